From an optimization exercise on the open Yosys and OpenROAD flow, aimed at small area; shortcuts taken in it are not production practice. Only simulation tests tie the RTL to the original design; equivalence was not proved. The runs stand in the order in which they began. Some may have run side by side, so a run need not build on the results above it, and the first need not be the original design. Some runs may be left out. An edit can pass the tests and still lose a function that they never use. In runs 9 to 16 the design's own scripts or RTL, not TritonCTS, make the clock network. The flow treats the clock pin as an ideal source. Dropping or thinning the clock tree relies on that and would not hold on a real chip. Power and IR drop assume default switching activity.

===== flow/run.sh =====
#!/bin/bash
# synth_recipe.tcl (not shown) runs the flow's synth.tcl, then flattens the netlist and writes it again
# the make line also repeats each setting of config.mk as NAME=value (left out here)
make -C /OpenROAD-flow-scripts/flow DESIGN_CONFIG=/design/flow/config.mk WORK_HOME=/design/flow/orfs CLKGATE_MAP_FILE= SYNTH_SCRIPT=/design/flow/synth_recipe.tcl finish

===== flow/config.mk =====
export PLATFORM = sky130hd
export DESIGN_NAME = LiftController
export DESIGN_NICKNAME = LiftController
export VERILOG_FILES = /design/flow/design.v
export SDC_FILE = /design/flow/constraint.sdc
export NUM_CORES = 4
export LEC_CHECK = 0
export CAP_MARGIN = 20
export CORE_MARGIN = 2
export CORE_UTILIZATION = 40
export SLEW_MARGIN = 20

===== flow/constraint.sdc =====
create_clock -name core_clock -period 5.0 [get_ports {clk}]
set_input_delay 1.0000 -clock core_clock [delete_from_list [all_inputs] [get_ports {clk}]]
set_output_delay 1.0000 -clock core_clock [all_outputs]
set_load 0.01 [all_outputs]

===== flow/design.v =====
`timescale 1ns / 1ps
module LiftController(d_up,d_down,f,p_dir,rfloor,clk, reset);
input  [3:0] d_up;  
input [3:0] d_down;  
input [4:0] f;  
output reg [1:0] p_dir;  
input clk , reset;
output reg[2:0]rfloor;  
parameter S0 = 4'd1 , U01 = 4'd2, D01 = 4'd3,  S1 = 4'd4, U12 = 4'd5, D12 = 4'd6, S2 = 4'd7, U23 = 4'd8, D23 = 4'd9, S3 = 4'd10,  U34 = 4'd11, D34 = 4'd12, S4= 4'd13 , M = 4'd14;
reg [2:0] pfloor;
reg [1:0] count;
reg [1:0] ndir;
reg [4:0] pstate , nstate;
reg [2:0] nfloor;
reg[1:0] pdir ;
reg rdir;
always @(posedge clk) begin
    if(reset) begin
        pstate <= S0;
        pfloor <= 3'd0;
        rdir = 1'b0;
        nstate = S0;
        rfloor = 3'd0;
        count = 2'd0;
        nfloor = 3'd0;
        pdir = 2'b10;
        p_dir = 2'b00;
        ndir = 2'b00;
    end else begin
        pstate <= nstate;
        pfloor <= nfloor;
        case (pstate)
            S0: begin 
                    if(f[1] == 1) begin 
                        rfloor = 3'd1; rdir = 1'b1;
                    end else if(f[2] == 1) begin 
                        rfloor = 3'd2; rdir = 1'b1;
                    end else if(f[3] == 1) begin 
                        rfloor = 3'd3; rdir = 1'b1;
                    end else if(f[4] == 1) begin 
                        rfloor = 3'd4; rdir = 1'b1;
                    end else if(d_up[1] == 1) begin 
                        rfloor = 3'd1; rdir = 1'b1;
                    end else if(d_down[0] == 1) begin 
                        rfloor = 3'd1; rdir = 1'b0;
                    end else if(d_up[2] == 1) begin 
                        rfloor = 3'd2; rdir = 1'b1;
                    end else if(d_down[1] == 1) begin 
                        rfloor = 3'd2; rdir = 1'b0;
                    end else if(d_up[3] == 1) begin 
                        rfloor = 3'd3; rdir = 1'b1;
                    end else if(d_down[2] == 1) begin 
                        rfloor = 3'd3; rdir = 1'b0;
                    end else if(d_down[3] == 1) begin 
                        rfloor = 3'd4; rdir = 1'b0;
                    end
                    if (rfloor != 3'd0) begin 
                        nstate = U01; nfloor = 3'd0; pdir = 2'b10; ndir = 2'b10;
                    end else begin 
                        nstate = S0; nfloor = 3'd0; ndir = 2'b00;
                    end
                    if(f == 5'd0 && d_up == 4'd0 && d_down == 4'd0) begin nstate = S0; nfloor = 3'd0; ndir = 2'b00; end
                end
            U01:begin 
                    if(f[1] == 1) begin 
                        rfloor = 3'd1; rdir = 1'b1;
                    end else if(f[2] == 1) begin 
                        rfloor = 3'd2; rdir = 1'b1;
                    end else if(f[3] == 1) begin 
                        rfloor = 3'd3; rdir = 1'b1;
                    end else if(f[4] == 1) begin 
                        rfloor = 3'd4; rdir = 1'b1;
                    end else if(d_up[1] == 1) begin 
                        rfloor = 3'd1; rdir = 1'b1;
                    end  else if(d_up[2] == 1) begin 
                        rfloor = 3'd2; rdir = 1'b1;
                    end else if(d_up[3] == 1) begin 
                        rfloor = 3'd3; rdir = 1'b1;
                    end  else if(d_down[3] == 1) begin 
                        rfloor = 3'd4; rdir = 1'b0;
                    end
                    if(count == 2'd2) begin 
                        count = 0; 
                        if(ndir == 2'b00) begin 
                            nstate = S1;
                            nfloor = 3'd1;
                        end else begin 
                            nstate = M;
                            nfloor = 3'd1;
                        end
                    end else begin 
                        nstate = U01;
                        count = count + 1; 
                        if(f[1] == 1) begin 
                            ndir = 2'b00;
                        end else if (rfloor == 3'd4 || rdir == 1) begin 
                            if(d_up[1] == 1) ndir = 2'b00;
                        end 
                    end
                    pdir = 2'b10; 
                end
            S1: begin 
                    if (rfloor == 3'd1) begin
                        if(rdir) begin 
                            if(f[2] == 1) begin 
                                rfloor = 3'd2; rdir = 1'b1;
                            end else if(f[3] == 1) begin 
                                rfloor = 3'd3; rdir = 1'b1;
                            end else if(f[4] == 1) begin 
                                rfloor = 3'd4; rdir = 1'b1;
                            end if(d_up[2] == 1) begin 
                                rfloor = 3'd2; rdir = 1'b1;
                            end else if(d_down[1] == 1) begin 
                                rfloor = 3'd2; rdir = 1'b0;
                            end else if(d_up[3] == 1) begin 
                                rfloor = 3'd3; rdir = 1'b1;
                            end else if(d_down[2] == 1) begin 
                                rfloor = 3'd3; rdir = 1'b0;
                            end else if(d_down[3] == 1) begin 
                                rfloor = 3'd4; rdir = 1'b0;
                            end
                            if(rfloor == 3'd1) begin 
                                if(f[0] == 1) begin 
                                    rfloor = 3'd0; rdir = 1'b0;pdir = 2'b01;
                                end else if(d_up[0] == 1) begin 
                                    rfloor = 3'd0; rdir = 1'b0;pdir = 2'b01;
                                end      
                            end else pdir = 2'b10;
                            if (rfloor != 3'd1) begin 
                                if(pdir == 2'b10) begin
                                    nstate = U12; ndir = 2'b10;
                                end else begin 
                                    nstate = D01; ndir = 2'b01; 
                                end
                            end else begin 
                                nstate = S1; nfloor = 3'd1; ndir = 2'b00;
                            end
                        end else begin 
                            if(f[0] == 1) begin 
                                rfloor = 3'd0; rdir = 1'b0;
                            end else if(d_up[0] == 1) begin 
                                rfloor = 3'd0; rdir = 1'b1;
                            end
                            if(rfloor == 3'd1) begin 
                                if(f != 5'd0) begin 
                                    if(f[2] == 1) begin 
                                        rfloor = 3'd2; rdir = 1'b1;
                                    end else if(f[3] == 1) begin 
                                        rfloor = 3'd3; rdir = 1'b1;
                                    end else if(f[4] == 1) begin 
                                        rfloor = 3'd4; rdir = 1'b1;
                                    end
                                end else if (d_up != 4'd0 || d_down != 4'd0) begin 
                                    if(d_up[2] == 1) begin 
                                        rfloor = 3'd2; rdir = 1'b1;pdir =  2'b10;
                                    end else if(d_down[1] == 1) begin 
                                        rfloor = 3'd2; rdir = 1'b0;pdir =  2'b10;
                                    end else if(d_up[3] == 1) begin 
                                        rfloor = 3'd3; rdir = 1'b1;pdir =  2'b10;
                                    end else if(d_down[2] == 1) begin 
                                        rfloor = 3'd3; rdir = 1'b0;pdir =  2'b10;
                                    end else if(d_down[3] == 1) begin 
                                        rfloor = 3'd4; rdir = 1'b0;pdir =  2'b10;
                                    end 
                                end
                            end else pdir =  2'b01;
                            if (rfloor != 3'd1) begin 
                                if(pdir ==  2'b10) begin
                                    nstate = U12; ndir = 2'b10;
                                end else begin 
                                    nstate = D01; ndir = 2'b01; 
                                end
                            end else begin 
                                nstate = S1; nfloor = 3'd1; ndir = 2'b00;
                            end
                        end
                    end else begin 
                        if(pdir ==  2'b10) begin 
                            nstate = U12; ndir = 2'b10; 
                        end else begin 
                            nstate = D01; ndir = 2'b01;
                        end
                    end
                    if(f == 5'd0 && d_up == 4'd0 && d_down == 4'd0) begin nstate = S1; nfloor = 3'd1; ndir = 2'b00; end
                end
            D01:begin 
                    if(count == 2'd2) begin 
                        count = 0; 
                        nstate = S0;
                        nfloor = 0;
                    end else begin 
                        nstate = D01;
                        count = count + 1; 
                        ndir = 2'b00;
                    end
                    pdir =  2'b01; 
                end
            U12:begin 
                     if(f[2] == 1) begin 
                        rfloor = 3'd2; rdir = 1'b1;
                    end else if(f[3] == 1) begin 
                        rfloor = 3'd3; rdir = 1'b1;
                    end else if(f[4] == 1) begin 
                        rfloor = 3'd4; rdir = 1'b1;
                    end  else if(d_up[2] == 1) begin 
                        rfloor = 3'd2; rdir = 1'b1;
                    end else if(d_up[3] == 1) begin 
                        rfloor = 3'd3; rdir = 1'b1;
                    end  else if(d_down[3] == 1) begin 
                        rfloor = 3'd4; rdir = 1'b0;
                    end
                    if(count == 2'd2) begin 
                        count = 0; 
                        if(ndir == 2'b00) begin 
                            nstate = S2;
                            nfloor = 3'd2;
                        end else begin 
                            nstate = M;
                            nfloor = 3'd2;
                        end
                    end else begin 
                        nstate = U12;
                        count = count + 1; 
                        if(f[2] == 1) begin 
                            ndir = 2'b00;
                        end else if (rfloor == 3'd4 || rdir == 1) begin 
                            if(d_up[2] == 1) ndir = 2'b00;
                        end 
                    end
                    pdir =  2'b10; 
                end
            D12:begin 
                     if(f[1] == 1) begin 
                           rfloor = 3'd1; rdir = 1'b0;pdir =  2'b01;
                       end else if(f[0] == 1) begin 
                           rfloor = 3'd0; rdir = 1'b0;pdir =  2'b01;
                       end  else if(d_down[0] == 1) begin 
                           rfloor = 3'd1; rdir = 1'b0;pdir =  2'b01; 
                       end else if(d_up[0] == 1) begin 
                           rfloor = 3'd0; rdir = 1'b1;pdir =  2'b01;
                       end
                    if(count == 2'd2) begin 
                        count = 0; 
                        if(ndir == 2'b00) begin 
                            nstate = S1;
                            nfloor = 3'd1;
                        end else begin 
                            nstate = M;
                            nfloor = 3'd1;
                        end
                    end else begin 
                        nstate = D12;
                        count = count + 1; 
                        if(f[1] == 1) begin 
                            ndir = 2'b00;
                        end else if (rfloor == 3'd0 || rdir == 0) begin 
                            if(d_down[0] == 1) ndir = 2'b00;
                        end 
                    end
                    pdir =  2'b01; 
                end
            S2:begin 
                    if (rfloor == 3'd2) begin
                        if(rdir) begin
                            if(f[3] == 1) begin 
                                rfloor = 3'd3; rdir = 1'b1;
                            end else if(f[4] == 1) begin 
                                rfloor = 3'd4; rdir = 1'b1;
                            end else if(d_up[3] == 1) begin 
                                rfloor = 3'd3; rdir = 1'b1;
                            end else if(d_down[2] == 1) begin 
                                rfloor = 3'd3; rdir = 1'b0;
                            end else if(d_down[3] == 1) begin 
                                rfloor = 3'd4; rdir = 1'b0;
                            end
                            if(rfloor == 3'd2) begin 
                                if(f[1] == 1) begin 
                                    rfloor = 3'd1; rdir = 1'b0; pdir =  2'b01;
                                end else if(f[0] == 1) begin 
                                    rfloor = 3'd0; rdir = 1'b0; pdir =  2'b01;
                                end else if(d_up[1] == 1) begin 
                                    rfloor = 3'd1; rdir = 1'b1; pdir = 2'b01;
                                end else if(d_down[0] == 1) begin 
                                    rfloor = 3'd1; rdir = 1'b0; pdir =  2'b01;
                                end else if(d_up[0] == 1) begin 
                                    rfloor = 3'd0; rdir = 1'b1; pdir =  2'b01;
                                end 
                            end else pdir =  2'b10;
                            if (rfloor != 3'd2) begin 
                                if(pdir ==  2'b10) begin
                                    nstate = U23; ndir = 2'b10;
                                end else begin 
                                    nstate = D12; ndir = 2'b01; 
                                end
                            end else begin 
                                nstate = S2; nfloor = 3'd2; ndir = 2'b00;
                            end
                        end else begin 
                            if(f[1] == 1) begin 
                                rfloor = 3'd1; rdir = 1'b0;
                            end else if(f[0] == 1) begin 
                                rfloor = 3'd0; rdir = 1'b0;
                            end else if(d_up[1] == 1) begin 
                                rfloor = 3'd1; rdir = 1'b1; 
                            end else if(d_down[0] == 1) begin 
                                rfloor = 3'd1; rdir = 1'b0; 
                            end else if(d_up[0] == 1) begin 
                                rfloor = 3'd0; rdir = 1'b1;
                            end
                            if(rfloor == 3'd2) begin 
                                if(f[3] == 1) begin 
                                    rfloor = 3'd3; rdir = 1'b1;pdir =  2'b10;
                                end else if(f[4] == 1) begin 
                                    rfloor = 3'd4; rdir = 1'b1;pdir =  2'b10;
                                end if(d_up[3] == 1) begin 
                                    rfloor = 3'd3; rdir = 1'b1;pdir =  2'b10;
                                end else if(d_down[2] == 1) begin 
                                    rfloor = 3'd3; rdir = 1'b0;pdir =  2'b10;
                                end else if(d_down[3] == 1) begin 
                                    rfloor = 3'd4; rdir = 1'b0;pdir =  2'b10;
                                end 
                            end else pdir =  2'b01;
                            if (rfloor != 3'd2) begin 
                                if(pdir ==  2'b10) begin
                                    nstate = U23; ndir = 2'b10;
                                end else begin 
                                    nstate = D12; ndir = 2'b01; 
                                end
                            end else begin 
                                nstate = S2; nfloor = 3'd2; ndir = 2'b00;
                            end
                        end
                    end else begin 
                        if(pdir ==  2'b10) begin 
                            nstate = U23; ndir = 2'b10; 
                        end else begin 
                            nstate = D12; ndir = 2'b01;
                        end
                    end
                    if(f == 5'd0 && d_up == 4'd0 && d_down == 4'd0) begin nstate = S2; nfloor = 3'd2; ndir = 2'b00; end
                end
            U23:begin 
                    if(f[3] == 1) begin 
                        rfloor = 3'd3; rdir = 1'b1;
                    end else if(f[4] == 1) begin 
                        rfloor = 3'd4; rdir = 1'b1;
                    end  else if(d_up[3] == 1) begin 
                        rfloor = 3'd3; rdir = 1'b1;
                    end  else if(d_down[3] == 1) begin 
                        rfloor = 3'd4; rdir = 1'b0;
                    end
                    if(count == 2'd2) begin 
                        count = 0; 
                        if(ndir == 2'b00) begin 
                            nstate = S3;
                            nfloor = 3'd3;
                        end else begin 
                            nstate = M;
                            nfloor = 3'd3;
                        end
                    end else begin 
                        nstate = U23;
                        count = count + 1; 
                        if(f[3] == 1) begin 
                            ndir = 2'b00;
                        end else if (rfloor == 3'd4 || rdir == 1) begin 
                            if(d_up[3] == 1) ndir = 2'b00;
                        end 
                    end
                    pdir =  2'b10; 
                end
            D23:begin 
                   if(f[2] == 1) begin 
                       rfloor = 3'd2; rdir = 1'b0;pdir =  2'b01;
                   end else if(f[1] == 1) begin 
                       rfloor = 3'd1; rdir = 1'b0;pdir =  2'b01;
                   end else if(f[0] == 1) begin 
                       rfloor = 3'd0; rdir = 1'b0;pdir =  2'b01;
                   end  else if(d_down[1] == 1) begin 
                       rfloor = 3'd2; rdir = 1'b0;pdir =  2'b01;
                   end  else if(d_down[0] == 1) begin 
                       rfloor = 3'd1; rdir = 1'b0;pdir =  2'b01; 
                   end else if(d_up[0] == 1) begin 
                       rfloor = 3'd0; rdir = 1'b1;pdir =  2'b01;
                   end
                    if(count == 2'd2) begin 
                        count = 0; 
                        if(ndir == 2'b00) begin 
                            nstate = S2;
                            nfloor = 3'd2;
                        end else begin 
                            nstate = M;
                            nfloor = 3'd2;
                    end
                    end else begin 
                        nstate = D23;
                        count = count + 1; 
                        if(f[2] == 1) begin 
                            ndir = 2'b00;
                        end else if (rfloor == 3'd0 || rdir == 0) begin 
                            if(d_down[1] == 1) ndir = 2'b00;
                        end 
                    end
                    pdir =  2'b01; 
                end
            S3:begin 
                    if (rfloor == 3'd3) begin
                        if(rdir) begin
                            if(f[4] == 1) begin 
                                rfloor = 3'd4; rdir = 1'b1;
                            end else if(d_down[3] == 1) begin 
                                rfloor = 3'd4; rdir = 1'b0;
                            end
                            if(rfloor == 3'd3) begin 
                                if(f[2] == 1) begin 
                                    rfloor = 3'd2; rdir = 1'b0; pdir =  2'b01;
                                end else if(f[1] == 1) begin 
                                    rfloor = 3'd1; rdir = 1'b0; pdir =  2'b01;
                                end else if(f[0] == 1) begin 
                                    rfloor = 3'd0; rdir = 1'b0; pdir = 2'b01;
                                end else if(d_up[2] == 1) begin 
                                    rfloor = 3'd2; rdir = 1'b1; pdir = 2'b01;
                                end else if(d_down[1] == 1) begin 
                                    rfloor = 3'd2; rdir = 1'b0; pdir =  2'b01;
                                end else if(d_up[1] == 1) begin 
                                    rfloor = 3'd1; rdir = 1'b1; pdir =  2'b01;
                                end else if(d_down[0] == 1) begin 
                                    rfloor = 3'd1; rdir = 1'b0; pdir =  2'b01;
                                end else if(d_up[0] == 1) begin 
                                    rfloor = 3'd0; rdir = 1'b1; pdir =  2'b01;
                                end 
                            end else pdir =  2'b10;
                            if (rfloor != 3'd3) begin 
                                if(pdir ==  2'b10) begin
                                    nstate = U34; ndir = 2'b10;
                                end else begin 
                                    nstate = D23; ndir = 2'b01; 
                                end
                            end else begin 
                                nstate = S3; nfloor = 3'd3; ndir = 2'b00;
                            end
                        end else begin 
                            if(f[2] == 1) begin 
                                rfloor = 3'd2; rdir = 1'b0;
                            end else if(f[1] == 1) begin 
                                rfloor = 3'd1; rdir = 1'b0;
                            end else if(f[0] == 1) begin 
                                rfloor = 3'd0; rdir = 1'b0;
                            end else if(d_up[2] == 1) begin 
                                rfloor = 3'd2; rdir = 1'b1; 
                            end else if(d_down[1] == 1) begin 
                                rfloor = 3'd2; rdir = 1'b0;
                            end else if(d_up[1] == 1) begin 
                                rfloor = 3'd1; rdir = 1'b1; 
                            end else if(d_down[0] == 1) begin 
                                rfloor = 3'd1; rdir = 1'b0; 
                            end else if(d_up[0] == 1) begin 
                                rfloor = 3'd0; rdir = 1'b1;
                            end
                            if(rfloor == 3'd3) begin 
                                if(f[4] == 1) begin 
                                    rfloor = 3'd4; rdir = 1'b1;pdir =  2'b10;
                                end else if(d_down[3] == 1) begin 
                                    rfloor = 3'd4; rdir = 1'b0;pdir =  2'b10;
                                end 
                            end else pdir =  2'b01;
                            if (rfloor != 3'd3) begin 
                                if(pdir ==  2'b10) begin
                                    nstate = U34; ndir = 2'b10;
                                end else begin 
                                    nstate = D23; ndir = 2'b01; 
                                end
                            end else begin 
                                nstate = S3; nfloor = 3'd3; ndir = 2'b00;
                            end
                        end
                    end else begin 
                        if(pdir ==  2'b10) begin 
                            nstate = U34; ndir = 2'b10; 
                        end else begin 
                            nstate = D23; ndir = 2'b01;
                        end
                    end
                    if(f == 5'd0 && d_up == 4'd0 && d_down == 4'd0) begin nstate = S3; nfloor = 3'd3; ndir = 2'b00; end
                end
            U34:begin
                    if(count == 2'd2) begin 
                        count = 0; 
                        nstate = S4;
                        nfloor = 3'd4;
                    end else begin 
                        nstate = U34;
                        count = count + 1; 
                        ndir = 2'b00;
                    end
                    pdir =  2'b10; 
                end
            D34:begin 
                   if(f[3] == 1) begin 
                       rfloor = 3'd3; rdir = 1'b0;pdir =  2'b01;
                   end else if(f[2] == 1) begin 
                       rfloor = 3'd2; rdir = 1'b0;pdir =  2'b01;
                   end else if(f[1] == 1) begin 
                       rfloor = 3'd1; rdir = 1'b0;pdir =  2'b01;
                   end else if(f[0] == 1) begin 
                       rfloor = 3'd0; rdir = 1'b0;pdir =  2'b01;
                   end else if(d_down[2] == 1) begin 
                       rfloor = 3'd3; rdir = 1'b0;pdir =  2'b01;
                   end else if(d_down[1] == 1) begin 
                       rfloor = 3'd2; rdir = 1'b0;pdir =  2'b01;
                   end  else if(d_down[0] == 1) begin 
                       rfloor = 3'd1; rdir = 1'b0;pdir =  2'b01; 
                   end else if(d_up[0] == 1) begin 
                       rfloor = 3'd0; rdir = 1'b1;pdir =  2'b01;
                   end
                    if(count == 2'd2) begin 
                        count = 0; 
                        if(ndir == 2'b00) begin 
                            nstate = S3;
                            nfloor = 3'd3;
                        end else begin 
                            nstate = M;
                            nfloor = 3'd3;
                        end
                    end else begin 
                        nstate = D34;
                        count = count + 1; 
                        if(f[3] == 1) begin 
                            ndir = 2'b00;
                        end else if (rfloor == 3'd0 || rdir == 0) begin 
                            if(d_down[2] == 1) ndir = 2'b00;
                        end 
                    end
                    pdir =  2'b01; 
                end     
             M : begin 
                     if(pdir ==  2'b10) begin 
                        case(pfloor) 
                            3'd1 : begin nstate = U12; 
                                         if(f[2] == 1) begin 
                                            rfloor = 3'd2; rdir = 1'b1;
                                        end else if(f[3] == 1) begin 
                                            rfloor = 3'd3; rdir = 1'b1;
                                        end else if(f[4] == 1) begin 
                                            rfloor = 3'd4; rdir = 1'b1;
                                        end  else if(d_up[2] == 1) begin 
                                            rfloor = 3'd2; rdir = 1'b1;
                                        end else if(d_up[3] == 1) begin 
                                            rfloor = 3'd3; rdir = 1'b1;
                                        end  else if(d_down[3] == 1) begin 
                                            rfloor = 3'd4; rdir = 1'b0;
                                        end
                                   end
                            3'd2:  begin nstate = U23; 
                                        if(f[3] == 1) begin 
                                           rfloor = 3'd3; rdir = 1'b1;
                                       end else if(f[4] == 1) begin 
                                           rfloor = 3'd4; rdir = 1'b1;
                                       end  else if(d_up[3] == 1) begin 
                                           rfloor = 3'd3; rdir = 1'b1;
                                       end  else if(d_down[3] == 1) begin 
                                           rfloor = 3'd4; rdir = 1'b0;
                                       end
                                  end
                            3'd3 : begin nstate= U34; end
                        endcase
                        pdir =  2'b10;
                        ndir = 2'b10;
                    end
                 else begin 
                        case(pfloor) 
                            3'd1 :begin nstate = D01; end
                            3'd2: begin nstate = D12;
                                      if(f[1] == 1) begin 
                                          rfloor = 3'd1; rdir = 1'b0;pdir =  2'b01;
                                      end else if(f[0] == 1) begin 
                                          rfloor = 3'd0; rdir = 1'b0;pdir =  2'b01;
                                      end  else if(d_down[0] == 1) begin 
                                          rfloor = 3'd1; rdir = 1'b0;pdir =  2'b01; 
                                      end else if(d_up[0] == 1) begin 
                                          rfloor = 3'd0; rdir = 1'b1;pdir =  2'b01;
                                      end
                                 end
                            3'd3 : begin nstate= D23;  
                                         if(f[2] == 1) begin 
                                             rfloor = 3'd2; rdir = 1'b0;pdir =  2'b01;
                                         end else if(f[1] == 1) begin 
                                             rfloor = 3'd1; rdir = 1'b0;pdir =  2'b01;
                                         end else if(f[0] == 1) begin 
                                             rfloor = 3'd0; rdir = 1'b0;pdir =  2'b01;
                                         end  else if(d_down[1] == 1) begin 
                                             rfloor = 3'd2; rdir = 1'b0;pdir =  2'b01;
                                         end  else if(d_down[0] == 1) begin 
                                             rfloor = 3'd1; rdir = 1'b0;pdir =  2'b01; 
                                         end else if(d_up[0] == 1) begin 
                                             rfloor = 3'd0; rdir = 1'b1;pdir =  2'b01;
                                         end
                                   end
                        endcase
                        pdir =  2'b01;
                        ndir = 2'b01;
                    end
             end
            S4:begin      
                    if(f[3] == 1) begin 
                        rfloor = 3'd3; rdir = 1'b0;pdir =  2'b01;
                    end else if(f[2] == 1) begin 
                        rfloor = 3'd2; rdir = 1'b0;pdir =  2'b01;
                    end else if(f[1] == 1) begin 
                        rfloor = 3'd1; rdir = 1'b0;pdir =  2'b01;
                    end else if(f[0] == 1) begin 
                        rfloor = 3'd0; rdir = 1'b0;pdir =  2'b01;
                    end else if(d_up[3] == 1) begin 
                        rfloor = 3'd3; rdir = 1'b1; pdir =  2'b01;
                    end else if(d_down[2] == 1) begin 
                        rfloor = 3'd3; rdir = 1'b0;pdir =  2'b01;
                    end else if(d_up[2] == 1) begin 
                        rfloor = 3'd2; rdir = 1'b1; pdir =  2'b01;
                    end else if(d_down[1] == 1) begin 
                        rfloor = 3'd2; rdir = 1'b0;pdir =  2'b01;
                    end else if(d_up[1] == 1) begin 
                        rfloor = 3'd1; rdir = 1'b1;pdir =  2'b01; 
                    end else if(d_down[0] == 1) begin 
                        rfloor = 3'd1; rdir = 1'b0;pdir =  2'b01; 
                    end else if(d_up[0] == 1) begin 
                        rfloor = 3'd0; rdir = 1'b1;pdir =  2'b01;
                    end
                    if (rfloor != 3'd4) begin                      
                        nstate = D34; ndir = 2'b01; 
                    end else begin 
                        nstate = S4; nfloor = 3'd4; ndir = 2'b00;
                    end                       
                    if(f == 5'd0 && d_up == 4'd0 && d_down == 4'd0) begin nstate = S4; nfloor = 3'd4; ndir = 2'b00; end
                end
        endcase
        p_dir = pdir;
        if(f == 5'd0 && d_up == 4'd0 && d_down == 4'd0)p_dir = 2'b00;
        end
end
endmodule

==> metrics.csv, run 1 <==
stage,metric,value,unit
route,vias_per_cell,7.32,
timing,whs,432,ps
finish,final_core_util,0.445,
finish,layout-drive-gt1-share,0.0958,
worst_setup_path,rr_worst_depth,7,
timing,tns,0,ps
worst_setup_path,r2r-end,rfloor[2],
status,status,"complete, no violations",
timing,rsz0062_at_grt,false,
timing,relSlewSlack,0.291,
power,powerDensity,174,mW/mm²
cts,cts_setup_buffers,0,
worst_setup_path,rrSetupSlack,1630,ps
global_routing,grt_util_all_layers,0.362,
finish,syn_to_final_growth,9.04,%
timing,layout_setup_ws,1020,ps
synthesis,ys_warn_count,1,
global_routing,grt_pass1_wl,31.4,mm
worst_setup_path,critPathMaxFanout,16,
worst_setup_path,critPathSlowestCell,clkdlybuf4s50_1,
floorplan,die_h,106,µm
worst_setup_path,cp.buffers_inverters,1,
cts,cts_buffers,3,
cts,htree_levels,1,
worst_setup_path,r2r-start,pstate[1],
timing,worstMarginPinSlew,1060,ps
synthesis,synthArstFlopShare,0,
synthesis,synth_area,0.00418,mm²
route,drtPass1Iterations,6,
cts,cts_root_buf,clkbuf_8,
cts,cts_tree,built,
worst_setup_path,cp.required,5180,ps
placed_design,gp_congestion,1.04,
worst_hold_path,min_to,pstate[0],
cts,clk-insertion-delay-late,290,ps
route,antenna_left,0,
worst_setup_path,crit_arrival,4160,ps
worst_setup_path,critPathKind,input port to flop,
worst_hold_path,min_from,nstate[0],
cts,cts_buffer_depth,2,
worst_setup_path,max_stage_delay,760,ps
worst_hold_path,hold_class,flop to flop,
power,ir_worst_vdd,0.128,mV
route,wl,20.6,mm
synthesis,synth_seq_cells,26,
worst_setup_path,startpoint_type,input port,
synthesis,syn_inst,647,
floorplan,core_region_area,0.0102,mm²
synthesis,synth-edff-count,0,
synthesis,synth.yosys.seq_area_share,0.125,
global_routing,grt.overflow.total,0,
finish,n_antenna_cell,0,
timing,finalCritPeriodShare,0.797,
synthesis,synthesis.nets,662,
route,post_drt_wl_per_cell,26.7,µm
placed_design,io_buffers,19,
global_routing,grt_pass1_vias,5192,
placed_design,dp_worst_setup_slack,842,ps
timing,period_minus_slack,3980,ps
synthesis,avgSynthCellArea,6.46,µm²
timing,report.final.slew_viol_count,0,
cts,cts_resized,0,
timing,max_freq,251,MHz
run,maxCapViolCount,0,
floorplan,dieArea,0.0113,mm²
global_routing,antenna_found_initial,0,
cts,postCtsHoldBufs,0,
worst_setup_path,crit_chain,clkdlybuf4s50_1 > nor4_1 > nand3_1 > a41oi_1 > nor4_1 > a2111oi_0 > a32oi_1 > or2_2,
timing,skew,8.25,ps
route,drt_iter0_drc,877,
worst_hold_path,worst_hold_path.num_cells,2,
worst_setup_path,critPathCaptureType,flop,
route,drc_errors,0,
timing,setup_viol,0,
cts,clk_pin_slew,100,ps
floorplan,ios,20,
floorplan,rows,37,
finish,nets,653,
timing,hold_viol,0,
worst_setup_path,path_common_cell,nor4_1,
floorplan,die_width,106,µm
synthesis,synth.distinct_cells,81,
synthesis,synth-main-ff-cell,dfxtp_1,
power,power.leakage,1.46,nW
floorplan,floorplan.initialDensity,0.408,
worst_setup_path,path_delay_family,simple AND/OR/NAND/NOR gates,
power,power.total,0.000791,W
cts,cts_num_sinks,26,
route,via_count,5661,
global_routing,grt_max_degree,37,
placed_design,place_hpwl,15.4,mm
## per-layer routing
metal | part of all wire | GRT usage | wire [µm] | up-vias
met5 | 0 | 0 | 0 | -
met4 | 0.027 | 0.102 | 563 | 0
met3 | 0.13 | 0.0975 | 2780 | 57
met2 | 0.43 | 0.533 | 8900 | 443
met1 | 0.41 | 0.514 | 8390 | 2701
li1 | - | - | - | 2460
## area by class of cell
cell class              instances  area (µm²)
fillers                      1110        5680
multi-input cells             544        3340
flip-flops and latches         26         520
repair buffers                 45         385
well taps                     136         170
inverters                      18        67.6
clock buffers                   3        41.3
clock inverters                 1        30.0
## layout by cell type (no fill, tap or decap), types with 5 or more instances in the layout
cell             Yosys  routed
a221oi_1             5       5
nand2_1             47      47
inv_1               18      18
nand4_1              9       9
a2bb2oi_1            5       5
nand2b_1            11      11
o21ai_0             54      54
or2_2               12      12
nand3_1             24      24
a211o_1              5       5
o31ai_1              6       6
nor3_1              35      35
buf_4                0      26
nor4_1              15      15
clkdlybuf4s50_1      0      19
a2111oi_0            9       9
or3_1                8       8
a31oi_1             12      12
nor2b_1             26      26
dfxtp_1             26      26
o22ai_1              6       6
a22oi_1              5       5
nand3b_1             6       6
o211ai_1            19      19
a21oi_1             55      55
nor2_1              65      65
a32oi_1              5       5
a211oi_1             9       9
o2111ai_1            5       5
## flip-flops by register name, indices dropped and copies added, names as in the netlist
| name | cells |
|---|---|
| ndir | 2 |
| nfloor | 3 |
| rfloor | 3 |
| count | 2 |
| pfloor | 3 |
| p_dir | 2 |
| rdir | 1 |
| pstate | 4 |
| pdir | 2 |
| nstate | 4 |
## worst min-delay path, delay by kind of cell, from the launching register on
family | cells | cell delay, ps
and+or+nand+nor | 1 | 50
buffers and inverters | 1 | 40
DFF | 1 | 320
## synthesized netlist by cell type, drive strengths merged, types with 4 or more instances
| cell | count | area, µm² |
|---|---|---|
| nand2 | 47 | 176 |
| or2 | 12 | 75.1 |
| o22ai | 7 | 57.6 |
| a21o | 4 | 30.0 |
| inv | 18 | 67.6 |
| a32oi | 6 | 71.3 |
| a211oi | 10 | 80.1 |
| nor2b | 26 | 163 |
| nand2b | 11 | 68.8 |
| a2bb2oi | 6 | 58.8 |
| nand3 | 24 | 120 |
| a22oi | 5 | 37.5 |
| nor2 | 65 | 244 |
| and2 | 4 | 25.0 |
| o211ai | 21 | 168 |
| o31ai | 6 | 45.0 |
| o2111ai | 5 | 43.8 |
| a311oi | 4 | 35.0 |
| a2111oi | 9 | 78.8 |
| nor4 | 16 | 106 |
| mux2i | 4 | 40.0 |
| clkbuf | 42 | 158 |
| nor3 | 35 | 175 |
| a211o | 5 | 43.8 |
| a31oi | 12 | 75.1 |
| or3 | 8 | 50.1 |
| o21ai | 54 | 270 |
| nand3b | 6 | 45.0 |
| nand4 | 9 | 56.3 |
| or4 | 4 | 33.8 |
| dfxtp | 26 | 521 |
| a21oi | 55 | 275 |
| buf | 17 | 91.3 |
| a221oi | 5 | 43.8 |
## how the worst max path moves through the flow
| stage | from | end | slack, ps | cells after the start |
|---|---|---|---|---|
| floorplan | d_up[1] | nfloor[0] | 1980 | 8 |
| global placement | f[0] | nfloor[2] | 800 | 8 |
| detailed placement | f[0] | pdir[1] | 840 | 8 |
| CTS | f[0] | pdir[1] | 1140 | 8 |
| global route | f[0] | rfloor[2] | 890 | 8 |
| finish | f[0] | pdir[1] | 1020 | 8 |
## metrics by stage
| step | instances | cell area, µm² |
|---|---|---|
| CTS | 773 | 4560 |
| floorplan | 647 | 4180 |
| finish | 773 | 4560 |
| global route | 773 | 4560 |
| detailed placement | 769 | 4480 |
| global placement | 769 | 4480 |
## cells by family (layout without fill, tap and decap cells)
logic type,count (synthesis),in the layout,share of synthesized area
mux,7,7,0.0177
flops,26,26,0.125
simple gates,286,286,0.362
compound gates,248,248,0.414
xor+xnor,3,3,0.00629
buf+inv,77,67,0.0758
## power by group
group          internal [W]  switching, W  total [W]
Clock              0.000107     0.0000765   0.000184
Combinational      0.000120      0.000234   0.000355
Sequential         0.000220     0.0000324   0.000252
==> inputs of run 2 (changes only) <==
==> flow/design.v (replaced) <==
module LiftController(d_up, d_down, f, p_dir, rfloor, clk, reset);
input  [3:0] d_up;
input  [3:0] d_down;
input  [4:0] f;
output reg [1:0] p_dir;
input  clk, reset;
output reg [2:0] rfloor;
localparam [3:0] S0 = 4'd0, U01 = 4'd1, D01 = 4'd2, S1 = 4'd3, U12 = 4'd4, D12 = 4'd5,
                 S2 = 4'd6, U23 = 4'd7, D23 = 4'd8, S3 = 4'd9, U34 = 4'd10, D34 = 4'd11,
                 S4 = 4'd12, M1 = 4'd13, M2 = 4'd14, M3 = 4'd15;
reg [3:0] pstate, nstate;
reg [1:0] count;
reg       nz;     
reg       pdir;   
reg       rdir;
wire none = ~(|f | |d_up | |d_down);
wire isS0 = pstate == S0, isS1 = pstate == S1, isS2 = pstate == S2, isS3 = pstate == S3,
     isS4 = pstate == S4, isU01 = pstate == U01, isU12 = pstate == U12, isU23 = pstate == U23,
     isU34 = pstate == U34, isD01 = pstate == D01,
     isD12 = pstate == D12, isD23 = pstate == D23, isD34 = pstate == D34,
     isM1 = pstate == M1, isM2 = pstate == M2, isM3 = pstate == M3;
wire isM = isM1 | isM2 | isM3;
wire isSk = isS1 | isS2 | isS3;
wire isU = isU01 | isU12 | isU23 | isU34;
wire isD = isD01 | isD12 | isD23 | isD34;
wire atk = isS1 & (rfloor == 3'd1) | isS2 & (rfloor == 3'd2) | isS3 & (rfloor == 3'd3);
wire mu1 = isM1 & pdir, mu2 = isM2 & pdir, md2 = isM2 & ~pdir, md3 = isM3 & ~pdir;
wire [4:1] ge = {isS0 | atk | isU01 | isU12 | isU23 | mu1 | mu2,
                 isS0 | atk & ~isS3 | isU01 | isU12 | isU23 | mu1 | mu2,
                 isS0 | atk & isS1 | isU01 | isU12 | mu1,
                 isS0 | isU01};
wire [3:0] le = {isS4 | isD34,
                 isS4 | atk & isS3 | isD34 | isD23 | md3,
                 isS4 | atk & ~isS1 | isD34 | isD23 | isD12 | md3 | md2,
                 isS4 | atk | isD34 | isD23 | isD12 | md3 | md2};
wire mv = ~(isS0 | isSk | isS4);
wire [4:1] fu = f[4:1] & ge;
wire [4:1] hu_u = {1'b0, d_up[3:1]} & ge;
wire [4:1] hu_d = d_down[3:0] & ge & {1'b1, {3{~mv}}};
wire [4:1] hu = hu_u | hu_d;
reg [2:0] fu_fl, hu_fl; reg hu_rd;
always @* begin
    casez (fu)
    4'b???1: fu_fl = 3'd1;
    4'b??10: fu_fl = 3'd2;
    4'b?100: fu_fl = 3'd3;
    default: fu_fl = 3'd4;
    endcase
    casez (hu)
    4'b???1: begin hu_fl = 3'd1; hu_rd = hu_u[1]; end
    4'b??10: begin hu_fl = 3'd2; hu_rd = hu_u[2]; end
    4'b?100: begin hu_fl = 3'd3; hu_rd = hu_u[3]; end
    default: begin hu_fl = 3'd4; hu_rd = 1'b0; end
    endcase
end
wire fu_hit = |fu;
wire hu_hit = |hu;
wire hfirst = (isS1 & rdir) | (isS2 & ~rdir);
wire s1q = isS1 & ~rdir;
wire hu_en = ~(s1q & |f[4:1]);
wire use_h = hu_en & hu_hit & (hfirst | ~fu_hit);
wire u_hit = fu_hit | (hu_en & hu_hit);
wire [2:0] u_fl = use_h ? hu_fl : fu_fl;
wire u_rd = use_h ? hu_rd : 1'b1;
wire u_pd = ~s1q | use_h;
wire [3:0] fd = f[3:0] & le;
wire [3:0] hd_u = d_up[3:0] & le & {{3{~mv}}, 1'b1};
wire [3:0] hd_d = {d_down[2:0], 1'b0} & le;
wire [3:0] hd = hd_u | hd_d;
reg [2:0] fd_fl, hd_fl; reg hd_rd;
always @* begin
    casez (fd)
    4'b1???: fd_fl = 3'd3;
    4'b01??: fd_fl = 3'd2;
    4'b001?: fd_fl = 3'd1;
    default: fd_fl = 3'd0;
    endcase
    casez (hd)
    4'b1???: begin hd_fl = 3'd3; hd_rd = hd_u[3]; end
    4'b01??: begin hd_fl = 3'd2; hd_rd = hd_u[2]; end
    4'b001?: begin hd_fl = 3'd1; hd_rd = hd_u[1]; end
    default: begin hd_fl = 3'd0; hd_rd = hd_u[0] & ~(isS1 & rdir); end
    endcase
end
wire fd_hit = |fd;
wire d_hit = fd_hit | |hd;
wire [2:0] d_fl = fd_hit ? fd_fl : hd_fl;
wire d_rd = ~fd_hit & hd_rd;
wire sel_u = u_hit & ~(atk & ~rdir & d_hit);
wire sel_d = d_hit & ~(atk & rdir & u_hit);
wire [2:0] rf = sel_u ? u_fl : sel_d ? d_fl : rfloor;
wire rd = sel_u ? u_rd : sel_d ? d_rd : rdir;
wire go0 = (u_hit | rfloor != 3'd0) & ~none;
wire go4 = (d_hit | rfloor != 3'd4) & ~none;
wire gok = (~atk | sel_u | sel_d) & ~none;
wire pd = isU | isS0 & (u_hit | rfloor != 3'd0) | pdir & ~isD &
          ~(isS4 & d_hit) & ~(isSk & sel_d) | isSk & sel_u & u_pd;
wire c2 = count == 2'd2;
wire [1:0] cnt = (isU | isD) ? (c2 ? 2'd0 : count + 2'd1) : count;
wire arrive = f[1] & (isU01 | isD12) | f[2] & (isU12 | isD23) | f[3] & (isU23 | isD34) |
              d_up[1] & isU01 | d_up[2] & isU12 | d_up[3] & isU23 |
              d_down[0] & isD12 | d_down[1] & isD23 | d_down[2] & isD34 | isU34 | isD01;
wire z = (isS0 | isS4 | isSk) ? ~(isS0 & go0 | isS4 & go4 | isSk & gok) :
         isM ? 1'b0 : (nz | ~c2 & arrive);
reg [3:0] ns;
always @* begin
    case (pstate)
    S0:  ns = go0 ? U01 : S0;
    S1:  ns = gok ? (pd ? U12 : D01) : S1;
    S2:  ns = gok ? (pd ? U23 : D12) : S2;
    S3:  ns = gok ? (pd ? U34 : D23) : S3;
    S4:  ns = go4 ? D34 : S4;
    U01: ns = c2 ? (nz ? S1 : M1) : U01;
    U12: ns = c2 ? (nz ? S2 : M2) : U12;
    U23: ns = c2 ? (nz ? S3 : M3) : U23;
    U34: ns = c2 ? S4 : U34;
    D01: ns = c2 ? S0 : D01;
    D12: ns = c2 ? (nz ? S1 : M1) : D12;
    D23: ns = c2 ? (nz ? S2 : M2) : D23;
    D34: ns = c2 ? (nz ? S3 : M3) : D34;
    M1:  ns = pdir ? U12 : D01;
    M2:  ns = pdir ? U23 : D12;
    default: ns = pdir ? U34 : D23;
    endcase
end
always @(posedge clk) begin
    if (reset) begin
        pstate <= S0; nstate <= S0; count <= 2'd0; nz <= 1'b1;
        pdir <= 1'b1; rdir <= 1'b0; rfloor <= 3'd0; p_dir <= 2'b00;
    end else begin
        pstate <= nstate;
        nstate <= ns; rfloor <= rf; rdir <= rd; count <= cnt; nz <= z; pdir <= pd;
        p_dir <= none ? 2'b00 : {pd, ~pd};
    end
end
endmodule
--- a/flow/config.mk
+++ b/flow/config.mk
@@ -6,4 +6,5 @@
 export NUM_CORES = 4
 export LEC_CHECK = 0
+export ABC_AREA = 1
 export CAP_MARGIN = 20
 export CORE_MARGIN = 2
==> metrics.csv, run 2 <==
stage,metric,value,unit
global_routing,grt.overflow.total,0,
route,drc_errors,0,
synthesis,yosysMostFrequentCell,nand2_1,
power,power.leakage,1.13,nW
worst_setup_path,critPathCaptureType,flop,
timing,relSlewSlack,0.676,
floorplan,floorplan.initialDensity,0.423,
synthesis,ys_warn_count,1,
floorplan,ios,20,
synthesis,avgSynthCellArea,5.68,µm²
timing,report.final.slew_viol_count,0,
finish,mostFrequentLayoutCells,"79 x nand2_1, 55 x inv_1, 38 x nor2_1",
synthesis,synth.distinct_cells,31,
cts,cts_buffer_depth,2,
finish,final_area,0.00216,mm²
global_routing,grt_max_degree,13,
route,wl,5.77,mm
cts,clk-insertion-delay-late,250,ps
worst_setup_path,critPathKind,input port to flop,
route,vias_per_cell,5.42,
timing,finalCritPeriodShare,0.571,
synthesis,synthesis.nets,344,
run,maxCapViolCount,0,
timing,worstMarginPinSlew,482,ps
floorplan,rows,24,
finish,layout-drive-gt1-share,0.135,
floorplan,die_h,72.4,µm
synthesis,syn_inst,329,
cts,clk_pin_slew,60,ps
placed_design,io_buffers,19,
synthesis,yosysTopAreaCell,dfxtp_1,
power,powerDensity,157,mW/mm²
finish,syn_to_final_growth,15.4,%
worst_setup_path,critPathMaxFanout,7,
placed_design,place_hpwl,4.86,mm
timing,whs,407,ps
status,status,"complete, no violations",
synthesis,synth-edff-count,0,
worst_setup_path,crit_arrival,3000,ps
synthesis,synth_seq_cells,18,
route,post_drt_wl_per_cell,14.4,µm
worst_hold_path,hold_class,flop to flop,
placed_design,gp_congestion,1.00,
synthesis,synth.yosys.seq_area_share,0.193,
cts,cts_root_buf,clkbuf_8,
route,drtPass1Iterations,5,
placed_design,place_area,0.00212,mm²
power,power.total,0.000339,W
timing,hold_viol,0,
finish,layout_commonest_cell,nand2_1,
global_routing,grt_pass1_vias,2082,
floorplan,die_width,72.4,µm
cts,cts_num_sinks,18,
cts,cts_resized,0,
floorplan,core_region_area,0.00441,mm²
synthesis,synthTopCellsByArea,"dfxtp_1 19%, nand2_1 16%, inv_1 11%, nor2_1 7.6%, nand3_1 5.6%",
synthesis,synth_area,0.00187,mm²
cts,postCtsHoldBufs,0,
route,drt_iter0_drc,172,
floorplan,dieArea,0.00524,mm²
synthesis,synth-main-ff-cell,dfxtp_1,
timing,period_minus_slack,2850,ps
timing,max_freq,350,MHz
timing,skew,2.70,ps
global_routing,grt_util_all_layers,0.232,
route,antenna_left,0,
synthesis,synthArstFlopShare,0,
cts,cts_tree,built,
finish,n_antenna_cell,0,
worst_setup_path,startpoint_type,input port,
power,ir_worst_vdd,0.211,mV
finish,nets,366,
cts,cts_buffers,3,
route,via_count,2175,
cts,htree_levels,1,
worst_setup_path,cp.required,5150,ps
synthesis,yosysTopAreaCellShare,0.193,
timing,rsz0062_at_grt,false,
global_routing,antenna_found_initial,0,
cts,cts_setup_buffers,0,
timing,setup_viol,0,
synthesis,synthTopCellsByCount,"79 x nand2_1, 55 x inv_1, 38 x nor2_1",
timing,tns,0,ps
global_routing,grt_pass1_wl,9.72,mm
==> run 2: cell type report <==
class,count,area [µm²]
multi-input combinational,247,1270
sequential,18,360
inverter,62,233
fill,503,2260
timing repair buffer,19,190
tap,52,65.1
clock buffer,3,41.3
==> run 2: power breakdown <==
group / total, W / internal [W] / switching, W
clock: 0.0000960 / 0.0000534 / 0.0000427
combinational: 0.0000836 / 0.0000341 / 0.0000494
sequential: 0.000160 / 0.000151 / 0.00000816
==> run 2: kinds of logic after synthesis <==
group,synth area share
simple gates,0.523
buf+inv,0.129
compound gates,0.155
flops,0.193
==> run 2: path summary, 6_finish.rpt <==
check	startpoint	to	slack, ps	cells past startpoint
worst max-delay path	f[1]	nstate[1]	2150	17
worst min-delay path	nstate[2]	pstate[2]	410	2
worst max register to register	pstate[0]	nstate[1]	2370	21
worst min register to register	nstate[2]	pstate[2]	410	2
==> run 2: routing by layer <==
| layer | track usage | vias to the layer above | part of all wire |
|---|---|---|---|
| met1 | 0.309 | 980 | 0.46 |
| li1 | - | 1105 | - |
| met5 | 0 | - | 0 |
| met2 | 0.390 | 75 | 0.46 |
| met4 | 0.0629 | 0 | 0.027 |
| met3 | 0.0361 | 15 | 0.049 |
==> run 2: through the flow <==
step | worst slack, ps | utilization | cells
floorplan | 2710 | - | 329
global route | 1880 | 0.489 | 401
finish | 2150 | 0.489 | 401
global placement | 1930 | 0.479 | 398
CTS | 2170 | 0.489 | 401
detailed placement | 1910 | 0.479 | 398
==> run 2: critical path: stages <==
cell	delay (ps)
clkdlybuf4s50_1	550
inv_1	90
nor2_1	200
inv_1	80
nand2_1	80
nand3b_1	130
inv_1	90
nand2_4	100
nand2_4	80
inv_2	90
nand3_2	70
nand3_1	140
nand2_1	70
nand2_1	60
nand3_1	70
nand2_1	60
inv_1	40
==> inputs of run 3 (changes only) <==
--- a/flow/design.v
+++ b/flow/design.v
@@ -3,10 +3,8 @@
 input  [3:0] d_down;
 input  [4:0] f;
-output reg [1:0] p_dir;
+output [1:0] p_dir;
 input  clk, reset;
 output reg [2:0] rfloor;
-localparam [3:0] S0 = 4'd0, U01 = 4'd1, D01 = 4'd2, S1 = 4'd3, U12 = 4'd4, D12 = 4'd5,
-                 S2 = 4'd6, U23 = 4'd7, D23 = 4'd8, S3 = 4'd9, U34 = 4'd10, D34 = 4'd11,
-                 S4 = 4'd12, M1 = 4'd13, M2 = 4'd14, M3 = 4'd15;
+localparam [3:0] S0 = 4'd15, U01 = 4'd11, D01 = 4'd0, S1 = 4'd7, U12 = 4'd13, D12 = 4'd14, S2 = 4'd9, U23 = 4'd6, D23 = 4'd2, S3 = 4'd1, U34 = 4'd10, D34 = 4'd8, S4 = 4'd4, M1 = 4'd3, M2 = 4'd12, M3 = 4'd5;
 reg [3:0] pstate, nstate;
 reg [1:0] count;
@@ -14,4 +12,6 @@
 reg       pdir;   
 reg       rdir;
+reg       idle;   
+assign p_dir = {pdir & ~idle, ~(pdir | idle)};
 wire none = ~(|f | |d_up | |d_down);
 wire isS0 = pstate == S0, isS1 = pstate == S1, isS2 = pstate == S2, isS3 = pstate == S3,
@@ -127,9 +127,9 @@
     if (reset) begin
         pstate <= S0; nstate <= S0; count <= 2'd0; nz <= 1'b1;
-        pdir <= 1'b1; rdir <= 1'b0; rfloor <= 3'd0; p_dir <= 2'b00;
+        pdir <= 1'b1; rdir <= 1'b0; rfloor <= 3'd0; idle <= 1'b1;
     end else begin
         pstate <= nstate;
         nstate <= ns; rfloor <= rf; rdir <= rd; count <= cnt; nz <= z; pdir <= pd;
-        p_dir <= none ? 2'b00 : {pd, ~pd};
+        idle <= none;
     end
 end
--- a/flow/config.mk
+++ b/flow/config.mk
@@ -10,3 +10,4 @@
 export CORE_MARGIN = 2
 export CORE_UTILIZATION = 40
+export CTS_BUF_LIST = sky130_fd_sc_hd__clkbuf_2 sky130_fd_sc_hd__clkbuf_4
 export SLEW_MARGIN = 20
==> metrics.csv, run 3 <==
stage,metric,value,unit
status,status,"complete, no violations",
finish,nets,353,
synthesis,synth_seq_cells,17,
floorplan,core_region_area,0.00406,mm²
cts,cts_root_buf,clkbuf_4,
route,vias_per_cell,5.53,
synthesis,avgSynthCellArea,5.45,µm²
synthesis,synthesis.nets,330,
power,clock_power_share,0.174,
route,post_drt_wl_per_cell,14.3,µm
route,antenna_left,0,
timing,setup_viol,0,
floorplan,die_width,69.5,µm
worst_setup_path,critPathSlowestCell,clkdlybuf4s50_1,
worst_setup_path,max_stage_delay,410,ps
worst_setup_path,cp.required,5170,ps
floorplan,floorplan.initialDensity,0.423,
synthesis,synthTopCellsByArea,"nand2_1 20%, dfxtp_1 20%, nand3_1 8.2%, inv_1 7.2%, nor2_1 7.2%",
synthesis,ys_warn_count,1,
synthesis,syn_inst,315,
route,drc_errors,0,
global_routing,grt.overflow.total,0,
synthesis,synth.distinct_cells,32,
placed_design,io_buffers,19,
power,power.total,0.000407,W
timing,finalCritPeriodShare,0.570,
timing,hold_viol,0,
timing,skew,0.673,ps
route,drtPass1Iterations,5,
cts,postCtsHoldBufs,0,
worst_setup_path,critPathMaxFanout,5,
worst_setup_path,startpoint_type,input port,
timing,layout_setup_ws,2150,ps
synthesis,yosysTopAreaCellShare,0.204,
timing,worstMarginPinSlew,412,ps
finish,layout-drive-gt1-share,0.104,
floorplan,die_h,69.5,µm
timing,report.final.slew_viol_count,0,
global_routing,grt_pass1_vias,1899,
finish,layout_commonest_cell,nand2_1,
synthesis,yosysMostFrequentCell,nand2_1,
worst_hold_path,hold_class,flop to flop,
global_routing,antenna_found_initial,0,
route,wl,5.53,mm
route,drt_iter0_drc,190,
synthesis,synthArstFlopShare,0,
synthesis,synth_area,0.00172,mm²
cts,cts_tree,built,
cts,clk_pin_slew,90,ps
placed_design,place_hpwl,4.60,mm
power,comb_power_share,0.420,
placed_design,place_area,0.00196,mm²
placed_design,gp_congestion,0.949,
power,seqPwrFrac,0.406,
worst_setup_path,critPathKind,input port to flop,
power,p_sw_frac,0.402,
cts,cts_resized,0,
power,p_switching,0.000164,W
cts,cts_buffers,3,
power,power.leakage,1.01,nW
timing,period_minus_slack,2850,ps
cts,htree_levels,1,
synthesis,synth.yosys.seq_area_share,0.198,
synthesis,synthTopCellsByCount,"93 x nand2_1, 33 x inv_1, 33 x nor2_1",
floorplan,rows,23,
global_routing,grt_pass1_wl,9.16,mm
timing,relSlewSlack,0.724,
cts,cts_buffer_depth,2,
power,p_int,0.000243,W
global_routing,grt_util_all_layers,0.234,
power,powerDensity,204,mW/mm²
power,ir_worst_vdd,0.160,mV
floorplan,dieArea,0.00483,mm²
cts,cts_num_sinks,17,
route,via_count,2140,
synthesis,yosysTopAreaCell,nand2_1,
global_routing,grt_max_degree,11,
timing,max_freq,351,MHz
finish,mostFrequentLayoutCells,"93 x nand2_1, 33 x inv_1, 33 x nor2_1",
cts,clk-insertion-delay-late,290,ps
placed_design,dp_worst_setup_slack,1880,ps
timing,tns,0,ps
run,maxCapViolCount,0,
finish,syn_to_final_growth,16.1,%
finish,n_antenna_cell,0,
finish,final_area,0.00199,mm²
worst_setup_path,crit_chain,clkdlybuf4s50_1 > inv_1 > nor2_1 > nand2_1 > o21ai_2 > a21oi_2 > nand2_1 > nand2_1 > nand3_1 > a21oi_1 > nand3_1 > o21ai_1 > nand3_1,
worst_setup_path,critPathCaptureType,flop,
synthesis,synth-main-ff-cell,dfxtp_1,
floorplan,ios,20,
timing,rsz0062_at_grt,false,
synthesis,synth-edff-count,0,
worst_setup_path,crit_arrival,3020,ps
cts,cts_setup_buffers,0,
run 3: changes by cell type in the layout (fill, tap and decap cells not counted), sizes merged, moves of 3 or more:
cell / change
inv: -15
o21ai: +3
a21oi: +4
or2: +7
nand3: +3
nor2: -13
o22ai: -4
run 3: power groups by stage:
stage,sequential (W),clock (W),combinational [W]
5_1_grt,0.000167,0.0000814,0.000191
3_3_place_gp,0.000168,0,0.000170
2_1_floorplan,0.000166,0,0.000113
4_1_cts,0.000165,0.0000744,0.000169
6_report,0.000165,0.0000709,0.000171
3_5_place_dp,0.000168,0,0.000168
run 3: stage by stage:
step	util	cells	hold slack, ps
floorplan	-	315	389
global placement	0.484	383	391
detailed placement	0.484	383	394
CTS	0.491	387	425
global route	0.491	387	437
finish	0.491	387	417
run 3: worst paths after layout:
kind          endpoint  slack, ps      start  cells past startpoint
max          nstate[0]       2150  d_down[0]                     13
min          pstate[1]        420  nstate[1]                      1
max reg2reg  nstate[3]       2260  pstate[3]                     19
min reg2reg  pstate[1]        420  nstate[1]                      1
run 3: kinds of logic (layout without fill, tap and decap cells):
kind of cell    count (synthesis)  count (layout)  synth area share
simple gates                  190             190             0.489
compound gates                 59              59             0.205
buf+inv                        49              71             0.107
flops                          17              17             0.198
run 3: critical path: cells and delay by family:
kind,cells,cell delay [ps]
buffers and inverters,2,560
AOI/OAI and AO/OA,4,680
and+or+nand+nor,7,790
run 3: cell type report:
cell class | instances | area (µm²)
Clock buffer | 3 | 22.5
Timing Repair Buffer | 19 | 190
Tap cell | 50 | 62.6
Inverter | 48 | 180
Fill cell | 449 | 2070
Sequential cell | 17 | 340
Multi-Input combinational cell | 249 | 1190
Clock inverter | 1 | 5.00
run 3: routing by layer:
metal / vias to the layer above / track usage / part of all wire
met2: 75 / 0.390 / 0.46
met3: 6 / 0.0305 / 0.050
li1: 1088 / - / -
met4: 0 / 0.0370 / 0.0098
met1: 971 / 0.328 / 0.48
met5: - / 0 / 0
==> inputs of run 4 (changes only) <==
==> flow/flow/run.sh (new file) <==
#!/bin/bash
# Standard synthesis, then a stronger area re-optimisation of its combinational logic
# (every flip-flop kept as it is), then the standard layout with small port buffers.
set -euo pipefail
R=orfs/results/${FLOW_PLATFORM}/LiftController/base
YOSYS=$FLOW_HOME/../tools/install/yosys/bin/yosys
[[ -x $YOSYS ]] || YOSYS=yosys
LIB=$FLOW_HOME/platforms/${FLOW_PLATFORM}/lib/sky130_fd_sc_hd__tt_025C_1v80.lib

bash standard.sh synth > synth.log 2>&1
cp $R/1_2_yosys.v std_yosys.v

REOPT_LIB=$LIB REOPT_DONTUSE=flow/dontuse.txt REOPT_IN=std_yosys.v REOPT_SCRIPT=flow/deep.abc \
REOPT_OUT=reopt.v REOPT_STAT=reopt_stat.txt $YOSYS -c flow/reopt.tcl > reopt.log 2>&1

cp reopt.v $R/1_2_yosys.v
rm -f $R/1_synth.odb $R/1_synth.sdc
bash standard.sh synth > synth_odb.log 2>&1

BUFFER_PORTS_ARGS="-buffer_cell sky130_fd_sc_hd__buf_1" bash standard.sh > layout.log 2>&1
==> flow/flow/LiftController (new file) <==
==> flow/flow/deep.abc (new file) <==
strash
&get -n
&deepsyn -T 20
&put
dch -f
amap
==> flow/flow/dontuse.txt (new file) <==
-dont_use sky130_fd_sc_hd__lpflow_bleeder_1 -dont_use sky130_fd_sc_hd__lpflow_clkbufkapwr_1 -dont_use sky130_fd_sc_hd__lpflow_clkbufkapwr_16 -dont_use sky130_fd_sc_hd__lpflow_clkbufkapwr_2 -dont_use sky130_fd_sc_hd__lpflow_clkbufkapwr_4 -dont_use sky130_fd_sc_hd__lpflow_clkbufkapwr_8 -dont_use sky130_fd_sc_hd__lpflow_clkinvkapwr_1 -dont_use sky130_fd_sc_hd__lpflow_clkinvkapwr_16 -dont_use sky130_fd_sc_hd__lpflow_clkinvkapwr_2 -dont_use sky130_fd_sc_hd__lpflow_clkinvkapwr_4 -dont_use sky130_fd_sc_hd__lpflow_clkinvkapwr_8 -dont_use sky130_fd_sc_hd__lpflow_decapkapwr_12 -dont_use sky130_fd_sc_hd__lpflow_decapkapwr_3 -dont_use sky130_fd_sc_hd__lpflow_decapkapwr_4 -dont_use sky130_fd_sc_hd__lpflow_decapkapwr_6 -dont_use sky130_fd_sc_hd__lpflow_decapkapwr_8 -dont_use sky130_fd_sc_hd__lpflow_inputiso0n_1 -dont_use sky130_fd_sc_hd__lpflow_inputiso0p_1 -dont_use sky130_fd_sc_hd__lpflow_inputiso1n_1 -dont_use sky130_fd_sc_hd__lpflow_inputiso1p_1 -dont_use sky130_fd_sc_hd__lpflow_inputisolatch_1 -dont_use sky130_fd_sc_hd__lpflow_isobufsrc_1 -dont_use sky130_fd_sc_hd__lpflow_isobufsrc_16 -dont_use sky130_fd_sc_hd__lpflow_isobufsrc_2 -dont_use sky130_fd_sc_hd__lpflow_isobufsrc_4 -dont_use sky130_fd_sc_hd__lpflow_isobufsrc_8 -dont_use sky130_fd_sc_hd__lpflow_isobufsrckapwr_16 -dont_use sky130_fd_sc_hd__lpflow_lsbuf_lh_hl_isowell_tap_1 -dont_use sky130_fd_sc_hd__lpflow_lsbuf_lh_hl_isowell_tap_2 -dont_use sky130_fd_sc_hd__lpflow_lsbuf_lh_hl_isowell_tap_4 -dont_use sky130_fd_sc_hd__lpflow_lsbuf_lh_isowell_4 -dont_use sky130_fd_sc_hd__lpflow_lsbuf_lh_isowell_tap_1 -dont_use sky130_fd_sc_hd__lpflow_lsbuf_lh_isowell_tap_2 -dont_use sky130_fd_sc_hd__lpflow_lsbuf_lh_isowell_tap_4 -dont_use sky130_fd_sc_hd__probe_p_8 -dont_use sky130_fd_sc_hd__probec_p_8 
==> flow/flow/reopt.tcl (new file) <==
# Re-optimise the combinational logic of the standard synthesis netlist, keeping every
# flip-flop instance (name, cell type, connections to its own nets) as it is.
set lib $::env(REOPT_LIB)
set dont_use [split [string trim [read [open $::env(REOPT_DONTUSE)]]]]
yosys read_liberty -ignore_miss_func $lib
yosys read_verilog $::env(REOPT_IN)
yosys hierarchy -top LiftController
yosys setattr -mod -set keep_hierarchy 1 sky130_fd_sc_hd__dfxtp_1
yosys flatten
yosys rename -hide w:*.*
yosys opt_clean -purge
yosys techmap
yosys opt -fast
yosys abc -script $::env(REOPT_SCRIPT) -liberty $lib {*}$dont_use
yosys opt_clean -purge
yosys hilomap -singleton -hicell sky130_fd_sc_hd__conb_1 HI -locell sky130_fd_sc_hd__conb_1 LO
yosys splitnets
yosys insbuf -buf sky130_fd_sc_hd__buf_4 A X
yosys opt_clean -purge
yosys blackbox sky130_fd_sc_hd__dfxtp_1
yosys tee -o $::env(REOPT_STAT) stat -liberty $lib
yosys select LiftController
yosys write_verilog -noattr -nohex -nodec -selected $::env(REOPT_OUT)
==> flow/standard.sh (new file) <==
#!/bin/bash
# synth_recipe.tcl (not shown) runs the flow's synth.tcl, then flattens the netlist and writes it again
# the make line also repeats each setting of config.mk as NAME=value (left out here)
make -C /OpenROAD-flow-scripts/flow DESIGN_CONFIG=/design/flow/config.mk WORK_HOME=/design/flow/orfs CLKGATE_MAP_FILE= SYNTH_SCRIPT=/design/flow/synth_recipe.tcl "${@:-finish}"
removed: flow/run.sh
==> metrics.csv, run 4 <==
stage,metric,value,unit
floorplan,die_width,63.4,µm
power,p_sw_frac,0.402,
timing,relSlewSlack,0.584,
power,ir_worst_vdd,0.134,mV
floorplan,rows,21,
power,powerDensity,244,mW/mm²
global_routing,grt.overflow.total,0,
global_routing,grt_max_degree,15,
power,power.leakage,0.533,nW
synthesis,ys_warn_count,1,
timing,hold_viol,0,
power,comb_power_share,0.390,
cts,cts_buffers,3,
worst_setup_path,startpoint_type,flop,
route,post_drt_wl_per_cell,15.2,µm
run,maxCapViolCount,0,
power,seqPwrFrac,0.418,
global_routing,grt_util_all_layers,0.239,
cts,cts_tree,built,
status,status,"complete, no violations",
power,clock_power_share,0.192,
timing,worstMarginPinSlew,615,ps
timing,tns,0,ps
route,via_count,1729,
route,drtPass1Iterations,4,
worst_setup_path,cp.required,5240,ps
worst_setup_path,critPathCaptureType,flop,
power,p_int,0.000234,W
placed_design,io_buffers,19,
timing,finalCritPeriodShare,0.887,
timing,rsz0062_at_grt,false,
synthesis,syn_inst,228,
finish,n_antenna_cell,0,
route,vias_per_cell,5.73,
synthesis,avgSynthCellArea,6.19,µm²
timing,skew,7.28,ps
route,antenna_left,0,
floorplan,floorplan.initialDensity,0.420,
placed_design,gp_congestion,0.958,
finish,layout_commonest_cell,nor2_1,
worst_setup_path,critPathMaxFanout,11,
worst_setup_path,crit_arrival,4680,ps
route,wl,4.59,mm
finish,nets,272,
floorplan,ios,20,
cts,cts_buffer_depth,2,
synthesis,synth_area,0.00141,mm²
route,drt_iter0_drc,180,
synthesis,synthesis.nets,243,
global_routing,grt_pass1_wl,7.58,mm
floorplan,core_region_area,0.00336,mm²
placed_design,place_area,0.00158,mm²
timing,setup_viol,0,
global_routing,antenna_found_initial,0,
power,p_switching,0.000158,W
timing,period_minus_slack,4440,ps
finish,layout-drive-gt1-share,0.0391,
timing,max_freq,225,MHz
cts,clk_pin_slew,110,ps
floorplan,die_h,63.4,µm
finish,fillers,379,
cts,htree_levels,1,
cts,cts_root_buf,clkbuf_4,
route,drc_errors,0,
floorplan,dieArea,0.00402,mm²
cts,cts_num_sinks,17,
timing,report.final.slew_viol_count,0,
finish,mostFrequentLayoutCells,"61 x nor2_1, 33 x clkinv_1, 19 x buf_1",
global_routing,grt_pass1_vias,1607,
worst_setup_path,critPathKind,flop to flop,
finish,final_area,0.00161,mm²
cts,cts_setup_buffers,0,
worst_hold_path,hold_class,flop to flop,
finish,syn_to_final_growth,13.8,%
placed_design,place_hpwl,3.55,mm
cts,clk-insertion-delay-late,290,ps
run 4: cell types whose count changed in the layout (fill, tap and decap cells not counted), moves of 7 or more:
cell             change
nand4_1              -7
nand3_1             -27
a21oi_1             -10
clkinv_1            +32
inv_1               -33
nand2_1             -82
or2_0                +8
buf_1               +19
nor3_1               +7
inv_2               -14
clkdlybuf4s50_1     -19
nor2_1              +28
run 4: cell type report:
class | instances | area, µm² | share of cell area
multi-input cells | 178 | 947 | 0.590
flip-flops and latches | 17 | 342 | 0.213
inverters | 33 | 124 | 0.0771
repair buffers | 24 | 109 | 0.0678
well taps | 46 | 57.6 | 0.0358
clock buffers | 3 | 22.5 | 0.0140
clock inverters | 1 | 5.00 | 0.00312
run 4: metrics by stage:
step                      hold slack [ps]  setup slack [ps]  power, W  utilization  cells
after floorplan                       391               920  0.000267            -    228
after global placement                397               494  0.000318        0.469    298
after detailed placement              397               473  0.000314        0.469    298
after CTS                             423               380  0.000389        0.477    302
after global routing                  454              70.1  0.000421        0.478    302
final                                 423               564  0.000392        0.478    302
run 4: power by group through the flow:
stage                clock, W  sequential, W  combinational (W)
finish              0.0000753       0.000164           0.000153
global route        0.0000854       0.000166           0.000170
CTS                 0.0000764       0.000163           0.000150
detailed placement          0       0.000166           0.000149
global placement            0       0.000166           0.000152
floorplan                   0       0.000167           0.000101
run 4: worst paths after layout:
check,startpoint,end,slack (ps),depth (start not counted)
max,pstate[2],nstate[0],560,21
min,nstate[3],pstate[3],420,1
max reg2reg,pstate[2],nstate[0],560,21
min reg2reg,nstate[3],pstate[3],420,1
run 4: timing repair:
item                                    in CTS  in global routing
resized for setup                            0                  2
hold buffers                                 0                  0
endpoints found under the setup margin       0                  5
run 4: per-layer routing:
layer	global-route usage	up-vias	wire length, µm
met4	0.0652	0	73
met5	0	-	0
met2	0.387	70	2130
li1	-	871	-
met1	0.319	781	2070
met3	0.0518	7	314
run 4: worst max-delay path, stage by stage (launching register included):
cell,delay (ps)
dfxtp_2,460
clkinv_1,260
nor2_1,310
clkinv_1,220
nor2_1,250
nor2_1,90
nor2_1,90
a2111oi_0,70
buf_4,170
or3_1,350
nor3_1,210
or2_0,220
o41ai_1,110
a211oi_1,170
or2_0,160
o21ai_0,110
or2_0,220
o21ai_1,240
nor2_1,80
or3_1,350
a21oi_1,130
or3_1,110
==> inputs of run 5 (changes only) <==
--- a/flow/design.v
+++ b/flow/design.v
@@ -6,5 +6,7 @@
 input  clk, reset;
 output reg [2:0] rfloor;
-localparam [3:0] S0 = 4'd15, U01 = 4'd11, D01 = 4'd0, S1 = 4'd7, U12 = 4'd13, D12 = 4'd14, S2 = 4'd9, U23 = 4'd6, D23 = 4'd2, S3 = 4'd1, U34 = 4'd10, D34 = 4'd8, S4 = 4'd4, M1 = 4'd3, M2 = 4'd12, M3 = 4'd5;
+localparam [3:0] S0 = 4'd0, U01 = 4'd1, D01 = 4'd2, S1 = 4'd3, U12 = 4'd4, D12 = 4'd5,
+                 S2 = 4'd6, U23 = 4'd7, D23 = 4'd8, S3 = 4'd9, U34 = 4'd10, D34 = 4'd11,
+                 S4 = 4'd12, M1 = 4'd13, M2 = 4'd14, M3 = 4'd15;
 reg [3:0] pstate, nstate;
 reg [1:0] count;
--- a/flow/flow/run.sh
+++ b/flow/flow/run.sh
@@ -11,10 +11,23 @@
 cp $R/1_2_yosys.v std_yosys.v
 
-REOPT_LIB=$LIB REOPT_DONTUSE=flow/dontuse.txt REOPT_IN=std_yosys.v REOPT_SCRIPT=flow/deep.abc \
-REOPT_OUT=reopt.v REOPT_STAT=reopt_stat.txt $YOSYS -c flow/reopt.tcl > reopt.log 2>&1
-
-cp reopt.v $R/1_2_yosys.v
-rm -f $R/1_synth.odb $R/1_synth.sdc
-bash standard.sh synth > synth_odb.log 2>&1
+# several seeds of the same re-optimisation in parallel; keep the smallest
+for s in 1 2 3 4; do
+  sed "s/@SEED@/$s/" flow/deep.abc > deep_$s.abc
+  REOPT_LIB=$LIB REOPT_DONTUSE=flow/dontuse.txt REOPT_IN=std_yosys.v REOPT_SCRIPT=deep_$s.abc \
+  REOPT_OUT=reopt_$s.v REOPT_STAT=reopt_stat_$s.txt $YOSYS -c flow/reopt.tcl > reopt_$s.log 2>&1 &
+done
+wait
+best=""; barea=""
+for s in 1 2 3 4; do
+  a=$(grep -i "chip area" reopt_stat_$s.txt | awk '{print $NF}') || continue
+  [[ -n "$a" ]] || continue
+  if [[ -z "$barea" ]] || awk "BEGIN{exit !($a < $barea)}"; then best=$s; barea=$a; fi
+done
+echo "seed $best area $barea" > reopt_choice.txt
+if [[ -n "$best" ]]; then
+  cp reopt_$best.v $R/1_2_yosys.v
+  rm -f $R/1_synth.odb $R/1_synth.sdc
+  bash standard.sh synth > synth_odb.log 2>&1
+fi
 
 BUFFER_PORTS_ARGS="-buffer_cell sky130_fd_sc_hd__buf_1" bash standard.sh > layout.log 2>&1
==> flow/flow/deep.abc (replaced) <==
strash
&get -n
&deepsyn -T 40 -S @SEED@
&put
dch -f
amap
--- a/flow/config.mk
+++ b/flow/config.mk
@@ -11,3 +11,4 @@
 export CORE_UTILIZATION = 40
 export CTS_BUF_LIST = sky130_fd_sc_hd__clkbuf_2 sky130_fd_sc_hd__clkbuf_4
+export GPL_TIMING_DRIVEN = 0
 export SLEW_MARGIN = 20
removed: flow/flow/LiftController
==> metrics.csv, run 5 <==
stage,metric,value,unit
global_routing,grt_pass1_wl,6.60,mm
timing,whs,457,ps
cts,clk-insertion-delay-late,310,ps
finish,nets,252,
synthesis,avgSynthCellArea,6.32,µm²
worst_setup_path,crit_arrival,4760,ps
power,power.leakage,0.499,nW
finish,layout_commonest_cell,nor2_1,
finish,mostFrequentLayoutCells,"42 x nor2_1, 32 x clkinv_1, 20 x o21ai_0",
cts,cts_tree,built,
cts,cts_root_buf,clkbuf_4,
power,ir_worst_vdd,0.127,mV
timing,layout_setup_ws,449,ps
worst_hold_path,hold_class,flop to flop,
route,post_drt_wl_per_cell,15.0,µm
global_routing,grt.overflow.total,0,
synthesis,synth_area,0.00131,mm²
cts,clk_pin_slew,100,ps
cts,cts_num_sinks,17,
placed_design,io_buffers,19,
route,via_count,1617,
synthesis,ys_warn_count,1,
cts,htree_levels,1,
synthesis,syn_inst,207,
floorplan,dieArea,0.00374,mm²
finish,n_antenna_cell,0,
cts,cts_buffer_depth,2,
route,drtPass1Iterations,4,
cts,cts_buffers,3,
floorplan,die_width,61.2,µm
cts,postCtsHoldBufs,0,
global_routing,grt_util_all_layers,0.235,
route,drc_errors,0,
status,status,"complete, no violations",
global_routing,grt_max_degree,16,
placed_design,place_hpwl,3.12,mm
timing,max_freq,220,MHz
synthesis,synthesis.nets,222,
worst_setup_path,r2r-start,pstate[1],
floorplan,floorplan.initialDensity,0.425,
floorplan,ios,20,
power,powerDensity,188,mW/mm²
timing,setup_viol,0,
worst_setup_path,rr_worst_depth,20,
finish,layout-drive-gt1-share,0.0508,
worst_hold_path,worst_hold_path.num_cells,1,
worst_setup_path,critPathMaxFanout,9,
placed_design,dp_worst_setup_slack,547,ps
worst_setup_path,startpoint_type,flop,
route,vias_per_cell,5.78,
global_routing,grt_pass1_vias,1395,
timing,hold_viol,0,
worst_hold_path,min_to,pstate[3],
worst_setup_path,critPathCaptureType,flop,
worst_hold_path,min_from,nstate[3],
timing,skew,5.24,ps
worst_setup_path,r2r-end,nstate[1],
timing,report.final.slew_viol_count,0,
timing,finalCritPeriodShare,0.910,
route,drt_iter0_drc,94,
placed_design,gp_congestion,0.985,
global_routing,antenna_found_initial,0,
finish,syn_to_final_growth,16.0,%
worst_setup_path,cp.required,5210,ps
timing,period_minus_slack,4550,ps
run,maxCapViolCount,0,
floorplan,core_region_area,0.00308,mm²
worst_setup_path,critPathKind,flop to flop,
timing,relSlewSlack,0.533,
route,wl,4.19,mm
floorplan,die_h,61.2,µm
floorplan,rows,20,
timing,worstMarginPinSlew,699,ps
route,antenna_left,0,
worst_setup_path,rrSetupSlack,450,ps
## run 5: how the worst max path moves through the flow
stage,from,endpoint,cells past startpoint
CTS,pstate[1],nstate[1],20
finish,pstate[1],nstate[1],20
global route,pstate[1],nstate[1],20
global placement,pstate[1],nstate[1],15
floorplan,pstate[1],nstate[1],20
detailed placement,pstate[1],nstate[1],20
## run 5: through the flow
step                      utilization  setup TNS, ps  area [µm²]  std cells  power (W)
final                           0.493              0        1520        280   0.000285
after global routing            0.493          -18.6        1520        280   0.000299
after CTS                       0.477              0        1470        274   0.000280
after detailed placement        0.468              0        1440        270   0.000207
after global placement          0.466              0        1430        270   0.000207
after floorplan                     -              0        1310        207   0.000185
## run 5: repair_timing
item,in CTS,in global routing
setup endpoints to repair,0,4
setup buffers,0,6
gates resized for setup,0,1
## run 5: worst max-delay path, cell delays in order, from the launching register on
cell        delay (ps)
dfxtp_1            510
clkinvlp_4         250
nor2_1             250
clkinv_1           220
nor2_1             240
clkinv_1           120
a21oi_1            140
o311ai_0           220
o211ai_1           280
clkinv_1           140
nor4_1             350
nand2b_1           190
nor2b_1             70
nand4_1            150
clkinv_1           150
o22ai_1            280
o221ai_1           230
nor2b_1            210
clkinv_1            90
a31oi_1             80
a211oi_1           270
## run 5: area by class of cell
class                           instances  area, µm²
Clock buffer                            3       22.5
Clock inverter                          1       5.00
Fill cell                             336       1560
Inverter                               33        128
Multi-Input combinational cell        157        850
Sequential cell                        17        340
Tap cell                               44       55.1
Timing Repair Buffer                   25        116
## run 5: routing by layer
metal | up-vias | GRT usage | wire (µm)
li1 | 816 | - | -
met1 | 733 | 0.329 | 1870
met2 | 57 | 0.378 | 1970
met3 | 11 | 0.0420 | 280
met4 | 0 | 0.0528 | 71
met5 | - | 0 | 0
## run 5: where the power goes
group          internal [W]  switching [W]  leakage [nW]
clock             0.0000299      0.0000484        0.0177
combinational     0.0000199      0.0000387         0.342
sequential         0.000142     0.00000568         0.140
total              0.000192      0.0000927         0.499
==> inputs of run 6 (changes only) <==
==> flow/design.v (replaced) <==
module LiftController(d_up, d_down, f, p_dir, rfloor, clk, reset);
input  [3:0] d_up;
input  [3:0] d_down;
input  [4:0] f;
output [1:0] p_dir;
input  clk, reset;
output reg [2:0] rfloor;
localparam [3:0] S0 = 4'b0000;
reg [3:0] pstate, nstate;
reg [1:0] count;
reg       nz;     
reg       pdn;    
wire      pdir = ~pdn;
reg       rdir;
reg       busy;   
wire      idle = ~busy;
assign p_dir = {pdir & ~idle, ~(pdir | idle)};
wire none = ~(|f | |d_up | |d_down);
wire [1:0] g = pstate[3:2] ^ 2'b10;
wire [1:0] i = pstate[1:0];
wire i0 = (i == 2'd0), i1 = (i == 2'd1), i3 = (i == 2'd3);
wire isU  = (g == 2'd0);
wire isD  = (g == 2'd1);
wire isS  = (g == 2'd2);           
wire isS0 = isS & i0;
wire isSk = isS & ~i0;             
wire isS1 = isS & i1;
wire isS2 = isS & (i == 2'd2);
wire isS4 = (g == 2'd3) & i0;
wire isM  = (g == 2'd3) & ~i0;
wire mv   = ~g[1] | isM;
wire atk  = isSk & (rfloor == {1'b0, i});
wire upen = isU & ~i3 | isS0 | atk | isM & pdir & ~i3;
wire [4:1] ge = {upen, upen & (i != 2'd3), upen & ~i[1], upen & i0};
wire dnen = isD & ~i0 | isS4 | atk | isM & ~pdir & ~i1;
wire [3:0] lt = {1'b0, i3, i[1], ~i0};            
wire [3:0] le = isS4 ? 4'b1111 : {4{dnen}} & (isD ? (lt | (4'b0001 << i)) : lt);
wire [4:1] fu = f[4:1] & ge;
wire [4:1] hu_u = {1'b0, d_up[3:1]} & ge;
wire [4:1] hu_d = d_down[3:0] & ge & {1'b1, {3{~mv}}};
wire [4:1] hu = hu_u | hu_d;
reg [2:0] fu_fl, hu_fl; reg hu_rd;
always @* begin
    casez (fu)
    4'b???1: fu_fl = 3'd1;
    4'b??10: fu_fl = 3'd2;
    4'b?100: fu_fl = 3'd3;
    default: fu_fl = 3'd4;
    endcase
    casez (hu)
    4'b???1: begin hu_fl = 3'd1; hu_rd = hu_u[1]; end
    4'b??10: begin hu_fl = 3'd2; hu_rd = hu_u[2]; end
    4'b?100: begin hu_fl = 3'd3; hu_rd = hu_u[3]; end
    default: begin hu_fl = 3'd4; hu_rd = 1'b0; end
    endcase
end
wire fu_hit = |fu;
wire hu_hit = |hu;
wire hfirst = (isS1 & rdir) | (isS2 & ~rdir);
wire s1q = isS1 & ~rdir;
wire hu_en = ~(s1q & |f[4:1]);
wire use_h = hu_en & hu_hit & (hfirst | ~fu_hit);
wire u_hit = fu_hit | (hu_en & hu_hit);
wire [2:0] u_fl = use_h ? hu_fl : fu_fl;
wire u_rd = use_h ? hu_rd : 1'b1;
wire u_pd = ~s1q | use_h;
wire [3:0] fd = f[3:0] & le;
wire [3:0] hd_u = d_up[3:0] & le & {{3{~mv}}, 1'b1};
wire [3:0] hd_d = {d_down[2:0], 1'b0} & le;
wire [3:0] hd = hd_u | hd_d;
reg [2:0] fd_fl, hd_fl; reg hd_rd;
always @* begin
    casez (fd)
    4'b1???: fd_fl = 3'd3;
    4'b01??: fd_fl = 3'd2;
    4'b001?: fd_fl = 3'd1;
    default: fd_fl = 3'd0;
    endcase
    casez (hd)
    4'b1???: begin hd_fl = 3'd3; hd_rd = hd_u[3]; end
    4'b01??: begin hd_fl = 3'd2; hd_rd = hd_u[2]; end
    4'b001?: begin hd_fl = 3'd1; hd_rd = hd_u[1]; end
    default: begin hd_fl = 3'd0; hd_rd = hd_u[0] & ~(isS1 & rdir); end
    endcase
end
wire fd_hit = |fd;
wire d_hit = fd_hit | |hd;
wire [2:0] d_fl = fd_hit ? fd_fl : hd_fl;
wire d_rd = ~fd_hit & hd_rd;
wire sel_u = u_hit & ~(atk & ~rdir & d_hit);
wire sel_d = d_hit & ~(atk & rdir & u_hit);
wire [2:0] rf = sel_u ? u_fl : sel_d ? d_fl : rfloor;
wire rd = sel_u ? u_rd : sel_d ? d_rd : rdir;
wire go = ~none & (isS0 & (u_hit | rfloor != 3'd0) | isS4 & (d_hit | rfloor != 3'd4) |
                   isSk & (~atk | sel_u | sel_d));
wire pd = isU | isS0 & (u_hit | rfloor != 3'd0) | pdir & ~isD &
          ~(isS4 & d_hit) & ~(isSk & sel_d) | isSk & sel_u & u_pd;
wire c2 = count == 2'd2;
wire [1:0] cnt = ~g[1] ? (c2 ? 2'd0 : count + 2'd1) : count;
wire [3:0] tgt = 4'b0001 << (isU ? i + 2'd1 : i);    
wire arrive = isU & (i3 | |(tgt[3:1] & (f[3:1] | d_up[3:1]))) |
              isD & (i0 | |(tgt[3:1] & (f[3:1] | d_down[2:0])));
wire z = g[1] ? (~isM & ~go) : (nz | ~c2 & arrive);
wire leave = isM | go;
wire up = isS0 | ~isS4 & (isM ? pdir : pd);
wire [3:0] ns0 = ~g[1] ? (c2 ? (isU ? {1'b1, ~nz | i3, i + 2'd1} : {1'b1, ~nz & ~i0, i}) : {g, i})
                       : (leave ? (up ? {2'b00, i} : {2'b01, i - 2'd1}) : {g, i});
wire [3:0] ns = ns0 ^ 4'b1000;
always @(posedge clk) begin
    rdir <= rd; nz <= z;
    if (reset) begin
        pstate <= S0; nstate <= S0; count <= 2'd0;
        pdn <= 1'b0; rfloor <= 3'd0; busy <= 1'b0;
    end else begin
        pstate <= nstate;
        nstate <= ns; rfloor <= rf; count <= cnt; pdn <= ~pd;
        busy <= ~none;
    end
end
endmodule
==> flow/flow/deep.abc (replaced) <==
strash
&get -n
&deepsyn -T 60 -S @SEED@
&put
dch -f
amap
==> metrics.csv, run 6 <==
stage,metric,value,unit
synthesis,ys_warn_count,1,
status,status,aborted with a tool error,
status,error,"[ERROR STA-0171] /design/flow/orfs/results/sky130hd/LiftController/base/1_2_yosys.v line 201, syntax error",
status,failed_stage,netlist read-in after synthesis,
==> inputs of run 7 (changes only) <==
--- a/flow/design.v
+++ b/flow/design.v
@@ -6,16 +6,14 @@
 input  clk, reset;
 output reg [2:0] rfloor;
-localparam [3:0] S0 = 4'b0000;
+localparam [3:0] S0 = 4'b1000;
 reg [3:0] pstate, nstate;
 reg [1:0] count;
 reg       nz;     
-reg       pdn;    
-wire      pdir = ~pdn;
+reg       pdir;   
 reg       rdir;
-reg       busy;   
-wire      idle = ~busy;
+reg       idle;   
 assign p_dir = {pdir & ~idle, ~(pdir | idle)};
 wire none = ~(|f | |d_up | |d_down);
-wire [1:0] g = pstate[3:2] ^ 2'b10;
+wire [1:0] g = pstate[3:2];
 wire [1:0] i = pstate[1:0];
 wire i0 = (i == 2'd0), i1 = (i == 2'd1), i3 = (i == 2'd3);
@@ -104,16 +102,14 @@
 wire leave = isM | go;
 wire up = isS0 | ~isS4 & (isM ? pdir : pd);
-wire [3:0] ns0 = ~g[1] ? (c2 ? (isU ? {1'b1, ~nz | i3, i + 2'd1} : {1'b1, ~nz & ~i0, i}) : {g, i})
-                       : (leave ? (up ? {2'b00, i} : {2'b01, i - 2'd1}) : {g, i});
-wire [3:0] ns = ns0 ^ 4'b1000;
+wire [3:0] ns = ~g[1] ? (c2 ? (isU ? {1'b1, ~nz | i3, i + 2'd1} : {1'b1, ~nz & ~i0, i}) : pstate)
+                       : (leave ? (up ? {2'b00, i} : {2'b01, i - 2'd1}) : pstate);
 always @(posedge clk) begin
-    rdir <= rd; nz <= z;
     if (reset) begin
-        pstate <= S0; nstate <= S0; count <= 2'd0;
-        pdn <= 1'b0; rfloor <= 3'd0; busy <= 1'b0;
+        pstate <= S0; nstate <= S0; count <= 2'd0; nz <= 1'b1;
+        pdir <= 1'b1; rdir <= 1'b0; rfloor <= 3'd0; idle <= 1'b1;
     end else begin
         pstate <= nstate;
-        nstate <= ns; rfloor <= rf; count <= cnt; pdn <= ~pd;
-        busy <= ~none;
+        nstate <= ns; rfloor <= rf; rdir <= rd; count <= cnt; nz <= z; pdir <= pd;
+        idle <= none;
     end
 end
==> flow/flow/deep.abc (replaced) <==
strash
&get -n
&deepsyn -T 60 -S @SEED@
&put
dch -f
amap -m -F 4 -A 10 -C 1000
--- a/flow/flow/reopt.tcl
+++ b/flow/flow/reopt.tcl
@@ -6,5 +6,5 @@
 yosys read_verilog $::env(REOPT_IN)
 yosys hierarchy -top LiftController
-yosys setattr -mod -set keep_hierarchy 1 sky130_fd_sc_hd__dfxtp_1
+yosys setattr -mod -set keep_hierarchy 1 sky130_fd_sc_hd__*df* sky130_fd_sc_hd__*dl*
 yosys flatten
 yosys rename -hide w:*.*
@@ -18,5 +18,5 @@
 yosys insbuf -buf sky130_fd_sc_hd__buf_4 A X
 yosys opt_clean -purge
-yosys blackbox sky130_fd_sc_hd__dfxtp_1
+yosys blackbox sky130_fd_sc_hd__*df* sky130_fd_sc_hd__*dl*
 yosys tee -o $::env(REOPT_STAT) stat -liberty $lib
 yosys select LiftController
--- a/flow/config.mk
+++ b/flow/config.mk
@@ -8,7 +8,7 @@
 export ABC_AREA = 1
 export CAP_MARGIN = 20
-export CORE_MARGIN = 2
-export CORE_UTILIZATION = 40
+export CORE_AREA = 2.3 2.72 77.74 76.16
 export CTS_BUF_LIST = sky130_fd_sc_hd__clkbuf_2 sky130_fd_sc_hd__clkbuf_4
+export DIE_AREA = 0 0 80 80
 export GPL_TIMING_DRIVEN = 0
 export SLEW_MARGIN = 20
==> metrics.csv, run 7 <==
stage,metric,value,unit
cts,cts_root_buf,clkbuf_4,
timing,report.final.slew_viol_count,0,
worst_setup_path,critPathSlowestCell,dfxtp_1,
route,antenna_left,0,
worst_setup_path,startpoint_type,flop,
worst_setup_path,cp.required,5160,ps
timing,period_minus_slack,4040,ps
global_routing,grt_pass1_vias,1277,
power,ir_worst_vdd,0.103,mV
worst_setup_path,crit_path_start,pstate[1],
worst_setup_path,path_delay_family,compound AO/OA/AOI/OAI gates,
timing,tns,0,ps
synthesis,syn_inst,177,
worst_setup_path,rrSetupSlack,960,ps
placed_design,gp_congestion,0.906,
worst_hold_path,hold_class,flop to flop,
route,via_count,1391,
finish,layout-drive-gt1-share,0.0200,
status,status,"complete, no violations",
synthesis,ys_warn_count,1,
route,vias_per_cell,5.11,
global_routing,grt.overflow.total,0,
cts,cts_num_sinks,17,
floorplan,rows,27,
finish,fillers,644,
power,powerDensity,233,mW/mm²
global_routing,grt_pass1_wl,5.84,mm
floorplan,dieArea,0.00640,mm²
finish,layout_commonest_cell,nor2_1,
floorplan,ios,20,
finish,n_antenna_cell,0,
route,drtPass1Iterations,4,
synthesis,synth_area,0.00117,mm²
global_routing,grt_max_degree,13,
worst_setup_path,critPathKind,flop to flop,
cts,cts_buffers,3,
cts,postCtsHoldBufs,0,
worst_setup_path,r2r-end,nstate[1],
finish,syn_to_final_growth,16.1,%
floorplan,floorplan.initialDensity,0.211,
cts,clk_pin_slew,100,ps
worst_setup_path,crit_chain,clkinv_1 > nor2_1 > clkinv_1 > a31oi_1 > o2111ai_1 > a32oi_1 > clkinv_1 > o21ai_0 > o221ai_1 > o21ai_0 > a21oi_1 > o21ai_0 > nor2_1 > o21ai_0 > a21oi_1,
timing,worstMarginPinSlew,691,ps
worst_setup_path,rr_worst_depth,15,
power,power.total,0.000317,W
placed_design,io_buffers,19,
timing,skew,3.89,ps
placed_design,place_hpwl,2.75,mm
route,drc_errors,0,
timing,hold_viol,0,
synthesis,synthesis.nets,192,
worst_setup_path,crit_arrival,4200,ps
worst_setup_path,crit_cells,15,
timing,relSlewSlack,0.533,
finish,nets,216,
run,maxCapViolCount,0,
cts,cts_setup_buffers,0,
global_routing,grt_util_all_layers,0.113,
timing,rsz0062_at_grt,false,
power,power.leakage,0.443,nW
timing,max_freq,248,MHz
synthesis,avgSynthCellArea,6.61,µm²
global_routing,antenna_found_initial,0,
route,post_drt_wl_per_cell,12.6,µm
timing,finalCritPeriodShare,0.807,
floorplan,die_width,80,µm
cts,htree_levels,1,
worst_setup_path,critPathMaxFanout,12,
route,wl,3.43,mm
cts,cts_buffer_depth,2,
cts,clk-insertion-delay-late,290,ps
cts,cts_resized,0,
route,drt_iter0_drc,138,
worst_setup_path,path_common_cell,o21ai_0,
floorplan,core_region_area,0.00554,mm²
worst_setup_path,max_stage_delay,600,ps
worst_setup_path,cp.buffers_inverters,3,
worst_setup_path,critPathCaptureType,flop,
worst_setup_path,crit_end,nstate[1],
cts,cts_tree,built,
timing,setup_viol,0,
worst_setup_path,r2r-start,pstate[1],
floorplan,die_h,80,µm
finish,mostFrequentLayoutCells,"41 x nor2_1, 24 x clkinv_1, 19 x buf_1",
run 7: report_power, final:
group / total (W) / internal (W) / switching (W)
logic: 0.0000891 / 0.0000311 / 0.0000580
registers: 0.000156 / 0.000145 / 0.0000105
clock network: 0.0000721 / 0.0000298 / 0.0000424
run 7: metal layers:
layer / up-vias / routed length [µm] / GRT usage
li1: 693 / - / -
met1: 619 / 1560 / 0.158
met2: 65 / 1480 / 0.167
met3: 14 / 306 / 0.0339
met4: 0 / 80 / 0.0322
met5: - / 0 / 0
run 7: area by class of cell:
type	count	area (µm²)	share of cell area
Tap cell	72	90.1	0.0663
Inverter	24	90.1	0.0663
Timing Repair Buffer	19	71.3	0.0525
Clock inverter	1	5.00	0.00368
Multi-Input combinational cell	136	739	0.544
Clock buffer	3	22.5	0.0166
Sequential cell	17	340	0.250
run 7: worst min-delay path by stage:
stage | startpoint | to | cells past startpoint
2_1_floorplan | nstate[3] | pstate[3] | 1
3_3_place_gp | nstate[3] | pstate[3] | 1
3_5_place_dp | nstate[3] | pstate[3] | 1
4_1_cts | nstate[3] | pstate[3] | 1
5_1_grt | nstate[0] | pstate[0] | 1
6_report | nstate[3] | pstate[3] | 1
run 7: per-stage QoR:
stage | cells | util | area [µm²] | worst slack, ps | hold WS, ps
2_1_floorplan | 177 | - | 1170 | 1920 | 391
3_3_place_gp | 268 | 0.240 | 1330 | 1020 | 397
3_5_place_dp | 268 | 0.240 | 1330 | 1060 | 404
4_1_cts | 272 | 0.245 | 1360 | 1050 | 442
5_1_grt | 272 | 0.245 | 1360 | 606 | 450
6_report | 272 | 0.245 | 1360 | 965 | 436
==> inputs of run 8 (changes only) <==
--- a/flow/design.v
+++ b/flow/design.v
@@ -29,7 +29,7 @@
 wire mv   = ~g[1] | isM;
 wire atk  = isSk & (rfloor == {1'b0, i});
-wire upen = isU & ~i3 | isS0 | atk | isM & pdir & ~i3;
+wire upen = (isU | isM) & ~i3 | isS;
 wire [4:1] ge = {upen, upen & (i != 2'd3), upen & ~i[1], upen & i0};
-wire dnen = isD & ~i0 | isS4 | atk | isM & ~pdir & ~i1;
+wire dnen = isD & ~i0 | isS4 | isSk | isM & ~i1;
 wire [3:0] lt = {1'b0, i3, i[1], ~i0};            
 wire [3:0] le = isS4 ? 4'b1111 : {4{dnen}} & (isD ? (lt | (4'b0001 << i)) : lt);
@@ -86,6 +86,8 @@
 wire [2:0] d_fl = fd_hit ? fd_fl : hd_fl;
 wire d_rd = ~fd_hit & hd_rd;
-wire sel_u = u_hit & ~(atk & ~rdir & d_hit);
-wire sel_d = d_hit & ~(atk & rdir & u_hit);
+wire u_ok = ~(isSk & ~atk) & ~(isM & ~pdir);
+wire d_ok = ~(isSk & ~atk) & ~(isM & pdir);
+wire sel_u = u_hit & u_ok & ~(atk & ~rdir & d_hit);
+wire sel_d = d_hit & d_ok & ~(atk & rdir & u_hit);
 wire [2:0] rf = sel_u ? u_fl : sel_d ? d_fl : rfloor;
 wire rd = sel_u ? u_rd : sel_d ? d_rd : rdir;
==> metrics.csv, run 8 <==
stage,metric,value,unit
finish,multi_input_area,752,µm²
timing,finalCritPeriodShare,0.783,
route,drtPass1Iterations,4,
cts,cts_buffers,3,
finish,syn_to_final_growth,16.0,%
floorplan,rows,27,
global_routing,grt_util_all_layers,0.118,
synthesis,avgSynthCellArea,6.66,µm²
worst_setup_path,path_delay_family,compound AO/OA/AOI/OAI gates,
worst_setup_path,cp.required,5220,ps
placed_design,gp_congestion,0.961,
timing,worstMarginPinSlew,563,ps
floorplan,floorplan.initialDensity,0.213,
cts,clk_pin_slew,100,ps
timing,tns,0,ps
timing,max_freq,256,MHz
timing,setup_viol,0,
finish,nets,216,
worst_setup_path,max_stage_delay,490,ps
synthesis,syn_inst,177,
power,powerDensity,222,mW/mm²
global_routing,grt_max_degree,14,
route,vias_per_cell,5.15,
synthesis,ys_warn_count,1,
power,ir_worst_vdd,0.0696,mV
power,power.total,0.000304,W
global_routing,grt_pass1_vias,1296,
finish,fillers,643,
cts,cts_resized,0,
floorplan,ios,20,
cts,cts_setup_buffers,0,
cts,cts_tree,built,
cts,cts_buffer_depth,2,
placed_design,io_buffers,19,
worst_setup_path,crit_arrival,4130,ps
floorplan,dieArea,0.00640,mm²
finish,n_antenna_cell,0,
worst_setup_path,critPathSlowestCell,dfxtp_1,
timing,relSlewSlack,0.625,
worst_setup_path,critPathKind,flop to flop,
route,drt_iter0_drc,69,
worst_setup_path,startpoint_type,flop,
route,post_drt_wl_per_cell,13.2,µm
placed_design,place_hpwl,2.82,mm
finish,layout-drive-gt1-share,0.0200,
cts,postCtsHoldBufs,0,
worst_setup_path,crit_chain,clkinv_1 > nor2_1 > clkinv_1 > nand2_1 > o21ai_0 > nor2_1 > or3_1 > nor2_1 > a221oi_1 > o22ai_1 > a31oi_1 > clkinv_1 > nand2_1 > o21ai_0 > o21ai_0 > o21a_1 > or2_0 > o21ai_0 > a211oi_1,
route,antenna_left,0,
worst_setup_path,cp.buffers_inverters,3,
route,wl,3.59,mm
floorplan,die_width,80,µm
floorplan,core_region_area,0.00554,mm²
timing,period_minus_slack,3910,ps
global_routing,antenna_found_initial,0,
floorplan,die_h,80,µm
synthesis,synthesis.nets,192,
worst_setup_path,path_common_cell,o21ai_0,
cts,cts_num_sinks,17,
synthesis,synth_area,0.00118,mm²
finish,seqCellArea,340,µm²
worst_setup_path,critPathMaxFanout,12,
status,status,"complete, no violations",
global_routing,grt.overflow.total,0,
worst_setup_path,critPathCaptureType,flop,
timing,report.final.slew_viol_count,0,
run,maxCapViolCount,0,
timing,hold_viol,0,
finish,mostFrequentLayoutCells,"34 x nor2_1, 23 x clkinv_1, 20 x o21ai_0",
cts,htree_levels,1,
timing,skew,1.12,ps
global_routing,grt_pass1_wl,5.99,mm
cts,clk-insertion-delay-late,300,ps
route,drc_errors,0,
timing,rsz0062_at_grt,false,
route,via_count,1401,
finish,layout_commonest_cell,nor2_1,
cts,cts_root_buf,clkbuf_4,
worst_hold_path,hold_class,flop to flop,
power,power.leakage,0.467,nW
## run 8: routing by layer
metal | vias up | part of all wire | track usage | wire length [µm]
met5 | - | 0 | 0 | 0
met4 | 0 | 0.033 | 0.0610 | 119
met3 | 13 | 0.072 | 0.0124 | 260
met2 | 60 | 0.41 | 0.173 | 1470
met1 | 631 | 0.49 | 0.167 | 1740
li1 | 697 | - | - | -
## run 8: where the power goes
group          internal [W]  leakage (nW)  switching, W   total, W
Combinational     0.0000284         0.310     0.0000459  0.0000743
Clock             0.0000298        0.0177     0.0000452  0.0000751
Sequential         0.000144         0.140     0.0000102   0.000154
Total              0.000202         0.467      0.000101   0.000304
## run 8: layout make-up
cell class,count,share of cell area
well taps,72,0.0659
clock buffers,3,0.0165
repair buffers,19,0.0522
multi-input cells,137,0.550
clock inverters,1,0.00366
inverters,23,0.0631
flip-flops and latches,17,0.249
## run 8: final timing paths
kind,from,endpoint,slack [ps],depth (start not counted)
setup / recovery,pstate[1],nstate[1],1090,19
hold / removal,nstate[3],pstate[3],430,1
setup reg to reg,pstate[1],nstate[1],1090,19
hold reg to reg,nstate[3],pstate[3],430,1
## run 8: metrics by stage
step | cells | worst slack (ps) | instance area [µm²] | hold WS, ps | util
floorplan | 177 | 1850 | 1180 | 391 | -
global placement | 268 | 1080 | 1340 | 394 | 0.242
detailed placement | 268 | 1190 | 1340 | 412 | 0.242
CTS | 272 | 1160 | 1370 | 425 | 0.247
global route | 272 | 660 | 1370 | 445 | 0.247
finish | 272 | 1090 | 1370 | 427 | 0.247
==> inputs of run 9 (changes only) <==
--- a/flow/design.v
+++ b/flow/design.v
@@ -28,8 +28,8 @@
 wire isM  = (g == 2'd3) & ~i0;
 wire mv   = ~g[1] | isM;
-wire atk  = isSk & (rfloor == {1'b0, i});
-wire upen = (isU | isM) & ~i3 | isS;
+wire atk  = isSk & (rfloor[1:0] == i);    
+wire upen = isU & ~i3 | isS0 | atk | isM & pdir & ~i3;
 wire [4:1] ge = {upen, upen & (i != 2'd3), upen & ~i[1], upen & i0};
-wire dnen = isD & ~i0 | isS4 | isSk | isM & ~i1;
+wire dnen = isD & ~i0 | isS4 | atk | isM & ~pdir & ~i1;
 wire [3:0] lt = {1'b0, i3, i[1], ~i0};            
 wire [3:0] le = isS4 ? 4'b1111 : {4{dnen}} & (isD ? (lt | (4'b0001 << i)) : lt);
@@ -86,16 +86,14 @@
 wire [2:0] d_fl = fd_hit ? fd_fl : hd_fl;
 wire d_rd = ~fd_hit & hd_rd;
-wire u_ok = ~(isSk & ~atk) & ~(isM & ~pdir);
-wire d_ok = ~(isSk & ~atk) & ~(isM & pdir);
-wire sel_u = u_hit & u_ok & ~(atk & ~rdir & d_hit);
-wire sel_d = d_hit & d_ok & ~(atk & rdir & u_hit);
+wire sel_u = u_hit & ~(atk & ~rdir & d_hit);
+wire sel_d = d_hit & ~(atk & rdir & u_hit);
 wire [2:0] rf = sel_u ? u_fl : sel_d ? d_fl : rfloor;
 wire rd = sel_u ? u_rd : sel_d ? d_rd : rdir;
-wire go = ~none & (isS0 & (u_hit | rfloor != 3'd0) | isS4 & (d_hit | rfloor != 3'd4) |
+wire go = ~none & (isS0 & (u_hit | rfloor != 3'd0) | isS4 & (d_hit | ~rfloor[2]) |
                    isSk & (~atk | sel_u | sel_d));
 wire pd = isU | isS0 & (u_hit | rfloor != 3'd0) | pdir & ~isD &
           ~(isS4 & d_hit) & ~(isSk & sel_d) | isSk & sel_u & u_pd;
-wire c2 = count == 2'd2;
-wire [1:0] cnt = ~g[1] ? (c2 ? 2'd0 : count + 2'd1) : count;
+wire c2 = count[1];
+wire [1:0] cnt = ~g[1] ? {count[0], ~(count[0] | count[1])} : count;
 wire [3:0] tgt = 4'b0001 << (isU ? i + 2'd1 : i);    
 wire arrive = isU & (i3 | |(tgt[3:1] & (f[3:1] | d_up[3:1]))) |
--- a/flow/flow/run.sh
+++ b/flow/flow/run.sh
@@ -1,5 +1,6 @@
 #!/bin/bash
 # Standard synthesis, then a stronger area re-optimisation of its combinational logic
-# (every flip-flop kept as it is), then the standard layout with small port buffers.
+# (every flip-flop kept as it is), then the standard layout with small port buffers
+# and a single clock buffer. Each tool's output goes to its own log file here.
 set -euo pipefail
 R=orfs/results/${FLOW_PLATFORM}/LiftController/base
@@ -11,13 +12,15 @@
 cp $R/1_2_yosys.v std_yosys.v
 
-# several seeds of the same re-optimisation in parallel; keep the smallest
-for s in 1 2 3 4; do
+# several seeds of the same re-optimisation, four at a time; keep the smallest
+SEEDS="1 2 3 4 5 6 7 8"
+for s in $SEEDS; do
   sed "s/@SEED@/$s/" flow/deep.abc > deep_$s.abc
   REOPT_LIB=$LIB REOPT_DONTUSE=flow/dontuse.txt REOPT_IN=std_yosys.v REOPT_SCRIPT=deep_$s.abc \
   REOPT_OUT=reopt_$s.v REOPT_STAT=reopt_stat_$s.txt $YOSYS -c flow/reopt.tcl > reopt_$s.log 2>&1 &
+  if (( s % 4 == 0 )); then wait; fi
 done
 wait
 best=""; barea=""
-for s in 1 2 3 4; do
+for s in $SEEDS; do
   a=$(grep -i "chip area" reopt_stat_$s.txt | awk '{print $NF}') || continue
   [[ -n "$a" ]] || continue
@@ -31,3 +34,5 @@
 fi
 
-BUFFER_PORTS_ARGS="-buffer_cell sky130_fd_sc_hd__buf_1" bash standard.sh > layout.log 2>&1
+# small port buffers; one clock buffer for all flip-flops instead of an H-tree
+BUFFER_PORTS_ARGS="-buffer_cell sky130_fd_sc_hd__buf_1" PRE_CTS_TCL=$(pwd)/flow/one_clkbuf.tcl \
+  bash standard.sh > layout.log 2>&1
==> flow/flow/deep.abc (replaced) <==
strash
&get -n
&deepsyn -T 45 -S @SEED@
&put
dch -f
amap -m -F 4 -A 10 -C 1000
==> flow/flow/one_clkbuf.tcl (new file) <==
# Clock distribution for a small design: one clock buffer drives every flip-flop clock pin
# (the clock port then feeds a single cell), in place of the H-tree that CTS builds.
set cb_master_name [expr {[info exists ::env(ONE_CLKBUF)] ? $::env(ONE_CLKBUF) : "sky130_fd_sc_hd__clkbuf_8"}]
set block [ord::get_db_block]
set db [ord::get_db]
set master [$db findMaster $cb_master_name]
set clknet [$block findNet clk]
set leaf [odb::dbNet_create $block clknet_leaf]
$leaf setSigType CLOCK
set buf [odb::dbInst_create $block $master clkbuf_leaf]
set sx 0; set sy 0; set n 0
foreach it [$clknet getITerms] {
  set inst [$it getInst]
  if {$inst eq $buf} { continue }
  $it disconnect
  $it connect $leaf
  set bb [$inst getBBox]
  set sx [expr {$sx + ([$bb xMin] + [$bb xMax]) / 2}]
  set sy [expr {$sy + ([$bb yMin] + [$bb yMax]) / 2}]
  incr n
}
[$buf findITerm A] connect $clknet
[$buf findITerm X] connect $leaf
$buf setLocation [expr {$sx / $n}] [expr {$sy / $n}]
$buf setPlacementStatus PLACED
global_connect
puts "one_clkbuf: $cb_master_name drives $n clock pins"
proc clock_tree_synthesis {args} { puts "one_clkbuf: clock_tree_synthesis skipped" }
set_propagated_clock [all_clocks]
==> metrics.csv, run 9 <==
stage,metric,value,unit
route,drc_errors,0,
global_routing,antenna_found_initial,0,
synthesis,ys_warn_count,1,
timing,max_freq,222,MHz
worst_setup_path,crit_path_start,pstate[1],
timing,setup_viol,0,
worst_setup_path,critPathKind,flop to flop,
route,via_count,1459,
power,power.leakage,0.432,nW
timing,report.final.slew_viol_count,0,
worst_setup_path,cp.required,5080,ps
worst_hold_path,hold_class,flop to flop,
worst_setup_path,startpoint_type,flop,
timing,tns,0,ps
power,ir_worst_vdd,0.0984,mV
timing,worstMarginPinSlew,648,ps
placed_design,place_hpwl,3.18,mm
route,antenna_left,0,
timing,finalCritPeriodShare,0.902,
power,powerDensity,206,mW/mm²
timing,period_minus_slack,4510,ps
synthesis,synth_area,0.00117,mm²
global_routing,grt.overflow.total,0,
timing,rsz0062_at_grt,false,
placed_design,io_buffers,19,
cts,clk_pin_slew,100,ps
timing,skew,1.34,ps
route,drt_iter0_drc,189,
worst_setup_path,critPathMaxFanout,7,
synthesis,avgSynthCellArea,6.34,µm²
floorplan,rows,27,
placed_design,gp_congestion,0.954,
floorplan,die_h,80,µm
timing,relSlewSlack,0.568,
finish,layout_commonest_cell,nor2_1,
route,wl,3.90,mm
synthesis,synthesis.nets,200,
worst_setup_path,r2r-start,pstate[1],
floorplan,die_width,80,µm
finish,syn_to_final_growth,15.3,%
status,status,"complete, no violations",
run,maxCapViolCount,0,
floorplan,ios,20,
finish,layout-drive-gt1-share,0.00976,
finish,n_antenna_cell,0,
route,post_drt_wl_per_cell,14.1,µm
cts,clk-insertion-delay-late,160,ps
worst_hold_path,min_from,nstate[3],
global_routing,grt_max_degree,18,
finish,final_area,0.00135,mm²
finish,nets,222,
route,vias_per_cell,5.27,
floorplan,core_region_area,0.00554,mm²
finish,mostFrequentLayoutCells,"42 x nor2_1, 29 x clkinv_1, 19 x buf_1",
route,drtPass1Iterations,5,
worst_setup_path,critPathCaptureType,flop,
global_routing,grt_pass1_vias,1384,
timing,hold_viol,0,
floorplan,dieArea,0.00640,mm²
global_routing,grt_pass1_wl,6.32,mm
floorplan,floorplan.initialDensity,0.212,
placed_design,place_area,0.00133,mm²
worst_setup_path,crit_arrival,4590,ps
synthesis,syn_inst,185,
global_routing,grt_util_all_layers,0.120,
## run 9: path summary, 6_finish.rpt
check,cells past startpoint,slack [ps],end
worst max-delay path,22,490,nstate[1]
worst min-delay path,1,420,pstate[3]
worst max register to register,22,490,nstate[1]
worst min register to register,1,420,pstate[3]
## run 9: timing repair
action | in CTS | in global routing
hold buffers | 0 | 0
setup buffers | 0 | 0
gates resized for setup | 0 | 2
setup endpoints to repair | 0 | 3
## run 9: area by class of cell
type / count / area (µm²)
sequential: 17 / 340
tap: 72 / 90.1
timing repair buffer: 19 / 71.3
multi-input combinational: 139 / 727
fill: 651 / 4190
inverter: 29 / 109
buffer: 1 / 13.8
## run 9: critical path, cell delays in order (launching register included)
cell and delay (ps):
dfxtp_1 470, clkinv_1 250, nor2_2 300, clkinv_1 200, a31oi_1 300, o22a_1 310, o211ai_1 220, nor3_1 320
or3_1 200, nor2_1 60, nand3_1 150, clkinv_1 200, nor2_1 170, nor2_1 120, clkinv_1 80, o21ai_0 70
a31oi_1 230, nor2_1 60, nor3_1 270, nand2_1 90, o21ai_0 130, nor2_1 70, a211oi_1 160
## run 9: metal layers
| layer | up-vias | part of all wire | track usage |
|---|---|---|---|
| li1 | 702 | - | - |
| met1 | 622 | 0.42 | 0.160 |
| met2 | 110 | 0.42 | 0.194 |
| met3 | 25 | 0.12 | 0.0147 |
| met4 | 0 | 0.046 | 0.0458 |
| met5 | - | 0 | 0 |
## run 9: per-stage QoR
stage	setup WS, ps	instances	util	hold slack [ps]	power, W
after floorplan	1570	185	-	391	0.000200
after global placement	459	276	0.241	396	0.000228
after detailed placement	518	276	0.241	403	0.000227
final	492	277	0.244	425	0.000279
after global routing	44.1	277	0.244	464	0.000298
after CTS	473	277	0.243	429	0.000279
## run 9: where the power goes
group          switching, W  leakage (nW)  internal [W]
registers         0.0000103         0.140      0.000143
logic             0.0000476         0.285     0.0000244
clock network     0.0000348       0.00719     0.0000186
total             0.0000926         0.432      0.000186
==> inputs of run 10 (changes only) <==
--- a/flow/design.v
+++ b/flow/design.v
@@ -91,5 +91,5 @@
 wire rd = sel_u ? u_rd : sel_d ? d_rd : rdir;
 wire go = ~none & (isS0 & (u_hit | rfloor != 3'd0) | isS4 & (d_hit | ~rfloor[2]) |
-                   isSk & (~atk | sel_u | sel_d));
+                   isSk & (~atk | u_hit | d_hit));
 wire pd = isU | isS0 & (u_hit | rfloor != 3'd0) | pdir & ~isD &
           ~(isS4 & d_hit) & ~(isSk & sel_d) | isSk & sel_u & u_pd;
--- a/flow/flow/run.sh
+++ b/flow/flow/run.sh
@@ -13,5 +13,5 @@
 
 # several seeds of the same re-optimisation, four at a time; keep the smallest
-SEEDS="1 2 3 4 5 6 7 8"
+SEEDS="1 2 3 4 5 6 7 8 9 10 11 12"
 for s in $SEEDS; do
   sed "s/@SEED@/$s/" flow/deep.abc > deep_$s.abc
--- a/flow/config.mk
+++ b/flow/config.mk
@@ -6,8 +6,6 @@
 export NUM_CORES = 4
 export LEC_CHECK = 0
-export ABC_AREA = 1
 export CAP_MARGIN = 20
 export CORE_AREA = 2.3 2.72 77.74 76.16
-export CTS_BUF_LIST = sky130_fd_sc_hd__clkbuf_2 sky130_fd_sc_hd__clkbuf_4
 export DIE_AREA = 0 0 80 80
 export GPL_TIMING_DRIVEN = 0
==> metrics.csv, run 10 <==
stage,metric,value,unit
run,maxCapViolCount,0,
worst_setup_path,critPathCaptureType,flop,
placed_design,place_hpwl,2.77,mm
route,top_layer,met4,
timing,max_freq,250,MHz
worst_setup_path,path_delay_family,compound AO/OA/AOI/OAI gates,
synthesis,synth_area,0.00115,mm²
route,post_drt_wl_per_cell,12.9,µm
floorplan,die_width,80,µm
timing,relSlewSlack,0.614,
synthesis,syn_inst,173,
floorplan,ios,20,
placed_design,gp_congestion,0.913,
worst_setup_path,crit_arrival,4050,ps
timing,worstMarginPinSlew,573,ps
placed_design,io_buffers,19,
power,ir_worst_vdd,0.0900,mV
worst_setup_path,startpoint_type,flop,
floorplan,rows,27,
placed_design,dp_worst_setup_slack,1140,ps
timing,setup_viol,0,
floorplan,floorplan.initialDensity,0.208,
cts,postCtsHoldBufs,0,
global_routing,antenna_found_initial,0,
route,drtPass1Iterations,5,
route,wl_met1,1.57,mm
timing,finalCritPeriodShare,0.800,
global_routing,grt.overflow.total,0,
finish,syn_to_final_growth,15.2,%
worst_setup_path,critPathMaxFanout,10,
floorplan,die_h,80,µm
power,power.total,0.000292,W
finish,layout-drive-gt1-share,0.00518,
cts,cts_setup_buffers,0,
route,vias_per_cell,4.96,
worst_setup_path,crit_chain,nor2_1 > clkinv_1 > nor2_1 > nor2_1 > nor2b_1 > or3_1 > nor3b_1 > a22oi_1 > o21a_1 > o21ai_0 > clkinv_1 > nor2_1 > a211oi_1 > o21ai_0 > o31ai_1 > o21ai_0 > o21ai_0 > a21oi_1,
route,drt_iter0_drc,74,
global_routing,grt_pass1_vias,1295,
worst_setup_path,critPathSlowestCell,nor2_1,
timing,report.final.slew_viol_count,0,
synthesis,ys_warn_count,1,
finish,nets,210,
synthesis,avgSynthCellArea,6.67,µm²
route,via_count,1314,
timing,period_minus_slack,4000,ps
finish,layout_commonest_cell,nor2_1,
worst_setup_path,cp.buffers_inverters,2,
timing,skew,4.03,ps
timing,tns,0,ps
cts,clk-insertion-delay-late,160,ps
global_routing,grt_util_all_layers,0.107,
worst_hold_path,hold_class,flop to flop,
global_routing,grt_max_degree,18,
power,powerDensity,220,mW/mm²
timing,layout_setup_ws,1000,ps
power,power.leakage,0.441,nW
route,antenna_left,0,
route,wl_met2,1.55,mm
cts,cts_resized,0,
route,wl,3.42,mm
floorplan,dieArea,0.00640,mm²
timing,hold_viol,0,
worst_setup_path,critPathKind,flop to flop,
status,status,"complete, no violations",
route,drc_errors,0,
route,wl_met3,262,µm
finish,mostFrequentLayoutCells,"31 x nor2_1, 23 x clkinv_1, 22 x o21ai_0",
cts,clk_pin_slew,100,ps
floorplan,core_region_area,0.00554,mm²
worst_setup_path,max_stage_delay,450,ps
finish,final_area,0.00133,mm²
synthesis,synthesis.nets,188,
placed_design,place_area,0.00132,mm²
finish,final_core_util,0.240,
timing,rsz0062_at_grt,false,
global_routing,grt_pass1_wl,5.79,mm
finish,n_antenna_cell,0,
worst_setup_path,cp.required,5050,ps
-- run 10: final cells by class --
class                           count  area (µm²)
Fill cell                         643        4210
Multi-Input combinational cell    133         727
Sequential cell                    17         340
Tap cell                           72        90.1
Inverter                           23        86.3
Timing Repair Buffer               19        71.3
Buffer                              1        13.8
-- run 10: path summary, 6_finish.rpt --
| check | startpoint | to | slack [ps] | depth (start not counted) |
|---|---|---|---|---|
| max | pstate[0] | nstate[1] | 1000 | 18 |
| min | nstate[3] | pstate[3] | 430 | 1 |
| max reg2reg | pstate[0] | nstate[1] | 1000 | 18 |
| min reg2reg | nstate[3] | pstate[3] | 430 | 1 |
-- run 10: through the flow --
step / cells / hold WS (ps)
finish: 265 / 430
global route: 265 / 454
CTS: 265 / 434
detailed placement: 264 / 409
global placement: 264 / 396
floorplan: 173 / 391
-- run 10: power by group --
group          leakage (nW)  total (W)  switching [W]  internal, W
Combinational         0.294  0.0000862      0.0000536    0.0000326
Clock               0.00719  0.0000528      0.0000342    0.0000186
Sequential            0.140   0.000153     0.00000860     0.000144
Total                 0.441   0.000292      0.0000964     0.000196
-- run 10: layer usage --
metal / vias up / global-route usage
met5: - / 0
met2: 65 / 0.181
li1: 677 / -
met3: 6 / 0.00905
met4: 0 / 0.0203
met1: 566 / 0.148
==> inputs of run 11 (changes only) <==
--- a/flow/design.v
+++ b/flow/design.v
@@ -31,7 +31,6 @@
 wire upen = isU & ~i3 | isS0 | atk | isM & pdir & ~i3;
 wire [4:1] ge = {upen, upen & (i != 2'd3), upen & ~i[1], upen & i0};
-wire dnen = isD & ~i0 | isS4 | atk | isM & ~pdir & ~i1;
-wire [3:0] lt = {1'b0, i3, i[1], ~i0};            
-wire [3:0] le = isS4 ? 4'b1111 : {4{dnen}} & (isD ? (lt | (4'b0001 << i)) : lt);
+wire dnen = isD & ~i1 | isS4 | atk | isM & ~pdir & ~i1;
+wire [3:0] le = {4{dnen}} & {i0, i0 | i3, i0 | i[1], 1'b1};    
 wire [4:1] fu = f[4:1] & ge;
 wire [4:1] hu_u = {1'b0, d_up[3:1]} & ge;
@@ -96,12 +95,12 @@
 wire c2 = count[1];
 wire [1:0] cnt = ~g[1] ? {count[0], ~(count[0] | count[1])} : count;
-wire [3:0] tgt = 4'b0001 << (isU ? i + 2'd1 : i);    
+wire [3:0] tgt = 4'b0001 << (isU ? i + 2'd1 : i - 2'd1);    
 wire arrive = isU & (i3 | |(tgt[3:1] & (f[3:1] | d_up[3:1]))) |
-              isD & (i0 | |(tgt[3:1] & (f[3:1] | d_down[2:0])));
+              isD & (i1 | |(tgt[3:1] & (f[3:1] | d_down[2:0])));
 wire z = g[1] ? (~isM & ~go) : (nz | ~c2 & arrive);
 wire leave = isM | go;
 wire up = isS0 | ~isS4 & (isM ? pdir : pd);
-wire [3:0] ns = ~g[1] ? (c2 ? (isU ? {1'b1, ~nz | i3, i + 2'd1} : {1'b1, ~nz & ~i0, i}) : pstate)
-                       : (leave ? (up ? {2'b00, i} : {2'b01, i - 2'd1}) : pstate);
+wire [3:0] ns = ~g[1] ? (c2 ? (isU ? {1'b1, ~nz | i3, i + 2'd1} : {1'b1, ~nz & ~i1, i - 2'd1}) : pstate)
+                       : (leave ? {1'b0, ~up, i} : pstate);
 always @(posedge clk) begin
     if (reset) begin
==> metrics.csv, run 11 <==
stage,metric,value,unit
status,status,"complete, no violations",
worst_setup_path,r2r-start,pstate[1],
placed_design,gp_congestion,0.915,
floorplan,die_width,80,µm
power,power.leakage,0.420,nW
synthesis,ys_warn_count,1,
worst_setup_path,cp.buffers_inverters,1,
route,drtPass1Iterations,4,
power,p_int,0.000179,W
route,drc_errors,0,
route,vias_per_cell,5.00,
finish,mostFrequentLayoutCells,"36 x nor2_1, 24 x clkinv_1, 19 x a21oi_1, 19 x buf_1, 17 x dfxtp_1",
timing,worstMarginPinSlew,570,ps
timing,finalCritPeriodShare,0.691,
floorplan,die_h,80,µm
floorplan,floorplan.initialDensity,0.203,
global_routing,gr-usage-met3,0.00905,
finish,n_antenna_cell,0,
finish,layout_commonest_cell,nor2_1,
worst_hold_path,min_from,nstate[3],
global_routing,grt_max_degree,18,
floorplan,core_region_area,0.00554,mm²
worst_setup_path,crit_arrival,3480,ps
power,seqPwrFrac,0.581,
run,maxCapViolCount,0,
cts,cts_setup_buffers,0,
route,via_count,1314,
cts,cts_resized,0,
worst_setup_path,critPathCaptureType,flop,
cts,postCtsHoldBufs,0,
worst_setup_path,startpoint_type,flop,
power,clock_power_share,0.211,
synthesis,synth_area,0.00112,mm²
synthesis,syn_inst,171,
worst_setup_path,rr_worst_depth,12,
finish,multi_input_area,693,µm²
global_routing,grt_pass1_vias,1272,
finish,fillers,642,
timing,report.final.slew_viol_count,0,
route,wl,3.36,mm
floorplan,rows,27,
global_routing,grtUsageMet2,0.198,
finish,seqCellArea,340,µm²
timing,hold_viol,0,
route,drt_iter0_drc,167,
power,p_switching,0.0000738,W
floorplan,ios,20,
finish,layout-drive-gt1-share,0.00524,
timing,skew,2.17,ps
global_routing,grt_util_all_layers,0.109,
worst_setup_path,crit_chain,nor2_1 > clkinv_1 > nor3_1 > a21oi_1 > nor2b_1 > o31ai_1 > nor4bb_1 > a21oi_1 > a21o_1 > nand2_1 > a31oi_1 > a2111oi_0,
synthesis,synthesis.nets,186,
worst_setup_path,rrSetupSlack,1550,ps
power,comb_power_share,0.209,
worst_setup_path,r2r-end,rdir,
power,ir_worst_vdd,0.0864,mV
synthesis,avgSynthCellArea,6.57,µm²
timing,period_minus_slack,3450,ps
worst_setup_path,max_stage_delay,470,ps
finish,syn_to_final_growth,15.6,%
timing,tns,0,ps
global_routing,grt_pass1_wl,5.71,mm
timing,rsz0062_at_grt,false,
route,antenna_left,0,
worst_setup_path,path_delay_family,compound AO/OA/AOI/OAI gates,
floorplan,dieArea,0.00640,mm²
worst_setup_path,critPathKind,flop to flop,
power,power.total,0.000253,W
timing,setup_viol,0,
worst_hold_path,min_to,pstate[3],
worst_hold_path,hold_class,flop to flop,
global_routing,grt.overflow.total,0,
finish,nets,208,
worst_setup_path,cp.required,5030,ps
worst_setup_path,path_common_cell,a21oi_1,
global_routing,grt_busiest_layer,met2,
worst_hold_path,worst_hold_path.num_cells,1,
placed_design,place_hpwl,2.74,mm
placed_design,io_buffers,19,
cts,clk_pin_slew,100,ps
power,p_sw_frac,0.291,
global_routing,use_met1,0.134,
cts,clk-insertion-delay-late,160,ps
route,post_drt_wl_per_cell,12.8,µm
timing,relSlewSlack,0.619,
timing,max_freq,290,MHz
global_routing,antenna_found_initial,0,
power,powerDensity,195,mW/mm²
worst_setup_path,critPathMaxFanout,9,
worst_setup_path,critPathSlowestCell,nor2_1,
[run 11: routing by layer]
metal  wire, µm  vias up
met5          0        -
met4         94        0
met3        202       10
met2       1600       51
met1       1460      594
li1           -      659
[run 11: through the flow]
| stage | utilization | cell area [µm²] | setup slack [ps] | cells | hold slack (ps) |
|---|---|---|---|---|---|
| after floorplan | - | 1120 | 2230 | 171 | 391 |
| after global placement | 0.232 | 1280 | 1510 | 262 | 393 |
| after detailed placement | 0.232 | 1280 | 1650 | 262 | 411 |
| after CTS | 0.234 | 1300 | 1640 | 263 | 429 |
| after global routing | 0.234 | 1300 | 1250 | 263 | 468 |
| final | 0.234 | 1300 | 1550 | 263 | 423 |
[run 11: power by group through the flow]
stage	registers, W	clock network [W]	logic, W
2_1_floorplan	0.000149	0	0.0000333
3_3_place_gp	0.000150	0	0.0000531
5_1_grt	0.000148	0.0000595	0.0000601
6_report	0.000147	0.0000533	0.0000528
4_1_cts	0.000147	0.0000562	0.0000525
3_5_place_dp	0.000150	0	0.0000522
[run 11: how the worst max path moves through the flow]
stage / slack (ps) / cells after the start / to / startpoint
after global placement: 1510 / 12 / rdir / pstate[1]
after CTS: 1640 / 12 / rdir / pstate[1]
final: 1550 / 12 / rdir / pstate[1]
after floorplan: 2230 / 10 / rfloor[2] / f[3]
after global routing: 1250 / 12 / nstate[2] / pstate[1]
after detailed placement: 1650 / 13 / rfloor[2] / d_up[3]
[run 11: layout make-up]
| class | instances | area share |
|---|---|---|
| plain buffers | 1 | 0.0106 |
| inverters | 24 | 0.0694 |
| multi-input cells | 130 | 0.534 |
| flip-flops and latches | 17 | 0.262 |
| well taps | 72 | 0.0694 |
| repair buffers | 19 | 0.0549 |
[run 11: worst register-to-register path, stage by stage, from the launching register on]
cell and delay, ps:
dfxtp_1 390, nor2_1 470, clkinv_1 380, nor3_1 310, a21oi_1 90, nor2b_1 170
o31ai_1 410, nor4bb_1 170, a21oi_1 290, a21o_1 240, nand2_1 120, a31oi_1 200
a2111oi_0 90
==> inputs of run 12 (changes only) <==
--- a/flow/design.v
+++ b/flow/design.v
@@ -6,5 +6,5 @@
 input  clk, reset;
 output reg [2:0] rfloor;
-localparam [3:0] S0 = 4'b1000;
+localparam [3:0] S0 = {2'b10, 2'd2};
 reg [3:0] pstate, nstate;
 reg [1:0] count;
@@ -16,5 +16,5 @@
 wire none = ~(|f | |d_up | |d_down);
 wire [1:0] g = pstate[3:2];
-wire [1:0] i = pstate[1:0];
+wire [1:0] i = (pstate[1:0] == 2'd0) ? 2'd2 : (pstate[1:0] == 2'd1) ? 2'd3 : (pstate[1:0] == 2'd2) ? 2'd0 : 2'd1;
 wire i0 = (i == 2'd0), i1 = (i == 2'd1), i3 = (i == 2'd3);
 wire isU  = (g == 2'd0);
@@ -101,6 +101,7 @@
 wire leave = isM | go;
 wire up = isS0 | ~isS4 & (isM ? pdir : pd);
-wire [3:0] ns = ~g[1] ? (c2 ? (isU ? {1'b1, ~nz | i3, i + 2'd1} : {1'b1, ~nz & ~i1, i - 2'd1}) : pstate)
-                       : (leave ? {1'b0, ~up, i} : pstate);
+wire [3:0] nsl = ~g[1] ? (c2 ? (isU ? {1'b1, ~nz | i3, i + 2'd1} : {1'b1, ~nz & ~i1, i - 2'd1}) : {g, i})
+                       : (leave ? {1'b0, ~up, i} : {g, i});
+wire [3:0] ns = {nsl[3:2], (nsl[1:0] == 2'd0) ? 2'd2 : (nsl[1:0] == 2'd1) ? 2'd3 : (nsl[1:0] == 2'd2) ? 2'd0 : 2'd1};
 always @(posedge clk) begin
     if (reset) begin
==> metrics.csv, run 12 <==
stage,metric,value,unit
global_routing,grt_max_degree,18,
worst_setup_path,rrSetupSlack,970,ps
floorplan,die_h,80,µm
worst_hold_path,hold_class,flop to flop,
power,p_switching,0.0000900,W
worst_setup_path,r2r-start,pstate[1],
global_routing,grt_pass1_wl,5.88,mm
cts,postCtsHoldBufs,0,
timing,period_minus_slack,4030,ps
timing,hold_viol,0,
route,wl,3.43,mm
power,p_int,0.000189,W
timing,skew,2.55,ps
worst_setup_path,r2r-end,rdir,
placed_design,place_area,0.00126,mm²
route,drc_errors,0,
status,status,"complete, no violations",
synthesis,syn_inst,160,
finish,final_area,0.00128,mm²
timing,max_freq,248,MHz
route,vias_per_cell,5.18,
floorplan,rows,27,
timing,setup_viol,0,
floorplan,die_width,80,µm
worst_setup_path,critPathCaptureType,flop,
worst_setup_path,crit_arrival,4110,ps
worst_setup_path,path_common_cell,nor2_1,
global_routing,grt_util_all_layers,0.110,
timing,rsz0062_at_grt,false,
floorplan,floorplan.initialDensity,0.199,
power,seqPwrFrac,0.551,
worst_setup_path,crit_chain,clkinv_1 > nor2_1 > nor2_1 > nor2_1 > o32ai_1 > or3_1 > nor4b_1 > nor2_1 > clkinv_1 > o221ai_1 > nor2_1 > o2111ai_1 > o221ai_1,
placed_design,io_buffers,19,
timing,relSlewSlack,0.541,
timing,worstMarginPinSlew,679,ps
run,maxCapViolCount,0,
cts,cts_setup_buffers,0,
finish,seqCellArea,340,µm²
floorplan,core_region_area,0.00554,mm²
global_routing,grt_pass1_vias,1240,
timing,tns,0,ps
global_routing,grt.overflow.total,0,
worst_setup_path,rr_worst_depth,13,
floorplan,dieArea,0.00640,mm²
synthesis,ys_warn_count,1,
worst_setup_path,critPathSlowestCell,nor4b_1,
route,drt_iter0_drc,154,
finish,n_antenna_cell,0,
worst_setup_path,critPathKind,flop to flop,
route,post_drt_wl_per_cell,13.6,µm
synthesis,synthesis.nets,175,
power,p_sw_frac,0.323,
cts,clk_pin_slew,110,ps
cts,clk-insertion-delay-late,160,ps
worst_setup_path,crit_path_start,pstate[1],
finish,multi_input_area,673,µm²
route,drtPass1Iterations,4,
power,clock_power_share,0.196,
worst_setup_path,critPathMaxFanout,9,
worst_setup_path,max_stage_delay,630,ps
power,ir_worst_vdd,0.0993,mV
finish,mostFrequentLayoutCells,"34 x nor2_1, 24 x clkinv_1, 19 x buf_1",
placed_design,gp_congestion,0.909,
finish,fillers,655,
finish,nets,197,
global_routing,antenna_found_initial,0,
timing,finalCritPeriodShare,0.806,
worst_setup_path,cp.required,5080,ps
worst_setup_path,startpoint_type,flop,
route,via_count,1305,
power,comb_power_share,0.253,
power,power.leakage,0.393,nW
worst_setup_path,crit_end,rdir,
route,antenna_left,0,
cts,cts_resized,0,
synthesis,avgSynthCellArea,6.90,µm²
finish,layout-drive-gt1-share,0.00556,
finish,syn_to_final_growth,15.9,%
floorplan,ios,20,
power,powerDensity,218,mW/mm²
synthesis,synth_area,0.00110,mm²
timing,report.final.slew_viol_count,0,
placed_design,place_hpwl,2.68,mm
finish,layout_commonest_cell,nor2_1,
run 12: per-stage QoR:
step                       util  total power, W  setup WS, ps  hold slack [ps]  cells
after floorplan               -        0.000200          1830              391    160
after global placement    0.228        0.000225          1040              396    251
after detailed placement  0.228        0.000226          1100              409    251
after CTS                 0.231        0.000280          1100              429    252
after global routing      0.231        0.000295           581              455    252
final                     0.231        0.000279           972              425    252
run 12: cell type report:
cell class / instances / area share
multi-input combinational: 119 / 0.526
sequential: 17 / 0.266
inverter: 24 / 0.0704
tap: 72 / 0.0704
timing repair buffer: 19 / 0.0558
buffer: 1 / 0.0108
run 12: power by group through the flow:
stage                      Clock, W  Sequential [W]  Combinational [W]
after floorplan                   0        0.000155          0.0000453
after global placement            0        0.000157          0.0000688
after detailed placement          0        0.000157          0.0000691
after CTS                 0.0000566        0.000154          0.0000694
after global routing      0.0000604        0.000156          0.0000789
final                     0.0000546        0.000154          0.0000706
run 12: critical path: cells and delay by family (launching register included):
kind	cells	cell delay, ps
AOI/OAI and AO/OA	4	740
buffers and inverters	2	420
and+or+nand+nor	7	2190
DFF	1	570
run 12: worst min-delay path by stage:
stage / start / depth (start not counted) / to
after global placement: nstate[3] / 1 / pstate[3]
after detailed placement: nstate[3] / 1 / pstate[3]
after CTS: nstate[1] / 1 / pstate[1]
final: nstate[1] / 1 / pstate[1]
after global routing: nstate[1] / 1 / pstate[1]
after floorplan: nstate[1] / 1 / pstate[1]
run 12: layer usage:
metal	part of all wire	wire (µm)	vias to the layer above	track usage
li1	-	-	641	-
met1	0.43	1470	605	0.151
met2	0.48	1660	53	0.195
met3	0.072	246	6	0.00566
met4	0.015	51	0	0.0136
met5	0	0	-	0
==> inputs of run 13 (changes only) <==
--- a/flow/design.v
+++ b/flow/design.v
@@ -6,5 +6,5 @@
 input  clk, reset;
 output reg [2:0] rfloor;
-localparam [3:0] S0 = {2'b10, 2'd2};
+localparam [3:0] S0 = {2'b10, 2'd0};
 reg [3:0] pstate, nstate;
 reg [1:0] count;
@@ -16,5 +16,5 @@
 wire none = ~(|f | |d_up | |d_down);
 wire [1:0] g = pstate[3:2];
-wire [1:0] i = (pstate[1:0] == 2'd0) ? 2'd2 : (pstate[1:0] == 2'd1) ? 2'd3 : (pstate[1:0] == 2'd2) ? 2'd0 : 2'd1;
+wire [1:0] i = (pstate[1:0] == 2'd0) ? 2'd0 : (pstate[1:0] == 2'd1) ? 2'd2 : (pstate[1:0] == 2'd2) ? 2'd1 : 2'd3;
 wire i0 = (i == 2'd0), i1 = (i == 2'd1), i3 = (i == 2'd3);
 wire isU  = (g == 2'd0);
@@ -103,5 +103,5 @@
 wire [3:0] nsl = ~g[1] ? (c2 ? (isU ? {1'b1, ~nz | i3, i + 2'd1} : {1'b1, ~nz & ~i1, i - 2'd1}) : {g, i})
                        : (leave ? {1'b0, ~up, i} : {g, i});
-wire [3:0] ns = {nsl[3:2], (nsl[1:0] == 2'd0) ? 2'd2 : (nsl[1:0] == 2'd1) ? 2'd3 : (nsl[1:0] == 2'd2) ? 2'd0 : 2'd1};
+wire [3:0] ns = {nsl[3:2], (nsl[1:0] == 2'd0) ? 2'd0 : (nsl[1:0] == 2'd1) ? 2'd2 : (nsl[1:0] == 2'd2) ? 2'd1 : 2'd3};
 always @(posedge clk) begin
     if (reset) begin
==> metrics.csv, run 13 <==
stage,metric,value,unit
finish,layout-drive-gt1-share,0.00515,
worst_setup_path,critPathKind,flop to flop,
global_routing,grt.overflow.total,0,
cts,cts_resized,0,
finish,fillers,642,
floorplan,die_width,80,µm
power,power.leakage,0.415,nW
timing,skew,0.716,ps
placed_design,io_buffers,19,
timing,tns,0,ps
floorplan,rows,27,
worst_setup_path,path_common_cell,nor2_1,
synthesis,ys_warn_count,1,
global_routing,grt_util_all_layers,0.102,
cts,clk-insertion-delay-late,160,ps
worst_setup_path,crit_cells,19,
cts,clk_pin_slew,100,ps
worst_setup_path,critPathCaptureType,flop,
worst_setup_path,crit_chain,clkinv_1 > nor2_1 > nor2_1 > nor3_1 > nor2_1 > o21ai_0 > o21a_1 > nor2_1 > nor2_1 > nor2_1 > nor2_1 > o21ai_0 > o21ai_0 > nand2_1 > clkinv_1 > o221ai_1 > a211oi_1 > a211oi_1 > nor3_1,
route,antenna_left,0,
timing,max_freq,276,MHz
status,status,"complete, no violations",
worst_setup_path,cp.required,5090,ps
floorplan,core_region_area,0.00554,mm²
route,drt_iter0_drc,205,
placed_design,place_hpwl,2.65,mm
route,via_count,1348,
synthesis,synthesis.nets,189,
finish,mostFrequentLayoutCells,"43 x nor2_1, 26 x clkinv_1, 19 x buf_1",
worst_setup_path,max_stage_delay,530,ps
cts,postCtsHoldBufs,0,
timing,setup_viol,0,
synthesis,avgSynthCellArea,6.42,µm²
finish,nets,211,
floorplan,ios,20,
timing,finalCritPeriodShare,0.724,
route,post_drt_wl_per_cell,12.5,µm
route,wl,3.34,mm
timing,relSlewSlack,0.539,
timing,hold_viol,0,
worst_setup_path,rr_worst_depth,19,
floorplan,floorplan.initialDensity,0.202,
worst_hold_path,hold_class,flop to flop,
timing,period_minus_slack,3620,ps
synthesis,syn_inst,174,
worst_setup_path,critPathMaxFanout,8,
placed_design,gp_congestion,0.899,
worst_hold_path,worst_hold_path.num_cells,1,
worst_setup_path,path_delay_family,simple AND/OR/NAND/NOR gates,
power,ir_worst_vdd,0.101,mV
finish,syn_to_final_growth,15.7,%
timing,report.final.slew_viol_count,0,
power,powerDensity,206,mW/mm²
worst_setup_path,cp.buffers_inverters,2,
timing,worstMarginPinSlew,692,ps
global_routing,grt_pass1_vias,1211,
finish,seqCellArea,340,µm²
global_routing,grt_pass1_wl,5.49,mm
power,power.total,0.000266,W
worst_setup_path,crit_arrival,3710,ps
finish,n_antenna_cell,0,
floorplan,die_h,80,µm
finish,layout_commonest_cell,nor2_1,
timing,rsz0062_at_grt,false,
floorplan,dieArea,0.00640,mm²
run,maxCapViolCount,0,
finish,multi_input_area,679,µm²
worst_setup_path,critPathSlowestCell,dfxtp_1,
global_routing,grt_max_degree,18,
synthesis,synth_area,0.00112,mm²
route,vias_per_cell,5.07,
worst_setup_path,startpoint_type,flop,
route,drc_errors,0,
route,drtPass1Iterations,7,
cts,cts_setup_buffers,0,
global_routing,antenna_found_initial,0,
run 13: metrics by stage:
stage / hold slack [ps] / instances / utilization / worst slack [ps] / instance area (µm²)
global placement: 394 / 265 / 0.231 / 1370 / 1280
finish: 420 / 266 / 0.233 / 1380 / 1290
detailed placement: 402 / 265 / 0.231 / 1390 / 1280
CTS: 428 / 266 / 0.233 / 1460 / 1290
floorplan: 391 / 174 / - / 1960 / 1120
global route: 438 / 266 / 0.233 / 987 / 1290
run 13: worst paths after layout:
path,start,end,slack [ps]
worst max-delay path,pstate[1],rdir,1380
worst min-delay path,nstate[3],pstate[3],420
worst max register to register,pstate[1],rdir,1380
worst min register to register,nstate[3],pstate[3],420
run 13: routing by layer:
layer  vias to the layer above  share of wire  track usage
met5                         -              0            0
met4                         0          0.019       0.0220
met3                        10           0.12       0.0136
met2                        99           0.41        0.157
met1                       587           0.46        0.151
li1                        652              -            -
run 13: cell type report:
cell class                      count  area share
Multi-Input combinational cell    131       0.526
Sequential cell                    17       0.263
Inverter                           26      0.0755
Tap cell                           72      0.0697
Timing Repair Buffer               19      0.0552
Buffer                              1      0.0106
run 13: report_power, final:
group,internal [W],leakage [nW],switching (W)
combinational,0.0000231,0.268,0.0000418
clock,0.0000186,0.00719,0.0000330
sequential,0.000143,0.140,0.00000743
run 13: worst reg2reg max path: stages (launching register included):
cell      delay, ps
dfxtp_1         530
clkinv_1        290
nor2_1          330
nor2_1          190
nor3_1          300
nor2_1           90
o21ai_0          90
o21a_1          140
nor2_1           40
nor2_1           90
nor2_1           70
nor2_1          180
o21ai_0         100
o21ai_0         110
nand2_1         110
clkinv_1        110
o221ai_1        160
a211oi_1        340
a211oi_1        140
nor3_1          130
==> inputs of run 14 (changes only) <==
--- a/flow/design.v
+++ b/flow/design.v
@@ -6,5 +6,5 @@
 input  clk, reset;
 output reg [2:0] rfloor;
-localparam [3:0] S0 = {2'b10, 2'd0};
+localparam [3:0] S0 = {2'b10, 2'd1};
 reg [3:0] pstate, nstate;
 reg [1:0] count;
@@ -16,5 +16,5 @@
 wire none = ~(|f | |d_up | |d_down);
 wire [1:0] g = pstate[3:2];
-wire [1:0] i = (pstate[1:0] == 2'd0) ? 2'd0 : (pstate[1:0] == 2'd1) ? 2'd2 : (pstate[1:0] == 2'd2) ? 2'd1 : 2'd3;
+wire [1:0] i = (pstate[1:0] == 2'd0) ? 2'd2 : (pstate[1:0] == 2'd1) ? 2'd0 : (pstate[1:0] == 2'd2) ? 2'd3 : 2'd1;
 wire i0 = (i == 2'd0), i1 = (i == 2'd1), i3 = (i == 2'd3);
 wire isU  = (g == 2'd0);
@@ -103,5 +103,5 @@
 wire [3:0] nsl = ~g[1] ? (c2 ? (isU ? {1'b1, ~nz | i3, i + 2'd1} : {1'b1, ~nz & ~i1, i - 2'd1}) : {g, i})
                        : (leave ? {1'b0, ~up, i} : {g, i});
-wire [3:0] ns = {nsl[3:2], (nsl[1:0] == 2'd0) ? 2'd0 : (nsl[1:0] == 2'd1) ? 2'd2 : (nsl[1:0] == 2'd2) ? 2'd1 : 2'd3};
+wire [3:0] ns = {nsl[3:2], (nsl[1:0] == 2'd0) ? 2'd1 : (nsl[1:0] == 2'd1) ? 2'd3 : (nsl[1:0] == 2'd2) ? 2'd0 : 2'd2};
 always @(posedge clk) begin
     if (reset) begin
--- a/flow/flow/run.sh
+++ b/flow/flow/run.sh
@@ -13,5 +13,5 @@
 
 # several seeds of the same re-optimisation, four at a time; keep the smallest
-SEEDS="1 2 3 4 5 6 7 8 9 10 11 12"
+SEEDS="1 2 3 4 5 6 7 8 9 10 11 12 13 14 15 16"
 for s in $SEEDS; do
   sed "s/@SEED@/$s/" flow/deep.abc > deep_$s.abc
==> flow/flow/deep.abc (replaced) <==
strash
&get -n
&deepsyn -T 60 -S @SEED@
&put
dch -f
amap -m -F 4 -A 10 -C 1000
==> metrics.csv, run 14 <==
stage,metric,value,unit
finish,nets,201,
power,p_int,0.000178,W
placed_design,io_buffers,19,
floorplan,floorplan.initialDensity,0.200,
route,drc_errors,0,
finish,fillers,643,
timing,report.final.slew_viol_count,0,
power,comb_power_share,0.201,
cts,clk_pin_slew,110,ps
placed_design,dp_worst_setup_slack,1020,ps
global_routing,grt_max_degree,18,
timing,tns,0,ps
finish,finalNonFillerCells,256,
finish,n_antenna_cell,0,
cts,clk-insertion-delay-late,170,ps
power,power.leakage,0.407,nW
power,power.total,0.000253,W
timing,finalCritPeriodShare,0.826,
floorplan,die_h,80,µm
worst_setup_path,startpoint_type,flop,
finish,mostFrequentLayoutCells,"30 x nor2_1, 28 x clkinv_1, 19 x buf_1",
cts,cts_setup_buffers,0,
placed_design,place_hpwl,2.63,mm
floorplan,die_width,80,µm
floorplan,rows,27,
synthesis,synthesis.nets,179,
cts,cts_resized,0,
route,drt_iter0_drc,66,
worst_setup_path,crit_chain,clkinv_1 > nor2_1 > clkinv_1 > a21oi_1 > nand2_1 > a31oi_1 > o21a_1 > nor2_1 > nor2_1 > nor2_1 > or3_1 > nor2_1 > nor2_1 > nand2_1 > nand2_1 > clkinv_1 > nor3_1 > a222oi_1 > clkinv_1,
power,ir_worst_vdd,0.0836,mV
status,status,"complete, no violations",
global_routing,grt_util_all_layers,0.103,
cts,postCtsHoldBufs,0,
placed_design,gp_congestion,0.903,
timing,layout_setup_ws,871,ps
finish,layout_commonest_cell,nor2_1,
worst_setup_path,cp.required,5060,ps
power,p_sw_frac,0.297,
power,p_switching,0.0000750,W
synthesis,synth_area,0.00111,mm²
power,seqPwrFrac,0.576,
global_routing,antenna_found_initial,0,
placed_design,place_area,0.00127,mm²
power,powerDensity,197,mW/mm²
worst_setup_path,crit_arrival,4190,ps
route,vias_per_cell,5.01,
route,via_count,1282,
worst_setup_path,critPathSlowestCell,a21oi_1,
timing,rsz0062_at_grt,false,
timing,worstMarginPinSlew,588,ps
finish,layout-drive-gt1-share,0.00543,
timing,setup_viol,0,
finish,syn_to_final_growth,15.8,%
route,wl,3.28,mm
floorplan,ios,20,
floorplan,dieArea,0.00640,mm²
global_routing,grt_pass1_vias,1202,
power,clock_power_share,0.223,
timing,relSlewSlack,0.608,
synthesis,syn_inst,164,
synthesis,ys_warn_count,1,
global_routing,grt.overflow.total,0,
worst_setup_path,critPathMaxFanout,10,
worst_hold_path,hold_class,flop to flop,
global_routing,grt_pass1_wl,5.59,mm
worst_setup_path,max_stage_delay,560,ps
timing,hold_viol,0,
floorplan,core_region_area,0.00554,mm²
finish,final_area,0.00128,mm²
timing,period_minus_slack,4130,ps
timing,max_freq,242,MHz
route,antenna_left,0,
worst_setup_path,critPathCaptureType,flop,
synthesis,avgSynthCellArea,6.74,µm²
placed_design,dp_cells,255,
worst_setup_path,critPathKind,flop to flop,
timing,skew,3.02,ps
run,maxCapViolCount,0,
route,drtPass1Iterations,4,
route,post_drt_wl_per_cell,12.8,µm
worst_setup_path,path_common_cell,nor2_1,
==> run 14: final timing paths <==
path / slack (ps) / cells past startpoint / endpoint / startpoint
worst max register to register: 870 / 19 / rfloor[0] / pstate[0]
worst min register to register: 430 / 1 / pstate[0] / nstate[0]
worst min-delay path: 430 / 1 / pstate[0] / nstate[0]
worst max-delay path: 870 / 19 / rfloor[0] / pstate[0]
==> run 14: power groups by stage <==
stage	Sequential, W	Combinational, W	Clock [W]
after floorplan	0.000148	0.0000309	0
after global placement	0.000148	0.0000508	0
after detailed placement	0.000149	0.0000499	0
after CTS	0.000146	0.0000502	0.0000573
after global routing	0.000146	0.0000568	0.0000618
final	0.000146	0.0000508	0.0000562
==> run 14: stage by stage <==
stage / util / hold WS [ps]
6_report: 0.231 / 426
3_3_place_gp: 0.229 / 394
2_1_floorplan: - / 391
4_1_cts: 0.231 / 430
3_5_place_dp: 0.229 / 404
5_1_grt: 0.231 / 460
==> run 14: critical path: cells and delay by family, from the launching register on <==
family,cells,cell delay [ps]
AO/OA/AOI/OAI,4,1450
AND/OR/NAND/NOR,11,1340
flip-flops,1,540
buffers and inverters,4,690
==> run 14: area by class of cell <==
| type | count | area [µm²] | share of cell area |
|---|---|---|---|
| plain buffers | 1 | 13.8 | 0.0107 |
| multi-input cells | 119 | 661 | 0.516 |
| flip-flops and latches | 17 | 340 | 0.266 |
| repair buffers | 19 | 71.3 | 0.0557 |
| well taps | 72 | 90.1 | 0.0703 |
| inverters | 28 | 105 | 0.0820 |
==> run 14: per-layer routing <==
layer | share of wire | GRT usage | vias up
li1 | - | - | 638
met4 | 0.019 | 0.0220 | 0
met1 | 0.46 | 0.140 | 589
met3 | 0.048 | 0.00566 | 6
met5 | 0 | 0 | -
met2 | 0.48 | 0.180 | 49
==> inputs of run 15 (changes only) <==
--- a/flow/design.v
+++ b/flow/design.v
@@ -6,5 +6,5 @@
 input  clk, reset;
 output reg [2:0] rfloor;
-localparam [3:0] S0 = {2'b10, 2'd1};
+localparam [3:0] S0 = {2'b10, 2'd3};
 reg [3:0] pstate, nstate;
 reg [1:0] count;
@@ -16,5 +16,5 @@
 wire none = ~(|f | |d_up | |d_down);
 wire [1:0] g = pstate[3:2];
-wire [1:0] i = (pstate[1:0] == 2'd0) ? 2'd2 : (pstate[1:0] == 2'd1) ? 2'd0 : (pstate[1:0] == 2'd2) ? 2'd3 : 2'd1;
+wire [1:0] i = (pstate[1:0] == 2'd0) ? 2'd2 : (pstate[1:0] == 2'd1) ? 2'd3 : (pstate[1:0] == 2'd2) ? 2'd1 : 2'd0;
 wire i0 = (i == 2'd0), i1 = (i == 2'd1), i3 = (i == 2'd3);
 wire isU  = (g == 2'd0);
@@ -103,5 +103,5 @@
 wire [3:0] nsl = ~g[1] ? (c2 ? (isU ? {1'b1, ~nz | i3, i + 2'd1} : {1'b1, ~nz & ~i1, i - 2'd1}) : {g, i})
                        : (leave ? {1'b0, ~up, i} : {g, i});
-wire [3:0] ns = {nsl[3:2], (nsl[1:0] == 2'd0) ? 2'd1 : (nsl[1:0] == 2'd1) ? 2'd3 : (nsl[1:0] == 2'd2) ? 2'd0 : 2'd2};
+wire [3:0] ns = {nsl[3:2], (nsl[1:0] == 2'd0) ? 2'd3 : (nsl[1:0] == 2'd1) ? 2'd2 : (nsl[1:0] == 2'd2) ? 2'd0 : 2'd1};
 always @(posedge clk) begin
     if (reset) begin
==> metrics.csv, run 15 <==
stage,metric,value,unit
status,status,"complete, no violations",
worst_setup_path,crit_chain,clkinv_1 > nor2_1 > clkinv_1 > nor2_1 > nor2_1 > or3_1 > o21ai_0 > nor3_1 > a221oi_1 > o21bai_1 > o21ai_0 > nand3_1 > clkinv_1 > a222oi_1 > clkinv_1,
synthesis,synthesis.nets,177,
timing,rsz0062_at_grt,false,
global_routing,grt_pass1_vias,1228,
placed_design,gp_congestion,0.941,
worst_setup_path,path_delay_family,simple AND/OR/NAND/NOR gates,
placed_design,dp_worst_setup_slack,965,ps
global_routing,antenna_found_initial,0,
timing,setup_viol,0,
cts,cts_setup_buffers,0,
timing,hold_viol,0,
worst_setup_path,cp.required,5050,ps
worst_setup_path,critPathMaxFanout,8,
global_routing,grt_max_degree,18,
cts,postCtsHoldBufs,0,
timing,whs,421,ps
floorplan,core_region_area,0.00554,mm²
floorplan,die_width,80,µm
route,wl_met2,1.56,mm
timing,finalCritPeriodShare,0.839,
synthesis,ys_warn_count,1,
timing,tns,0,ps
worst_hold_path,worst_hold_path.num_cells,1,
finish,n_antenna_cell,0,
worst_setup_path,crit_arrival,4250,ps
timing,skew,1.41,ps
route,vias_per_cell,5.11,
worst_setup_path,cp.buffers_inverters,4,
cts,clk-insertion-delay-late,160,ps
timing,max_freq,238,MHz
global_routing,grt_pass1_wl,5.77,mm
power,power.leakage,0.404,nW
worst_setup_path,rrSetupSlack,800,ps
floorplan,floorplan.initialDensity,0.200,
cts,clk_pin_slew,100,ps
route,post_drt_wl_per_cell,13.0,µm
floorplan,die_h,80,µm
synthesis,syn_inst,162,
route,via_count,1297,
timing,relSlewSlack,0.600,
floorplan,dieArea,0.00640,mm²
worst_setup_path,path_common_cell,clkinv_1,
timing,layout_setup_ws,804,ps
worst_hold_path,min_to,pstate[3],
power,powerDensity,191,mW/mm²
route,drc_errors,0,
worst_setup_path,critPathSlowestCell,dfxtp_1,
route,drtPass1Iterations,4,
worst_setup_path,max_stage_delay,500,ps
finish,layout_commonest_cell,nor2_1,
finish,syn_to_final_growth,15.8,%
global_routing,grt_util_all_layers,0.107,
worst_setup_path,critPathCaptureType,flop,
power,ir_worst_vdd,0.0883,mV
synthesis,synth_area,0.00111,mm²
timing,report.final.slew_viol_count,0,
route,wl,3.30,mm
worst_setup_path,critPathKind,flop to flop,
timing,period_minus_slack,4200,ps
route,wl_met1,1.46,mm
timing,worstMarginPinSlew,598,ps
route,antenna_left,0,
global_routing,grt.overflow.total,0,
synthesis,avgSynthCellArea,6.83,µm²
worst_setup_path,r2r-start,pstate[0],
finish,nets,199,
run,maxCapViolCount,0,
worst_setup_path,r2r-end,rfloor[0],
route,drt_iter0_drc,65,
power,power.total,0.000244,W
route,top_layer,met4,
worst_hold_path,min_from,nstate[3],
finish,layout-drive-gt1-share,0.00549,
worst_setup_path,rr_worst_depth,15,
worst_setup_path,startpoint_type,flop,
finish,mostFrequentLayoutCells,"29 x nor2_1, 25 x clkinv_1, 19 x buf_1",
route,wl_met3,223,µm
worst_hold_path,hold_class,flop to flop,
placed_design,io_buffers,19,
placed_design,place_hpwl,2.70,mm
cts,cts_resized,0,
floorplan,rows,27,
floorplan,ios,20,
-- run 15: worst register-to-register path: cells and delay by family, from the launching register on --
family	cells	cell delay, ps
simple gates	6	1590
compound gates	5	1210
flops	1	500
buf+inv	4	800
-- run 15: routing by layer --
metal	vias to the layer above	GRT usage
li1	644	-
met4	0	0.0356
met1	589	0.146
met5	-	0
met2	60	0.178
met3	4	0.00792
-- run 15: power breakdown --
group / switching (W) / internal [W]
Combinational: 0.0000302 / 0.0000166
Clock: 0.0000331 / 0.0000186
Sequential: 0.00000526 / 0.000141
Total: 0.0000686 / 0.000176
-- run 15: layout make-up --
cell class              instances  area, µm²
inverters                      25       93.8
flip-flops and latches         17        340
repair buffers                 19       71.3
fillers                       642       4260
plain buffers                   1       13.8
multi-input cells             120        672
well taps                      72       90.1
-- run 15: worst max-delay path by stage --
stage / start / end / slack (ps) / depth (start not counted)
after floorplan: pstate[0] / rfloor[0] / 1800 / 15
after global placement: pstate[0] / rfloor[0] / 900 / 15
after detailed placement: pstate[0] / rfloor[0] / 970 / 15
after CTS: pstate[0] / rfloor[0] / 960 / 15
after global routing: pstate[0] / rfloor[0] / 340 / 15
final: pstate[0] / rfloor[0] / 800 / 15
-- run 15: per-stage QoR --
stage	cells	utilization	area, µm²
floorplan	162	-	1110
global placement	253	0.229	1270
detailed placement	253	0.229	1270
CTS	254	0.231	1280
global route	254	0.231	1280
finish	254	0.231	1280
==> inputs of run 16 (changes only) <==
--- a/flow/design.v
+++ b/flow/design.v
@@ -6,5 +6,5 @@
 input  clk, reset;
 output reg [2:0] rfloor;
-localparam [3:0] S0 = {2'b10, 2'd3};
+localparam [3:0] S0 = {2'b10, 2'd2};
 reg [3:0] pstate, nstate;
 reg [1:0] count;
@@ -16,5 +16,5 @@
 wire none = ~(|f | |d_up | |d_down);
 wire [1:0] g = pstate[3:2];
-wire [1:0] i = (pstate[1:0] == 2'd0) ? 2'd2 : (pstate[1:0] == 2'd1) ? 2'd3 : (pstate[1:0] == 2'd2) ? 2'd1 : 2'd0;
+wire [1:0] i = (pstate[1:0] == 2'd0) ? 2'd2 : (pstate[1:0] == 2'd1) ? 2'd3 : (pstate[1:0] == 2'd2) ? 2'd0 : 2'd1;
 wire i0 = (i == 2'd0), i1 = (i == 2'd1), i3 = (i == 2'd3);
 wire isU  = (g == 2'd0);
@@ -91,6 +91,5 @@
 wire go = ~none & (isS0 & (u_hit | rfloor != 3'd0) | isS4 & (d_hit | ~rfloor[2]) |
                    isSk & (~atk | u_hit | d_hit));
-wire pd = isU | isS0 & (u_hit | rfloor != 3'd0) | pdir & ~isD &
-          ~(isS4 & d_hit) & ~(isSk & sel_d) | isSk & sel_u & u_pd;
+wire pd = isU | sel_u & u_pd | isS0 & rfloor != 3'd0 | pdir & ~isD & ~sel_d;
 wire c2 = count[1];
 wire [1:0] cnt = ~g[1] ? {count[0], ~(count[0] | count[1])} : count;
@@ -100,8 +99,8 @@
 wire z = g[1] ? (~isM & ~go) : (nz | ~c2 & arrive);
 wire leave = isM | go;
-wire up = isS0 | ~isS4 & (isM ? pdir : pd);
+wire up = pd & ~isS4;
 wire [3:0] nsl = ~g[1] ? (c2 ? (isU ? {1'b1, ~nz | i3, i + 2'd1} : {1'b1, ~nz & ~i1, i - 2'd1}) : {g, i})
                        : (leave ? {1'b0, ~up, i} : {g, i});
-wire [3:0] ns = {nsl[3:2], (nsl[1:0] == 2'd0) ? 2'd3 : (nsl[1:0] == 2'd1) ? 2'd2 : (nsl[1:0] == 2'd2) ? 2'd0 : 2'd1};
+wire [3:0] ns = {nsl[3:2], (nsl[1:0] == 2'd0) ? 2'd2 : (nsl[1:0] == 2'd1) ? 2'd3 : (nsl[1:0] == 2'd2) ? 2'd0 : 2'd1};
 always @(posedge clk) begin
     if (reset) begin
==> metrics.csv, run 16 <==
stage,metric,value,unit
power,p_int,0.000178,W
worst_setup_path,cp.required,5080,ps
route,via_count,1292,
timing,worstMarginPinSlew,716,ps
placed_design,io_buffers,19,
route,wl,3.52,mm
route,drc_errors,0,
cts,cts_resized,0,
worst_setup_path,startpoint_type,flop,
route,antenna_left,0,
power,seqPwrFrac,0.584,
timing,skew,1.32,ps
timing,tns,0,ps
timing,finalCritPeriodShare,0.717,
synthesis,syn_inst,165,
timing,period_minus_slack,3580,ps
cts,postCtsHoldBufs,0,
timing,relSlewSlack,0.517,
timing,setup_viol,0,
worst_hold_path,hold_class,flop to flop,
finish,n_antenna_cell,0,
floorplan,die_width,80,µm
global_routing,grt_pass1_vias,1223,
global_routing,grt_pass1_wl,5.74,mm
timing,rsz0062_at_grt,false,
floorplan,dieArea,0.00640,mm²
route,drt_iter0_drc,147,
global_routing,grt_util_all_layers,0.107,
placed_design,place_hpwl,2.83,mm
synthesis,ys_warn_count,1,
worst_setup_path,crit_arrival,3660,ps
timing,hold_viol,0,
floorplan,core_region_area,0.00554,mm²
worst_setup_path,r2r-start,pstate[3],
floorplan,rows,27,
floorplan,floorplan.initialDensity,0.200,
power,ir_worst_vdd,0.0948,mV
finish,final_core_util,0.232,
worst_setup_path,critPathKind,flop to flop,
global_routing,antenna_found_initial,0,
power,power.total,0.000250,W
worst_setup_path,critPathMaxFanout,9,
finish,syn_to_final_growth,15.8,%
floorplan,die_h,80,µm
finish,layout-drive-gt1-share,0.00541,
finish,mostFrequentLayoutCells,"36 x nor2_1, 25 x clkinv_1, 19 x buf_1",
placed_design,gp_congestion,0.921,
cts,clk-insertion-delay-late,160,ps
floorplan,ios,20,
worst_setup_path,critPathCaptureType,flop,
global_routing,grt.overflow.total,0,
cts,cts_setup_buffers,0,
power,p_switching,0.0000717,W
synthesis,synth_area,0.00111,mm²
worst_setup_path,crit_path_start,pstate[3],
timing,report.final.slew_viol_count,0,
worst_setup_path,crit_end,nstate[2],
worst_setup_path,rr_worst_depth,16,
power,clock_power_share,0.206,
synthesis,avgSynthCellArea,6.72,µm²
worst_setup_path,rrSetupSlack,1420,ps
status,status,"complete, no violations",
finish,layout_commonest_cell,nor2_1,
cts,clk_pin_slew,100,ps
power,power.leakage,0.421,nW
route,drtPass1Iterations,5,
power,comb_power_share,0.210,
power,p_sw_frac,0.287,
finish,nets,202,
run,maxCapViolCount,0,
route,vias_per_cell,5.03,
global_routing,grt_max_degree,18,
synthesis,synthesis.nets,180,
route,post_drt_wl_per_cell,13.7,µm
worst_setup_path,r2r-end,nstate[2],
timing,max_freq,279,MHz
power,powerDensity,195,mW/mm²
[run 16: final cells by class]
type	count	area [µm²]
plain buffers	1	13.8
fillers	650	4260
inverters	25	93.8
multi-input cells	123	674
flip-flops and latches	17	340
well taps	72	90.1
repair buffers	19	71.3
[run 16: per-stage QoR]
| step | area (µm²) | cells | worst slack [ps] | hold slack, ps |
|---|---|---|---|---|
| 2_1_floorplan | 1110 | 165 | 2030 | 391 |
| 4_1_cts | 1280 | 257 | 1460 | 431 |
| 3_5_place_dp | 1270 | 256 | 1410 | 405 |
| 3_3_place_gp | 1270 | 256 | 1400 | 397 |
| 6_report | 1280 | 257 | 1420 | 423 |
| 5_1_grt | 1280 | 257 | 1020 | 443 |
[run 16: worst max-delay path, cell delays in order, from the launching register on]
cell and delay, ps:
dfxtp_1 520, clkinv_1 340, nor2_1 340, nand3_1 140
o21ai_0 140, nand2b_1 170, nor2_1 70, clkinv_1 40
a31oi_1 100, o21bai_1 220, a31oi_1 220, clkinv_1 140
o22a_1 210, o21ai_0 140, nand2_1 170, a221o_1 360
o22ai_1 180
[run 16: worst min-delay path by stage]
stage / slack (ps) / end / cells after the start / start
after floorplan: 390 / pstate[1] / 1 / nstate[1]
after global placement: 400 / pstate[1] / 1 / nstate[1]
after detailed placement: 410 / pstate[1] / 1 / nstate[1]
after CTS: 430 / pstate[1] / 1 / nstate[1]
after global routing: 440 / pstate[1] / 1 / nstate[1]
final: 420 / pstate[1] / 1 / nstate[1]
[run 16: power groups by stage]
stage | Sequential (W) | Clock, W | Combinational (W)
2_1_floorplan | 0.000149 | 0 | 0.0000320
3_3_place_gp | 0.000149 | 0 | 0.0000515
3_5_place_dp | 0.000149 | 0 | 0.0000515
4_1_cts | 0.000146 | 0.0000558 | 0.0000518
5_1_grt | 0.000147 | 0.0000582 | 0.0000588
6_report | 0.000146 | 0.0000515 | 0.0000525
[run 16: metal layers]
layer,up-vias,global-route usage,share of wire
met2,73,0.163,0.42
met5,-,0,0
met3,6,0.00792,0.094
met1,573,0.163,0.48
met4,0,0.0237,0.012
li1,640,-,-

[afterwards: timing with drivers on the ports]
In the flow no input, the clock included, has a driving cell. The finished layouts below were timed again as built, in two steps.
Step 1 (the two cells are an assumption about what drives the block):
set clk [get_ports {clk}]
set_driving_cell -lib_cell sky130_fd_sc_hd__clkbuf_16 $clk
set_driving_cell -lib_cell sky130_fd_sc_hd__buf_2 [delete_from_list [all_inputs] $clk]
Step 2 moves the port delays by t, midway between the first and last clock arrival at a register: inputs arrive t later, outputs are due t later. That takes back most of the time a late clock gives input paths.
a / b / c = no drivers / after step 1 / after step 2; a / b = the first two.
run	t (ns)	setup WS [ns]	slew at the worst register clock pin (ns)	pins driven straight from the clock port
run 1	0.312	1.016 / 1.026 / 0.714	0.10 / 0.10	1
run 2	0.267	2.147 / 2.147 / 1.880	0.06 / 0.06	1
run 3	0.305	2.152 / 2.142 / 1.837	0.09 / 0.09	1
run 4	0.313	0.564 / 0.564 / 0.564	0.11 / 0.11	1
run 5	0.325	0.449 / 0.449 / 0.449	0.11 / 0.11	1
run 7	0.309	0.965 / 0.965 / 0.965	0.10 / 0.10	1
run 8	0.318	1.087 / 1.087 / 1.087	0.10 / 0.10	1
run 9	0.182	0.492 / 0.492 / 0.492	0.10 / 0.10	1
run 10	0.177	1.002 / 1.002 / 1.002	0.10 / 0.10	1
run 11	0.185	1.546 / 1.546 / 1.546	0.10 / 0.10	1
run 12	0.184	0.972 / 0.972 / 0.972	0.11 / 0.11	1
run 13	0.179	1.381 / 1.381 / 1.282	0.10 / 0.10	1
run 14	0.189	0.871 / 0.871 / 0.871	0.11 / 0.11	1
run 15	0.178	0.804 / 0.804 / 0.804	0.10 / 0.10	1
run 16	0.181	1.416 / 1.416 / 1.326	0.10 / 0.10	1
After both steps every run listed still meets setup and hold. For run 3, which loses most, drivers alone change the setup slack by -0.010 ns; drivers and shift together by -0.315 ns.
